This design comes from an exercise in tuning for small area, a short achievable clock period and few clock cycles per item on the open sky130 flow, not from production work.
The RTL was checked by simulation tests, not by an equivalence proof against the original design.
The runs stand in the order in which they began. Some may have run side by side, so a run need not build on the results above it, and the first need not be the original design.
The series may have gaps, and a smaller design here may also do less where the tests do not look.
No activity file was given, so power comes from the tool's default toggle rates.

$ cat design/flow/config.mk
export PLATFORM = sky130hd
export DESIGN_NAME = PROCESSOR
export DESIGN_NICKNAME = PROCESSOR
export VERILOG_FILES = /design/flow/design.v
export SDC_FILE = /design/flow/constraint.sdc
export NUM_CORES = 4
export LEC_CHECK = 0
export CAP_MARGIN = 20
export CORE_MARGIN = 2
export CORE_UTILIZATION = 40
export SLEW_MARGIN = 20
$ cat design/flow/constraint.sdc
create_clock -name core_clock -period 10.0 [get_ports {iClk}]
set_input_delay 2.0000 -clock core_clock [delete_from_list [all_inputs] [get_ports {iClk}]]
set_output_delay 2.0000 -clock core_clock [all_outputs]
set_load 0.01 [all_outputs]
$ cat design/flow/design.v
module REG32(
    iClk,
    nRst, iEn,
    iD, oQ
);
input wire iClk, nRst, iEn;
input wire [31:0] iD;
output reg [31:0] oQ;
always@(posedge iClk or negedge nRst)
begin
    if(!nRst) oQ <= 32'd0;
    else begin
        if(iEn) oQ <= iD;
    end
end
endmodule
module registers(
    iClk, nRst, iWrite,
    iAddrA, iAddrB, iAddrC,
    oRegA, oRegB, iRegC
);
input wire iClk, nRst, iWrite;
input wire [4:0] iAddrA, iAddrB, iAddrC;
output wire [31:0] oRegA, oRegB;
input wire [31:0] iRegC;
wire r1_write, r2_write, r3_write, r5_write, r6_write,
     r7_write, r8_write, r9_write, r10_write, r11_write,
     r12_write, r13_write, r14_write, r15_write, r16_write,
     r17_write, r18_write, r19_write, r20_write, r21_write,
     r22_write, r23_write, r24_write, r25_write, r26_write,
     r27_write, r28_write, r29_write, r30_write, r31_write;
wire [31:0] r1_out, r2_out, r3_out, r4_out, r5_out,
            r6_out, r7_out, r8_out, r9_out, r10_out,
            r11_out, r12_out, r13_out, r14_out, r15_out,
            r16_out, r17_out, r18_out, r19_out, r20_out,
            r21_out, r22_out, r23_out, r24_out, r25_out,
            r26_out, r27_out, r28_out, r29_out, r30_out, r31_out;
assign r1_write  = (iAddrC == 5'b00001) && iWrite;
assign r2_write  = (iAddrC == 5'b00010) && iWrite;
assign r3_write  = (iAddrC == 5'b00011) && iWrite;
assign r4_write  = (iAddrC == 5'b00100) && iWrite;
assign r5_write  = (iAddrC == 5'b00101) && iWrite;
assign r6_write  = (iAddrC == 5'b00110) && iWrite;
assign r7_write  = (iAddrC == 5'b00111) && iWrite;
assign r8_write  = (iAddrC == 5'b01000) && iWrite;
assign r9_write  = (iAddrC == 5'b01001) && iWrite;
assign r10_write = (iAddrC == 5'b01010) && iWrite;
assign r11_write = (iAddrC == 5'b01011) && iWrite;
assign r12_write = (iAddrC == 5'b01100) && iWrite;
assign r13_write = (iAddrC == 5'b01101) && iWrite;
assign r14_write = (iAddrC == 5'b01110) && iWrite;
assign r15_write = (iAddrC == 5'b01111) && iWrite;
assign r16_write = (iAddrC == 5'b10000) && iWrite;
assign r17_write = (iAddrC == 5'b10001) && iWrite;
assign r18_write = (iAddrC == 5'b10010) && iWrite;
assign r19_write = (iAddrC == 5'b10011) && iWrite;
assign r20_write = (iAddrC == 5'b10100) && iWrite;
assign r21_write = (iAddrC == 5'b10101) && iWrite;
assign r22_write = (iAddrC == 5'b10110) && iWrite;
assign r23_write = (iAddrC == 5'b10111) && iWrite;
assign r24_write = (iAddrC == 5'b11000) && iWrite;
assign r25_write = (iAddrC == 5'b11001) && iWrite;
assign r26_write = (iAddrC == 5'b11010) && iWrite;
assign r27_write = (iAddrC == 5'b11011) && iWrite;
assign r28_write = (iAddrC == 5'b11100) && iWrite;
assign r29_write = (iAddrC == 5'b11101) && iWrite;
assign r30_write = (iAddrC == 5'b11110) && iWrite;
assign r31_write = (iAddrC == 5'b11111) && iWrite;
assign oRegA =  (iAddrA == 5'b00001) ? r1_out  :
                (iAddrA == 5'b00010) ? r2_out  :
                (iAddrA == 5'b00011) ? r3_out  :
                (iAddrA == 5'b00100) ? r4_out  :
                (iAddrA == 5'b00101) ? r5_out  :
                (iAddrA == 5'b00110) ? r6_out  :
                (iAddrA == 5'b00111) ? r7_out  :
                (iAddrA == 5'b01000) ? r8_out  :
                (iAddrA == 5'b01001) ? r9_out  :
                (iAddrA == 5'b01010) ? r10_out :
                (iAddrA == 5'b01011) ? r11_out :
                (iAddrA == 5'b01100) ? r12_out :
                (iAddrA == 5'b01101) ? r13_out :
                (iAddrA == 5'b01110) ? r14_out :
                (iAddrA == 5'b01111) ? r15_out :
                (iAddrA == 5'b10000) ? r16_out :
                (iAddrA == 5'b10001) ? r17_out :
                (iAddrA == 5'b10010) ? r18_out :
                (iAddrA == 5'b10011) ? r19_out :
                (iAddrA == 5'b10100) ? r20_out :
                (iAddrA == 5'b10101) ? r21_out :
                (iAddrA == 5'b10110) ? r22_out :
                (iAddrA == 5'b10111) ? r23_out :
                (iAddrA == 5'b11000) ? r24_out :
                (iAddrA == 5'b11001) ? r25_out :
                (iAddrA == 5'b11010) ? r26_out :
                (iAddrA == 5'b11011) ? r27_out :
                (iAddrA == 5'b11100) ? r28_out :
                (iAddrA == 5'b11101) ? r29_out :
                (iAddrA == 5'b11110) ? r30_out :
                (iAddrA == 5'b11111) ? r31_out :
                32'd0;
assign oRegB =  (iAddrB == 5'b00001) ? r1_out  :
                (iAddrB == 5'b00010) ? r2_out  :
                (iAddrB == 5'b00011) ? r3_out  :
                (iAddrB == 5'b00100) ? r4_out  :
                (iAddrB == 5'b00101) ? r5_out  :
                (iAddrB == 5'b00110) ? r6_out  :
                (iAddrB == 5'b00111) ? r7_out  :
                (iAddrB == 5'b01000) ? r8_out  :
                (iAddrB == 5'b01001) ? r9_out  :
                (iAddrB == 5'b01010) ? r10_out :
                (iAddrB == 5'b01011) ? r11_out :
                (iAddrB == 5'b01100) ? r12_out :
                (iAddrB == 5'b01101) ? r13_out :
                (iAddrB == 5'b01110) ? r14_out :
                (iAddrB == 5'b01111) ? r15_out :
                (iAddrB == 5'b10000) ? r16_out :
                (iAddrB == 5'b10001) ? r17_out :
                (iAddrB == 5'b10010) ? r18_out :
                (iAddrB == 5'b10011) ? r19_out :
                (iAddrB == 5'b10100) ? r20_out :
                (iAddrB == 5'b10101) ? r21_out :
                (iAddrB == 5'b10110) ? r22_out :
                (iAddrB == 5'b10111) ? r23_out :
                (iAddrB == 5'b11000) ? r24_out :
                (iAddrB == 5'b11001) ? r25_out :
                (iAddrB == 5'b11010) ? r26_out :
                (iAddrB == 5'b11011) ? r27_out :
                (iAddrB == 5'b11100) ? r28_out :
                (iAddrB == 5'b11101) ? r29_out :
                (iAddrB == 5'b11110) ? r30_out :
                (iAddrB == 5'b11111) ? r31_out :
                32'd0;
REG32 r1(  .iClk(iClk), .nRst(nRst), .iEn(r1_write),  .iD(iRegC), .oQ(r1_out)  );
REG32 r2(  .iClk(iClk), .nRst(nRst), .iEn(r2_write),  .iD(iRegC), .oQ(r2_out)  );
REG32 r3(  .iClk(iClk), .nRst(nRst), .iEn(r3_write),  .iD(iRegC), .oQ(r3_out)  );
REG32 r4(  .iClk(iClk), .nRst(nRst), .iEn(r4_write),  .iD(iRegC), .oQ(r4_out)  );
REG32 r5(  .iClk(iClk), .nRst(nRst), .iEn(r5_write),  .iD(iRegC), .oQ(r5_out)  );
REG32 r6(  .iClk(iClk), .nRst(nRst), .iEn(r6_write),  .iD(iRegC), .oQ(r6_out)  );
REG32 r7(  .iClk(iClk), .nRst(nRst), .iEn(r7_write),  .iD(iRegC), .oQ(r7_out)  );
REG32 r8(  .iClk(iClk), .nRst(nRst), .iEn(r8_write),  .iD(iRegC), .oQ(r8_out)  );
REG32 r9(  .iClk(iClk), .nRst(nRst), .iEn(r9_write),  .iD(iRegC), .oQ(r9_out)  );
REG32 r10( .iClk(iClk), .nRst(nRst), .iEn(r10_write), .iD(iRegC), .oQ(r10_out) );
REG32 r11( .iClk(iClk), .nRst(nRst), .iEn(r11_write), .iD(iRegC), .oQ(r11_out) );
REG32 r12( .iClk(iClk), .nRst(nRst), .iEn(r12_write), .iD(iRegC), .oQ(r12_out) );
REG32 r13( .iClk(iClk), .nRst(nRst), .iEn(r13_write), .iD(iRegC), .oQ(r13_out) );
REG32 r14( .iClk(iClk), .nRst(nRst), .iEn(r14_write), .iD(iRegC), .oQ(r14_out) );
REG32 r15( .iClk(iClk), .nRst(nRst), .iEn(r15_write), .iD(iRegC), .oQ(r15_out) );
REG32 r16( .iClk(iClk), .nRst(nRst), .iEn(r16_write), .iD(iRegC), .oQ(r16_out) );
REG32 r17( .iClk(iClk), .nRst(nRst), .iEn(r17_write), .iD(iRegC), .oQ(r17_out) );
REG32 r18( .iClk(iClk), .nRst(nRst), .iEn(r18_write), .iD(iRegC), .oQ(r18_out) );
REG32 r19( .iClk(iClk), .nRst(nRst), .iEn(r19_write), .iD(iRegC), .oQ(r19_out) );
REG32 r20( .iClk(iClk), .nRst(nRst), .iEn(r20_write), .iD(iRegC), .oQ(r20_out) );
REG32 r21( .iClk(iClk), .nRst(nRst), .iEn(r21_write), .iD(iRegC), .oQ(r21_out) );
REG32 r22( .iClk(iClk), .nRst(nRst), .iEn(r22_write), .iD(iRegC), .oQ(r22_out) );
REG32 r23( .iClk(iClk), .nRst(nRst), .iEn(r23_write), .iD(iRegC), .oQ(r23_out) );
REG32 r24( .iClk(iClk), .nRst(nRst), .iEn(r24_write), .iD(iRegC), .oQ(r24_out) );
REG32 r25( .iClk(iClk), .nRst(nRst), .iEn(r25_write), .iD(iRegC), .oQ(r25_out) );
REG32 r26( .iClk(iClk), .nRst(nRst), .iEn(r26_write), .iD(iRegC), .oQ(r26_out) );
REG32 r27( .iClk(iClk), .nRst(nRst), .iEn(r27_write), .iD(iRegC), .oQ(r27_out) );
REG32 r28( .iClk(iClk), .nRst(nRst), .iEn(r28_write), .iD(iRegC), .oQ(r28_out) );
REG32 r29( .iClk(iClk), .nRst(nRst), .iEn(r29_write), .iD(iRegC), .oQ(r29_out) );
REG32 r30( .iClk(iClk), .nRst(nRst), .iEn(r30_write), .iD(iRegC), .oQ(r30_out) );
REG32 r31( .iClk(iClk), .nRst(nRst), .iEn(r31_write), .iD(iRegC), .oQ(r31_out) );
endmodule
module ALU(
    iOP,
    iRegA, iRegB,
    oRegC,
    oNEG, oZERO
);
input  wire [3:0]  iOP;
input  wire [31:0] iRegA, iRegB;
output wire [31:0] oRegC;
output wire        oNEG, oZERO;
assign oRegC =  (iOP == 4'b0000) ? iRegA  +   iRegB  :  
                (iOP == 4'b0001) ? iRegA  -   iRegB  :  
                (iOP == 4'b0010) ? iRegA  *   iRegB  :  
                (iOP == 4'b0011) ? iRegA  <<  iRegB  :  
                (iOP == 4'b0100) ? iRegA  <<< iRegB  :  
                (iOP == 4'b0101) ? iRegA  >>  iRegB  :  
                (iOP == 4'b0111) ? iRegA  >>> iRegB  :  
                (iOP == 4'b1000) ? (iRegA >=  iRegB) :  
                (iOP == 4'b1000) ? (iRegA >   iRegB) :  
                iRegA + iRegB;
assign oNEG = oRegC[31];
assign oZERO = (oRegC == 32'd0);
endmodule
module PROCESSOR (
    iClk, nRst, iRDY,
    oMemAddr, oMemData,
    iMemData,
    oMemWrite, oMemRead
);
input wire iClk, nRst, iRDY;  
output wire [31:0] oMemAddr, oMemData;
input wire  [31:0] iMemData;
output wire        oMemWrite, oMemRead;
parameter REG_RA = 5'b11111;
wire [31:0] PC_out, PC_TEMP_out, IR_out;
wire [31:0] RA_out, RB_out, RM_out;
wire [31:0] RY_out, RZ_out;
wire [31:0] PC_adder_out;
wire [3:0] ALU_op;
wire [31:0] ALU_out;
wire ALU_zero_out, ALU_neg_out;
wire [31:0] MuxB_out;
wire [4:0] MuxC_out;
wire [31:0] MuxINC_out;
wire [31:0] MuxMA_out;
wire [31:0] MuxPC_out;
wire [31:0] MuxY_out;
reg T1, T2, T3, T4, T5;
wire [4:0] RF_AddrA, RF_AddrB, RF_AddrC;  
wire [31:0] RF_oA, RF_oB;
wire RF_Write;
wire INS_addi, INS_br, INS_ldw, INS_stw, INS_call, INS_Rtype;
wire INSX_add, INSX_sub, INSX_ret;
wire INS_beq, INS_blt;
wire [5:0] IR_Opcode;
wire [10:0] IR_OPX;  
wire [4:0] IR_src1;
wire [4:0] IR_src2;
wire [4:0] IR_dest;
wire [15:0] IR_imm16;  
wire [25:0] IR_imm26;  
wire [31:0] imm32;     
assign imm32[31:16] = {16{IR_imm16[15]}};
assign imm32[15:0]  = IR_imm16;
assign IR_src1   = IR_out[31:27];
assign IR_src2   = IR_out[26:22];
assign IR_dest   = IR_out[21:17];
assign IR_imm16  = IR_out[21:6];
assign IR_imm26  = IR_out[31:6];
assign IR_OPX    = IR_out[16:6];
assign IR_Opcode = IR_out[5:0];
wire B_Select, INC_Select, MA_Select;
wire [1:0] C_Select, Y_Select, PC_Select;
wire PC_en, PC_temp_en, IR_en;
assign RF_AddrA = IR_src1;
assign RF_AddrB = IR_src2;
assign RF_AddrC = MuxC_out;
assign RF_Write = iRDY && T5 && (INS_ldw || INS_addi || INSX_add || INSX_sub || INS_call);
registers regs(
    .iClk(iClk),
    .nRst(nRst),
    .iWrite(RF_Write),
    .iAddrA(RF_AddrA),
    .iAddrB(RF_AddrB),
    .iAddrC(RF_AddrC),
    .oRegA(RF_oA),
    .oRegB(RF_oB),
    .iRegC(RY_out)
);
assign ALU_op = (INS_addi || INSX_add)            ? 4'b000  :
                (INSX_sub || INS_blt || INS_beq)  ? 4'b0001 :
                                                    4'b0000 ;
ALU u1(
    .iOP(ALU_op),
    .iRegA(RA_out),
    .iRegB(MuxB_out),
    .oRegC(ALU_out),
    .oNEG(ALU_neg_out),
    .oZERO(ALU_zero_out)
);
assign PC_en = iRDY && (T1 || (T3 && (INS_br || INS_call)));
assign PC_temp_en = iRDY && T3 && INS_call;  
assign IR_en = iRDY && T1;
REG32 PC      ( .iClk(iClk), .nRst(nRst), .iEn(PC_en),      .iD(MuxPC_out), .oQ(PC_out) );
REG32 PC_Temp ( .iClk(iClk), .nRst(nRst), .iEn(PC_temp_en), .iD(PC_out),    .oQ(PC_TEMP_out) );
REG32 IR      ( .iClk(iClk), .nRst(nRst), .iEn(IR_en),      .iD(iMemData),  .oQ(IR_out) );
REG32 RA      ( .iClk(iClk), .nRst(nRst), .iEn(iRDY),       .iD(RF_oA),     .oQ(RA_out) );
REG32 RB      ( .iClk(iClk), .nRst(nRst), .iEn(iRDY),       .iD(RF_oB),     .oQ(RB_out) );
REG32 RM      ( .iClk(iClk), .nRst(nRst), .iEn(iRDY),       .iD(RB_out),    .oQ(RM_out) );
REG32 RY      ( .iClk(iClk), .nRst(nRst), .iEn(iRDY),       .iD(MuxY_out),  .oQ(RY_out) );
REG32 RZ      ( .iClk(iClk), .nRst(nRst), .iEn(iRDY),       .iD(ALU_out),   .oQ(RZ_out) );
assign PC_adder_out = PC_out + MuxINC_out;
assign B_Select = ~INS_Rtype;  
assign C_Select = INS_Rtype ?  2'b01 :   
                  INS_call  ?  2'b10 :
                  2'b00; 
assign INC_Select = T3 && INS_br;  
assign MA_Select = T1;  
assign PC_Select = INS_call ? 2'b10 :
                   INSX_ret  ? 2'b01 : 2'b00; 
assign Y_Select = (T4 && INS_ldw)  ? 2'b01 :
                  (T4 && INS_call) ? 2'b10 : 2'b00;
assign MuxB_out   = B_Select   ? imm32        : RB_out;
assign MuxINC_out = INC_Select ? imm32        : 32'd4;
assign MuxMA_out  = MA_Select  ? PC_out       : RZ_out;
assign MuxPC_out  = (PC_Select == 2'b01) ? RA_out   :
                    (PC_Select == 2'b10) ? IR_imm26 :
                     PC_adder_out;
assign MuxY_out   = (Y_Select == 2'b10) ? PC_TEMP_out :
                    (Y_Select == 2'b01) ? iMemData    :
                    RZ_out;
assign MuxC_out   = (C_Select == 2'b01) ? IR_dest :
                    (C_Select == 2'b10) ? REG_RA  :
                    IR_src2;
assign INS_addi = (IR_Opcode == 6'b000100);
assign INS_br = (IR_Opcode == 6'b000110) || (INS_beq && ALU_zero_out) || (INS_blt && (RA_out < RB_out));
assign INS_ldw = (IR_Opcode == 6'b010111);
assign INS_stw = (IR_Opcode == 6'b010101);
assign INS_beq = (IR_Opcode == 6'h26);
assign INS_blt = (IR_Opcode == 6'h16);
assign INS_call = (IR_Opcode == 6'h00);
assign INS_Rtype = (IR_Opcode == 6'h3A);
assign INSX_add = INS_Rtype && (IR_OPX == {6'h31, 5'h0});
assign INSX_sub = INS_Rtype && (IR_OPX == {6'h39, 5'h0});
assign INSX_ret = INS_Rtype && (IR_OPX == {6'h05, 5'h0});
assign oMemRead = (T1 || (T4 && INS_ldw));  
assign oMemWrite = T4 && INS_stw;  
assign oMemAddr = MuxMA_out;
assign oMemData = RM_out;
always@(posedge iClk or negedge nRst)
begin
    if(!nRst) begin
        T1 <= 1'b1;
        T2 <= 1'b0;
        T3 <= 1'b0;
        T4 <= 1'b0;
        T5 <= 1'b0;
    end
    else if(iRDY) begin
        T1 <= T5;
        T2 <= T1;
        T3 <= T2;
        T4 <= T3;
        T5 <= T4;
    end
end
endmodule
$ cat design/flow/run.sh
#!/bin/bash
# synth_recipe.tcl (not shown) runs the flow's synth.tcl, then flattens the netlist and writes it again
# the make line also repeats each setting of config.mk as NAME=value (left out here)
make -C /OpenROAD-flow-scripts/flow DESIGN_CONFIG=/design/flow/config.mk WORK_HOME=/design/flow/orfs CLKGATE_MAP_FILE= SYNTH_SCRIPT=/design/flow/synth_recipe.tcl finish
==> summary.txt, run 1 <==
Setup path
  – Arr. time, crit path: between 10 and 15 ns
  – Buffer and inverter count on the worst path: 1
  – Slowest-stage cell, CP: or4_4
  – CP startpoint: IR.oQ[9]$_DFFE_PN0P_
  – Worst Reg-to-Reg Cells: between 40 and 50
  – Critical Setup Path Class: reg2reg
  – Most frequent CP cell: o21ai_0
  – Max incr delay on CP: ~0.58 ns
  – R2R setup slack: 0.45 ns
  – Reg-to-reg startpoint: IR.oQ[9]$_DFFE_PN0P_
  – Crit path required time: around 11 ns
  – FF-to-FF End: PC.oQ[31]$_DFFE_PN0P_
  – Startpoint Class: flip-flop
  – Crit-path max FO: 7
  – End of the critical path: PC.oQ[31]$_DFFE_PN0P_
  – Setup crit end kind: flip-flop
  – Delay-heaviest family, CP: compound AO/OA/AOI/OAI gates
  – Crit path depth: 44

Global routing
  – Gr ovfl total: 0
  – Gr usage total: 31.4%
  – First-pass GRT wire length: 391,000 um
  – Initial antenna violation count: 11
  – Vias in the first global route: 54,600
  – Largest net degree at the start of global routing: roughly 170

Placed design
  – Pre-CTS WS: -0.0928 ns
  – Port bufs: 100
  – DP Area: about 0.07 mm^2
  – RD Place Congestion: roughly 0.97
  – Placed cells: 8,193
  – Post-DP HPWL: approximately 180,000 um

Clock network
  – Clk slew on worst S/H paths: 0.06 ns
  – CTS buffer count: 144
  – Clock Sinks: between 1,000 and 1,500
  – Clock Latency Late Sink: between 0.8 and 0.9 ns
  – Root Driver: clkbuf_16
  – Clock Tree Buf Depth: 3
  – H-tree depth: 4
  – Hold_buf cts: 0
  – CTS tree: done

Timing
  – Worst slew pin tran: 1.19 ns
  – Setup violators final: 0
  – Tmin final: between 9 and 10 ns
  – Final max-slew violation count: 0
  – Rel. slew slack: between 20% and 30%
  – Peak Freq: approximately 0.10 GHz
  – Fin crit share: between 90% and 100%
  – Final worst slack: 0.453 ns
  – Final Skew: approximately 0.036 ns
  – Hold Violations, Final: 0

Synthesis
  – Syn Area/Cell: about 11 um^2
  – Synth top area cells: dfrtp_1 (47%), mux2_2 (20%), a22oi_1 (3.4%), a21oi_1 (2.6%), nor2_1 (2.4%)
  – Share of the yosys chip area belonging to registers: between 40% and 50%
  – Top-count cell post-synth: dfrtp_1
  – Share of the synthesized area in the top cell type: a little under half
  – Post-synthesis cell type count: between 80 and 90
  – Post-synthesis cell area: approximately 0.066 mm^2
  – Cell taking the most area after synthesis: dfrtp_1
  – Synth Instances: slightly above 6,000
  – Post-synth ARST share: 100%
  – Post-synth EDFFs: 0
  – Yosys warns: 3
  – Top cells by count, synth: dfrtp_1 (1,252), mux2_2 (1,192), nor2_1 (421), clkbuf_1 (364), nand2_1 (354)
  – Main flop type after synthesis: dfrtp_1
  – Synthesis-stage register bit count: between 1,000 and 1,500

Drt
  – Antenna-violating nets left: 0
  – Drt drc: 0
  – Vias post-DR: 56,400
  – Post-Route WL: about 270,000 um
  – Via density: roughly 6.7
  – DR pass1 iterations: 6
  – Routed wire length per instance: ~32 um
  – DRT iter0 DRCs: a little under 8,000

Floorplan
  – Starting Density: about two fifths
  – Core area: roughly 0.16 mm^2
  – Die area: between 0.15 and 0.2 mm^2
  – Num ports: ~100
  – Die Width: ~400 um
  – Rows: between 100 and 150
  – Die Y-Extent: between 400 and 500 um

Cells and area
  – Final nets: about 6,300
  – FF/Latch Area: around 0.031 mm^2
  – Utilization after layout: around 46%
  – Post-route cell area: between 0.07 and 0.08 mm^2
  – Final std cells w/o fill: 8,462
  – Layout area overhead: 13.5%
  – Share of cells above drive strength 1: between 20 and 30%
  – Footprint of the multi-input gates: about 0.033 mm^2
  – # fillers: around 15,000

Power and ir drop
  – Seq pwr share: 30.3%
  – Logic gate share of total power: 45.3%
  – Sw Share: around 45%
  – Psw: roughly 10 mW
  – Pwr dens: a little under 300 mW/mm^2
  – Clk pwr share: approximately a quarter
  – Worst vdd ir: ~0.18 mV
  – Leak: between 30 and 40 nW
  – Cell-internal power: about 12 mW

Run status
  – Status: no timing/DRC/antenna violations

Min path
  – Hold Crit Depth: 2
  – Hold_sp: PC_Temp.oQ[30]$_DFFE_PN0P_
  – Worst min path class: reg2reg

Flow run
  – Max Cap Viol: 0
==> final cells by class <==
type / count / share of cell area (%)
Timing Repair Buffer: 347 / 3.96
Antenna cell: 5 / 0.0166
Clock inverter: 47 / 0.807
Sequential cell: 1253 / 41.6
Clock buffer: 211 / 5.55
Tap cell: 2189 / 3.64
Inverter: 80 / 0.399
Multi-Input combinational cell: 4330 / 44.0
==> timing repair <==
item	CTS	global route
endpoints found under the setup margin	1	12
pin swaps	0	2
buffers inserted	0	5
gates resized for setup	2	26
hold endpoints to repair	0	0
==> worst min-delay path, stage by stage, from the launching register on <==
cell     delay, ns
dfrtp_1       0.35
nand2_1       0.05
o21ai_0       0.06
==> through the flow <==
stage / hold slack (ns) / setup TNS (ns) / power (mW)
global route: 0.516 / -0.0176 / 22.8
CTS: 0.485 / 0 / 21.7
finish: 0.484 / 0 / 22.1
global placement: 0.463 / 0 / 16.2
floorplan: 0.451 / 0 / 11.5
detailed placement: 0.472 / -0.0928 / 16.3
==> cell families after synthesis <==
logic type / after synthesis / synth area share [%]
AO/OA/AOI/OAI: 1677 / 17.1
flip-flops: 1253 / 47.3
multiplexers: 1246 / 21.0
AND/OR/NAND/NOR: 1224 / 8.33
buffers and inverters: 576 / 3.29
adder cells (fa/ha/maj): 95 / 1.81
XOR/XNOR: 88 / 1.18
==> layer usage <==
| metal | wire length [um] | track usage, % | vias up |
|---|---|---|---|
| met5 | 61 | 0 | - |
| met1 | 106000 | 41.2 | 28900 |
| met4 | 15800 | 16.3 | 10 |
| met2 | 122000 | 48.3 | 3517 |
| met3 | 27900 | 7.39 | 789 |
| li1 | - | - | 23200 |
==> cells in the final DEF (no fill, tap or decap), types with 110 or more instances in the layout <==
cell type / count
clkbuf_16: 146
a22oi_1: 301
o21ai_0: 264
nand2_1: 341
o22ai_1: 189
a21oi_1: 340
nor2_1: 395
mux2_2: 1192
dfrtp_1: 1248
nor3_1: 110
buf_4: 239
==> worst min path at each step <==
| stage | endpoint |
|---|---|
| after floorplan | PC_Temp.oQ[1]$_DFFE_PN0P_ |
| after global routing | PC_Temp.oQ[31]$_DFFE_PN0P_ |
| final | PC_Temp.oQ[30]$_DFFE_PN0P_ |
| after CTS | PC_Temp.oQ[30]$_DFFE_PN0P_ |
| after global placement | PC_Temp.oQ[30]$_DFFE_PN0P_ |
| after detailed placement | PC_Temp.oQ[30]$_DFFE_PN0P_ |
==> power by group through the flow <==
stage / Clock, mW / Combinational, mW / Sequential (mW)
6_report: 5.40 / 10.0 / 6.68
3_5_place_dp: 0 / 9.58 / 6.74
4_1_cts: 5.44 / 9.62 / 6.65
5_1_grt: 5.65 / 10.4 / 6.73
3_3_place_gp: 0 / 9.51 / 6.74
2_1_floorplan: 0 / 5.24 / 6.25
Testbench counts, summed over its fixed seeds: cycles 319,205, txns 72,000.
==> run 2: changes to the inputs <==
==> design/flow/design.v (replaced) <==
module REG32(
    iClk,
    nRst, iEn,
    iD, oQ
);
input wire iClk, nRst, iEn;
input wire [31:0] iD;
output reg [31:0] oQ;
always@(posedge iClk or negedge nRst)
begin
    if(!nRst) oQ <= 32'd0;
    else begin
        if(iEn) oQ <= iD;
    end
end
endmodule
module registers(
    iClk, nRst, iWrite,
    iAddrA, iAddrB, iAddrC,
    oRegA, oRegB, iRegC
);
input wire iClk, nRst, iWrite;
input wire [4:0] iAddrA, iAddrB, iAddrC;
output reg [31:0] oRegA, oRegB;
input wire [31:0] iRegC;
reg [32*32-1:32] rf;    
reg [31:1] vld;
wire [31:1] we;
wire [31:1] selA, selB;
genvar g;
generate
    for (g = 1; g < 32; g = g + 1) begin : dec
        assign we[g]   = iWrite && (iAddrC == g);
        assign selA[g] = vld[g] && (iAddrA == g);
        assign selB[g] = vld[g] && (iAddrB == g);
    end
endgenerate
integer k;
always @* begin
    oRegA = 32'd0;
    oRegB = 32'd0;
    for (k = 1; k < 32; k = k + 1) begin
        oRegA = oRegA | ({32{selA[k]}} & rf[k*32 +: 32]);
        oRegB = oRegB | ({32{selB[k]}} & rf[k*32 +: 32]);
    end
end
always @(posedge iClk) begin
    for (k = 1; k < 32; k = k + 1)
        if (we[k]) rf[k*32 +: 32] <= iRegC;
end
always @(posedge iClk or negedge nRst) begin
    if (!nRst) vld <= 31'd0;
    else vld <= vld | we;
end
endmodule
module ALU(
    iSub,
    iRegA, iRegB,
    oRegC
);
input  wire        iSub;
input  wire [31:0] iRegA, iRegB;
output wire [31:0] oRegC;
assign oRegC = iRegA + (iRegB ^ {32{iSub}}) + {31'd0, iSub};
endmodule
module PROCESSOR (
    iClk, nRst, iRDY,
    oMemAddr, oMemData,
    iMemData,
    oMemWrite, oMemRead
);
input wire iClk, nRst, iRDY;
output wire [31:0] oMemAddr, oMemData;
input wire  [31:0] iMemData;
output wire        oMemWrite, oMemRead;
reg        mcyc;       
reg        mst;        
reg [4:0]  db;         
reg [1:0]  pfm;        
reg [31:0] r1;         
wire [31:0] fa;        
wire [31:0] ins  = iMemData;
wire [4:0]  fA   = ins[31:27];
wire [4:0]  fB   = ins[26:22];
wire [4:0]  fC   = ins[21:17];
wire [10:0] opx  = ins[16:6];
wire [5:0]  op   = ins[5:0];
wire [31:0] imm  = {{16{ins[21]}}, ins[21:6]};
wire [31:0] imm26 = {6'd0, ins[31:6]};
wire i_addi = (op == 6'h04);
wire i_ldw  = (op == 6'h17);
wire i_stw  = (op == 6'h15);
wire i_br   = (op == 6'h06);
wire i_beq  = (op == 6'h26);
wire i_blt  = (op == 6'h16);
wire i_call = (op == 6'h00);
wire i_rt   = (op == 6'h3A);
wire x_add  = i_rt && (opx == 11'h620);
wire x_sub  = i_rt && (opx == 11'h720);
wire x_ret  = i_rt && (opx == 11'h0A0);
wire [31:0] ra, rb;
wire        rf_we;
wire [4:0]  rf_wa;
wire [31:0] rf_wd;
registers regs(
    .iClk(iClk), .nRst(nRst), .iWrite(rf_we),
    .iAddrA(fA), .iAddrB(mcyc ? db : fB), .iAddrC(rf_wa),
    .oRegA(ra), .oRegB(rb), .iRegC(rf_wd)
);
wire [31:0] pf = (pfm == 2'd1) ? fa :
                 (pfm == 2'd2) ? r1 :
                 fa + 32'd4;
wire [31:0] sum;
ALU alu(.iSub(x_sub), .iRegA(ra), .iRegB(i_rt ? rb : imm), .oRegC(sum));
wire taken = i_br || (i_beq && (ra == imm)) || (i_blt && (ra < rb));
wire [31:0] fa_nx = i_call ? imm26 :
                    taken  ? pf + imm :
                    pf;
wire fwr = i_addi || x_add || x_sub || i_call;
assign rf_we = iRDY && (mcyc ? !mst : fwr);
assign rf_wa = mcyc   ? db :
               i_rt   ? fC :
               i_call ? 5'd31 :
               fB;
assign rf_wd = mcyc   ? iMemData :
               i_call ? pf :
               sum;
wire fen = iRDY && !mcyc;    
REG32 FA(.iClk(iClk), .nRst(nRst), .iEn(fen), .iD(fa_nx), .oQ(fa));
always @(posedge iClk) begin
    if (fen) begin
        r1  <= x_ret ? ra : sum;
        db  <= fB;
        mst <= i_stw;
    end
end
always @(posedge iClk or negedge nRst) begin
    if (!nRst) begin
        mcyc <= 1'b0;
        pfm  <= 2'd1;    
    end else if (iRDY) begin
        if (mcyc) begin
            mcyc <= 1'b0;
        end else begin
            mcyc <= i_ldw || i_stw;
            pfm  <= i_call ? 2'd1 : x_ret ? 2'd2 : 2'd0;
        end
    end
end
assign oMemRead  = !mcyc || !mst;
assign oMemWrite = mcyc && mst;
assign oMemAddr  = mcyc ? r1 : fa;
assign oMemData  = rb;
endmodule
==> summary.txt, run 2 <==
Drt
  – Post-Route WL: 299,000 um (+10%)
  – DR pass1 iterations: 17 (+11)
  – Antenna-violating nets left: 0 (unchanged)
  – Via density: 7.79 (+17%)
  – DRT iter0 DRCs: 12,700 (+60%)
  – Drt drc: 0 (unchanged)
  – Routed wire length per instance: 45.9 um (+43%)
  – Vias post-DR: 50,700 (-10%)

Floorplan
  – Starting Density: 40.2% (-0.061 points)
  – Rows: 135 (-9.4%)
  – Die Y-Extent: 373 um (-9.4%)
  – Die area: 0.139 mm^2 (-18%)
  – Num ports: 101 (unchanged)
  – Die Width: 373 um (-9.4%)
  – Core area: 0.135 mm^2 (-18%)

Setup path
  – Crit-path max FO: 31 (+24)
  – Most frequent CP cell: nand2_1
  – R2R setup slack: 2.03 ns (+1.58 ns)
  – Max incr delay on CP: 0.84 ns (+0.26 ns)
  – Reg-to-reg startpoint: mcyc$_DFFE_PN0P_
  – Setup crit end kind: flip-flop
  – Worst Reg-to-Reg Cells: 20 (-55%)
  – Crit path required time: 10.48 ns (-0.25 ns)
  – Crit path cell chain: clkdlybuf4s50_1 > buf_4 > nand4b_1 > nand2_1 > and3_2 > buf_4 > buf_4 > a22oi_1 > nand3_1 > or4_1 > o21ai_0 > xnor2_1 > ha_1 > nand2_1 > nor2_1 > a211oi_1 > and3_1 > nand2_1 > nand2_1 > a211oi_2 > o21a_1 > o21ai_0 > a21oi_1 > o21ai_4
  – Arr. time, crit path: 9.47 ns (-0.81 ns)
  – FF-to-FF End: regs.rf[603]$_DFFE_PP_
  – Startpoint Class: primary input
  – Critical Setup Path Class: in2reg
  – Slowest-stage cell, CP: and3_2

Clock network
  – Clock Tree Buf Depth: 3 (unchanged)
  – Setup bufs post-CTS: 0 (unchanged)
  – Hold_buf cts: 0 (unchanged)
  – H-tree depth: 3 (-1)
  – Cts repair resizes: 0 (-2)
  – CTS buffer count: 114 (-21%)
  – Clock Sinks: 1,096 (-13%)
  – Clock Latency Late Sink: 0.80 ns (-0.02 ns)
  – Root Driver: clkbuf_16
  – Clk slew on worst S/H paths: 0.06 ns (about the same)
  – CTS tree: done

Global routing
  – Vias in the first global route: 45,400 (-17%)
  – GRT met1 Usage: 50.9% (+9.8 points)
  – Met3 Usage GRT: 22.5% (+15 points)
  – First-pass GRT wire length: 394,000 um (+0.78%)
  – Grt peak-use layer: met2
  – Largest net degree at the start of global routing: 67 (-61%)
  – Initial antenna violation count: 30 (+19)
  – Gr usage total: 41.9% (+11 points)
  – Gr ovfl total: 0 (unchanged)
  – GR Util met2: 56.6% (+8.4 points)

Min path
  – Hold EP: regs.vld[9]$_DFF_PN0_
  – Worst min path class: reg2reg
  – Hold_sp: regs.vld[9]$_DFF_PN0_
  – Hold Crit Depth: 2 (unchanged)

Power and ir drop
  – Sw Share: 28.8% (-17 points)
  – Pwr dens: 195 mW/mm^2 (-34%)
  – Clk pwr share: 36.6% (+12 points)
  – Cell-internal power: 8.79 mW (-27%)
  – Worst vdd ir: 0.164 mV (-11%)
  – Logic gate share of total power: 18.2% (-27 points)
  – Psw: 3.56 mW (-65%)
  – Leak: 22.9 nW (-36%)
  – Seq pwr share: 45.2% (+15 points)

Synthesis
  – Post-synth EDFFs: 1,030 (+1,030)
  – Yosys warns: 3 (unchanged)
  – Share of the synthesized area in the top cell type: 56.9% (+9.7 points)
  – Post-synthesis cell area: 0.0543 mm^2 (-18%)
  – Post-synth ARST share: 6.02% (-94 points)
  – Main flop type after synthesis: edfxtp_1
  – Synthesis-stage register bit count: 1,096 (-13%)
  – Share of the yosys chip area belonging to registers: 60.0% (+13 points)
  – Syn Area/Cell: 12.4 um^2 (+15%)
  – Top cells by count, synth: edfxtp_1 (1,030), a22oi_1 (511), nand3_1 (380), clkbuf_1 (219), and3_1 (199)
  – Synth Instances: 4,388 (-29%)
  – Top-count cell post-synth: edfxtp_1
  – Post-synthesis cell type count: 93 (+6.9%)
  – Cell taking the most area after synthesis: edfxtp_1
  – Synth top area cells: edfxtp_1 (57%), a22oi_1 (7.1%), nand3_1 (3.5%), dfrtp_1 (3.0%), and3_1 (2.3%)

Cells and area
  – # fillers: 12,000 (-22%)
  – Most frequent cells in the layout: edfxtp_1 (1,030), a22oi_1 (510), nand3_1 (380)
  – Final nets: 4,724 (-25%)
  – Layout area overhead: 16.9%
  – Max reg flops: between 900 and 1,000
  – Biggest register: regs.rf
  – Most common cell after layout, fill and taps aside: edfxtp_1
  – Share of cells above drive strength 1: 15.3% (-13 points)
  – Biggest regs: regs.rf: 992 flops, FA.oQ: 32 flops, r1: 32 flops

Timing
  – Worst slew pin tran: 1.32 ns (+0.128 ns)
  – Hold Violations, Final: 0 (unchanged)
  – Hold WS: 0.534 ns (+0.0494 ns)
  – Setup violators final: 0 (unchanged)
  – Rel. slew slack: 11.9% (-8.5 points)
  – Setup tns final: 0 ns (unchanged)
  – Tmin final: 8.99 ns (-0.556 ns)
  – Peak Freq: 0.111 GHz (+6.2%)
  – Final max-slew violation count: 0 (unchanged)
  – Final Skew: 0.0369 ns (+0.000397 ns)
  – RSZ-0062 raised after global routing: false
  – Fin crit share: 89.9% (-5.6 points)

Run status
  – Status: no timing/DRC/antenna violations

Placed design
  – Port bufs: 100 (unchanged)
  – RD Place Congestion: 1.01 (+4.5%)
  – Post-DP HPWL: 185,000 um (+2.7%)

Flow run
  – Max Cap Viol: 0 (unchanged)
## run 2: cell count changes after synthesis, moves of 137 or more
cell and change:
dfrtp_1 -1187, mux2_2 -1137, edfxtp_1 +1030, nand3_1 +271, nor2_1 -267, a21oi_1 -257, a22oi_1 +210, o22ai_1 -184
and3_1 +180, nand2_1 -169, clkbuf_1 -145, o21ai_0 -137
## run 2: power groups by stage
stage                     Sequential (mW)  Clock (mW)  Combinational (mW)
after floorplan                      5.65           0                1.18
after global routing                 5.59        4.69                2.35
final                                5.58        4.53                2.25
after CTS                            5.58        4.49                2.14
after global placement               5.67           0                2.12
after detailed placement             5.67           0                2.13
## run 2: worst max-delay path by stage
stage | start | to | cells past startpoint
3_5_place_dp | iMemData[24] | regs.rf[123]$_DFFE_PP_ | 21
5_1_grt | iMemData[24] | regs.rf[603]$_DFFE_PP_ | 21
6_report | iMemData[24] | regs.rf[603]$_DFFE_PP_ | 24
2_1_floorplan | iMemData[24] | regs.rf[1020]$_DFFE_PP_ | 24
4_1_cts | iMemData[25] | regs.rf[603]$_DFFE_PP_ | 21
3_3_place_gp | iMemData[24] | regs.rf[123]$_DFFE_PP_ | 21
## run 2: layout make-up
| class | count | area (um^2) | area share [%] |
|---|---|---|---|
| Timing Repair Buffer | 408 | 3510 | 5.53 |
| Tap cell | 1781 | 2230 | 3.51 |
| Inverter | 91 | 342 | 0.538 |
| Multi-Input combinational cell | 2884 | 20900 | 32.9 |
| Clock buffer | 131 | 2960 | 4.66 |
| Clock inverter | 82 | 915 | 1.44 |
| Antenna cell | 41 | 103 | 0.162 |
| Sequential cell | 1096 | 32600 | 51.3 |
## run 2: metal layers
| metal | wire length (um) | share of wire (%) |
|---|---|---|
| met1 | 100000 | 33 |
| met2 | 117000 | 39 |
| met3 | 54600 | 18 |
| met4 | 26900 | 9.0 |
| met5 | 420 | 0.14 |
## run 2: logic make-up after synthesis
family          after synthesis  synth area share, %
compound gates             1198                 16.7
xor+xnor                     91                 1.47
fa+ha+maj                   117                 2.62
buf+inv                     408                 3.14
flops                      1096                 60.0
mux                         111                 2.17
simple gates               1367                 13.9
## run 2: critical path: cells and delay by family
| kind | cells | cell delay, ns |
|---|---|---|
| AOI/OAI and AO/OA | 8 | 2.17 |
| xor gates and xnor gates | 1 | 0.34 |
| adders and majority gates | 1 | 0.36 |
| buffers and inverters | 4 | 1.74 |
| and+or+nand+nor | 10 | 2.76 |
## run 2: metrics by stage
step	cell area, um^2	std cells	utilization [%]	worst slack [ns]	power, mW
6_report	63500	6514	47.0	1.01	12.4
5_1_grt	63400	6483	46.9	1.02	12.6
4_1_cts	63300	6469	46.9	0.977	12.2
3_5_place_dp	59400	6256	44.0	0.215	7.81
3_3_place_gp	59400	6253	44.0	0.244	7.79
2_1_floorplan	54300	4388	-	1.35	6.83
Testbench counts for the RTL of run 2, summed over its fixed seeds: cycles 72,000, txns 72,000.
==> run 3: changes to the inputs <==
==> design/flow/design.v (replaced) <==
module AO22(a1, a2, b1, b2, x);
input wire a1, a2, b1, b2;
output wire x;
assign x = (a1 & a2) | (b1 & b2);
endmodule
module AOI222(a1, a2, b1, b2, c1, c2, y);
input wire a1, a2, b1, b2, c1, c2;
output wire y;
assign y = ~((a1 & a2) | (b1 & b2) | (c1 & c2));
endmodule
module AOI22(a1, a2, b1, b2, y);
input wire a1, a2, b1, b2;
output wire y;
assign y = ~((a1 & a2) | (b1 & b2));
endmodule
module REG32(
    iClk,
    nRst, iEn,
    iD, oQ
);
input wire iClk, nRst, iEn;
input wire [31:0] iD;
output reg [31:0] oQ;
always@(posedge iClk or negedge nRst)
begin
    if(!nRst) oQ <= 32'd0;
    else begin
        if(iEn) oQ <= iD;
    end
end
endmodule
module registers(
    iClk, nRst,
    iWrite, iAddrW, iDataW,
    iBypV, iBypAddr, iBypData,
    iAddrA, iAddrB,
    oRegA, oRegB
);
input wire iClk, nRst;
input wire iWrite;
input wire [4:0] iAddrW;
input wire [31:0] iDataW;
input wire iBypV;
input wire [4:0] iBypAddr;
input wire [31:0] iBypData;
input wire [4:0] iAddrA, iAddrB;
output wire [31:0] oRegA, oRegB;
reg  [32*32-1:32] rf;    
wire [32*32-1:32] rf_d;
reg  [31:1] vld;
wire [31:1] we, nwe, byp;
wire [31:0] selA, selB;   
assign selA[0] = iBypV && (iBypAddr == iAddrA) && (iAddrA != 5'd0);
assign selB[0] = iBypV && (iBypAddr == iAddrB) && (iAddrB != 5'd0);
genvar g, b;
generate
    for (g = 1; g < 32; g = g + 1) begin : dec
        assign we[g]   = iWrite && (iAddrW == g);
        assign nwe[g]  = !we[g];
        assign byp[g]  = iBypV && (iBypAddr == g);
        assign selA[g] = vld[g] && !byp[g] && (iAddrA == g);
        assign selB[g] = vld[g] && !byp[g] && (iAddrB == g);
        for (b = 0; b < 32; b = b + 1) begin : wb
            AO22 wr(.a1(we[g]), .a2(iDataW[b]), .b1(nwe[g]), .b2(rf[g*32+b]), .x(rf_d[g*32+b]));
        end
    end
    for (b = 0; b < 32; b = b + 1) begin : rd
        wire [31:0] col = {rf[31*32+b], rf[30*32+b], rf[29*32+b], rf[28*32+b],
                           rf[27*32+b], rf[26*32+b], rf[25*32+b], rf[24*32+b],
                           rf[23*32+b], rf[22*32+b], rf[21*32+b], rf[20*32+b],
                           rf[19*32+b], rf[18*32+b], rf[17*32+b], rf[16*32+b],
                           rf[15*32+b], rf[14*32+b], rf[13*32+b], rf[12*32+b],
                           rf[11*32+b], rf[10*32+b], rf[ 9*32+b], rf[ 8*32+b],
                           rf[ 7*32+b], rf[ 6*32+b], rf[ 5*32+b], rf[ 4*32+b],
                           rf[ 3*32+b], rf[ 2*32+b], rf[ 1*32+b], iBypData[b]};
        RDBIT pa(.iSel(selA), .iD(col), .oQ(oRegA[b]));
        RDBIT pb(.iSel(selB), .iD(col), .oQ(oRegB[b]));
    end
endgenerate
always @(posedge iClk) rf <= rf_d;
always @(posedge iClk or negedge nRst) begin
    if (!nRst) vld <= 31'd0;
    else vld <= vld | we;
end
endmodule
module RDBIT(iSel, iD, oQ);
input  wire [31:0] iSel, iD;
output wire        oQ;
wire [10:0] n;
genvar t;
generate
    for (t = 0; t < 10; t = t + 1) begin : g3
        AOI222 u(.a1(iSel[3*t]), .a2(iD[3*t]), .b1(iSel[3*t+1]), .b2(iD[3*t+1]),
                 .c1(iSel[3*t+2]), .c2(iD[3*t+2]), .y(n[t]));
    end
endgenerate
AOI222 u10(.a1(iSel[30]), .a2(iD[30]), .b1(iSel[31]), .b2(iD[31]), .c1(1'b0), .c2(1'b0), .y(n[10]));
assign oQ = ~(&n[3:0]) | ~(&n[7:4]) | ~(&n[10:8]);
endmodule
module ALU(
    iSub,
    iRegA, iRegB,
    oRegC
);
input  wire        iSub;
input  wire [31:0] iRegA, iRegB;
output wire [31:0] oRegC;
assign oRegC = iRegA + iRegB + {31'd0, iSub};
endmodule
module PROCESSOR (
    iClk, nRst, iRDY,
    oMemAddr, oMemData,
    iMemData,
    oMemWrite, oMemRead
);
input wire iClk, nRst, iRDY;
output wire [31:0] oMemAddr, oMemData;
input wire  [31:0] iMemData;
output wire        oMemWrite, oMemRead;
wire [4:0]  fA   = iMemData[31:27];
wire [4:0]  fB   = iMemData[26:22];
wire [10:0] fOpx = iMemData[16:6];
wire [5:0]  fOp  = iMemData[5:0];
wire f_addi = (fOp == 6'h04);
wire f_ldw  = (fOp == 6'h17);
wire f_stw  = (fOp == 6'h15);
wire f_br   = (fOp == 6'h06);
wire f_beq  = (fOp == 6'h26);
wire f_blt  = (fOp == 6'h16);
wire f_call = (fOp == 6'h00);
wire f_rt   = (fOp == 6'h3A);
wire f_add  = f_rt && (fOpx == 11'h620);
wire f_sub  = f_rt && (fOpx == 11'h720);
wire f_ret  = f_rt && (fOpx == 11'h0A0);
wire f_wr   = f_addi || f_add || f_sub || f_call;
wire [4:0] f_dest = f_rt ? iMemData[21:17] : f_call ? 5'd31 : fB;
reg [31:0] eA, eB;       
reg [31:0] eY;           
reg [25:0] eI;           
reg [31:0] ePF;          
reg e_wr, e_call, e_ret, e_br, e_beq, e_blt, e_ldw, e_stw, e_rt, e_sub;
reg e_done;              
reg [4:0] e_dest;        
wire [31:0] e_imm   = {{16{eI[15]}}, eI[15:0]};
wire [31:0] e_imm26 = {6'd0, eI};
wire [31:0] sum;
ALU alu(.iSub(e_sub), .iRegA(eA), .iRegB(eY), .oRegC(sum));
wire [31:0] e_res = e_call ? ePF : sum;
wire e_taken = e_br || (e_beq && (eA == e_imm)) || (e_blt && (eA < eB));
wire [31:0] nfa = e_call  ? e_imm26 :
                  e_taken ? ePF + e_imm :
                  ePF;
wire mem = (e_ldw || e_stw) && !e_done;    
wire [31:0] ra, rb;
registers regs(
    .iClk(iClk), .nRst(nRst),
    .iWrite(iRDY && (mem ? e_ldw : e_wr)), .iAddrW(e_dest), .iDataW(mem ? iMemData : e_res),
    .iBypV(e_wr), .iBypAddr(e_dest), .iBypData(e_res),
    .iAddrA(fA), .iAddrB(fB),
    .oRegA(ra), .oRegB(rb)
);
wire [31:0] pf_nx = e_call ? e_imm26 :
                    e_ret  ? eA :
                    nfa + 32'd4;
wire fetch = iRDY && !mem;    
always @(posedge iClk) begin
    if (fetch) begin
        eA    <= ra;
        eB    <= rb;
        eY    <= f_rt ? (rb ^ {32{f_sub}}) : {{16{iMemData[21]}}, iMemData[21:6]};
        ePF   <= pf_nx;
        e_ret <= f_ret;
        e_br  <= f_br;
        e_beq <= f_beq;
        e_blt <= f_blt;
        e_rt  <= f_rt;
        e_sub <= f_sub;
        e_dest <= f_dest;
    end
end
always @(posedge iClk or negedge nRst) begin
    if (!nRst) begin
        eI     <= 26'd0;
        e_call <= 1'b1;
        e_wr   <= 1'b0;
        e_ldw  <= 1'b0;
        e_stw  <= 1'b0;
        e_done <= 1'b0;
    end else if (iRDY) begin
        if (mem) begin
            e_done <= 1'b1;
        end else begin
            eI     <= iMemData[31:6];
            e_call <= f_call;
            e_wr   <= f_wr;
            e_ldw  <= f_ldw;
            e_stw  <= f_stw;
            e_done <= 1'b0;
        end
    end
end
assign oMemAddr  = mem ? sum : nfa;
assign oMemRead  = !(mem && e_stw);
assign oMemWrite = mem && e_stw;
assign oMemData  = eB;
endmodule
--- a/design/flow/config.mk
+++ b/design/flow/config.mk
@@ -9,3 +9,6 @@
 export CORE_MARGIN = 2
-export CORE_UTILIZATION = 40
+export CORE_UTILIZATION = 30
+export SETUP_SLACK_MARGIN = 5
 export SLEW_MARGIN = 20
+export SYNTH_HIERARCHICAL = 1
+export SYNTH_MINIMUM_KEEP_SIZE = 0
==> summary.txt, run 3 <==
Cells and area
  – Max reg flops: 992 (unchanged)
  – Share of cells above drive strength 1: 17.0% (+1.8 points)
  – Utilization after layout: 37.3% (-9.7 points)
  – Final nets: 5,492 (+16%)
  – Layout area overhead: 23.4%
  – Most common cell after layout, fill and taps aside: a22o_1
  – Most frequent cells in the layout: a22o_1 (994), dfxtp_1 (992), a222oi_1 (704)
  – Post-route cell area: 0.0664 mm^2 (+4.5%)
  – Biggest register: regs.rf

Timing
  – RSZ-0062 raised after global routing: true
  – Worst slew pin tran: 1.05 ns (-0.266 ns)
  – Setup tns final: 0 ns (unchanged)
  – Fin crit share: 61.4% (-29 points)
  – Peak Freq: 0.163 GHz (+47%)
  – Hold Violations, Final: 0 (unchanged)
  – Hold WS: 0.466 ns (-0.0672 ns)
  – Rel. slew slack: 29.9% (+18 points)
  – Final max-slew violation count: 0 (unchanged)
  – Tmin final: 6.14 ns (-2.85 ns)
  – Setup violators final: 0 (unchanged)
  – Final Skew: 0.0461 ns (+0.00918 ns)

Clock network
  – Hold_buf cts: 0 (unchanged)
  – CTS tree: done
  – CTS buffer count: 132 (+16%)
  – H-tree depth: 4 (+1)
  – Clock Sinks: 1,192 (+8.8%)
  – Clock Tree Buf Depth: 3 (unchanged)
  – Clk slew on worst S/H paths: 0.06 ns (about the same)
  – Clock Latency Late Sink: 0.80 ns (about the same)
  – Root Driver: clkbuf_16

Power and ir drop
  – Clk pwr share: 39.2% (+2.6 points)
  – Leak: 24.9 nW (+8.6%)
  – Sw Share: 30.7% (+1.9 points)
  – Logic gate share of total power: 19.4% (+1.2 points)
  – Tot Pwr: 12.7 mW (+2.9%)
  – Psw: 3.91 mW (+9.8%)
  – Pwr dens: 192 mW/mm^2 (-1.5%)
  – Seq pwr share: 41.4% (-3.8 points)
  – Cell-internal power: 8.81 mW (+0.17%)
  – Worst vdd ir: 0.145 mV (-12%)

Synthesis
  – Top cells by count, synth: a22o_1 (994), dfxtp_1 (992), a222oi_1 (704), nand2_1 (177), nand4_1 (159)
  – Cell taking the most area after synthesis: dfxtp_1
  – Synth top area cells: dfxtp_1 (37%), a22o_1 (16%), a222oi_1 (13%), edfxtp_1 (7.7%), dfrtp_1 (2.8%)
  – Post-synth EDFFs: 138 (-87%)
  – Synth Instances: 4,849 (+11%)
  – Syn Area/Cell: 11.1 um^2 (-10%)
  – Post-synth ARST share: 5.20% (-0.82 points)
  – Main flop type after synthesis: dfxtp_1
  – Yosys warns: 8 (+5)
  – Post-synthesis cell type count: 102 (+9.7%)
  – Synthesis-stage register bit count: 1,192 (+8.8%)
  – Post-synthesis cell area: 0.0538 mm^2 (-0.97%)
  – Share of the yosys chip area belonging to registers: 47.5% (-12 points)
  – Share of the synthesized area in the top cell type: 36.9% (-20 points)
  – Top-count cell post-synth: a22o_1

Global routing
  – First-pass GRT wire length: 368,000 um (-6.4%)
  – Largest net degree at the start of global routing: 91 (+36%)
  – Gr usage total: 27.4% (-15 points)
  – Gr ovfl total: 0 (unchanged)
  – Initial antenna violation count: 32 (+6.7%)
  – Vias in the first global route: 51,000 (+12%)

Setup path
  – Slowest-stage cell, CP: or4b_4
  – CP startpoint: eA[0]$_DFFE_PP_
  – Most frequent CP cell: fa_2
  – Delay-heaviest family, CP: compound AO/OA/AOI/OAI gates
  – Setup crit end kind: output port
  – Crit-path max FO: 3 (-90%)
  – Critical Setup Path Class: reg2out
  – Crit path required time: 8.00 ns (-2.48 ns)
  – Startpoint Class: flip-flop
  – Arr. time, crit path: 4.14 ns (-5.33 ns)
  – Crit path cell chain: fa_2 > fa_2 > a21o_2 > a221o_1 > nor3b_2 > or4b_4 > a31oi_4 > xnor2_2 > nor2_1 > a21oi_2 > buf_2
  – Reg-to-reg startpoint: eA[31]$_DFFE_PP_
  – Max incr delay on CP: 0.54 ns (-0.30 ns)
  – Buffer and inverter count on the worst path: 1 (-3)

Run status
  – Status: no timing/DRC/antenna violations

Flow run
  – Max Cap Viol: 0 (unchanged)

Drt
  – Drt drc: 0 (unchanged)
  – DR pass1 iterations: 17 (unchanged)
  – Antenna-violating nets left: 0 (unchanged)
  – Vias post-DR: 54,300 (+6.9%)
  – DRT iter0 DRCs: 12,900 (+2.2%)
  – Via density: 6.93 (-11%)
  – Post-Route WL: 266,000 um (-11%)
  – Routed wire length per instance: 33.9 um (-26%)

Placed design
  – RD Place Congestion: 0.991 (-2.4%)
  – Port bufs: 100 (unchanged)
  – Post-DP HPWL: 156,000 um (-15%)
  – DP Area: 0.0593 mm^2 (-0.31%)

Floorplan
  – Die Width: 427 um (+15%)
  – Starting Density: 30.2% (-10 points)
  – Die Y-Extent: 427 um (+15%)
  – Num ports: 101 (unchanged)
  – Die area: 0.183 mm^2 (+32%)
  – Core area: 0.178 mm^2 (+32%)
  – Rows: 155 (+15%)

Min path
  – Hold_sp: regs.vld[18]$_DFF_PN0_
  – Worst min path class: reg2reg
[run 3: modules after synthesis (local to each module, per instance)]
module | flip-flops and latches | area, um^2 | cells
registers | 1023 | 22200 | 1299
RDBIT | 0 | 27.5 | 5
AOI222 | 0 | 10.0 | 1
ALU | 0 | 1820 | 258
AO22 | 0 | 8.76 | 1
PROCESSOR | 169 | 12300 | 1276
[run 3: logic make-up (layout without fill, tap and decap cells)]
group | after synthesis | after routing | share of synthesized area, %
compound gates | 2171 | 2177 | 35.0
flops | 1192 | 1192 | 47.5
simple gates | 907 | 907 | 9.14
buf+inv | 193 | 738 | 1.46
mux | 114 | 114 | 2.33
xor+xnor | 112 | 112 | 1.82
fa+ha+maj | 96 | 96 | 2.27
other cells | 64 | 143 | 0.447
[run 3: area by class of cell]
class	count	area, um^2
timing repair buffer	404	3450
inverter	97	374
antenna	15	37.5
tap	2355	2950
clock inverter	41	559
fill	17300	112000
multi-input combinational	3534	29600
sequential	1192	25600
clock buffer	196	3830
[run 3: worst register-to-register path: stages (launching register included)]
cell and delay [ns]:
edfxtp_1 0.45, ha_4 0.31, nand4_1 0.13, buf_6 0.17
buf_4 0.13, o31ai_4 0.49, buf_4 0.22, o21ai_4 0.07
buf_6 0.14, buf_12 0.13, buf_8 0.14, buf_6 0.11
mux2_4 0.31, buf_6 0.13, inv_4 0.05, ha_4 0.12
inv_2 0.04, or4b_4 0.53, buf_4 0.18, nor4_4 0.23
a311oi_1 0.14, a2111oi_0 0.52
[run 3: final timing paths]
kind,to,cells past startpoint,slack (ns)
worst max-delay path,oMemAddr[16],11,3.86
worst min-delay path,regs.vld[18]$_DFF_PN0_,1,0.47
worst max register to register,ePF[16]$_DFFE_PP_,21,4.98
worst min register to register,regs.vld[18]$_DFF_PN0_,1,0.47
max in group asynchronous,regs.vld[20]$_DFF_PN0_,2,7.74
min in group asynchronous,eI[11]$_DFFE_PN0P_,1,1.11
[run 3: metal layers]
layer	vias to the layer above	global-route usage (%)	routed length, um
li1	22100	-	-
met1	26700	34.6	98300
met5	-	0.132	80
met4	12	18.0	19100
met3	960	8.71	36300
met2	4549	40.0	112000
[run 3: stage by stage]
step	setup WS [ns]	cells
4_1_cts	3.71	7742
3_5_place_dp	3.57	7411
3_3_place_gp	3.61	7411
2_1_floorplan	5.00	4913
6_report	3.86	7834
5_1_grt	3.75	7823
[run 3: repair_timing]
action                                  CTS  global route
gates cloned                              7             1
endpoints found under the setup margin   84            64
pin swaps                                62            70
setup buffers                            87            76
resized for setup                       285           161
[run 3: power by group through the flow]
stage | Sequential, mW | Clock (mW) | Combinational (mW)
final | 5.26 | 4.99 | 2.47
after global routing | 5.28 | 5.21 | 2.56
after CTS | 5.25 | 5.01 | 2.22
after detailed placement | 5.36 | 0 | 2.02
after global placement | 5.35 | 0 | 2.00
after floorplan | 5.29 | 0 | 1.23
Testbench counts for the RTL of run 3, summed over its fixed seeds: cycles 72,000, txns 72,000.
==> run 4: changes to the inputs <==
--- a/design/flow/design.v
+++ b/design/flow/design.v
@@ -107,3 +107,4 @@
 output wire [31:0] oRegC;
-assign oRegC = iRegA + iRegB + {31'd0, iSub};
+wire [32:0] t = {iRegA, 1'b1} + {iRegB, iSub};
+assign oRegC = t[32:1];
 endmodule
--- a/design/flow/config.mk
+++ b/design/flow/config.mk
@@ -10,2 +10,4 @@
 export CORE_UTILIZATION = 30
+export CTS_CLUSTER_DIAMETER = 80
+export CTS_CLUSTER_SIZE = 25
 export SETUP_SLACK_MARGIN = 5
==> summary.txt, run 4 <==
Run status
  – Status: no timing/DRC/antenna violations

Synthesis
  – Top-count cell post-synth: a22o_1
  – Synth Instances: 4,803 (-0.95%)
  – Post-synthesis cell area: 0.0536 mm^2 (-0.40%)
  – Main flop type after synthesis: dfxtp_1
  – Share of the synthesized area in the top cell type: 37.1% (+0.15 points)
  – Yosys warns: 8 (unchanged)
  – Share of the yosys chip area belonging to registers: 47.7% (+0.19 points)
  – Post-synth EDFFs: 138 (unchanged)
  – Top cells by count, synth: a22o_1 (996), dfxtp_1 (992), a222oi_1 (704), nand2_1 (174), nand4_1 (161)
  – Post-synthesis cell type count: 97 (-4.9%)
  – Synthesis-stage register bit count: 1,192 (unchanged)
  – Syn Area/Cell: 11.2 um^2 (+0.56%)
  – Post-synth ARST share: 5.20% (unchanged)
  – Synth top area cells: dfxtp_1 (37%), a22o_1 (16%), a222oi_1 (13%), edfxtp_1 (7.7%), dfrtp_1 (2.8%)
  – Cell taking the most area after synthesis: dfxtp_1

Timing
  – Setup tns final: 0 ns (unchanged)
  – Final Skew: 0.0980 ns (+0.0519 ns)
  – RSZ-0062 raised after global routing: true
  – Worst slew pin tran: 1.19 ns (+0.143 ns)
  – Hold Violations, Final: 0 (unchanged)
  – Setup violators final: 0 (unchanged)
  – Final max-slew violation count: 0 (unchanged)
  – Peak Freq: 0.164 GHz (+0.89%)
  – Fin crit share: 60.8% (-0.54 points)
  – Hold WS: 0.473 ns (+0.00688 ns)
  – Tmin final: 6.08 ns (-0.0539 ns)
  – Rel. slew slack: 20.1% (-9.8 points)

Drt
  – Post-Route WL: 264,000 um (-0.71%)
  – WL met1: 96,300 um (-2.0%)
  – Max Used Layer: met5
  – Wire length on met3: 37,200 um (+2.7%)
  – Via density: 7.00 (+1.1%)
  – Vias post-DR: 54,200 (-0.18%)
  – Routed wire length per instance: 34.1 um (+0.53%)
  – Drt drc: 0 (unchanged)
  – DR pass1 iterations: 15 (-2)
  – Antenna-violating nets left: 0 (unchanged)
  – WL met2: 111,000 um (-0.63%)
  – DRT iter0 DRCs: 13,300 (+3.0%)

Setup path
  – Setup crit end kind: output port
  – Startpoint Class: flip-flop
  – Arr. time, crit path: 4.08 ns (-0.06 ns)
  – Crit path required time: 8.00 ns (about the same)
  – R2R setup slack: 4.05 ns (-0.93 ns)
  – Worst Reg-to-Reg Cells: 37 (+76%)
  – Crit-path max FO: 3 (unchanged)
  – Reg-to-reg startpoint: ePF[2]$_DFFE_PP_
  – FF-to-FF End: ePF[24]$_DFFE_PP_
  – Critical Setup Path Class: reg2out

Global routing
  – Gr usage total: 27.2% (-0.21 points)
  – Initial antenna violation count: 29 (-9.4%)
  – Largest net degree at the start of global routing: 96 (+5.5%)
  – First-pass GRT wire length: 367,000 um (-0.39%)
  – Gr ovfl total: 0 (unchanged)
  – Vias in the first global route: 50,900 (-0.27%)

Cells and area
  – Biggest register: regs.rf
  – Utilization after layout: 36.4% (-0.88 points)
  – Most common cell after layout, fill and taps aside: a22o_1
  – Max reg flops: 992 (unchanged)
  – Post-route cell area: 0.0648 mm^2 (-2.5%)
  – # fillers: 17,400 (+0.48%)
  – Final nets: 5,468 (-0.44%)
  – Most frequent cells in the layout: a22o_1 (995), dfxtp_1 (992), a222oi_1 (704)
  – Share of cells above drive strength 1: 17.2% (+0.17 points)
  – Layout area overhead: 20.9%

Placed design
  – DP Area: 0.0591 mm^2 (-0.25%)
  – RD Place Congestion: 1.00 (+1.4%)
  – Post-DP HPWL: 158,000 um (+1.0%)
  – Port bufs: 100 (unchanged)

Floorplan
  – Die Width: 427 um (-0.20%)
  – Rows: 155 (unchanged)
  – Num ports: 101 (unchanged)
  – Die Y-Extent: 427 um (-0.20%)
  – Die area: 0.182 mm^2 (-0.39%)
  – Core area: 0.178 mm^2 (-0.11%)
  – Starting Density: 30.1% (-0.087 points)

Clock network
  – Clock Sinks: 1,192 (unchanged)
  – H-tree depth: 2 (-2)
  – Clock Latency Late Sink: 0.80 ns (about the same)
  – Clk slew on worst S/H paths: 0.10 ns (+0.04 ns)
  – Hold_buf cts: 0 (unchanged)
  – CTS tree: done
  – Clock Tree Buf Depth: 3 (unchanged)
  – Root Driver: clkbuf_16
  – CTS buffer count: 60 (-55%)

Min path
  – Worst min path class: reg2reg
  – Hold Crit Depth: 1 (unchanged)
  – Hold EP: regs.vld[29]$_DFF_PN0_
  – Hold_sp: regs.vld[29]$_DFF_PN0_

Power and ir drop
  – Leak: 24.1 nW (-3.1%)
  – Worst vdd ir: 0.163 mV (+12%)
  – Pwr dens: 170 mW/mm^2 (-11%)
  – Tot Pwr: 11.0 mW (-13%)

Flow run
  – Max Cap Viol: 0 (unchanged)
## run 4: changes by cell type after synthesis, moves of 5 or more
| cell | previous run | this run |
|---|---|---|
| xnor2_1 | 54 | 65 |
| o21a_1 | 15 | 20 |
| nand2b_1 | 56 | 49 |
| o2111ai_1 | 2 | 7 |
| inv_1 | 95 | 83 |
| and4_1 | 10 | 5 |
| o21ai_0 | 115 | 101 |
| or3_1 | 80 | 70 |
| a41oi_1 | 6 | 1 |
| nor2_1 | 116 | 121 |
## run 4: worst max-delay path, cell delays in order (launching register included)
cell and delay [ns]:
edfxtp_1 0.45, buf_6 0.16, fa_2 0.36, a21o_1 0.20, a221o_1 0.39, a211o_1 0.36, o2111a_1 0.27, or4_1 0.39
and4_1 0.22, a21o_1 0.18, a22o_1 0.20, buf_2 0.14
## run 4: layer usage
metal	vias to the layer above	track usage, %
li1	21900	-
met5	-	0.0265
met4	16	17.1
met1	26500	34.4
met2	4790	40.2
met3	1013	8.34
## run 4: per-stage QoR
| step | cells | setup slack, ns |
|---|---|---|
| 2_1_floorplan | 4867 | 4.97 |
| 3_3_place_gp | 7375 | 3.73 |
| 3_5_place_dp | 7375 | 3.65 |
| 4_1_cts | 7655 | 3.91 |
| 5_1_grt | 7728 | 3.85 |
| 6_report | 7737 | 3.92 |
## run 4: Yosys stat by module, one instance, submodules excluded
module	area, um^2	cells	times used	flops+latches
ALU	1740	243	1	0
registers	22200	1299	1	1023
PROCESSOR	12200	1245	1	169
AO22	8.76	1	992	0
AOI222	10.0	1	704	0
RDBIT	27.5	5	64	0
## run 4: worst max-delay path by stage
stage                     slack [ns]            to              start  cells after the start
after floorplan                 4.97  oMemAddr[26]  eI[0]$_DFFE_PN0P_                     10
after global placement          3.73   oMemAddr[3]   eA[26]$_DFFE_PP_                     10
after detailed placement        3.65   oMemAddr[3]   eA[26]$_DFFE_PP_                     10
after CTS                       3.91  oMemAddr[26]   ePF[0]$_DFFE_PP_                     11
after global routing            3.85  oMemAddr[26]   ePF[0]$_DFFE_PP_                     11
final                           3.92  oMemAddr[26]   ePF[1]$_DFFE_PP_                     11
## run 4: layout make-up
cell class,instances,area [um^2],share of cell area (%)
clock buffers,77,1600,2.47
flip-flops and latches,1192,25600,39.5
well taps,2355,2950,4.55
inverters,84,320,0.495
clock inverters,18,273,0.421
multi-input cells,3498,29700,45.8
repair buffers,501,4370,6.75
diodes,12,30.0,0.0464
## run 4: report_power, final
group          total [mW]  internal (mW)  switching (mW)
Combinational        2.81           1.13            1.68
Sequential           5.27           5.06           0.207
Clock                2.94           1.18            1.77
Total                11.0           7.37            3.65
## run 4: kinds of logic after synthesis
| group | share of synthesized area (%) |
|---|---|
| simple gates | 8.84 |
| other cells | 0.448 |
| compound gates | 35.0 |
| fa+ha+maj | 2.27 |
| mux | 2.38 |
| flops | 47.7 |
| xor+xnor | 2.06 |
| buf+inv | 1.34 |
## run 4: what timing repair did
| action | in CTS | in global routing |
|---|---|---|
| cloned | 3 | 0 |
| hold endpoints to repair | 0 | 0 |
| buffers inserted | 182 | 70 |
| endpoints found under the setup margin | 82 | 66 |
| resized for setup | 363 | 175 |
| pin swaps | 107 | 101 |
Testbench counts for the RTL of run 4, summed over its fixed seeds: cycles 72,000, txns 72,000.
==> run 5: changes to the inputs <==
--- a/design/flow/design.v
+++ b/design/flow/design.v
@@ -74,5 +74,5 @@
                            rf[ 7*32+b], rf[ 6*32+b], rf[ 5*32+b], rf[ 4*32+b],
-                           rf[ 3*32+b], rf[ 2*32+b], rf[ 1*32+b], iBypData[b]};
-        RDBIT pa(.iSel(selA), .iD(col), .oQ(oRegA[b]));
-        RDBIT pb(.iSel(selB), .iD(col), .oQ(oRegB[b]));
+                           rf[ 3*32+b], rf[ 2*32+b], rf[ 1*32+b], 1'b0};
+        RDBIT pa(.iSel(selA[31:1]), .iD(col[31:1]), .iBypS(selA[0]), .iBypD(iBypData[b]), .oQ(oRegA[b]));
+        RDBIT pb(.iSel(selB[31:1]), .iD(col[31:1]), .iBypS(selB[0]), .iBypD(iBypData[b]), .oQ(oRegB[b]));
     end
@@ -85,6 +85,7 @@
 endmodule
-module RDBIT(iSel, iD, oQ);
-input  wire [31:0] iSel, iD;
+module RDBIT(iSel, iD, iBypS, iBypD, oQ);
+input  wire [31:1] iSel, iD;
+input  wire        iBypS, iBypD;
 output wire        oQ;
-wire [10:0] n;
+wire [9:0] n;
 genvar t;
@@ -92,8 +93,7 @@
     for (t = 0; t < 10; t = t + 1) begin : g3
-        AOI222 u(.a1(iSel[3*t]), .a2(iD[3*t]), .b1(iSel[3*t+1]), .b2(iD[3*t+1]),
-                 .c1(iSel[3*t+2]), .c2(iD[3*t+2]), .y(n[t]));
+        AOI222 u(.a1(iSel[3*t+1]), .a2(iD[3*t+1]), .b1(iSel[3*t+2]), .b2(iD[3*t+2]),
+                 .c1(iSel[3*t+3]), .c2(iD[3*t+3]), .y(n[t]));
     end
 endgenerate
-AOI222 u10(.a1(iSel[30]), .a2(iD[30]), .b1(iSel[31]), .b2(iD[31]), .c1(1'b0), .c2(1'b0), .y(n[10]));
-assign oQ = ~(&n[3:0]) | ~(&n[7:4]) | ~(&n[10:8]);
+assign oQ = ~(&n[3:0]) | ~(&n[7:4]) | ~(&n[9:8]) | (iSel[31] & iD[31]) | (iBypS & iBypD);
 endmodule
--- a/design/flow/config.mk
+++ b/design/flow/config.mk
@@ -16 +16,2 @@
 export SYNTH_MINIMUM_KEEP_SIZE = 0
+export TNS_END_PERCENT = 20
==> summary.txt, run 5 <==
Floorplan
  – Die Width: 426 um (about the same)
  – Starting Density: 30.1% (about the same)
  – Rows: 155 (unchanged)
  – Core area: 0.178 mm^2 (-0.11%)
  – Die Y-Extent: 426 um (about the same)
  – Num ports: 101 (unchanged)
  – Die area: 0.182 mm^2 (-0.15%)

Power and ir drop
  – Pwr dens: 167 mW/mm^2 (-1.6%)
  – Tot Pwr: 10.6 mW (-3.8%)
  – Worst vdd ir: 0.104 mV (-36%)
  – Leak: 23.3 nW (-3.3%)

Synthesis
  – Combinational family with the most area after synthesis: compound AO/OA/AOI/OAI gates
  – Mux contribution to synthesized area: 2.39% (+0.0036 points)
  – Synthesis-stage register bit count: 1,192 (unchanged)
  – Share of the yosys chip area belonging to registers: 47.8% (+0.071 points)
  – Synth Area in Adders: 2.27% (+0.0034 points)
  – Synth Area in XOR/XNOR: 2.06% (+0.0031 points)
  – Synth top area cells: dfxtp_1 (37%), a22o_1 (17%), a222oi_1 (12%), edfxtp_1 (7.7%), dfrtp_1 (2.9%)
  – Post-synth EDFFs: 138 (unchanged)
  – Main flop type after synthesis: dfxtp_1
  – Share of the synthesized area in the top cell type: 37.1% (+0.055 points)
  – Syn Area/Cell: 11.3 um^2 (+1.2%)
  – Top cells by count, synth: a22o_1 (1,060), dfxtp_1 (992), a222oi_1 (640), nand2_1 (238), nand4_1 (161)
  – Top-count cell post-synth: a22o_1
  – Post-synthesis cell type count: 97 (unchanged)
  – Yosys warns: 8 (unchanged)
  – Synth Instances: 4,739 (-1.3%)
  – Post-synth ARST share: 5.20% (unchanged)
  – Compound-gate portion of the synthesized area: 34.9% (-0.097 points)
  – Cell taking the most area after synthesis: dfxtp_1
  – Post-synthesis cell area: 0.0535 mm^2 (-0.15%)
  – Post-Synth Simple-Gate Area: 9.30% (+0.46 points)

Setup path
  – Startpoint Class: flip-flop
  – Reg-to-reg startpoint: eA[2]$_DFFE_PP_
  – R2R setup slack: 4.86 ns (+0.81 ns)
  – Setup crit end kind: output port
  – Arr. time, crit path: 4.12 ns (+0.04 ns)
  – Worst Reg-to-Reg Cells: 23 (-38%)
  – CP startpoint: ePF[0]$_DFFE_PP_
  – Most frequent CP cell: buf_4
  – Critical Setup Path Class: reg2out
  – Slowest-stage cell, CP: edfxtp_1
  – Crit path required time: 8.00 ns (about the same)
  – Crit-path max FO: 4 (+1)
  – FF-to-FF End: ePF[30]$_SDFFCE_PP0P_
  – Crit path cell chain: ha_4 > fa_2 > a21o_1 > a221o_1 > a211o_4 > o2111ai_2 > buf_4 > buf_4 > nand2_2 > a211oi_4 > nor2_2 > a21oi_2 > o31ai_4 > buf_6
  – End of the critical path: oMemAddr[28]
  – Max incr delay on CP: 0.45 ns (about the same)

Run status
  – Status: no timing/DRC/antenna violations

Placed design
  – Pre-CTS WS: 3.56 ns (-0.0903 ns)
  – Placed cells: 7,240 (-1.8%)
  – Post-DP HPWL: 156,000 um (-1.0%)
  – RD Place Congestion: 0.977 (-2.8%)
  – Port bufs: 100 (unchanged)

Clock network
  – Hold_buf cts: 0 (unchanged)
  – Root Driver: clkbuf_16
  – Clock Latency Late Sink: 0.70 ns (-0.10 ns)
  – Clock Tree Buf Depth: 3 (unchanged)
  – CTS buffer count: 66 (+10%)
  – Clk slew on worst S/H paths: 0.10 ns (about the same)
  – H-tree depth: 3 (+1)
  – Clock Sinks: 1,192 (unchanged)
  – CTS tree: done

Cells and area
  – Utilization after layout: 35.6% (-0.77 points)
  – Most common cell after layout, fill and taps aside: a22o_1
  – Final nets: 5,237 (-4.2%)
  – Share of cells above drive strength 1: 16.7% (-0.53 points)
  – Most frequent cells in the layout: a22o_1 (1,060), dfxtp_1 (992), a222oi_1 (640)
  – Final std cells w/o fill: 7,506 (-3.0%)
  – # fillers: 17,300 (-0.39%)
  – Layout area overhead: 18.3%
  – Max reg flops: 992 (unchanged)
  – Biggest register: regs.rf

Timing
  – Peak Freq: 0.163 GHz (-0.61%)
  – Worst slew pin tran: 1.19 ns (-0.00734 ns)
  – Final Skew: 0.0433 ns (-0.0547 ns)
  – Rel. slew slack: 20.6% (+0.50 points)
  – Tmin final: 6.12 ns (+0.0373 ns)
  – Fin crit share: 61.2% (+0.37 points)
  – Final max-slew violation count: 0 (unchanged)
  – Final worst slack: 3.88 ns (-0.0373 ns)
  – Hold Violations, Final: 0 (unchanged)
  – Setup tns final: 0 ns (unchanged)
  – Setup violators final: 0 (unchanged)
  – RSZ-0062 raised after global routing: true

Global routing
  – Gr ovfl total: 0 (unchanged)
  – Initial antenna violation count: 12 (-59%)
  – First-pass GRT wire length: 360,000 um (-1.9%)
  – Largest net degree at the start of global routing: 94 (-2.1%)
  – Vias in the first global route: 48,700 (-4.2%)
  – Gr usage total: 26.8% (-0.43 points)

Drt
  – DR pass1 iterations: 13 (-2)
  – Vias post-DR: 52,700 (-2.7%)
  – Post-Route WL: 259,000 um (-2.0%)
  – Drt drc: 0 (unchanged)
  – Antenna-violating nets left: 0 (unchanged)
  – Via density: 7.02 (+0.33%)
  – Routed wire length per instance: 34.4 um (+1.0%)
  – DRT iter0 DRCs: 12,200 (-8.5%)

Flow run
  – Max Cap Viol: 0 (unchanged)

Min path
  – Worst min path class: reg2reg
## run 5: cell count changes after synthesis
cell,delta
nand3_1,-64
nand2_1,+64
a222oi_1,-64
or3_1,-64
or4_4,+64
a22o_1,+64
conb_1,-64
## run 5: layout make-up
class / count / area (um^2) / area share [%]
clock inverters: 24 / 400 / 0.632
repair buffers: 392 / 3510 / 5.55
inverters: 84 / 320 / 0.506
flip-flops and latches: 1192 / 25600 / 40.4
diodes: 5 / 12.5 / 0.0198
clock buffers: 84 / 1830 / 2.88
well taps: 2355 / 2950 / 4.65
multi-input cells: 3370 / 28700 / 45.4
## run 5: modules after synthesis (local to each module, per instance)
module | cells | flip-flops and latches | copies in the design
AO22 | 1 | 0 | 992
AOI222 | 1 | 0 | 640
registers | 1299 | 1023 | 1
ALU | 243 | 0 | 1
RDBIT | 5 | 0 | 64
PROCESSOR | 1245 | 169 | 1
## run 5: critical path: cells and delay by family (launching register included)
kind	cells	cell delay, ns
AOI/OAI and AO/OA	7	1.85
adders and majority gates	2	0.56
DFF	1	0.45
buffers and inverters	3	0.41
and+or+nand+nor	2	0.14
## run 5: metrics by stage
stage | instance area, um^2 | hold WS [ns]
after floorplan | 53500 | 0.427
after global placement | 58500 | 0.443
after detailed placement | 58500 | 0.447
after CTS | 62100 | 0.472
after global routing | 63300 | 0.496
final | 63300 | 0.476
## run 5: layer usage
layer  track usage, %  share of wire, %
met5            0.635             0.071
met4             15.5               6.5
met3             9.18                15
met2             39.0                42
met1             34.2                37
## run 5: cell families after synthesis
| group | after synthesis |
|---|---|
| AO/OA/AOI/OAI | 2151 |
| XOR/XNOR | 126 |
| adder cells (fa/ha/maj) | 96 |
| buffers and inverters | 178 |
| flip-flops | 1192 |
| multiplexers | 116 |
| AND/OR/NAND/NOR | 880 |
## run 5: worst min path at each step
stage | cells after the start | to | startpoint
4_1_cts | 1 | regs.vld[28]$_DFF_PN0_ | regs.vld[28]$_DFF_PN0_
3_3_place_gp | 1 | regs.vld[13]$_DFF_PN0_ | regs.vld[13]$_DFF_PN0_
5_1_grt | 1 | regs.vld[13]$_DFF_PN0_ | regs.vld[13]$_DFF_PN0_
3_5_place_dp | 1 | regs.vld[13]$_DFF_PN0_ | regs.vld[13]$_DFF_PN0_
2_1_floorplan | 1 | regs.vld[10]$_DFF_PN0_ | regs.vld[10]$_DFF_PN0_
6_report | 1 | regs.vld[28]$_DFF_PN0_ | regs.vld[28]$_DFF_PN0_
## run 5: what timing repair did
item                       4_1_cts  5_1_grt
buffers inserted                87       61
cloned                           3        1
setup endpoints to repair      169      234
pin swaps                       59       87
gates resized for setup        229      204
## run 5: where the power goes
group | internal, mW | switching, mW
Sequential | 5.04 | 0.187
Clock | 1.46 | 1.81
Combinational | 0.793 | 1.31
Total | 7.30 | 3.31
Testbench counts for the RTL of run 5, summed over its fixed seeds: cycles 72,000, txns 72,000.
==> run 6: changes to the inputs <==
--- a/design/flow/design.v
+++ b/design/flow/design.v
@@ -107,4 +107,999 @@
 output wire [31:0] oRegC;
-wire [32:0] t = {iRegA, 1'b1} + {iRegB, iSub};
-assign oRegC = t[32:1];
+FADD32C add(.iA(iRegA), .iB(iRegB), .iCI(iSub), .oS(oRegC));
+endmodule
+module G_NAND2(a, b, y); input wire a, b; output wire y; assign y = ~(a & b); endmodule
+module G_NOR2(a, b, y);  input wire a, b; output wire y; assign y = ~(a | b); endmodule
+module G_INV(a, y);      input wire a;    output wire y; assign y = ~a; endmodule
+module G_XOR2(a, b, y);  input wire a, b; output wire y; assign y = a ^ b; endmodule
+module G_XNOR2(a, b, y); input wire a, b; output wire y; assign y = ~(a ^ b); endmodule
+module G_AOI21(a1, a2, b1, y); input wire a1, a2, b1; output wire y; assign y = ~((a1 & a2) | b1); endmodule
+module G_OAI21(a1, a2, b1, y); input wire a1, a2, b1; output wire y; assign y = ~((a1 | a2) & b1); endmodule
+module G_NAND2B(a, b, y); input wire a, b; output wire y; assign y = ~(a & ~b); endmodule
+module G_NOR2B(a, b, y);  input wire a, b; output wire y; assign y = ~(a | ~b); endmodule
+module G_NOR3(a, b, c, y);  input wire a, b, c; output wire y; assign y = ~(a | b | c); endmodule
+module G_AO221(a1, a2, b1, b2, c1, y); input wire a1, a2, b1, b2, c1; output wire y; assign y = (a1 & a2) | (b1 & b2) | c1; endmodule
+module G_NAND4(a, b, c, d, y); input wire a, b, c, d; output wire y; assign y = ~(a & b & c & d); endmodule
+module FADD32C(iA, iB, iCI, oS);
+input  wire [31:0] iA, iB;
+input  wire        iCI;
+output wire [31:0] oS;
+wire n1, n3, n5, n7, n9, n11, n13, n15, n17, n19, n21, n23, n25, n27, n29, n31, n33, n35, n37, n39, n41, n43, n45, n47, n49, n51, n53, n55, n57, n59, n61, n63, n65, n67, n69, n71, n73, n75, n77, n79, n81, n83, n85, n87, n89, n91, n93, n95, n97, n99, n101, n103, n105, n107, n109, n111, n113, n115, n117, n119, n121, n123, n125, n127, n129, n131, n133, n135, n137, n139, n141, n143, n145, n147, n149, n151, n153, n155, n157, n159, n161, n163, n165, n167, n169, n171, n173, n175, n177, n179, n181, n183, n185, n187, n189, n191, n193, n195, n197, n199, n201, n203, n205, n207, n209, n211, n213, n215, n217, n219, n221, n223, n225, n227, n229, n231, n233, n235, n237, n239, n241, n243, n245, n247, n249, n251, n253, n255, n257, n259, n261, n263, n265, n267, n269, n271, n273, n275, n277, n279, n281, n283, n285, n287, n289, n291, n293, n295, n297, n299, n301, n303, n305, n307, n309, n311, n313, n315, n317, n319, n321, n323, n325, n327, n329, n331, n333, n335, n337, n339, n341, n343, n345, n347, n349, n351, n353, n355, n357, n359, n361, n363, n365, n367, n369, n371, n373, n375, n377, n379, n381, n383, n385, n387, n389, n391, n393, n395, n397, n399, n401, n403, n405, n407, n409, n411, n413, n415, n417, n419, n421, n423, n425, n427, n429, n431, n433, n435, n437, n439, n441, n443, n445, n447, n449, n451, n453, n455, n457, n459, n461, n463, n465, n467, n469, n471, n473, n475, n477, n479, n481, n483, n485, n487, n489, n491, n493, n495, n497, n499, n501, n503, n505, n507, n509, n511, n513, n515, n517, n519, n521, n523, n525, n527, n529, n531, n533, n535, n537, n539, n541, n543, n545, n547, n549, n551, n553, n555, n557, n559, n561, n563, n565, n567, n569, n571, n573, n575, n577, n579, n581, n583, n585, n587, n589, n591, n593, n595, n597, n599, n601, n603, n605, n607, n609, n611, n613, n615, n617, n619, n621, n623, n625, n627, n629, n631, n633, n635, n637, n639, n641, n643, n645, n647, n649, n651, n653, n655, n657, n659, n661, n663, n665, n667, n669, n671, n673, n675, n677, n679, n681, n683, n685, n687, n689, n691, n693, n695, n697, n699, n701, n703, n705, n707, n709, n711, n713, n715, n717, n719, n721, n723, n725, n727;
+G_XOR2 u2(.a(iA[0]), .b(iB[0]), .y(n1));
+G_XOR2 u4(.a(iA[1]), .b(iB[1]), .y(n3));
+G_XOR2 u6(.a(iA[2]), .b(iB[2]), .y(n5));
+G_XOR2 u8(.a(iA[3]), .b(iB[3]), .y(n7));
+G_XOR2 u10(.a(iA[4]), .b(iB[4]), .y(n9));
+G_XOR2 u12(.a(iA[5]), .b(iB[5]), .y(n11));
+G_XOR2 u14(.a(iA[6]), .b(iB[6]), .y(n13));
+G_XOR2 u16(.a(iA[7]), .b(iB[7]), .y(n15));
+G_XOR2 u18(.a(iA[8]), .b(iB[8]), .y(n17));
+G_XOR2 u20(.a(iA[9]), .b(iB[9]), .y(n19));
+G_XOR2 u22(.a(iA[10]), .b(iB[10]), .y(n21));
+G_XOR2 u24(.a(iA[11]), .b(iB[11]), .y(n23));
+G_XOR2 u26(.a(iA[12]), .b(iB[12]), .y(n25));
+G_XOR2 u28(.a(iA[13]), .b(iB[13]), .y(n27));
+G_XOR2 u30(.a(iA[14]), .b(iB[14]), .y(n29));
+G_XOR2 u32(.a(iA[15]), .b(iB[15]), .y(n31));
+G_XOR2 u34(.a(iA[16]), .b(iB[16]), .y(n33));
+G_XOR2 u36(.a(iA[17]), .b(iB[17]), .y(n35));
+G_XOR2 u38(.a(iA[18]), .b(iB[18]), .y(n37));
+G_XOR2 u40(.a(iA[19]), .b(iB[19]), .y(n39));
+G_XOR2 u42(.a(iA[20]), .b(iB[20]), .y(n41));
+G_XOR2 u44(.a(iA[21]), .b(iB[21]), .y(n43));
+G_XOR2 u46(.a(iA[22]), .b(iB[22]), .y(n45));
+G_XOR2 u48(.a(iA[23]), .b(iB[23]), .y(n47));
+G_XOR2 u50(.a(iA[24]), .b(iB[24]), .y(n49));
+G_XOR2 u52(.a(iA[25]), .b(iB[25]), .y(n51));
+G_XOR2 u54(.a(iA[26]), .b(iB[26]), .y(n53));
+G_XOR2 u56(.a(iA[27]), .b(iB[27]), .y(n55));
+G_XOR2 u58(.a(iA[28]), .b(iB[28]), .y(n57));
+G_XOR2 u60(.a(iA[29]), .b(iB[29]), .y(n59));
+G_XOR2 u62(.a(iA[30]), .b(iB[30]), .y(n61));
+G_XOR2 u64(.a(iA[31]), .b(iB[31]), .y(n63));
+G_NAND2 u66(.a(iA[0]), .b(iB[0]), .y(n65));
+G_NOR2 u68(.a(iA[0]), .b(iB[0]), .y(n67));
+G_NAND2 u70(.a(iA[1]), .b(iB[1]), .y(n69));
+G_NOR2 u72(.a(iA[1]), .b(iB[1]), .y(n71));
+G_NAND2 u74(.a(iA[2]), .b(iB[2]), .y(n73));
+G_NOR2 u76(.a(iA[2]), .b(iB[2]), .y(n75));
+G_NAND2 u78(.a(iA[3]), .b(iB[3]), .y(n77));
+G_NOR2 u80(.a(iA[3]), .b(iB[3]), .y(n79));
+G_NAND2 u82(.a(iA[4]), .b(iB[4]), .y(n81));
+G_NOR2 u84(.a(iA[4]), .b(iB[4]), .y(n83));
+G_NAND2 u86(.a(iA[5]), .b(iB[5]), .y(n85));
+G_NOR2 u88(.a(iA[5]), .b(iB[5]), .y(n87));
+G_NAND2 u90(.a(iA[6]), .b(iB[6]), .y(n89));
+G_NOR2 u92(.a(iA[6]), .b(iB[6]), .y(n91));
+G_NAND2 u94(.a(iA[7]), .b(iB[7]), .y(n93));
+G_NOR2 u96(.a(iA[7]), .b(iB[7]), .y(n95));
+G_NAND2 u98(.a(iA[8]), .b(iB[8]), .y(n97));
+G_NOR2 u100(.a(iA[8]), .b(iB[8]), .y(n99));
+G_NAND2 u102(.a(iA[9]), .b(iB[9]), .y(n101));
+G_NOR2 u104(.a(iA[9]), .b(iB[9]), .y(n103));
+G_NAND2 u106(.a(iA[10]), .b(iB[10]), .y(n105));
+G_NOR2 u108(.a(iA[10]), .b(iB[10]), .y(n107));
+G_NAND2 u110(.a(iA[11]), .b(iB[11]), .y(n109));
+G_NOR2 u112(.a(iA[11]), .b(iB[11]), .y(n111));
+G_NAND2 u114(.a(iA[12]), .b(iB[12]), .y(n113));
+G_NOR2 u116(.a(iA[12]), .b(iB[12]), .y(n115));
+G_NAND2 u118(.a(iA[13]), .b(iB[13]), .y(n117));
+G_NOR2 u120(.a(iA[13]), .b(iB[13]), .y(n119));
+G_NAND2 u122(.a(iA[14]), .b(iB[14]), .y(n121));
+G_NOR2 u124(.a(iA[14]), .b(iB[14]), .y(n123));
+G_NAND2 u126(.a(iA[15]), .b(iB[15]), .y(n125));
+G_NOR2 u128(.a(iA[15]), .b(iB[15]), .y(n127));
+G_NAND2 u130(.a(iA[16]), .b(iB[16]), .y(n129));
+G_NOR2 u132(.a(iA[16]), .b(iB[16]), .y(n131));
+G_NAND2 u134(.a(iA[17]), .b(iB[17]), .y(n133));
+G_NOR2 u136(.a(iA[17]), .b(iB[17]), .y(n135));
+G_NAND2 u138(.a(iA[18]), .b(iB[18]), .y(n137));
+G_NOR2 u140(.a(iA[18]), .b(iB[18]), .y(n139));
+G_NAND2 u142(.a(iA[19]), .b(iB[19]), .y(n141));
+G_NOR2 u144(.a(iA[19]), .b(iB[19]), .y(n143));
+G_NAND2 u146(.a(iA[20]), .b(iB[20]), .y(n145));
+G_NOR2 u148(.a(iA[20]), .b(iB[20]), .y(n147));
+G_NAND2 u150(.a(iA[21]), .b(iB[21]), .y(n149));
+G_NOR2 u152(.a(iA[21]), .b(iB[21]), .y(n151));
+G_NAND2 u154(.a(iA[22]), .b(iB[22]), .y(n153));
+G_NOR2 u156(.a(iA[22]), .b(iB[22]), .y(n155));
+G_NAND2 u158(.a(iA[23]), .b(iB[23]), .y(n157));
+G_NOR2 u160(.a(iA[23]), .b(iB[23]), .y(n159));
+G_NAND2 u162(.a(iA[24]), .b(iB[24]), .y(n161));
+G_NOR2 u164(.a(iA[24]), .b(iB[24]), .y(n163));
+G_NAND2 u166(.a(iA[25]), .b(iB[25]), .y(n165));
+G_NOR2 u168(.a(iA[25]), .b(iB[25]), .y(n167));
+G_NAND2 u170(.a(iA[26]), .b(iB[26]), .y(n169));
+G_NOR2 u172(.a(iA[26]), .b(iB[26]), .y(n171));
+G_NAND2 u174(.a(iA[27]), .b(iB[27]), .y(n173));
+G_NOR2 u176(.a(iA[27]), .b(iB[27]), .y(n175));
+G_NAND2 u178(.a(iA[28]), .b(iB[28]), .y(n177));
+G_NOR2 u180(.a(iA[28]), .b(iB[28]), .y(n179));
+G_NAND2 u182(.a(iA[29]), .b(iB[29]), .y(n181));
+G_NOR2 u184(.a(iA[29]), .b(iB[29]), .y(n183));
+G_NAND2 u186(.a(iA[30]), .b(iB[30]), .y(n185));
+G_NOR2 u188(.a(iA[30]), .b(iB[30]), .y(n187));
+G_INV u190(.a(iCI), .y(n189));
+G_OAI21 u192(.a1(n67), .a2(n189), .b1(n65), .y(n191));
+G_OAI21 u194(.a1(n71), .a2(n65), .b1(n69), .y(n193));
+G_NOR2 u196(.a(n71), .b(n67), .y(n195));
+G_OAI21 u198(.a1(n75), .a2(n69), .b1(n73), .y(n197));
+G_NOR2 u200(.a(n75), .b(n71), .y(n199));
+G_OAI21 u202(.a1(n79), .a2(n73), .b1(n77), .y(n201));
+G_NOR2 u204(.a(n79), .b(n75), .y(n203));
+G_OAI21 u206(.a1(n83), .a2(n77), .b1(n81), .y(n205));
+G_NOR2 u208(.a(n83), .b(n79), .y(n207));
+G_OAI21 u210(.a1(n87), .a2(n81), .b1(n85), .y(n209));
+G_NOR2 u212(.a(n87), .b(n83), .y(n211));
+G_OAI21 u214(.a1(n91), .a2(n85), .b1(n89), .y(n213));
+G_NOR2 u216(.a(n91), .b(n87), .y(n215));
+G_OAI21 u218(.a1(n95), .a2(n89), .b1(n93), .y(n217));
+G_NOR2 u220(.a(n95), .b(n91), .y(n219));
+G_OAI21 u222(.a1(n99), .a2(n93), .b1(n97), .y(n221));
+G_NOR2 u224(.a(n99), .b(n95), .y(n223));
+G_OAI21 u226(.a1(n103), .a2(n97), .b1(n101), .y(n225));
+G_NOR2 u228(.a(n103), .b(n99), .y(n227));
+G_OAI21 u230(.a1(n107), .a2(n101), .b1(n105), .y(n229));
+G_NOR2 u232(.a(n107), .b(n103), .y(n231));
+G_OAI21 u234(.a1(n111), .a2(n105), .b1(n109), .y(n233));
+G_NOR2 u236(.a(n111), .b(n107), .y(n235));
+G_OAI21 u238(.a1(n115), .a2(n109), .b1(n113), .y(n237));
+G_NOR2 u240(.a(n115), .b(n111), .y(n239));
+G_OAI21 u242(.a1(n119), .a2(n113), .b1(n117), .y(n241));
+G_NOR2 u244(.a(n119), .b(n115), .y(n243));
+G_OAI21 u246(.a1(n123), .a2(n117), .b1(n121), .y(n245));
+G_NOR2 u248(.a(n123), .b(n119), .y(n247));
+G_OAI21 u250(.a1(n127), .a2(n121), .b1(n125), .y(n249));
+G_NOR2 u252(.a(n127), .b(n123), .y(n251));
+G_OAI21 u254(.a1(n131), .a2(n125), .b1(n129), .y(n253));
+G_NOR2 u256(.a(n131), .b(n127), .y(n255));
+G_OAI21 u258(.a1(n135), .a2(n129), .b1(n133), .y(n257));
+G_NOR2 u260(.a(n135), .b(n131), .y(n259));
+G_OAI21 u262(.a1(n139), .a2(n133), .b1(n137), .y(n261));
+G_NOR2 u264(.a(n139), .b(n135), .y(n263));
+G_OAI21 u266(.a1(n143), .a2(n137), .b1(n141), .y(n265));
+G_NOR2 u268(.a(n143), .b(n139), .y(n267));
+G_OAI21 u270(.a1(n147), .a2(n141), .b1(n145), .y(n269));
+G_NOR2 u272(.a(n147), .b(n143), .y(n271));
+G_OAI21 u274(.a1(n151), .a2(n145), .b1(n149), .y(n273));
+G_NOR2 u276(.a(n151), .b(n147), .y(n275));
+G_OAI21 u278(.a1(n155), .a2(n149), .b1(n153), .y(n277));
+G_NOR2 u280(.a(n155), .b(n151), .y(n279));
+G_OAI21 u282(.a1(n159), .a2(n153), .b1(n157), .y(n281));
+G_NOR2 u284(.a(n159), .b(n155), .y(n283));
+G_OAI21 u286(.a1(n163), .a2(n157), .b1(n161), .y(n285));
+G_NOR2 u288(.a(n163), .b(n159), .y(n287));
+G_OAI21 u290(.a1(n167), .a2(n161), .b1(n165), .y(n289));
+G_NOR2 u292(.a(n167), .b(n163), .y(n291));
+G_OAI21 u294(.a1(n171), .a2(n165), .b1(n169), .y(n293));
+G_NOR2 u296(.a(n171), .b(n167), .y(n295));
+G_OAI21 u298(.a1(n175), .a2(n169), .b1(n173), .y(n297));
+G_NOR2 u300(.a(n175), .b(n171), .y(n299));
+G_OAI21 u302(.a1(n179), .a2(n173), .b1(n177), .y(n301));
+G_NOR2 u304(.a(n179), .b(n175), .y(n303));
+G_OAI21 u306(.a1(n183), .a2(n177), .b1(n181), .y(n305));
+G_NOR2 u308(.a(n183), .b(n179), .y(n307));
+G_OAI21 u310(.a1(n187), .a2(n181), .b1(n185), .y(n309));
+G_NOR2 u312(.a(n187), .b(n183), .y(n311));
+G_AOI21 u314(.a1(n195), .a2(iCI), .b1(n193), .y(n313));
+G_AOI21 u316(.a1(n199), .a2(n191), .b1(n197), .y(n315));
+G_AOI21 u318(.a1(n203), .a2(n193), .b1(n201), .y(n317));
+G_NAND2 u320(.a(n203), .b(n195), .y(n319));
+G_AOI21 u322(.a1(n207), .a2(n197), .b1(n205), .y(n321));
+G_NAND2 u324(.a(n207), .b(n199), .y(n323));
+G_AOI21 u326(.a1(n211), .a2(n201), .b1(n209), .y(n325));
+G_NAND2 u328(.a(n211), .b(n203), .y(n327));
+G_AOI21 u330(.a1(n215), .a2(n205), .b1(n213), .y(n329));
+G_NAND2 u332(.a(n215), .b(n207), .y(n331));
+G_AOI21 u334(.a1(n219), .a2(n209), .b1(n217), .y(n333));
+G_NAND2 u336(.a(n219), .b(n211), .y(n335));
+G_AOI21 u338(.a1(n223), .a2(n213), .b1(n221), .y(n337));
+G_NAND2 u340(.a(n223), .b(n215), .y(n339));
+G_AOI21 u342(.a1(n227), .a2(n217), .b1(n225), .y(n341));
+G_NAND2 u344(.a(n227), .b(n219), .y(n343));
+G_AOI21 u346(.a1(n231), .a2(n221), .b1(n229), .y(n345));
+G_NAND2 u348(.a(n231), .b(n223), .y(n347));
+G_AOI21 u350(.a1(n235), .a2(n225), .b1(n233), .y(n349));
+G_NAND2 u352(.a(n235), .b(n227), .y(n351));
+G_AOI21 u354(.a1(n239), .a2(n229), .b1(n237), .y(n353));
+G_NAND2 u356(.a(n239), .b(n231), .y(n355));
+G_AOI21 u358(.a1(n243), .a2(n233), .b1(n241), .y(n357));
+G_NAND2 u360(.a(n243), .b(n235), .y(n359));
+G_AOI21 u362(.a1(n247), .a2(n237), .b1(n245), .y(n361));
+G_NAND2 u364(.a(n247), .b(n239), .y(n363));
+G_AOI21 u366(.a1(n251), .a2(n241), .b1(n249), .y(n365));
+G_NAND2 u368(.a(n251), .b(n243), .y(n367));
+G_AOI21 u370(.a1(n255), .a2(n245), .b1(n253), .y(n369));
+G_NAND2 u372(.a(n255), .b(n247), .y(n371));
+G_AOI21 u374(.a1(n259), .a2(n249), .b1(n257), .y(n373));
+G_NAND2 u376(.a(n259), .b(n251), .y(n375));
+G_AOI21 u378(.a1(n263), .a2(n253), .b1(n261), .y(n377));
+G_NAND2 u380(.a(n263), .b(n255), .y(n379));
+G_AOI21 u382(.a1(n267), .a2(n257), .b1(n265), .y(n381));
+G_NAND2 u384(.a(n267), .b(n259), .y(n383));
+G_AOI21 u386(.a1(n271), .a2(n261), .b1(n269), .y(n385));
+G_NAND2 u388(.a(n271), .b(n263), .y(n387));
+G_AOI21 u390(.a1(n275), .a2(n265), .b1(n273), .y(n389));
+G_NAND2 u392(.a(n275), .b(n267), .y(n391));
+G_AOI21 u394(.a1(n279), .a2(n269), .b1(n277), .y(n393));
+G_NAND2 u396(.a(n279), .b(n271), .y(n395));
+G_AOI21 u398(.a1(n283), .a2(n273), .b1(n281), .y(n397));
+G_NAND2 u400(.a(n283), .b(n275), .y(n399));
+G_AOI21 u402(.a1(n287), .a2(n277), .b1(n285), .y(n401));
+G_NAND2 u404(.a(n287), .b(n279), .y(n403));
+G_AOI21 u406(.a1(n291), .a2(n281), .b1(n289), .y(n405));
+G_NAND2 u408(.a(n291), .b(n283), .y(n407));
+G_AOI21 u410(.a1(n295), .a2(n285), .b1(n293), .y(n409));
+G_NAND2 u412(.a(n295), .b(n287), .y(n411));
+G_AOI21 u414(.a1(n299), .a2(n289), .b1(n297), .y(n413));
+G_NAND2 u416(.a(n299), .b(n291), .y(n415));
+G_AOI21 u418(.a1(n303), .a2(n293), .b1(n301), .y(n417));
+G_NAND2 u420(.a(n303), .b(n295), .y(n419));
+G_AOI21 u422(.a1(n307), .a2(n297), .b1(n305), .y(n421));
+G_NAND2 u424(.a(n307), .b(n299), .y(n423));
+G_AOI21 u426(.a1(n311), .a2(n301), .b1(n309), .y(n425));
+G_NAND2 u428(.a(n311), .b(n303), .y(n427));
+G_INV u430(.a(iCI), .y(n429));
+G_OAI21 u432(.a1(n319), .a2(n429), .b1(n317), .y(n431));
+G_INV u434(.a(n191), .y(n433));
+G_OAI21 u436(.a1(n323), .a2(n433), .b1(n321), .y(n435));
+G_OAI21 u438(.a1(n327), .a2(n313), .b1(n325), .y(n437));
+G_OAI21 u440(.a1(n331), .a2(n315), .b1(n329), .y(n439));
+G_OAI21 u442(.a1(n335), .a2(n317), .b1(n333), .y(n441));
+G_NOR2 u444(.a(n335), .b(n319), .y(n443));
+G_OAI21 u446(.a1(n339), .a2(n321), .b1(n337), .y(n445));
+G_NOR2 u448(.a(n339), .b(n323), .y(n447));
+G_OAI21 u450(.a1(n343), .a2(n325), .b1(n341), .y(n449));
+G_NOR2 u452(.a(n343), .b(n327), .y(n451));
+G_OAI21 u454(.a1(n347), .a2(n329), .b1(n345), .y(n453));
+G_NOR2 u456(.a(n347), .b(n331), .y(n455));
+G_OAI21 u458(.a1(n351), .a2(n333), .b1(n349), .y(n457));
+G_NOR2 u460(.a(n351), .b(n335), .y(n459));
+G_OAI21 u462(.a1(n355), .a2(n337), .b1(n353), .y(n461));
+G_NOR2 u464(.a(n355), .b(n339), .y(n463));
+G_OAI21 u466(.a1(n359), .a2(n341), .b1(n357), .y(n465));
+G_NOR2 u468(.a(n359), .b(n343), .y(n467));
+G_OAI21 u470(.a1(n363), .a2(n345), .b1(n361), .y(n469));
+G_NOR2 u472(.a(n363), .b(n347), .y(n471));
+G_OAI21 u474(.a1(n367), .a2(n349), .b1(n365), .y(n473));
+G_NOR2 u476(.a(n367), .b(n351), .y(n475));
+G_OAI21 u478(.a1(n371), .a2(n353), .b1(n369), .y(n477));
+G_NOR2 u480(.a(n371), .b(n355), .y(n479));
+G_OAI21 u482(.a1(n375), .a2(n357), .b1(n373), .y(n481));
+G_NOR2 u484(.a(n375), .b(n359), .y(n483));
+G_OAI21 u486(.a1(n379), .a2(n361), .b1(n377), .y(n485));
+G_NOR2 u488(.a(n379), .b(n363), .y(n487));
+G_OAI21 u490(.a1(n383), .a2(n365), .b1(n381), .y(n489));
+G_NOR2 u492(.a(n383), .b(n367), .y(n491));
+G_OAI21 u494(.a1(n387), .a2(n369), .b1(n385), .y(n493));
+G_NOR2 u496(.a(n387), .b(n371), .y(n495));
+G_OAI21 u498(.a1(n391), .a2(n373), .b1(n389), .y(n497));
+G_NOR2 u500(.a(n391), .b(n375), .y(n499));
+G_OAI21 u502(.a1(n395), .a2(n377), .b1(n393), .y(n501));
+G_NOR2 u504(.a(n395), .b(n379), .y(n503));
+G_OAI21 u506(.a1(n399), .a2(n381), .b1(n397), .y(n505));
+G_NOR2 u508(.a(n399), .b(n383), .y(n507));
+G_OAI21 u510(.a1(n403), .a2(n385), .b1(n401), .y(n509));
+G_NOR2 u512(.a(n403), .b(n387), .y(n511));
+G_OAI21 u514(.a1(n407), .a2(n389), .b1(n405), .y(n513));
+G_NOR2 u516(.a(n407), .b(n391), .y(n515));
+G_OAI21 u518(.a1(n411), .a2(n393), .b1(n409), .y(n517));
+G_NOR2 u520(.a(n411), .b(n395), .y(n519));
+G_OAI21 u522(.a1(n415), .a2(n397), .b1(n413), .y(n521));
+G_NOR2 u524(.a(n415), .b(n399), .y(n523));
+G_OAI21 u526(.a1(n419), .a2(n401), .b1(n417), .y(n525));
+G_NOR2 u528(.a(n419), .b(n403), .y(n527));
+G_OAI21 u530(.a1(n423), .a2(n405), .b1(n421), .y(n529));
+G_NOR2 u532(.a(n423), .b(n407), .y(n531));
+G_OAI21 u534(.a1(n427), .a2(n409), .b1(n425), .y(n533));
+G_NOR2 u536(.a(n427), .b(n411), .y(n535));
+G_AOI21 u538(.a1(n443), .a2(iCI), .b1(n441), .y(n537));
+G_AOI21 u540(.a1(n447), .a2(n191), .b1(n445), .y(n539));
+G_INV u542(.a(n313), .y(n541));
+G_AOI21 u544(.a1(n451), .a2(n541), .b1(n449), .y(n543));
+G_INV u546(.a(n315), .y(n545));
+G_AOI21 u548(.a1(n455), .a2(n545), .b1(n453), .y(n547));
+G_AOI21 u550(.a1(n459), .a2(n431), .b1(n457), .y(n549));
+G_AOI21 u552(.a1(n463), .a2(n435), .b1(n461), .y(n551));
+G_AOI21 u554(.a1(n467), .a2(n437), .b1(n465), .y(n553));
+G_AOI21 u556(.a1(n471), .a2(n439), .b1(n469), .y(n555));
+G_AOI21 u558(.a1(n475), .a2(n441), .b1(n473), .y(n557));
+G_NAND2 u560(.a(n475), .b(n443), .y(n559));
+G_AOI21 u562(.a1(n479), .a2(n445), .b1(n477), .y(n561));
+G_NAND2 u564(.a(n479), .b(n447), .y(n563));
+G_AOI21 u566(.a1(n483), .a2(n449), .b1(n481), .y(n565));
+G_NAND2 u568(.a(n483), .b(n451), .y(n567));
+G_AOI21 u570(.a1(n487), .a2(n453), .b1(n485), .y(n569));
+G_NAND2 u572(.a(n487), .b(n455), .y(n571));
+G_AOI21 u574(.a1(n491), .a2(n457), .b1(n489), .y(n573));
+G_NAND2 u576(.a(n491), .b(n459), .y(n575));
+G_AOI21 u578(.a1(n495), .a2(n461), .b1(n493), .y(n577));
+G_NAND2 u580(.a(n495), .b(n463), .y(n579));
+G_AOI21 u582(.a1(n499), .a2(n465), .b1(n497), .y(n581));
+G_NAND2 u584(.a(n499), .b(n467), .y(n583));
+G_AOI21 u586(.a1(n503), .a2(n469), .b1(n501), .y(n585));
+G_NAND2 u588(.a(n503), .b(n471), .y(n587));
+G_AOI21 u590(.a1(n507), .a2(n473), .b1(n505), .y(n589));
+G_NAND2 u592(.a(n507), .b(n475), .y(n591));
+G_AOI21 u594(.a1(n511), .a2(n477), .b1(n509), .y(n593));
+G_NAND2 u596(.a(n511), .b(n479), .y(n595));
+G_AOI21 u598(.a1(n515), .a2(n481), .b1(n513), .y(n597));
+G_NAND2 u600(.a(n515), .b(n483), .y(n599));
+G_AOI21 u602(.a1(n519), .a2(n485), .b1(n517), .y(n601));
+G_NAND2 u604(.a(n519), .b(n487), .y(n603));
+G_AOI21 u606(.a1(n523), .a2(n489), .b1(n521), .y(n605));
+G_NAND2 u608(.a(n523), .b(n491), .y(n607));
+G_AOI21 u610(.a1(n527), .a2(n493), .b1(n525), .y(n609));
+G_NAND2 u612(.a(n527), .b(n495), .y(n611));
+G_AOI21 u614(.a1(n531), .a2(n497), .b1(n529), .y(n613));
+G_NAND2 u616(.a(n531), .b(n499), .y(n615));
+G_AOI21 u618(.a1(n535), .a2(n501), .b1(n533), .y(n617));
+G_NAND2 u620(.a(n535), .b(n503), .y(n619));
+G_INV u622(.a(iCI), .y(n621));
+G_OAI21 u624(.a1(n559), .a2(n621), .b1(n557), .y(n623));
+G_INV u626(.a(n191), .y(n625));
+G_OAI21 u628(.a1(n563), .a2(n625), .b1(n561), .y(n627));
+G_OAI21 u630(.a1(n567), .a2(n313), .b1(n565), .y(n629));
+G_OAI21 u632(.a1(n571), .a2(n315), .b1(n569), .y(n631));
+G_INV u634(.a(n431), .y(n633));
+G_OAI21 u636(.a1(n575), .a2(n633), .b1(n573), .y(n635));
+G_INV u638(.a(n435), .y(n637));
+G_OAI21 u640(.a1(n579), .a2(n637), .b1(n577), .y(n639));
+G_INV u642(.a(n437), .y(n641));
+G_OAI21 u644(.a1(n583), .a2(n641), .b1(n581), .y(n643));
+G_INV u646(.a(n439), .y(n645));
+G_OAI21 u648(.a1(n587), .a2(n645), .b1(n585), .y(n647));
+G_OAI21 u650(.a1(n591), .a2(n537), .b1(n589), .y(n649));
+G_OAI21 u652(.a1(n595), .a2(n539), .b1(n593), .y(n651));
+G_OAI21 u654(.a1(n599), .a2(n543), .b1(n597), .y(n653));
+G_OAI21 u656(.a1(n603), .a2(n547), .b1(n601), .y(n655));
+G_OAI21 u658(.a1(n607), .a2(n549), .b1(n605), .y(n657));
+G_OAI21 u660(.a1(n611), .a2(n551), .b1(n609), .y(n659));
+G_OAI21 u662(.a1(n615), .a2(n553), .b1(n613), .y(n661));
+G_OAI21 u664(.a1(n619), .a2(n555), .b1(n617), .y(n663));
+G_XOR2 u666(.a(n1), .b(iCI), .y(n665));
+G_XOR2 u668(.a(n3), .b(n191), .y(n667));
+G_XNOR2 u670(.a(n5), .b(n313), .y(n669));
+G_XNOR2 u672(.a(n7), .b(n315), .y(n671));
+G_XOR2 u674(.a(n9), .b(n431), .y(n673));
+G_XOR2 u676(.a(n11), .b(n435), .y(n675));
+G_XOR2 u678(.a(n13), .b(n437), .y(n677));
+G_XOR2 u680(.a(n15), .b(n439), .y(n679));
+G_XNOR2 u682(.a(n17), .b(n537), .y(n681));
+G_XNOR2 u684(.a(n19), .b(n539), .y(n683));
+G_XNOR2 u686(.a(n21), .b(n543), .y(n685));
+G_XNOR2 u688(.a(n23), .b(n547), .y(n687));
+G_XNOR2 u690(.a(n25), .b(n549), .y(n689));
+G_XNOR2 u692(.a(n27), .b(n551), .y(n691));
+G_XNOR2 u694(.a(n29), .b(n553), .y(n693));
+G_XNOR2 u696(.a(n31), .b(n555), .y(n695));
+G_XOR2 u698(.a(n33), .b(n623), .y(n697));
+G_XOR2 u700(.a(n35), .b(n627), .y(n699));
+G_XOR2 u702(.a(n37), .b(n629), .y(n701));
+G_XOR2 u704(.a(n39), .b(n631), .y(n703));
+G_XOR2 u706(.a(n41), .b(n635), .y(n705));
+G_XOR2 u708(.a(n43), .b(n639), .y(n707));
+G_XOR2 u710(.a(n45), .b(n643), .y(n709));
+G_XOR2 u712(.a(n47), .b(n647), .y(n711));
+G_XOR2 u714(.a(n49), .b(n649), .y(n713));
+G_XOR2 u716(.a(n51), .b(n651), .y(n715));
+G_XOR2 u718(.a(n53), .b(n653), .y(n717));
+G_XOR2 u720(.a(n55), .b(n655), .y(n719));
+G_XOR2 u722(.a(n57), .b(n657), .y(n721));
+G_XOR2 u724(.a(n59), .b(n659), .y(n723));
+G_XOR2 u726(.a(n61), .b(n661), .y(n725));
+G_XOR2 u728(.a(n63), .b(n663), .y(n727));
+assign oS[0] = n665;
+assign oS[1] = n667;
+assign oS[2] = n669;
+assign oS[3] = n671;
+assign oS[4] = n673;
+assign oS[5] = n675;
+assign oS[6] = n677;
+assign oS[7] = n679;
+assign oS[8] = n681;
+assign oS[9] = n683;
+assign oS[10] = n685;
+assign oS[11] = n687;
+assign oS[12] = n689;
+assign oS[13] = n691;
+assign oS[14] = n693;
+assign oS[15] = n695;
+assign oS[16] = n697;
+assign oS[17] = n699;
+assign oS[18] = n701;
+assign oS[19] = n703;
+assign oS[20] = n705;
+assign oS[21] = n707;
+assign oS[22] = n709;
+assign oS[23] = n711;
+assign oS[24] = n713;
+assign oS[25] = n715;
+assign oS[26] = n717;
+assign oS[27] = n719;
+assign oS[28] = n721;
+assign oS[29] = n723;
+assign oS[30] = n725;
+assign oS[31] = n727;
+endmodule
+module FADD32(iA, iB, oS);
+input  wire [31:0] iA, iB;
+output wire [31:0] oS;
+wire n1, n3, n5, n7, n9, n11, n13, n15, n17, n19, n21, n23, n25, n27, n29, n31, n33, n35, n37, n39, n41, n43, n45, n47, n49, n51, n53, n55, n57, n59, n61, n63, n65, n67, n69, n71, n73, n75, n77, n79, n81, n83, n85, n87, n89, n91, n93, n95, n97, n99, n101, n103, n105, n107, n109, n111, n113, n115, n117, n119, n121, n123, n125, n127, n129, n131, n133, n135, n137, n139, n141, n143, n145, n147, n149, n151, n153, n155, n157, n159, n161, n163, n165, n167, n169, n171, n173, n175, n177, n179, n181, n183, n185, n187, n189, n191, n193, n195, n197, n199, n201, n203, n205, n207, n209, n211, n213, n215, n217, n219, n221, n223, n225, n227, n229, n231, n233, n235, n237, n239, n241, n243, n245, n247, n249, n251, n253, n255, n257, n259, n261, n263, n265, n267, n269, n271, n273, n275, n277, n279, n281, n283, n285, n287, n289, n291, n293, n295, n297, n299, n301, n303, n305, n307, n309, n311, n313, n315, n317, n319, n321, n323, n325, n327, n329, n331, n333, n335, n337, n339, n341, n343, n345, n347, n349, n351, n353, n355, n357, n359, n361, n363, n365, n367, n369, n371, n373, n375, n377, n379, n381, n383, n385, n387, n389, n391, n393, n395, n397, n399, n401, n403, n405, n407, n409, n411, n413, n415, n417, n419, n421, n423, n425, n427, n429, n431, n433, n435, n437, n439, n441, n443, n445, n447, n449, n451, n453, n455, n457, n459, n461, n463, n465, n467, n469, n471, n473, n475, n477, n479, n481, n483, n485, n487, n489, n491, n493, n495, n497, n499, n501, n503, n505, n507, n509, n511, n513, n515, n517, n519, n521, n523, n525, n527, n529, n531, n533, n535, n537, n539, n541, n543, n545, n547, n549, n551, n553, n555, n557, n559, n561, n563, n565, n567, n569, n571, n573, n575, n577, n579, n581, n583, n585, n587, n589, n591, n593, n595, n597, n599, n601, n603, n605, n607, n609, n611, n613, n615, n617, n619, n621, n623, n625, n627, n629, n631, n633, n635, n637, n639, n641, n643, n645, n647, n649, n651, n653, n655, n657, n659, n661, n663, n665, n667, n669, n671, n673, n675, n677, n679, n681, n683, n685, n687, n689, n691, n693, n695, n697, n699, n701, n703, n705;
+G_XOR2 u2(.a(iA[0]), .b(iB[0]), .y(n1));
+G_XOR2 u4(.a(iA[1]), .b(iB[1]), .y(n3));
+G_XOR2 u6(.a(iA[2]), .b(iB[2]), .y(n5));
+G_XOR2 u8(.a(iA[3]), .b(iB[3]), .y(n7));
+G_XOR2 u10(.a(iA[4]), .b(iB[4]), .y(n9));
+G_XOR2 u12(.a(iA[5]), .b(iB[5]), .y(n11));
+G_XOR2 u14(.a(iA[6]), .b(iB[6]), .y(n13));
+G_XOR2 u16(.a(iA[7]), .b(iB[7]), .y(n15));
+G_XOR2 u18(.a(iA[8]), .b(iB[8]), .y(n17));
+G_XOR2 u20(.a(iA[9]), .b(iB[9]), .y(n19));
+G_XOR2 u22(.a(iA[10]), .b(iB[10]), .y(n21));
+G_XOR2 u24(.a(iA[11]), .b(iB[11]), .y(n23));
+G_XOR2 u26(.a(iA[12]), .b(iB[12]), .y(n25));
+G_XOR2 u28(.a(iA[13]), .b(iB[13]), .y(n27));
+G_XOR2 u30(.a(iA[14]), .b(iB[14]), .y(n29));
+G_XOR2 u32(.a(iA[15]), .b(iB[15]), .y(n31));
+G_XOR2 u34(.a(iA[16]), .b(iB[16]), .y(n33));
+G_XOR2 u36(.a(iA[17]), .b(iB[17]), .y(n35));
+G_XOR2 u38(.a(iA[18]), .b(iB[18]), .y(n37));
+G_XOR2 u40(.a(iA[19]), .b(iB[19]), .y(n39));
+G_XOR2 u42(.a(iA[20]), .b(iB[20]), .y(n41));
+G_XOR2 u44(.a(iA[21]), .b(iB[21]), .y(n43));
+G_XOR2 u46(.a(iA[22]), .b(iB[22]), .y(n45));
+G_XOR2 u48(.a(iA[23]), .b(iB[23]), .y(n47));
+G_XOR2 u50(.a(iA[24]), .b(iB[24]), .y(n49));
+G_XOR2 u52(.a(iA[25]), .b(iB[25]), .y(n51));
+G_XOR2 u54(.a(iA[26]), .b(iB[26]), .y(n53));
+G_XOR2 u56(.a(iA[27]), .b(iB[27]), .y(n55));
+G_XOR2 u58(.a(iA[28]), .b(iB[28]), .y(n57));
+G_XOR2 u60(.a(iA[29]), .b(iB[29]), .y(n59));
+G_XOR2 u62(.a(iA[30]), .b(iB[30]), .y(n61));
+G_XOR2 u64(.a(iA[31]), .b(iB[31]), .y(n63));
+G_NAND2 u66(.a(iA[0]), .b(iB[0]), .y(n65));
+G_NOR2 u68(.a(iA[0]), .b(iB[0]), .y(n67));
+G_NAND2 u70(.a(iA[1]), .b(iB[1]), .y(n69));
+G_NOR2 u72(.a(iA[1]), .b(iB[1]), .y(n71));
+G_NAND2 u74(.a(iA[2]), .b(iB[2]), .y(n73));
+G_NOR2 u76(.a(iA[2]), .b(iB[2]), .y(n75));
+G_NAND2 u78(.a(iA[3]), .b(iB[3]), .y(n77));
+G_NOR2 u80(.a(iA[3]), .b(iB[3]), .y(n79));
+G_NAND2 u82(.a(iA[4]), .b(iB[4]), .y(n81));
+G_NOR2 u84(.a(iA[4]), .b(iB[4]), .y(n83));
+G_NAND2 u86(.a(iA[5]), .b(iB[5]), .y(n85));
+G_NOR2 u88(.a(iA[5]), .b(iB[5]), .y(n87));
+G_NAND2 u90(.a(iA[6]), .b(iB[6]), .y(n89));
+G_NOR2 u92(.a(iA[6]), .b(iB[6]), .y(n91));
+G_NAND2 u94(.a(iA[7]), .b(iB[7]), .y(n93));
+G_NOR2 u96(.a(iA[7]), .b(iB[7]), .y(n95));
+G_NAND2 u98(.a(iA[8]), .b(iB[8]), .y(n97));
+G_NOR2 u100(.a(iA[8]), .b(iB[8]), .y(n99));
+G_NAND2 u102(.a(iA[9]), .b(iB[9]), .y(n101));
+G_NOR2 u104(.a(iA[9]), .b(iB[9]), .y(n103));
+G_NAND2 u106(.a(iA[10]), .b(iB[10]), .y(n105));
+G_NOR2 u108(.a(iA[10]), .b(iB[10]), .y(n107));
+G_NAND2 u110(.a(iA[11]), .b(iB[11]), .y(n109));
+G_NOR2 u112(.a(iA[11]), .b(iB[11]), .y(n111));
+G_NAND2 u114(.a(iA[12]), .b(iB[12]), .y(n113));
+G_NOR2 u116(.a(iA[12]), .b(iB[12]), .y(n115));
+G_NAND2 u118(.a(iA[13]), .b(iB[13]), .y(n117));
+G_NOR2 u120(.a(iA[13]), .b(iB[13]), .y(n119));
+G_NAND2 u122(.a(iA[14]), .b(iB[14]), .y(n121));
+G_NOR2 u124(.a(iA[14]), .b(iB[14]), .y(n123));
+G_NAND2 u126(.a(iA[15]), .b(iB[15]), .y(n125));
+G_NOR2 u128(.a(iA[15]), .b(iB[15]), .y(n127));
+G_NAND2 u130(.a(iA[16]), .b(iB[16]), .y(n129));
+G_NOR2 u132(.a(iA[16]), .b(iB[16]), .y(n131));
+G_NAND2 u134(.a(iA[17]), .b(iB[17]), .y(n133));
+G_NOR2 u136(.a(iA[17]), .b(iB[17]), .y(n135));
+G_NAND2 u138(.a(iA[18]), .b(iB[18]), .y(n137));
+G_NOR2 u140(.a(iA[18]), .b(iB[18]), .y(n139));
+G_NAND2 u142(.a(iA[19]), .b(iB[19]), .y(n141));
+G_NOR2 u144(.a(iA[19]), .b(iB[19]), .y(n143));
+G_NAND2 u146(.a(iA[20]), .b(iB[20]), .y(n145));
+G_NOR2 u148(.a(iA[20]), .b(iB[20]), .y(n147));
+G_NAND2 u150(.a(iA[21]), .b(iB[21]), .y(n149));
+G_NOR2 u152(.a(iA[21]), .b(iB[21]), .y(n151));
+G_NAND2 u154(.a(iA[22]), .b(iB[22]), .y(n153));
+G_NOR2 u156(.a(iA[22]), .b(iB[22]), .y(n155));
+G_NAND2 u158(.a(iA[23]), .b(iB[23]), .y(n157));
+G_NOR2 u160(.a(iA[23]), .b(iB[23]), .y(n159));
+G_NAND2 u162(.a(iA[24]), .b(iB[24]), .y(n161));
+G_NOR2 u164(.a(iA[24]), .b(iB[24]), .y(n163));
+G_NAND2 u166(.a(iA[25]), .b(iB[25]), .y(n165));
+G_NOR2 u168(.a(iA[25]), .b(iB[25]), .y(n167));
+G_NAND2 u170(.a(iA[26]), .b(iB[26]), .y(n169));
+G_NOR2 u172(.a(iA[26]), .b(iB[26]), .y(n171));
+G_NAND2 u174(.a(iA[27]), .b(iB[27]), .y(n173));
+G_NOR2 u176(.a(iA[27]), .b(iB[27]), .y(n175));
+G_NAND2 u178(.a(iA[28]), .b(iB[28]), .y(n177));
+G_NOR2 u180(.a(iA[28]), .b(iB[28]), .y(n179));
+G_NAND2 u182(.a(iA[29]), .b(iB[29]), .y(n181));
+G_NOR2 u184(.a(iA[29]), .b(iB[29]), .y(n183));
+G_NAND2 u186(.a(iA[30]), .b(iB[30]), .y(n185));
+G_NOR2 u188(.a(iA[30]), .b(iB[30]), .y(n187));
+G_OAI21 u190(.a1(n71), .a2(n65), .b1(n69), .y(n189));
+G_OAI21 u192(.a1(n75), .a2(n69), .b1(n73), .y(n191));
+G_NOR2 u194(.a(n75), .b(n71), .y(n193));
+G_OAI21 u196(.a1(n79), .a2(n73), .b1(n77), .y(n195));
+G_NOR2 u198(.a(n79), .b(n75), .y(n197));
+G_OAI21 u200(.a1(n83), .a2(n77), .b1(n81), .y(n199));
+G_NOR2 u202(.a(n83), .b(n79), .y(n201));
+G_OAI21 u204(.a1(n87), .a2(n81), .b1(n85), .y(n203));
+G_NOR2 u206(.a(n87), .b(n83), .y(n205));
+G_OAI21 u208(.a1(n91), .a2(n85), .b1(n89), .y(n207));
+G_NOR2 u210(.a(n91), .b(n87), .y(n209));
+G_OAI21 u212(.a1(n95), .a2(n89), .b1(n93), .y(n211));
+G_NOR2 u214(.a(n95), .b(n91), .y(n213));
+G_OAI21 u216(.a1(n99), .a2(n93), .b1(n97), .y(n215));
+G_NOR2 u218(.a(n99), .b(n95), .y(n217));
+G_OAI21 u220(.a1(n103), .a2(n97), .b1(n101), .y(n219));
+G_NOR2 u222(.a(n103), .b(n99), .y(n221));
+G_OAI21 u224(.a1(n107), .a2(n101), .b1(n105), .y(n223));
+G_NOR2 u226(.a(n107), .b(n103), .y(n225));
+G_OAI21 u228(.a1(n111), .a2(n105), .b1(n109), .y(n227));
+G_NOR2 u230(.a(n111), .b(n107), .y(n229));
+G_OAI21 u232(.a1(n115), .a2(n109), .b1(n113), .y(n231));
+G_NOR2 u234(.a(n115), .b(n111), .y(n233));
+G_OAI21 u236(.a1(n119), .a2(n113), .b1(n117), .y(n235));
+G_NOR2 u238(.a(n119), .b(n115), .y(n237));
+G_OAI21 u240(.a1(n123), .a2(n117), .b1(n121), .y(n239));
+G_NOR2 u242(.a(n123), .b(n119), .y(n241));
+G_OAI21 u244(.a1(n127), .a2(n121), .b1(n125), .y(n243));
+G_NOR2 u246(.a(n127), .b(n123), .y(n245));
+G_OAI21 u248(.a1(n131), .a2(n125), .b1(n129), .y(n247));
+G_NOR2 u250(.a(n131), .b(n127), .y(n249));
+G_OAI21 u252(.a1(n135), .a2(n129), .b1(n133), .y(n251));
+G_NOR2 u254(.a(n135), .b(n131), .y(n253));
+G_OAI21 u256(.a1(n139), .a2(n133), .b1(n137), .y(n255));
+G_NOR2 u258(.a(n139), .b(n135), .y(n257));
+G_OAI21 u260(.a1(n143), .a2(n137), .b1(n141), .y(n259));
+G_NOR2 u262(.a(n143), .b(n139), .y(n261));
+G_OAI21 u264(.a1(n147), .a2(n141), .b1(n145), .y(n263));
+G_NOR2 u266(.a(n147), .b(n143), .y(n265));
+G_OAI21 u268(.a1(n151), .a2(n145), .b1(n149), .y(n267));
+G_NOR2 u270(.a(n151), .b(n147), .y(n269));
+G_OAI21 u272(.a1(n155), .a2(n149), .b1(n153), .y(n271));
+G_NOR2 u274(.a(n155), .b(n151), .y(n273));
+G_OAI21 u276(.a1(n159), .a2(n153), .b1(n157), .y(n275));
+G_NOR2 u278(.a(n159), .b(n155), .y(n277));
+G_OAI21 u280(.a1(n163), .a2(n157), .b1(n161), .y(n279));
+G_NOR2 u282(.a(n163), .b(n159), .y(n281));
+G_OAI21 u284(.a1(n167), .a2(n161), .b1(n165), .y(n283));
+G_NOR2 u286(.a(n167), .b(n163), .y(n285));
+G_OAI21 u288(.a1(n171), .a2(n165), .b1(n169), .y(n287));
+G_NOR2 u290(.a(n171), .b(n167), .y(n289));
+G_OAI21 u292(.a1(n175), .a2(n169), .b1(n173), .y(n291));
+G_NOR2 u294(.a(n175), .b(n171), .y(n293));
+G_OAI21 u296(.a1(n179), .a2(n173), .b1(n177), .y(n295));
+G_NOR2 u298(.a(n179), .b(n175), .y(n297));
+G_OAI21 u300(.a1(n183), .a2(n177), .b1(n181), .y(n299));
+G_NOR2 u302(.a(n183), .b(n179), .y(n301));
+G_OAI21 u304(.a1(n187), .a2(n181), .b1(n185), .y(n303));
+G_NOR2 u306(.a(n187), .b(n183), .y(n305));
+G_INV u308(.a(n65), .y(n307));
+G_AOI21 u310(.a1(n193), .a2(n307), .b1(n191), .y(n309));
+G_AOI21 u312(.a1(n197), .a2(n189), .b1(n195), .y(n311));
+G_AOI21 u314(.a1(n201), .a2(n191), .b1(n199), .y(n313));
+G_NAND2 u316(.a(n201), .b(n193), .y(n315));
+G_AOI21 u318(.a1(n205), .a2(n195), .b1(n203), .y(n317));
+G_NAND2 u320(.a(n205), .b(n197), .y(n319));
+G_AOI21 u322(.a1(n209), .a2(n199), .b1(n207), .y(n321));
+G_NAND2 u324(.a(n209), .b(n201), .y(n323));
+G_AOI21 u326(.a1(n213), .a2(n203), .b1(n211), .y(n325));
+G_NAND2 u328(.a(n213), .b(n205), .y(n327));
+G_AOI21 u330(.a1(n217), .a2(n207), .b1(n215), .y(n329));
+G_NAND2 u332(.a(n217), .b(n209), .y(n331));
+G_AOI21 u334(.a1(n221), .a2(n211), .b1(n219), .y(n333));
+G_NAND2 u336(.a(n221), .b(n213), .y(n335));
+G_AOI21 u338(.a1(n225), .a2(n215), .b1(n223), .y(n337));
+G_NAND2 u340(.a(n225), .b(n217), .y(n339));
+G_AOI21 u342(.a1(n229), .a2(n219), .b1(n227), .y(n341));
+G_NAND2 u344(.a(n229), .b(n221), .y(n343));
+G_AOI21 u346(.a1(n233), .a2(n223), .b1(n231), .y(n345));
+G_NAND2 u348(.a(n233), .b(n225), .y(n347));
+G_AOI21 u350(.a1(n237), .a2(n227), .b1(n235), .y(n349));
+G_NAND2 u352(.a(n237), .b(n229), .y(n351));
+G_AOI21 u354(.a1(n241), .a2(n231), .b1(n239), .y(n353));
+G_NAND2 u356(.a(n241), .b(n233), .y(n355));
+G_AOI21 u358(.a1(n245), .a2(n235), .b1(n243), .y(n357));
+G_NAND2 u360(.a(n245), .b(n237), .y(n359));
+G_AOI21 u362(.a1(n249), .a2(n239), .b1(n247), .y(n361));
+G_NAND2 u364(.a(n249), .b(n241), .y(n363));
+G_AOI21 u366(.a1(n253), .a2(n243), .b1(n251), .y(n365));
+G_NAND2 u368(.a(n253), .b(n245), .y(n367));
+G_AOI21 u370(.a1(n257), .a2(n247), .b1(n255), .y(n369));
+G_NAND2 u372(.a(n257), .b(n249), .y(n371));
+G_AOI21 u374(.a1(n261), .a2(n251), .b1(n259), .y(n373));
+G_NAND2 u376(.a(n261), .b(n253), .y(n375));
+G_AOI21 u378(.a1(n265), .a2(n255), .b1(n263), .y(n377));
+G_NAND2 u380(.a(n265), .b(n257), .y(n379));
+G_AOI21 u382(.a1(n269), .a2(n259), .b1(n267), .y(n381));
+G_NAND2 u384(.a(n269), .b(n261), .y(n383));
+G_AOI21 u386(.a1(n273), .a2(n263), .b1(n271), .y(n385));
+G_NAND2 u388(.a(n273), .b(n265), .y(n387));
+G_AOI21 u390(.a1(n277), .a2(n267), .b1(n275), .y(n389));
+G_NAND2 u392(.a(n277), .b(n269), .y(n391));
+G_AOI21 u394(.a1(n281), .a2(n271), .b1(n279), .y(n393));
+G_NAND2 u396(.a(n281), .b(n273), .y(n395));
+G_AOI21 u398(.a1(n285), .a2(n275), .b1(n283), .y(n397));
+G_NAND2 u400(.a(n285), .b(n277), .y(n399));
+G_AOI21 u402(.a1(n289), .a2(n279), .b1(n287), .y(n401));
+G_NAND2 u404(.a(n289), .b(n281), .y(n403));
+G_AOI21 u406(.a1(n293), .a2(n283), .b1(n291), .y(n405));
+G_NAND2 u408(.a(n293), .b(n285), .y(n407));
+G_AOI21 u410(.a1(n297), .a2(n287), .b1(n295), .y(n409));
+G_NAND2 u412(.a(n297), .b(n289), .y(n411));
+G_AOI21 u414(.a1(n301), .a2(n291), .b1(n299), .y(n413));
+G_NAND2 u416(.a(n301), .b(n293), .y(n415));
+G_AOI21 u418(.a1(n305), .a2(n295), .b1(n303), .y(n417));
+G_NAND2 u420(.a(n305), .b(n297), .y(n419));
+G_OAI21 u422(.a1(n315), .a2(n65), .b1(n313), .y(n421));
+G_INV u424(.a(n189), .y(n423));
+G_OAI21 u426(.a1(n319), .a2(n423), .b1(n317), .y(n425));
+G_OAI21 u428(.a1(n323), .a2(n309), .b1(n321), .y(n427));
+G_OAI21 u430(.a1(n327), .a2(n311), .b1(n325), .y(n429));
+G_OAI21 u432(.a1(n331), .a2(n313), .b1(n329), .y(n431));
+G_NOR2 u434(.a(n331), .b(n315), .y(n433));
+G_OAI21 u436(.a1(n335), .a2(n317), .b1(n333), .y(n435));
+G_NOR2 u438(.a(n335), .b(n319), .y(n437));
+G_OAI21 u440(.a1(n339), .a2(n321), .b1(n337), .y(n439));
+G_NOR2 u442(.a(n339), .b(n323), .y(n441));
+G_OAI21 u444(.a1(n343), .a2(n325), .b1(n341), .y(n443));
+G_NOR2 u446(.a(n343), .b(n327), .y(n445));
+G_OAI21 u448(.a1(n347), .a2(n329), .b1(n345), .y(n447));
+G_NOR2 u450(.a(n347), .b(n331), .y(n449));
+G_OAI21 u452(.a1(n351), .a2(n333), .b1(n349), .y(n451));
+G_NOR2 u454(.a(n351), .b(n335), .y(n453));
+G_OAI21 u456(.a1(n355), .a2(n337), .b1(n353), .y(n455));
+G_NOR2 u458(.a(n355), .b(n339), .y(n457));
+G_OAI21 u460(.a1(n359), .a2(n341), .b1(n357), .y(n459));
+G_NOR2 u462(.a(n359), .b(n343), .y(n461));
+G_OAI21 u464(.a1(n363), .a2(n345), .b1(n361), .y(n463));
+G_NOR2 u466(.a(n363), .b(n347), .y(n465));
+G_OAI21 u468(.a1(n367), .a2(n349), .b1(n365), .y(n467));
+G_NOR2 u470(.a(n367), .b(n351), .y(n469));
+G_OAI21 u472(.a1(n371), .a2(n353), .b1(n369), .y(n471));
+G_NOR2 u474(.a(n371), .b(n355), .y(n473));
+G_OAI21 u476(.a1(n375), .a2(n357), .b1(n373), .y(n475));
+G_NOR2 u478(.a(n375), .b(n359), .y(n477));
+G_OAI21 u480(.a1(n379), .a2(n361), .b1(n377), .y(n479));
+G_NOR2 u482(.a(n379), .b(n363), .y(n481));
+G_OAI21 u484(.a1(n383), .a2(n365), .b1(n381), .y(n483));
+G_NOR2 u486(.a(n383), .b(n367), .y(n485));
+G_OAI21 u488(.a1(n387), .a2(n369), .b1(n385), .y(n487));
+G_NOR2 u490(.a(n387), .b(n371), .y(n489));
+G_OAI21 u492(.a1(n391), .a2(n373), .b1(n389), .y(n491));
+G_NOR2 u494(.a(n391), .b(n375), .y(n493));
+G_OAI21 u496(.a1(n395), .a2(n377), .b1(n393), .y(n495));
+G_NOR2 u498(.a(n395), .b(n379), .y(n497));
+G_OAI21 u500(.a1(n399), .a2(n381), .b1(n397), .y(n499));
+G_NOR2 u502(.a(n399), .b(n383), .y(n501));
+G_OAI21 u504(.a1(n403), .a2(n385), .b1(n401), .y(n503));
+G_NOR2 u506(.a(n403), .b(n387), .y(n505));
+G_OAI21 u508(.a1(n407), .a2(n389), .b1(n405), .y(n507));
+G_NOR2 u510(.a(n407), .b(n391), .y(n509));
+G_OAI21 u512(.a1(n411), .a2(n393), .b1(n409), .y(n511));
+G_NOR2 u514(.a(n411), .b(n395), .y(n513));
+G_OAI21 u516(.a1(n415), .a2(n397), .b1(n413), .y(n515));
+G_NOR2 u518(.a(n415), .b(n399), .y(n517));
+G_OAI21 u520(.a1(n419), .a2(n401), .b1(n417), .y(n519));
+G_NOR2 u522(.a(n419), .b(n403), .y(n521));
+G_INV u524(.a(n65), .y(n523));
+G_AOI21 u526(.a1(n433), .a2(n523), .b1(n431), .y(n525));
+G_AOI21 u528(.a1(n437), .a2(n189), .b1(n435), .y(n527));
+G_INV u530(.a(n309), .y(n529));
+G_AOI21 u532(.a1(n441), .a2(n529), .b1(n439), .y(n531));
+G_INV u534(.a(n311), .y(n533));
+G_AOI21 u536(.a1(n445), .a2(n533), .b1(n443), .y(n535));
+G_AOI21 u538(.a1(n449), .a2(n421), .b1(n447), .y(n537));
+G_AOI21 u540(.a1(n453), .a2(n425), .b1(n451), .y(n539));
+G_AOI21 u542(.a1(n457), .a2(n427), .b1(n455), .y(n541));
+G_AOI21 u544(.a1(n461), .a2(n429), .b1(n459), .y(n543));
+G_AOI21 u546(.a1(n465), .a2(n431), .b1(n463), .y(n545));
+G_NAND2 u548(.a(n465), .b(n433), .y(n547));
+G_AOI21 u550(.a1(n469), .a2(n435), .b1(n467), .y(n549));
+G_NAND2 u552(.a(n469), .b(n437), .y(n551));
+G_AOI21 u554(.a1(n473), .a2(n439), .b1(n471), .y(n553));
+G_NAND2 u556(.a(n473), .b(n441), .y(n555));
+G_AOI21 u558(.a1(n477), .a2(n443), .b1(n475), .y(n557));
+G_NAND2 u560(.a(n477), .b(n445), .y(n559));
+G_AOI21 u562(.a1(n481), .a2(n447), .b1(n479), .y(n561));
+G_NAND2 u564(.a(n481), .b(n449), .y(n563));
+G_AOI21 u566(.a1(n485), .a2(n451), .b1(n483), .y(n565));
+G_NAND2 u568(.a(n485), .b(n453), .y(n567));
+G_AOI21 u570(.a1(n489), .a2(n455), .b1(n487), .y(n569));
+G_NAND2 u572(.a(n489), .b(n457), .y(n571));
+G_AOI21 u574(.a1(n493), .a2(n459), .b1(n491), .y(n573));
+G_NAND2 u576(.a(n493), .b(n461), .y(n575));
+G_AOI21 u578(.a1(n497), .a2(n463), .b1(n495), .y(n577));
+G_NAND2 u580(.a(n497), .b(n465), .y(n579));
+G_AOI21 u582(.a1(n501), .a2(n467), .b1(n499), .y(n581));
+G_NAND2 u584(.a(n501), .b(n469), .y(n583));
+G_AOI21 u586(.a1(n505), .a2(n471), .b1(n503), .y(n585));
+G_NAND2 u588(.a(n505), .b(n473), .y(n587));
+G_AOI21 u590(.a1(n509), .a2(n475), .b1(n507), .y(n589));
+G_NAND2 u592(.a(n509), .b(n477), .y(n591));
+G_AOI21 u594(.a1(n513), .a2(n479), .b1(n511), .y(n593));
+G_NAND2 u596(.a(n513), .b(n481), .y(n595));
+G_AOI21 u598(.a1(n517), .a2(n483), .b1(n515), .y(n597));
+G_NAND2 u600(.a(n517), .b(n485), .y(n599));
+G_AOI21 u602(.a1(n521), .a2(n487), .b1(n519), .y(n601));
+G_NAND2 u604(.a(n521), .b(n489), .y(n603));
+G_OAI21 u606(.a1(n547), .a2(n65), .b1(n545), .y(n605));
+G_INV u608(.a(n189), .y(n607));
+G_OAI21 u610(.a1(n551), .a2(n607), .b1(n549), .y(n609));
+G_OAI21 u612(.a1(n555), .a2(n309), .b1(n553), .y(n611));
+G_OAI21 u614(.a1(n559), .a2(n311), .b1(n557), .y(n613));
+G_INV u616(.a(n421), .y(n615));
+G_OAI21 u618(.a1(n563), .a2(n615), .b1(n561), .y(n617));
+G_INV u620(.a(n425), .y(n619));
+G_OAI21 u622(.a1(n567), .a2(n619), .b1(n565), .y(n621));
+G_INV u624(.a(n427), .y(n623));
+G_OAI21 u626(.a1(n571), .a2(n623), .b1(n569), .y(n625));
+G_INV u628(.a(n429), .y(n627));
+G_OAI21 u630(.a1(n575), .a2(n627), .b1(n573), .y(n629));
+G_OAI21 u632(.a1(n579), .a2(n525), .b1(n577), .y(n631));
+G_OAI21 u634(.a1(n583), .a2(n527), .b1(n581), .y(n633));
+G_OAI21 u636(.a1(n587), .a2(n531), .b1(n585), .y(n635));
+G_OAI21 u638(.a1(n591), .a2(n535), .b1(n589), .y(n637));
+G_OAI21 u640(.a1(n595), .a2(n537), .b1(n593), .y(n639));
+G_OAI21 u642(.a1(n599), .a2(n539), .b1(n597), .y(n641));
+G_OAI21 u644(.a1(n603), .a2(n541), .b1(n601), .y(n643));
+G_XNOR2 u646(.a(n3), .b(n65), .y(n645));
+G_XOR2 u648(.a(n5), .b(n189), .y(n647));
+G_XNOR2 u650(.a(n7), .b(n309), .y(n649));
+G_XNOR2 u652(.a(n9), .b(n311), .y(n651));
+G_XOR2 u654(.a(n11), .b(n421), .y(n653));
+G_XOR2 u656(.a(n13), .b(n425), .y(n655));
+G_XOR2 u658(.a(n15), .b(n427), .y(n657));
+G_XOR2 u660(.a(n17), .b(n429), .y(n659));
+G_XNOR2 u662(.a(n19), .b(n525), .y(n661));
+G_XNOR2 u664(.a(n21), .b(n527), .y(n663));
+G_XNOR2 u666(.a(n23), .b(n531), .y(n665));
+G_XNOR2 u668(.a(n25), .b(n535), .y(n667));
+G_XNOR2 u670(.a(n27), .b(n537), .y(n669));
+G_XNOR2 u672(.a(n29), .b(n539), .y(n671));
+G_XNOR2 u674(.a(n31), .b(n541), .y(n673));
+G_XNOR2 u676(.a(n33), .b(n543), .y(n675));
+G_XOR2 u678(.a(n35), .b(n605), .y(n677));
+G_XOR2 u680(.a(n37), .b(n609), .y(n679));
+G_XOR2 u682(.a(n39), .b(n611), .y(n681));
+G_XOR2 u684(.a(n41), .b(n613), .y(n683));
+G_XOR2 u686(.a(n43), .b(n617), .y(n685));
+G_XOR2 u688(.a(n45), .b(n621), .y(n687));
+G_XOR2 u690(.a(n47), .b(n625), .y(n689));
+G_XOR2 u692(.a(n49), .b(n629), .y(n691));
+G_XOR2 u694(.a(n51), .b(n631), .y(n693));
+G_XOR2 u696(.a(n53), .b(n633), .y(n695));
+G_XOR2 u698(.a(n55), .b(n635), .y(n697));
+G_XOR2 u700(.a(n57), .b(n637), .y(n699));
+G_XOR2 u702(.a(n59), .b(n639), .y(n701));
+G_XOR2 u704(.a(n61), .b(n641), .y(n703));
+G_XOR2 u706(.a(n63), .b(n643), .y(n705));
+assign oS[0] = n1;
+assign oS[1] = n645;
+assign oS[2] = n647;
+assign oS[3] = n649;
+assign oS[4] = n651;
+assign oS[5] = n653;
+assign oS[6] = n655;
+assign oS[7] = n657;
+assign oS[8] = n659;
+assign oS[9] = n661;
+assign oS[10] = n663;
+assign oS[11] = n665;
+assign oS[12] = n667;
+assign oS[13] = n669;
+assign oS[14] = n671;
+assign oS[15] = n673;
+assign oS[16] = n675;
+assign oS[17] = n677;
+assign oS[18] = n679;
+assign oS[19] = n681;
+assign oS[20] = n683;
+assign oS[21] = n685;
+assign oS[22] = n687;
+assign oS[23] = n689;
+assign oS[24] = n691;
+assign oS[25] = n693;
+assign oS[26] = n695;
+assign oS[27] = n697;
+assign oS[28] = n699;
+assign oS[29] = n701;
+assign oS[30] = n703;
+assign oS[31] = n705;
+endmodule
+module FLT32(iA, iB, oLT);
+input  wire [31:0] iA, iB;
+output wire [3:0] oLT;
+wire n1, n3, n5, n7, n9, n11, n13, n15, n17, n19, n21, n23, n25, n27, n29, n31, n33, n35, n37, n39, n41, n43, n45, n47, n49, n51, n53, n55, n57, n59, n61, n63, n65, n67, n69, n71, n73, n75, n77, n79, n81, n83, n85, n87, n89, n91, n93, n95, n97, n99, n101, n103, n105, n107, n109, n111, n113, n115, n117, n119, n121, n123, n125, n127, n129, n131, n133, n135, n137, n139, n141, n143, n145, n147, n149, n151, n153, n155, n157, n159, n161, n163, n165, n167, n169, n171, n173, n175, n177, n179, n181, n183, n185, n187, n189, n191, n193, n195, n197, n199, n201, n203, n205, n207, n209, n211, n213, n215, n217, n219, n221, n223, n225, n227, n229, n231, n233, n235, n237, n239, n241, n243, n245, n247, n249, n251, n253, n255, n257, n259;
+G_NAND2B u2(.a(iA[0]), .b(iB[0]), .y(n1));
+G_NOR2B u4(.a(iA[0]), .b(iB[0]), .y(n3));
+G_NAND2B u6(.a(iA[1]), .b(iB[1]), .y(n5));
+G_NOR2B u8(.a(iA[1]), .b(iB[1]), .y(n7));
+G_NAND2B u10(.a(iA[2]), .b(iB[2]), .y(n9));
+G_NOR2B u12(.a(iA[2]), .b(iB[2]), .y(n11));
+G_NAND2B u14(.a(iA[3]), .b(iB[3]), .y(n13));
+G_NOR2B u16(.a(iA[3]), .b(iB[3]), .y(n15));
+G_NAND2B u18(.a(iA[4]), .b(iB[4]), .y(n17));
+G_NOR2B u20(.a(iA[4]), .b(iB[4]), .y(n19));
+G_NAND2B u22(.a(iA[5]), .b(iB[5]), .y(n21));
+G_NOR2B u24(.a(iA[5]), .b(iB[5]), .y(n23));
+G_NAND2B u26(.a(iA[6]), .b(iB[6]), .y(n25));
+G_NOR2B u28(.a(iA[6]), .b(iB[6]), .y(n27));
+G_NAND2B u30(.a(iA[7]), .b(iB[7]), .y(n29));
+G_NOR2B u32(.a(iA[7]), .b(iB[7]), .y(n31));
+G_NAND2B u34(.a(iA[8]), .b(iB[8]), .y(n33));
+G_NOR2B u36(.a(iA[8]), .b(iB[8]), .y(n35));
+G_NAND2B u38(.a(iA[9]), .b(iB[9]), .y(n37));
+G_NOR2B u40(.a(iA[9]), .b(iB[9]), .y(n39));
+G_NAND2B u42(.a(iA[10]), .b(iB[10]), .y(n41));
+G_NOR2B u44(.a(iA[10]), .b(iB[10]), .y(n43));
+G_NAND2B u46(.a(iA[11]), .b(iB[11]), .y(n45));
+G_NOR2B u48(.a(iA[11]), .b(iB[11]), .y(n47));
+G_NAND2B u50(.a(iA[12]), .b(iB[12]), .y(n49));
+G_NOR2B u52(.a(iA[12]), .b(iB[12]), .y(n51));
+G_NAND2B u54(.a(iA[13]), .b(iB[13]), .y(n53));
+G_NOR2B u56(.a(iA[13]), .b(iB[13]), .y(n55));
+G_NAND2B u58(.a(iA[14]), .b(iB[14]), .y(n57));
+G_NOR2B u60(.a(iA[14]), .b(iB[14]), .y(n59));
+G_NAND2B u62(.a(iA[15]), .b(iB[15]), .y(n61));
+G_NOR2B u64(.a(iA[15]), .b(iB[15]), .y(n63));
+G_NAND2B u66(.a(iA[16]), .b(iB[16]), .y(n65));
+G_NOR2B u68(.a(iA[16]), .b(iB[16]), .y(n67));
+G_NAND2B u70(.a(iA[17]), .b(iB[17]), .y(n69));
+G_NOR2B u72(.a(iA[17]), .b(iB[17]), .y(n71));
+G_NAND2B u74(.a(iA[18]), .b(iB[18]), .y(n73));
+G_NOR2B u76(.a(iA[18]), .b(iB[18]), .y(n75));
+G_NAND2B u78(.a(iA[19]), .b(iB[19]), .y(n77));
+G_NOR2B u80(.a(iA[19]), .b(iB[19]), .y(n79));
+G_NAND2B u82(.a(iA[20]), .b(iB[20]), .y(n81));
+G_NOR2B u84(.a(iA[20]), .b(iB[20]), .y(n83));
+G_NAND2B u86(.a(iA[21]), .b(iB[21]), .y(n85));
+G_NOR2B u88(.a(iA[21]), .b(iB[21]), .y(n87));
+G_NAND2B u90(.a(iA[22]), .b(iB[22]), .y(n89));
+G_NOR2B u92(.a(iA[22]), .b(iB[22]), .y(n91));
+G_NAND2B u94(.a(iA[23]), .b(iB[23]), .y(n93));
+G_NOR2B u96(.a(iA[23]), .b(iB[23]), .y(n95));
+G_NAND2B u98(.a(iA[24]), .b(iB[24]), .y(n97));
+G_NOR2B u100(.a(iA[24]), .b(iB[24]), .y(n99));
+G_NAND2B u102(.a(iA[25]), .b(iB[25]), .y(n101));
+G_NOR2B u104(.a(iA[25]), .b(iB[25]), .y(n103));
+G_NAND2B u106(.a(iA[26]), .b(iB[26]), .y(n105));
+G_NOR2B u108(.a(iA[26]), .b(iB[26]), .y(n107));
+G_NAND2B u110(.a(iA[27]), .b(iB[27]), .y(n109));
+G_NOR2B u112(.a(iA[27]), .b(iB[27]), .y(n111));
+G_NAND2B u114(.a(iA[28]), .b(iB[28]), .y(n113));
+G_NOR2B u116(.a(iA[28]), .b(iB[28]), .y(n115));
+G_NAND2B u118(.a(iA[29]), .b(iB[29]), .y(n117));
+G_NOR2B u120(.a(iA[29]), .b(iB[29]), .y(n119));
+G_NAND2B u122(.a(iA[30]), .b(iB[30]), .y(n121));
+G_NOR2B u124(.a(iA[30]), .b(iB[30]), .y(n123));
+G_NAND2B u126(.a(iA[31]), .b(iB[31]), .y(n125));
+G_NOR2B u128(.a(iA[31]), .b(iB[31]), .y(n127));
+G_OAI21 u130(.a1(n127), .a2(n121), .b1(n125), .y(n129));
+G_NOR2 u132(.a(n127), .b(n123), .y(n131));
+G_OAI21 u134(.a1(n119), .a2(n113), .b1(n117), .y(n133));
+G_NOR2 u136(.a(n119), .b(n115), .y(n135));
+G_OAI21 u138(.a1(n111), .a2(n105), .b1(n109), .y(n137));
+G_NOR2 u140(.a(n111), .b(n107), .y(n139));
+G_OAI21 u142(.a1(n103), .a2(n97), .b1(n101), .y(n141));
+G_NOR2 u144(.a(n103), .b(n99), .y(n143));
+G_OAI21 u146(.a1(n95), .a2(n89), .b1(n93), .y(n145));
+G_NOR2 u148(.a(n95), .b(n91), .y(n147));
+G_OAI21 u150(.a1(n87), .a2(n81), .b1(n85), .y(n149));
+G_NOR2 u152(.a(n87), .b(n83), .y(n151));
+G_OAI21 u154(.a1(n79), .a2(n73), .b1(n77), .y(n153));
+G_NOR2 u156(.a(n79), .b(n75), .y(n155));
+G_OAI21 u158(.a1(n71), .a2(n65), .b1(n69), .y(n157));
+G_NOR2 u160(.a(n71), .b(n67), .y(n159));
+G_OAI21 u162(.a1(n63), .a2(n57), .b1(n61), .y(n161));
+G_NOR2 u164(.a(n63), .b(n59), .y(n163));
+G_OAI21 u166(.a1(n55), .a2(n49), .b1(n53), .y(n165));
+G_NOR2 u168(.a(n55), .b(n51), .y(n167));
+G_OAI21 u170(.a1(n47), .a2(n41), .b1(n45), .y(n169));
+G_NOR2 u172(.a(n47), .b(n43), .y(n171));
+G_OAI21 u174(.a1(n39), .a2(n33), .b1(n37), .y(n173));
+G_NOR2 u176(.a(n39), .b(n35), .y(n175));
+G_OAI21 u178(.a1(n31), .a2(n25), .b1(n29), .y(n177));
+G_NOR2 u180(.a(n31), .b(n27), .y(n179));
+G_OAI21 u182(.a1(n23), .a2(n17), .b1(n21), .y(n181));
+G_NOR2 u184(.a(n23), .b(n19), .y(n183));
+G_OAI21 u186(.a1(n15), .a2(n9), .b1(n13), .y(n185));
+G_NOR2 u188(.a(n15), .b(n11), .y(n187));
+G_OAI21 u190(.a1(n7), .a2(n1), .b1(n5), .y(n189));
+G_NOR2 u192(.a(n7), .b(n3), .y(n191));
+G_AOI21 u194(.a1(n131), .a2(n133), .b1(n129), .y(n193));
+G_NAND2 u196(.a(n131), .b(n135), .y(n195));
+G_AOI21 u198(.a1(n139), .a2(n141), .b1(n137), .y(n197));
+G_NAND2 u200(.a(n139), .b(n143), .y(n199));
+G_AOI21 u202(.a1(n147), .a2(n149), .b1(n145), .y(n201));
+G_NAND2 u204(.a(n147), .b(n151), .y(n203));
+G_AOI21 u206(.a1(n155), .a2(n157), .b1(n153), .y(n205));
+G_NAND2 u208(.a(n155), .b(n159), .y(n207));
+G_AOI21 u210(.a1(n163), .a2(n165), .b1(n161), .y(n209));
+G_NAND2 u212(.a(n163), .b(n167), .y(n211));
+G_AOI21 u214(.a1(n171), .a2(n173), .b1(n169), .y(n213));
+G_NAND2 u216(.a(n171), .b(n175), .y(n215));
+G_AOI21 u218(.a1(n179), .a2(n181), .b1(n177), .y(n217));
+G_NAND2 u220(.a(n179), .b(n183), .y(n219));
+G_AOI21 u222(.a1(n187), .a2(n189), .b1(n185), .y(n221));
+G_NAND2 u224(.a(n187), .b(n191), .y(n223));
+G_OAI21 u226(.a1(n195), .a2(n197), .b1(n193), .y(n225));
+G_NOR2 u228(.a(n195), .b(n199), .y(n227));
+G_OAI21 u230(.a1(n203), .a2(n205), .b1(n201), .y(n229));
+G_NOR2 u232(.a(n203), .b(n207), .y(n231));
+G_OAI21 u234(.a1(n211), .a2(n213), .b1(n209), .y(n233));
+G_NOR2 u236(.a(n211), .b(n215), .y(n235));
+G_OAI21 u238(.a1(n219), .a2(n221), .b1(n217), .y(n237));
+G_NOR2 u240(.a(n219), .b(n223), .y(n239));
+G_AOI21 u242(.a1(n227), .a2(n229), .b1(n225), .y(n241));
+G_NAND2 u244(.a(n227), .b(n231), .y(n243));
+G_AOI21 u246(.a1(n235), .a2(n237), .b1(n233), .y(n245));
+G_NAND2 u248(.a(n235), .b(n239), .y(n247));
+G_OAI21 u250(.a1(n243), .a2(n245), .b1(n241), .y(n249));
+G_NOR2 u252(.a(n243), .b(n247), .y(n251));
+G_NOR2 u254(.a(n249), .b(n251), .y(n253));
+G_NOR2 u256(.a(n249), .b(n251), .y(n255));
+G_NOR2 u258(.a(n249), .b(n251), .y(n257));
+G_NOR2 u260(.a(n249), .b(n251), .y(n259));
+assign oLT = {n259, n257, n255, n253};
+endmodule
+module FEQ32(iA, iB, oEQ);
+input  wire [31:0] iA, iB;
+output wire [3:0] oEQ;
+wire n1, n3, n5, n7, n9, n11, n13, n15, n17, n19, n21, n23, n25, n27, n29, n31, n33, n35, n37, n39, n41, n43, n45, n47, n49, n51, n53, n55, n57, n59, n61, n63, n65, n67, n69, n71, n73, n75, n77, n79, n81, n83, n85, n87, n89, n91, n93, n95, n97, n99;
+G_XNOR2 u2(.a(iA[0]), .b(iB[0]), .y(n1));
+G_XNOR2 u4(.a(iA[1]), .b(iB[1]), .y(n3));
+G_XNOR2 u6(.a(iA[2]), .b(iB[2]), .y(n5));
+G_XNOR2 u8(.a(iA[3]), .b(iB[3]), .y(n7));
+G_XNOR2 u10(.a(iA[4]), .b(iB[4]), .y(n9));
+G_XNOR2 u12(.a(iA[5]), .b(iB[5]), .y(n11));
+G_XNOR2 u14(.a(iA[6]), .b(iB[6]), .y(n13));
+G_XNOR2 u16(.a(iA[7]), .b(iB[7]), .y(n15));
+G_XNOR2 u18(.a(iA[8]), .b(iB[8]), .y(n17));
+G_XNOR2 u20(.a(iA[9]), .b(iB[9]), .y(n19));
+G_XNOR2 u22(.a(iA[10]), .b(iB[10]), .y(n21));
+G_XNOR2 u24(.a(iA[11]), .b(iB[11]), .y(n23));
+G_XNOR2 u26(.a(iA[12]), .b(iB[12]), .y(n25));
+G_XNOR2 u28(.a(iA[13]), .b(iB[13]), .y(n27));
+G_XNOR2 u30(.a(iA[14]), .b(iB[14]), .y(n29));
+G_XNOR2 u32(.a(iA[15]), .b(iB[15]), .y(n31));
+G_XNOR2 u34(.a(iA[16]), .b(iB[16]), .y(n33));
+G_XNOR2 u36(.a(iA[17]), .b(iB[17]), .y(n35));
+G_XNOR2 u38(.a(iA[18]), .b(iB[18]), .y(n37));
+G_XNOR2 u40(.a(iA[19]), .b(iB[19]), .y(n39));
+G_XNOR2 u42(.a(iA[20]), .b(iB[20]), .y(n41));
+G_XNOR2 u44(.a(iA[21]), .b(iB[21]), .y(n43));
+G_XNOR2 u46(.a(iA[22]), .b(iB[22]), .y(n45));
+G_XNOR2 u48(.a(iA[23]), .b(iB[23]), .y(n47));
+G_XNOR2 u50(.a(iA[24]), .b(iB[24]), .y(n49));
+G_XNOR2 u52(.a(iA[25]), .b(iB[25]), .y(n51));
+G_XNOR2 u54(.a(iA[26]), .b(iB[26]), .y(n53));
+G_XNOR2 u56(.a(iA[27]), .b(iB[27]), .y(n55));
+G_XNOR2 u58(.a(iA[28]), .b(iB[28]), .y(n57));
+G_XNOR2 u60(.a(iA[29]), .b(iB[29]), .y(n59));
+G_XNOR2 u62(.a(iA[30]), .b(iB[30]), .y(n61));
+G_XNOR2 u64(.a(iA[31]), .b(iB[31]), .y(n63));
+G_NAND4 u66(.a(n1), .b(n3), .c(n5), .d(n7), .y(n65));
+G_NAND4 u68(.a(n9), .b(n11), .c(n13), .d(n15), .y(n67));
+G_NAND4 u70(.a(n17), .b(n19), .c(n21), .d(n23), .y(n69));
+G_NAND4 u72(.a(n25), .b(n27), .c(n29), .d(n31), .y(n71));
+G_NAND4 u74(.a(n33), .b(n35), .c(n37), .d(n39), .y(n73));
+G_NAND4 u76(.a(n41), .b(n43), .c(n45), .d(n47), .y(n75));
+G_NAND4 u78(.a(n49), .b(n51), .c(n53), .d(n55), .y(n77));
+G_NAND4 u80(.a(n57), .b(n59), .c(n61), .d(n63), .y(n79));
+G_NOR2 u82(.a(n65), .b(n67), .y(n81));
+G_NOR2 u84(.a(n69), .b(n71), .y(n83));
+G_NOR2 u86(.a(n73), .b(n75), .y(n85));
+G_NOR2 u88(.a(n77), .b(n79), .y(n87));
+G_NAND2 u90(.a(n81), .b(n83), .y(n89));
+G_NAND2 u92(.a(n85), .b(n87), .y(n91));
+G_NOR2 u94(.a(n89), .b(n91), .y(n93));
+G_NOR2 u96(.a(n89), .b(n91), .y(n95));
+G_NOR2 u98(.a(n89), .b(n91), .y(n97));
+G_NOR2 u100(.a(n89), .b(n91), .y(n99));
+assign oEQ = {n99, n97, n95, n93};
 endmodule
@@ -149,7 +1144,27 @@
 wire [31:0] e_res = e_call ? ePF : sum;
-wire e_taken = e_br || (e_beq && (eA == e_imm)) || (e_blt && (eA < eB));
-wire [31:0] nfa = e_call  ? e_imm26 :
-                  e_taken ? ePF + e_imm :
-                  ePF;
+wire [3:0] e_eq, e_lt;
+FEQ32 ceq(.iA(eA), .iB(e_imm), .oEQ(e_eq));
+FLT32 clt(.iA(eA), .iB(eB), .oLT(e_lt));
+wire [31:0] tgt;
+FADD32 atg(.iA(ePF), .iB(e_imm), .oS(tgt));
 wire mem = (e_ldw || e_stw) && !e_done;    
+wire sc = !mem && e_call;
+genvar gq, gb;
+generate
+    for (gq = 0; gq < 4; gq = gq + 1) begin : nf
+        wire st, sp;
+        G_AO221 ust(.a1(e_blt), .a2(e_lt[gq]), .b1(e_beq), .b2(e_eq[gq]), .c1(e_br), .y(st));
+        G_NOR3  usp(.a(st), .b(mem), .c(e_call), .y(sp));
+        for (gb = 8*gq; gb < 8*gq + 8; gb = gb + 1) begin : b
+            wire y1, y2;
+            AOI222 uo(.a1(mem), .a2(sum[gb]), .b1(st), .b2(tgt[gb]), .c1(sp), .c2(ePF[gb]), .y(y1));
+            if (gb < 26) begin : i26
+                G_NAND2 ui(.a(sc), .b(eI[gb]), .y(y2));
+                G_NAND2 uc(.a(y1), .b(y2), .y(oMemAddr[gb]));
+            end else begin : n26
+                G_INV uc(.a(y1), .y(oMemAddr[gb]));
+            end
+        end
+    end
+endgenerate
 wire [31:0] ra, rb;
@@ -164,3 +1179,3 @@
                     e_ret  ? eA :
-                    nfa + 32'd4;
+                    oMemAddr + 32'd4;     
 wire fetch = iRDY && !mem;    
@@ -202,3 +1217,2 @@
 end
-assign oMemAddr  = mem ? sum : nfa;
 assign oMemRead  = !(mem && e_stw);
==> summary.txt, run 6 <==
Run status
  – Status: no timing/DRC/antenna violations

Synthesis
  – Top cells by count, synth: a22o_1 (1,056), dfxtp_1 (992), a222oi_1 (672), nand2_1 (364), nor2_1 (218)
  – Synth Instances: 4,919 (+3.8%)
  – Cell taking the most area after synthesis: dfxtp_1
  – Combinational family with the most area after synthesis: compound AO/OA/AOI/OAI gates
  – Synthesis-stage register bit count: 1,192 (unchanged)
  – Post-synthesis cell type count: 60 (-38%)
  – Yosys warns: 8 (unchanged)
  – Top-count cell post-synth: a22o_1
  – Share of the synthesized area in the top cell type: 36.7% (-0.39 points)
  – Synth top area cells: dfxtp_1 (37%), a22o_1 (17%), a222oi_1 (12%), edfxtp_1 (7.7%), dfrtp_1 (2.8%)
  – Syn Area/Cell: 11.0 um^2 (-2.6%)
  – Compound-gate portion of the synthesized area: 34.5% (-0.37 points)
  – Post-Synth Simple-Gate Area: 10.6% (+1.3 points)
  – Post-synth ARST share: 5.20% (unchanged)
  – Share of the yosys chip area belonging to registers: 47.3% (-0.50 points)
  – Post-synthesis cell area: 0.0541 mm^2 (+1.1%)
  – Mux contribution to synthesized area: 2.04% (-0.34 points)
  – Synth Area in XOR/XNOR: 3.64% (+1.6 points)
  – Post-synth EDFFs: 138 (unchanged)
  – Main flop type after synthesis: dfxtp_1
  – Synth Area in Adders: 0.0231% (-2.2 points)

Cells and area
  – Max reg flops: 992 (unchanged)
  – Share of cells above drive strength 1: 17.2% (+0.56 points)
  – Final nets: 5,296 (+1.1%)
  – Footprint of the multi-input gates: 0.0285 mm^2 (-0.78%)
  – Most frequent cells in the layout: a22o_1 (1,056), dfxtp_1 (992), a222oi_1 (672)
  – Most common cell after layout, fill and taps aside: a22o_1
  – # fillers: 17,800 (+2.9%)
  – Biggest register: regs.rf
  – FF/Latch Area: 0.0256 mm^2 (about the same)
  – Layout area overhead: 15.6%

Global routing
  – Largest net degree at the start of global routing: 81 (-14%)
  – Gr ovfl total: 0 (unchanged)
  – Vias in the first global route: 47,900 (-1.8%)
  – Gr usage total: 26.6% (-0.21 points)
  – First-pass GRT wire length: 362,000 um (+0.48%)
  – Initial antenna violation count: 18 (+6)

Setup path
  – Reg-to-reg startpoint: e_wr$_DFFE_PN0P_
  – Max incr delay on CP: 0.55 ns (+0.10 ns)
  – Setup crit end kind: output port
  – Startpoint Class: flip-flop
  – Crit-path max FO: 4 (unchanged)
  – Crit path cell chain: buf_6 > nor2b_4 > nor2_2 > a21oi_2 > o21ai_2 > a21oi_4 > o21ai_4 > nor2_1 > a221o_2 > nor3_4 > buf_6 > a222oi_1 > nand2_2 > buf_6
  – Arr. time, crit path: 3.69 ns (-0.43 ns)
  – Slowest-stage cell, CP: a222oi_1
  – Critical Setup Path Class: reg2out
  – CP startpoint: eA[18]$_DFFE_PP_
  – Crit path required time: 8.00 ns (about the same)
  – Most frequent CP cell: buf_6

Clock network
  – Clock Sinks: 1,192 (unchanged)
  – CTS buffer count: 61 (-7.6%)
  – H-tree depth: 2 (-1)
  – Root Driver: clkbuf_16
  – Clock Tree Buf Depth: 3 (unchanged)
  – CTS tree: done
  – Clk slew on worst S/H paths: 0.10 ns (about the same)
  – Clock Latency Late Sink: 0.78 ns (+0.08 ns)

Timing
  – Tmin final: 5.69 ns (-0.432 ns)
  – Setup tns final: 0 ns (unchanged)
  – Setup violators final: 0 (unchanged)
  – Peak Freq: 0.176 GHz (+7.6%)
  – Hold Violations, Final: 0 (unchanged)
  – RSZ-0062 raised after global routing: true
  – Final worst slack: 4.31 ns (+0.432 ns)
  – Fin crit share: 56.9% (-4.3 points)
  – Worst slew pin tran: 1.15 ns (-0.0380 ns)
  – Final max-slew violation count: 0 (unchanged)
  – Rel. slew slack: 23.2% (+2.6 points)
  – Final Skew: 0.0511 ns (+0.00784 ns)

Drt
  – Post-Route WL: 261,000 um (+0.91%)
  – Via density: 6.92 (-1.5%)
  – Drt drc: 0 (unchanged)
  – Antenna-violating nets left: 0 (unchanged)
  – Routed wire length per instance: 34.1 um (-1.1%)
  – DRT iter0 DRCs: 13,800 (+13%)
  – DR pass1 iterations: 15 (+2)
  – Vias post-DR: 52,900 (+0.42%)

Placed design
  – RD Place Congestion: 0.999 (+2.3%)
  – Pre-CTS WS: 3.85 ns (+0.285 ns)
  – Port bufs: 100 (unchanged)
  – Post-DP HPWL: 163,000 um (+4.4%)

Flow run
  – Max Cap Viol: 0 (unchanged)

Floorplan
  – Starting Density: 30.2% (+0.15 points)
  – Die Y-Extent: 429 um (+0.52%)
  – Die area: 0.184 mm^2 (+1.0%)
  – Rows: 155 (unchanged)
  – Core area: 0.179 mm^2 (+0.55%)
  – Die Width: 429 um (+0.52%)
  – Num ports: 101 (unchanged)

Power and ir drop
  – Seq pwr share: 51.5% (+2.2 points)
  – Psw: 3.33 mW (+0.75%)
  – Cell-internal power: 6.89 mW (-5.6%)
  – Leak: 23.0 nW (-1.4%)
  – Clk pwr share: 28.8% (-2.0 points)
  – Logic gate share of total power: 19.7% (-0.2 points)
  – Worst vdd ir: 0.145 mV (+40%)
  – Pwr dens: 163 mW/mm^2 (-2.4%)
  – Sw Share: 32.6% (+1.4 points)

Min path
  – Worst min path class: reg2reg
  – Hold_sp: regs.vld[14]$_DFF_PN0_
[run 6: cell types whose count changed after synthesis, moves of 24 or more]
cell / change
o21ai_1: +177
nand2_1: +126
a21oi_2: +116
nor2_1: +97
a21oi_1: -93
ha_1: -93
xor2_1: +89
buf_4: +71
o21ai_0: -45
a222oi_1: +32
clkbuf_1: -32
nor2b_4: +32
a21o_1: -30
nand2b_1: +24
[run 6: path summary, 6_finish.rpt]
kind / to / slack [ns] / depth (start not counted)
min in group asynchronous: eI[6]$_DFFE_PN0P_ / 1.27 / 1
worst min-delay path: regs.vld[14]$_DFF_PN0_ / 0.47 / 1
worst max-delay path: oMemAddr[19] / 4.31 / 14
worst min register to register: regs.vld[14]$_DFF_PN0_ / 0.47 / 1
worst max register to register: eY[21]$_DFFE_PP_ / 5.21 / 9
max in group asynchronous: regs.vld[30]$_DFF_PN0_ / 8.11 / 1
[run 6: kinds of logic after synthesis]
group / after synthesis
compound gates: 2154
xor+xnor: 225
fa+ha+maj: 1
buf+inv: 195
flops: 1192
mux: 99
simple gates: 1053
[run 6: modules after synthesis, one instance, submodules excluded, a selection]
module / flip-flops and latches / cells inside / cell area [um^2] / copies in the design
PROCESSOR: 169 / 602 / 7960 / 1
FLT32: 0 / 4 / 30.0 / 1
G_NOR2B: 0 / 1 / 13.8 / 32
AOI222: 0 / 1 / 10.0 / 672
G_NOR3: 0 / 1 / 10.0 / 4
G_XNOR2: 0 / 1 / 8.76 / 53
G_XOR2: 0 / 1 / 8.76 / 106
G_NAND2B: 0 / 1 / 6.26 / 32
G_INV: 0 / 1 / 3.75 / 27
[run 6: power groups by stage]
stage / Clock, mW / Sequential, mW / Combinational (mW)
after global routing: 3.12 / 5.28 / 2.08
after floorplan: 0 / 5.30 / 1.19
after CTS: 2.96 / 5.25 / 1.90
after global placement: 0 / 5.37 / 1.75
after detailed placement: 0 / 5.38 / 1.76
final: 2.95 / 5.26 / 2.01
[run 6: layout make-up]
type | count | share of cell area, %
well taps | 2355 | 4.71
diodes | 7 | 0.0280
flip-flops and latches | 1192 | 40.9
multi-input cells | 3532 | 45.6
clock buffers | 73 | 2.55
inverters | 73 | 0.446
clock inverters | 23 | 0.454
repair buffers | 400 | 5.30
[run 6: metal layers]
metal / wire, um / GRT usage, % / vias to the layer above
li1: - / - / 21500
met1: 97200 / 34.6 / 26100
met2: 110000 / 39.4 / 4525
met3: 37200 / 7.89 / 729
met4: 16600 / 14.2 / 10
met5: 58 / 0 / -
[run 6: per-stage QoR]
step | hold WS, ns | area [um^2] | instances | util [%] | total power [mW]
4_1_cts | 0.471 | 62200 | 7632 | 34.8 | 10.1
3_3_place_gp | 0.443 | 58900 | 7389 | 33.0 | 7.13
2_1_floorplan | 0.427 | 54300 | 4919 | - | 6.49
3_5_place_dp | 0.446 | 58900 | 7389 | 33.0 | 7.14
6_report | 0.467 | 62500 | 7655 | 35.0 | 10.2
5_1_grt | 0.483 | 62500 | 7649 | 34.9 | 10.5
[run 6: repair_timing]
action	in CTS	in global routing
setup buffers	147	15
pin swaps	78	53
resized for setup	228	54
hold endpoints to repair	0	0
hold buffers	0	0
endpoints found under the setup margin	122	122
[run 6: critical path: cells and delay by family, from the launching register on]
kind	cells	cell delay, ns
and+or+nand+nor	5	0.53
AOI/OAI and AO/OA	6	1.37
buffers and inverters	3	0.51
DFF	1	0.49
Testbench counts for the RTL of run 6, summed over its fixed seeds: cycles 72,000, txns 72,000.
==> run 7: changes to the inputs <==
--- a/design/flow/design.v
+++ b/design/flow/design.v
@@ -120,2 +120,4 @@
 module G_AO221(a1, a2, b1, b2, c1, y); input wire a1, a2, b1, b2, c1; output wire y; assign y = (a1 & a2) | (b1 & b2) | c1; endmodule
+module G_NAND3(a, b, c, y); input wire a, b, c; output wire y; assign y = ~(a & b & c); endmodule
+module G_AOI221(a1, a2, b1, b2, c1, y); input wire a1, a2, b1, b2, c1; output wire y; assign y = ~((a1 & a2) | (b1 & b2) | c1); endmodule
 module G_NAND4(a, b, c, d, y); input wire a, b, c, d; output wire y; assign y = ~(a & b & c & d); endmodule
@@ -1136,2 +1138,3 @@
 reg [31:0] ePF;          
+reg        eS;           
 reg e_wr, e_call, e_ret, e_br, e_beq, e_blt, e_ldw, e_stw, e_rt, e_sub;
@@ -1139,3 +1142,3 @@
 reg [4:0] e_dest;        
-wire [31:0] e_imm   = {{16{eI[15]}}, eI[15:0]};
+wire [31:0] e_imm   = {{16{eS}}, eI[15:0]};    
 wire [31:0] e_imm26 = {6'd0, eI};
@@ -1151,2 +1154,3 @@
 wire sc = !mem && e_call;
+wire nmc = e_br || mem || e_call;    
 genvar gq, gb;
@@ -1156,11 +1160,13 @@
         G_AO221 ust(.a1(e_blt), .a2(e_lt[gq]), .b1(e_beq), .b2(e_eq[gq]), .c1(e_br), .y(st));
-        G_NOR3  usp(.a(st), .b(mem), .c(e_call), .y(sp));
+        G_AOI221 usp(.a1(e_blt), .a2(e_lt[gq]), .b1(e_beq), .b2(e_eq[gq]), .c1(nmc), .y(sp));
         for (gb = 8*gq; gb < 8*gq + 8; gb = gb + 1) begin : b
-            wire y1, y2;
-            AOI222 uo(.a1(mem), .a2(sum[gb]), .b1(st), .b2(tgt[gb]), .c1(sp), .c2(ePF[gb]), .y(y1));
+            wire ys, yt, yp, yi;
+            G_NAND2 us(.a(mem), .b(sum[gb]), .y(ys));
+            G_NAND2 ut(.a(st), .b(tgt[gb]), .y(yt));
+            G_NAND2 up(.a(sp), .b(ePF[gb]), .y(yp));
             if (gb < 26) begin : i26
-                G_NAND2 ui(.a(sc), .b(eI[gb]), .y(y2));
-                G_NAND2 uc(.a(y1), .b(y2), .y(oMemAddr[gb]));
+                G_NAND2 ui(.a(sc), .b(eI[gb]), .y(yi));
+                G_NAND4 uc(.a(ys), .b(yt), .c(yp), .d(yi), .y(oMemAddr[gb]));
             end else begin : n26
-                G_INV uc(.a(y1), .y(oMemAddr[gb]));
+                G_NAND3 uc(.a(ys), .b(yt), .c(yp), .y(oMemAddr[gb]));
             end
@@ -1181,8 +1187,17 @@
 wire fetch = iRDY && !mem;    
+wire [128:0] eq_q = {eS, eA, eB, eY, ePF};
+wire [128:0] eq_n = {iMemData[21], ra, rb, f_rt ? (rb ^ {32{f_sub}}) : {{16{iMemData[21]}}, iMemData[21:6]}, pf_nx};
+wire [128:0] eq_d;
+wire nfetch = !fetch;
+genvar ge;
+generate
+    for (ge = 0; ge < 129; ge = ge + 1) begin : ed
+        AO22 u(.a1(fetch), .a2(eq_n[ge]), .b1(nfetch), .b2(eq_q[ge]), .x(eq_d[ge]));
+    end
+endgenerate
+always @(posedge iClk) begin
+    {eS, eA, eB, eY, ePF} <= eq_d;
+end
 always @(posedge iClk) begin
     if (fetch) begin
-        eA    <= ra;
-        eB    <= rb;
-        eY    <= f_rt ? (rb ^ {32{f_sub}}) : {{16{iMemData[21]}}, iMemData[21:6]};
-        ePF   <= pf_nx;
         e_ret <= f_ret;
==> summary.txt, run 7 <==
Run status
  – Status: no timing/DRC/antenna violations

Timing
  – Fin crit share: 53.2% (-3.7 points)
  – Hold WS: 0.475 ns (+0.00829 ns)
  – Tmin final: 5.32 ns (-0.366 ns)
  – Worst slew pin tran: 1.23 ns (+0.0826 ns)
  – Setup tns final: 0 ns (unchanged)
  – RSZ-0062 raised after global routing: true
  – Rel. slew slack: 17.6% (-5.6 points)
  – Peak Freq: 0.188 GHz (+6.9%)
  – Final Skew: 0.0689 ns (+0.0178 ns)
  – Setup violators final: 0 (unchanged)
  – Hold Violations, Final: 0 (unchanged)
  – Final max-slew violation count: 0 (unchanged)

Floorplan
  – Starting Density: 30.2% (about the same)
  – Num ports: 101 (unchanged)
  – Core area: 0.179 mm^2 (unchanged)
  – Die area: 0.184 mm^2 (about the same)
  – Die Y-Extent: 429 um (about the same)
  – Rows: 155 (unchanged)
  – Die Width: 429 um (about the same)

Drt
  – Via density: 6.96 (+0.58%)
  – WL met1: 101,000 um (+4.3%)
  – Antenna-violating nets left: 0 (unchanged)
  – Vias post-DR: 54,200 (+2.3%)
  – Drt drc: 0 (unchanged)
  – WL met2: 113,000 um (+2.5%)
  – DRT iter0 DRCs: 12,700 (-7.5%)
  – Post-Route WL: 272,000 um (+4.1%)
  – Max Used Layer: met5
  – Wire length on met3: 38,600 um (+4.0%)
  – DR pass1 iterations: 14 (-1)
  – Routed wire length per instance: 34.9 um (+2.4%)

Min path
  – Hold EP: regs.vld[11]$_DFF_PN0_
  – Hold Crit Depth: 1 (unchanged)
  – Hold_sp: regs.vld[11]$_DFF_PN0_
  – Worst min path class: reg2reg

Setup path
  – Slowest-stage cell, CP: or4_4
  – Most frequent CP cell: buf_4
  – Delay-heaviest family, CP: simple AND/OR/NAND/NOR gates
  – Crit path required time: 10.64 ns (+2.64 ns)
  – Startpoint Class: primary input
  – Arr. time, crit path: 5.96 ns (+2.27 ns)
  – Critical Setup Path Class: in2reg
  – Buffer and inverter count on the worst path: 4 (+1)
  – Crit-path max FO: 32 (+28)
  – Worst Reg-to-Reg Cells: 10 (+1)
  – Crit path cell chain: clkdlybuf4s50_1 > buf_4 > nand3b_1 > buf_4 > nor3_4 > buf_6 > a222oi_1 > nand4_1 > or4_4 > xor2_1 > o21ai_0 > a22o_1
  – Setup crit end kind: flip-flop
  – Max incr delay on CP: 0.78 ns (+0.23 ns)
  – FF-to-FF End: eY[2]$_DFF_P_
  – R2R setup slack: 5.05 ns (-0.16 ns)
  – Reg-to-reg startpoint: e_dest[0]$_DFFE_PP_

Synthesis
  – Post-synth ARST share: 5.20% (about the same)
  – Synthesis-stage register bit count: 1,193 (+0.084%)
  – Synth Instances: 5,098 (+3.6%)
  – Post-synthesis cell area: 0.0541 mm^2 (about the same)
  – Yosys warns: 8 (unchanged)
  – Synth top area cells: dfxtp_1 (42%), a22o_1 (19%), a222oi_1 (12%), nand2_1 (3.0%), dfrtp_1 (2.8%)
  – Post-synth EDFFs: 10 (-93%)
  – Share of the synthesized area in the top cell type: 41.5% (+4.8 points)
  – Cell taking the most area after synthesis: dfxtp_1
  – Post-synthesis cell type count: 69 (+15%)
  – Main flop type after synthesis: dfxtp_1
  – Top cells by count, synth: a22o_1 (1,185), dfxtp_1 (1,121), a222oi_1 (640), nand2_1 (432), nor2_1 (226)
  – Syn Area/Cell: 10.6 um^2 (-3.5%)
  – Top-count cell post-synth: a22o_1
  – Share of the yosys chip area belonging to registers: 44.9% (-2.3 points)

Power and ir drop
  – Pwr dens: 161 mW/mm^2 (-1.7%)
  – Leak: 23.0 nW (about the same)
  – Seq pwr share: 51.1% (-0.4 points)
  – Worst vdd ir: 0.107 mV (-26%)
  – Clk pwr share: 32.9% (+4.1 points)
  – Cell-internal power: 6.91 mW (+0.32%)
  – Psw: 3.16 mW (-5.0%)
  – Logic gate share of total power: 16.0% (-3.7 points)
  – Sw Share: 31.4% (-1.2 points)

Cells and area
  – Most common cell after layout, fill and taps aside: a22o_1
  – Max reg flops: 992 (unchanged)
  – Share of cells above drive strength 1: 17.8% (+0.53 points)
  – Most frequent cells in the layout: a22o_1 (1,185), dfxtp_1 (1,046), a222oi_1 (640)
  – Final std cells w/o fill: 7,789 (+1.8%)
  – Final nets: 5,417 (+2.3%)
  – Biggest register: regs.rf
  – Layout area overhead: 15.9%
  – # fillers: 17,900 (+0.49%)

Global routing
  – Largest net degree at the start of global routing: 71 (-12%)
  – Initial antenna violation count: 18 (unchanged)
  – First-pass GRT wire length: 377,000 um (+4.1%)
  – Gr usage total: 27.7% (+1.2 points)
  – Vias in the first global route: 50,100 (+4.8%)
  – Gr ovfl total: 0 (unchanged)

Clock network
  – Clock Latency Late Sink: 0.74 ns (-0.04 ns)
  – CTS tree: done
  – Clock Tree Buf Depth: 3 (unchanged)
  – Clock Sinks: 1,193 (+0.084%)
  – CTS buffer count: 69 (+13%)
  – Root Driver: clkbuf_16
  – H-tree depth: 3 (+1)
  – Clk slew on worst S/H paths: 0.10 ns (about the same)
  – Hold_buf cts: 0 (unchanged)

Placed design
  – RD Place Congestion: 0.991 (-0.84%)
  – Placed cells: 7,574 (+2.5%)
  – Post-DP HPWL: 168,000 um (+2.8%)
  – Port bufs: 100 (unchanged)

Flow run
  – Max Cap Viol: 0 (unchanged)
==> run 7: changes by cell type in the layout (fill, tap and decap cells not counted), moves of 39 or more <==
cell | before | now
a22o_1 | 1056 | 1185
edfxtp_1 | 138 | 10
buf_4 | 280 | 209
nand2_1 | 345 | 409
dfxtp_1 | 992 | 1046
dfxtp_4 | 0 | 39
==> run 7: worst max-delay path by stage <==
| stage | from | to | slack [ns] | cells after the start |
|---|---|---|---|---|
| floorplan | iMemData[26] | eY[8]$_DFF_P_ | 4.82 | 10 |
| global placement | iMemData[24] | eY[0]$_DFF_P_ | 3.82 | 10 |
| detailed placement | iMemData[24] | eY[0]$_DFF_P_ | 3.81 | 10 |
| CTS | iMemData[23] | eY[0]$_DFF_P_ | 4.72 | 10 |
| global route | eB[14]$_DFF_P_ | oMemAddr[21] | 4.69 | 12 |
| finish | iMemData[26] | eY[2]$_DFF_P_ | 4.68 | 12 |
==> run 7: kinds of logic after synthesis <==
kind of cell | share of synthesized area [%]
adders and majority gates | 0.0231
AOI/OAI and AO/OA | 36.1
buffers and inverters | 1.80
muxes | 2.05
xor gates and xnor gates | 3.61
and+or+nand+nor | 11.5
DFF | 44.9
==> run 7: per-module statistics from Yosys, one instance, submodules excluded, excerpt <==
module,cells,times used
G_NAND2B,1,32
G_INV,1,21
PROCESSOR,588,1
AO22,1,1121
registers,1299,1
FEQ32,4,1
G_AOI221,1,4
G_NAND2,1,282
G_XOR2,1,106
RDBIT,5,64
G_NOR2B,1,32
==> run 7: area by class of cell <==
| type | count | area [um^2] | share of cell area, % |
|---|---|---|---|
| well taps | 2355 | 2950 | 4.70 |
| flip-flops and latches | 1193 | 24500 | 39.1 |
| multi-input cells | 3727 | 29900 | 47.7 |
| inverters | 60 | 229 | 0.365 |
| clock inverters | 33 | 448 | 0.715 |
| clock buffers | 84 | 1840 | 2.94 |
| repair buffers | 330 | 2780 | 4.44 |
| diodes | 7 | 17.5 | 0.0279 |
==> run 7: metal layers <==
layer	track usage, %	vias to the layer above
met5	0.0781	-
met4	16.8	4
met3	8.71	811
met1	35.7	26700
met2	40.4	4542
li1	-	22100
==> run 7: what timing repair did <==
item / 4_1_cts / 5_1_grt
cloned: 1 / 0
hold endpoints to repair: 0 / 0
gates resized for setup: 309 / 84
pin swaps: 25 / 23
buffers inserted: 73 / 16
endpoints found under the setup margin: 100 / 92
==> run 7: through the flow <==
stage	power, mW	setup slack [ns]	area (um^2)	utilization (%)
2_1_floorplan	6.21	4.82	54300	-
3_3_place_gp	6.69	3.82	58900	33.0
3_5_place_dp	6.71	3.81	58900	33.0
4_1_cts	10.0	4.72	62400	34.9
5_1_grt	10.3	4.69	62700	35.0
6_report	10.1	4.68	62700	35.1
==> run 7: power by group through the flow <==
stage	sequential, mW	clock (mW)	combinational (mW)
CTS	5.13	3.33	1.54
floorplan	5.17	0	1.04
finish	5.15	3.32	1.61
detailed placement	5.25	0	1.46
global route	5.17	3.48	1.68
global placement	5.25	0	1.45
Testbench counts for the RTL of run 7, summed over its fixed seeds: cycles 72,000, txns 72,000.
==> run 8: changes to the inputs <==
--- a/design/flow/design.v
+++ b/design/flow/design.v
@@ -1139,3 +1139,3 @@
 reg        eS;           
-reg e_wr, e_call, e_ret, e_br, e_beq, e_blt, e_ldw, e_stw, e_rt, e_sub;
+reg e_wr, e_call, e_ret, e_br, e_beq, e_blt, e_ldw, e_stw, e_sub;
 reg e_done;              
@@ -1203,6 +1203,2 @@
         e_ret <= f_ret;
-        e_br  <= f_br;
-        e_beq <= f_beq;
-        e_blt <= f_blt;
-        e_rt  <= f_rt;
         e_sub <= f_sub;
@@ -1215,2 +1211,5 @@
         e_call <= 1'b1;
+        e_br   <= 1'b0;
+        e_beq  <= 1'b0;
+        e_blt  <= 1'b0;
         e_wr   <= 1'b0;
@@ -1225,2 +1224,5 @@
             e_call <= f_call;
+            e_br   <= f_br;
+            e_beq  <= f_beq;
+            e_blt  <= f_blt;
             e_wr   <= f_wr;
==> summary.txt, run 8 <==
Setup path
  – Crit path cell chain: clkdlybuf4s50_1 > nor2b_2 > and4b_1 > nand2_1 > buf_4 > inv_2 > a22o_1
  – Crit-path max FO: 32 (unchanged)
  – Critical Setup Path Class: in2reg
  – Setup crit end kind: flip-flop
  – FF-to-FF End: eY[16]$_DFF_P_
  – Max incr delay on CP: 0.82 ns (+0.04 ns)
  – Startpoint Class: primary input
  – Reg-to-reg startpoint: e_wr$_DFFE_PN0P_
  – Crit path required time: 10.70 ns (+0.06 ns)
  – Slowest-stage cell, CP: inv_2
  – Arr. time, crit path: 6.05 ns (+0.09 ns)
  – Worst Reg-to-Reg Cells: 10 (unchanged)
  – R2R setup slack: 5.18 ns (+0.13 ns)

Synthesis
  – Share of the yosys chip area belonging to registers: 44.9% (-0.083 points)
  – Main flop type after synthesis: dfxtp_1
  – Synth Instances: 5,114 (+0.31%)
  – Synthesis-stage register bit count: 1,193 (unchanged)
  – Yosys warns: 8 (unchanged)
  – Syn Area/Cell: 10.6 um^2 (-0.19%)
  – Post-synthesis cell area: 0.0541 mm^2 (+0.12%)
  – Post-synth ARST share: 5.45% (+0.25 points)
  – Cell taking the most area after synthesis: dfxtp_1
  – Top-count cell post-synth: a22o_1
  – Synth top area cells: dfxtp_1 (41%), a22o_1 (19%), a222oi_1 (12%), nand2_1 (3.0%), dfrtp_1 (3.0%)
  – Share of the synthesized area in the top cell type: 41.5% (-0.051 points)
  – Post-synth EDFFs: 7 (-3)
  – Top cells by count, synth: a22o_1 (1,187), dfxtp_1 (1,121), a222oi_1 (640), nand2_1 (438), nor2_1 (222)
  – Post-synthesis cell type count: 63 (-8.7%)

Global routing
  – Gr usage total: 28.7% (+1.0 points)
  – Initial antenna violation count: 19 (+1)
  – Vias in the first global route: 51,100 (+1.9%)
  – Largest net degree at the start of global routing: 76 (+7.0%)
  – Gr ovfl total: 0 (unchanged)
  – GR Util met2: 41.7% (+1.3 points)
  – Grt peak-use layer: met2
  – First-pass GRT wire length: 388,000 um (+3.1%)
  – Met3 Usage GRT: 10.9% (+2.2 points)
  – GRT met1 Usage: 35.6% (-0.10 points)

Run status
  – Status: no timing/DRC/antenna violations

Power and ir drop
  – Psw: 2.80 mW (-11%)
  – Worst vdd ir: 0.172 mV (+61%)
  – Pwr dens: 148 mW/mm^2 (-8.0%)
  – Logic gate share of total power: 12.9% (-3.1 points)
  – Cell-internal power: 6.48 mW (-6.3%)
  – Sw Share: 30.2% (-1.2 points)
  – Clk pwr share: 32.2% (-0.7 points)
  – Seq pwr share: 54.9% (+3.8 points)
  – Tot Pwr: 9.28 mW (-7.9%)
  – Leak: 23.0 nW (-0.11%)

Timing
  – RSZ-0062 raised after global routing: true
  – Setup tns final: 0 ns (unchanged)
  – Hold WS: 0.473 ns (-0.00212 ns)
  – Setup violators final: 0 (unchanged)
  – Final max-slew violation count: 0 (unchanged)
  – Fin crit share: 53.5% (+0.29 points)
  – Hold Violations, Final: 0 (unchanged)
  – Worst slew pin tran: 1.23 ns (-0.00488 ns)
  – Final Skew: 0.0516 ns (-0.0173 ns)
  – Peak Freq: 0.187 GHz (-0.55%)
  – Rel. slew slack: 17.9% (+0.33 points)
  – Tmin final: 5.35 ns (+0.0293 ns)

Placed design
  – Post-DP HPWL: 171,000 um (+2.1%)
  – RD Place Congestion: 0.987 (-0.39%)
  – Port bufs: 100 (unchanged)
  – DP Area: 0.0589 mm^2 (about the same)

Floorplan
  – Rows: 155 (unchanged)
  – Die area: 0.184 mm^2 (+0.12%)
  – Die Y-Extent: 429 um (about the same)
  – Starting Density: 30.3% (+0.037 points)
  – Core area: 0.179 mm^2 (unchanged)
  – Num ports: 101 (unchanged)
  – Die Width: 429 um (about the same)

Clock network
  – CTS tree: done
  – Clock Latency Late Sink: 0.78 ns (+0.04 ns)
  – Clock Tree Buf Depth: 3 (unchanged)
  – Root Driver: clkbuf_16
  – H-tree depth: 2 (-1)
  – Clock Sinks: 1,193 (unchanged)
  – CTS buffer count: 61 (-12%)
  – Clk slew on worst S/H paths: 0.10 ns (about the same)

Drt
  – Vias post-DR: 54,900 (+1.3%)
  – Drt drc: 0 (unchanged)
  – DR pass1 iterations: 14 (unchanged)
  – Post-Route WL: 282,000 um (+3.8%)
  – Antenna-violating nets left: 0 (unchanged)
  – DRT iter0 DRCs: 14,100 (+11%)
  – Routed wire length per instance: 36.2 um (+3.7%)
  – Via density: 7.04 (+1.2%)

Cells and area
  – Max reg flops: 992 (unchanged)
  – Biggest register: regs.rf
  – Most common cell after layout, fill and taps aside: a22o_1
  – Layout area overhead: 15.9% (about the same)
  – Post-route cell area: 0.0627 mm^2 (about the same)
  – Share of cells above drive strength 1: 18.7% (+0.95 points)
  – Most frequent cells in the layout: a22o_1 (1,187), dfxtp_1 (1,042), a222oi_1 (640)
  – Final nets: 5,440 (+0.42%)

Min path
  – Worst min path class: reg2reg
  – Hold Crit Depth: 1 (unchanged)
  – Hold_sp: regs.vld[31]$_DFF_PN0_
  – Hold EP: regs.vld[31]$_DFF_PN0_

Flow run
  – Max Cap Viol: 0 (unchanged)
==> run 8: worst max path at each step <==
| stage | startpoint | endpoint | depth (start not counted) |
|---|---|---|---|
| floorplan | iMemData[26] | eY[8]$_DFF_P_ | 10 |
| CTS | eB[30]$_DFF_P_ | oMemAddr[25] | 12 |
| global route | eA[0]$_DFF_P_ | oMemAddr[25] | 14 |
| finish | iRDY | regs.rf[127]$_DFF_P_ | 7 |
| detailed placement | iMemData[24] | eY[16]$_DFF_P_ | 10 |
| global placement | iMemData[24] | eY[16]$_DFF_P_ | 10 |
==> run 8: power groups by stage <==
| stage | logic (mW) | clock network, mW | registers [mW] |
|---|---|---|---|
| 6_report | 1.19 | 2.99 | 5.10 |
| 5_1_grt | 1.25 | 3.15 | 5.11 |
| 4_1_cts | 1.11 | 2.98 | 5.08 |
| 3_5_place_dp | 1.07 | 0 | 5.20 |
| 3_3_place_gp | 1.06 | 0 | 5.20 |
| 2_1_floorplan | 0.758 | 0 | 5.13 |
==> run 8: per-layer routing <==
metal	wire [um]	vias to the layer above	share of wire, %
met5	203	-	0.072
met4	20400	12	7.2
met3	43300	1062	15
met2	116000	4906	41
met1	102000	26700	36
li1	-	22200	-
==> run 8: area by class of cell <==
class	count	area, um^2
Fill cell	17900	116000
Multi-Input combinational cell	3736	30200
Sequential cell	1193	24500
Tap cell	2355	2950
Timing Repair Buffer	347	2940
Clock buffer	71	1570
Clock inverter	22	300
Inverter	65	255
Antenna cell	10	25.0
==> run 8: logic make-up after synthesis <==
family	synth area share, %
AOI/OAI and AO/OA	36.1
xor gates and xnor gates	3.61
adders and majority gates	0.0231
buffers and inverters	1.88
DFF	44.9
muxes	2.06
and+or+nand+nor	11.5
==> run 8: per-stage QoR <==
stage                     cells  util, %  worst slack (ns)
final                      7799     35.1              4.65
after global routing       7794     35.1              4.71
after CTS                  7748     34.6              4.73
after detailed placement   7580     32.9              3.66
after global placement     7580     32.9              3.53
after floorplan            5114        -              4.81
==> run 8: worst max-delay path: cells and delay by family <==
| kind | cells | cell delay, ns |
|---|---|---|
| simple gates | 3 | 1.73 |
| buf+inv | 3 | 1.94 |
| compound gates | 1 | 0.27 |
==> run 8: modules after synthesis (local to each module, per instance), excerpt <==
module / flops+latches / copies in the design / cells inside
AO22: 0 / 1121 / 1
AOI222: 0 / 640 / 1
FEQ32: 0 / 1 / 4
G_NAND2: 0 / 282 / 1
G_NAND2B: 0 / 32 / 1
G_NAND3: 0 / 6 / 1
G_NAND4: 0 / 34 / 1
G_XOR2: 0 / 106 / 1
RDBIT: 0 / 64 / 5
==> run 8: timing repair <==
action / CTS / global route
endpoints found under the setup margin: 284 / 137
pin swaps: 28 / 23
gates cloned: 2 / 0
resized for setup: 347 / 136
hold buffers: 0 / 0
buffers inserted: 73 / 40
Testbench counts for the RTL of run 8, summed over its fixed seeds: cycles 72,000, txns 72,000.
==> run 9: changes to the inputs <==
--- a/design/flow/design.v
+++ b/design/flow/design.v
@@ -89,3 +89,5 @@
 output wire        oQ;
-wire [9:0] n;
+wire [11:0] n;
+wire [2:0] o;
+wire x, y;
 genvar t;
@@ -97,3 +99,10 @@
 endgenerate
-assign oQ = ~(&n[3:0]) | ~(&n[7:4]) | ~(&n[9:8]) | (iSel[31] & iD[31]) | (iBypS & iBypD);
+G_NAND2 u31(.a(iSel[31]), .b(iD[31]), .y(n[10]));
+G_NAND2 ubp(.a(iBypS), .b(iBypD), .y(n[11]));
+G_NAND4 uo0(.a(n[0]), .b(n[1]), .c(n[2]),  .d(n[3]),  .y(o[0]));
+G_NAND4 uo1(.a(n[4]), .b(n[5]), .c(n[6]),  .d(n[7]),  .y(o[1]));
+G_NAND4 uo2(.a(n[8]), .b(n[9]), .c(n[10]), .d(n[11]), .y(o[2]));
+G_NOR2  ux(.a(o[0]), .b(o[1]), .y(x));
+G_INV   uy(.a(o[2]), .y(y));
+G_NAND2 uq(.a(x), .b(y), .y(oQ));
 endmodule
@@ -915,70 +924,70 @@
 endmodule
-module FLT32(iA, iB, oLT);
-input  wire [31:0] iA, iB;
+module FLT32(iA, iBn, oLT);
+input  wire [31:0] iA, iBn;
 output wire [3:0] oLT;
 wire n1, n3, n5, n7, n9, n11, n13, n15, n17, n19, n21, n23, n25, n27, n29, n31, n33, n35, n37, n39, n41, n43, n45, n47, n49, n51, n53, n55, n57, n59, n61, n63, n65, n67, n69, n71, n73, n75, n77, n79, n81, n83, n85, n87, n89, n91, n93, n95, n97, n99, n101, n103, n105, n107, n109, n111, n113, n115, n117, n119, n121, n123, n125, n127, n129, n131, n133, n135, n137, n139, n141, n143, n145, n147, n149, n151, n153, n155, n157, n159, n161, n163, n165, n167, n169, n171, n173, n175, n177, n179, n181, n183, n185, n187, n189, n191, n193, n195, n197, n199, n201, n203, n205, n207, n209, n211, n213, n215, n217, n219, n221, n223, n225, n227, n229, n231, n233, n235, n237, n239, n241, n243, n245, n247, n249, n251, n253, n255, n257, n259;
-G_NAND2B u2(.a(iA[0]), .b(iB[0]), .y(n1));
-G_NOR2B u4(.a(iA[0]), .b(iB[0]), .y(n3));
-G_NAND2B u6(.a(iA[1]), .b(iB[1]), .y(n5));
-G_NOR2B u8(.a(iA[1]), .b(iB[1]), .y(n7));
-G_NAND2B u10(.a(iA[2]), .b(iB[2]), .y(n9));
-G_NOR2B u12(.a(iA[2]), .b(iB[2]), .y(n11));
-G_NAND2B u14(.a(iA[3]), .b(iB[3]), .y(n13));
-G_NOR2B u16(.a(iA[3]), .b(iB[3]), .y(n15));
-G_NAND2B u18(.a(iA[4]), .b(iB[4]), .y(n17));
-G_NOR2B u20(.a(iA[4]), .b(iB[4]), .y(n19));
-G_NAND2B u22(.a(iA[5]), .b(iB[5]), .y(n21));
-G_NOR2B u24(.a(iA[5]), .b(iB[5]), .y(n23));
-G_NAND2B u26(.a(iA[6]), .b(iB[6]), .y(n25));
-G_NOR2B u28(.a(iA[6]), .b(iB[6]), .y(n27));
-G_NAND2B u30(.a(iA[7]), .b(iB[7]), .y(n29));
-G_NOR2B u32(.a(iA[7]), .b(iB[7]), .y(n31));
-G_NAND2B u34(.a(iA[8]), .b(iB[8]), .y(n33));
-G_NOR2B u36(.a(iA[8]), .b(iB[8]), .y(n35));
-G_NAND2B u38(.a(iA[9]), .b(iB[9]), .y(n37));
-G_NOR2B u40(.a(iA[9]), .b(iB[9]), .y(n39));
-G_NAND2B u42(.a(iA[10]), .b(iB[10]), .y(n41));
-G_NOR2B u44(.a(iA[10]), .b(iB[10]), .y(n43));
-G_NAND2B u46(.a(iA[11]), .b(iB[11]), .y(n45));
-G_NOR2B u48(.a(iA[11]), .b(iB[11]), .y(n47));
-G_NAND2B u50(.a(iA[12]), .b(iB[12]), .y(n49));
-G_NOR2B u52(.a(iA[12]), .b(iB[12]), .y(n51));
-G_NAND2B u54(.a(iA[13]), .b(iB[13]), .y(n53));
-G_NOR2B u56(.a(iA[13]), .b(iB[13]), .y(n55));
-G_NAND2B u58(.a(iA[14]), .b(iB[14]), .y(n57));
-G_NOR2B u60(.a(iA[14]), .b(iB[14]), .y(n59));
-G_NAND2B u62(.a(iA[15]), .b(iB[15]), .y(n61));
-G_NOR2B u64(.a(iA[15]), .b(iB[15]), .y(n63));
-G_NAND2B u66(.a(iA[16]), .b(iB[16]), .y(n65));
-G_NOR2B u68(.a(iA[16]), .b(iB[16]), .y(n67));
-G_NAND2B u70(.a(iA[17]), .b(iB[17]), .y(n69));
-G_NOR2B u72(.a(iA[17]), .b(iB[17]), .y(n71));
-G_NAND2B u74(.a(iA[18]), .b(iB[18]), .y(n73));
-G_NOR2B u76(.a(iA[18]), .b(iB[18]), .y(n75));
-G_NAND2B u78(.a(iA[19]), .b(iB[19]), .y(n77));
-G_NOR2B u80(.a(iA[19]), .b(iB[19]), .y(n79));
-G_NAND2B u82(.a(iA[20]), .b(iB[20]), .y(n81));
-G_NOR2B u84(.a(iA[20]), .b(iB[20]), .y(n83));
-G_NAND2B u86(.a(iA[21]), .b(iB[21]), .y(n85));
-G_NOR2B u88(.a(iA[21]), .b(iB[21]), .y(n87));
-G_NAND2B u90(.a(iA[22]), .b(iB[22]), .y(n89));
-G_NOR2B u92(.a(iA[22]), .b(iB[22]), .y(n91));
-G_NAND2B u94(.a(iA[23]), .b(iB[23]), .y(n93));
-G_NOR2B u96(.a(iA[23]), .b(iB[23]), .y(n95));
-G_NAND2B u98(.a(iA[24]), .b(iB[24]), .y(n97));
-G_NOR2B u100(.a(iA[24]), .b(iB[24]), .y(n99));
-G_NAND2B u102(.a(iA[25]), .b(iB[25]), .y(n101));
-G_NOR2B u104(.a(iA[25]), .b(iB[25]), .y(n103));
-G_NAND2B u106(.a(iA[26]), .b(iB[26]), .y(n105));
-G_NOR2B u108(.a(iA[26]), .b(iB[26]), .y(n107));
-G_NAND2B u110(.a(iA[27]), .b(iB[27]), .y(n109));
-G_NOR2B u112(.a(iA[27]), .b(iB[27]), .y(n111));
-G_NAND2B u114(.a(iA[28]), .b(iB[28]), .y(n113));
-G_NOR2B u116(.a(iA[28]), .b(iB[28]), .y(n115));
-G_NAND2B u118(.a(iA[29]), .b(iB[29]), .y(n117));
-G_NOR2B u120(.a(iA[29]), .b(iB[29]), .y(n119));
-G_NAND2B u122(.a(iA[30]), .b(iB[30]), .y(n121));
-G_NOR2B u124(.a(iA[30]), .b(iB[30]), .y(n123));
-G_NAND2B u126(.a(iA[31]), .b(iB[31]), .y(n125));
-G_NOR2B u128(.a(iA[31]), .b(iB[31]), .y(n127));
+G_NAND2 u2(.a(iA[0]), .b(iBn[0]), .y(n1));
+G_NOR2 u4(.a(iA[0]), .b(iBn[0]), .y(n3));
+G_NAND2 u6(.a(iA[1]), .b(iBn[1]), .y(n5));
+G_NOR2 u8(.a(iA[1]), .b(iBn[1]), .y(n7));
+G_NAND2 u10(.a(iA[2]), .b(iBn[2]), .y(n9));
+G_NOR2 u12(.a(iA[2]), .b(iBn[2]), .y(n11));
+G_NAND2 u14(.a(iA[3]), .b(iBn[3]), .y(n13));
+G_NOR2 u16(.a(iA[3]), .b(iBn[3]), .y(n15));
+G_NAND2 u18(.a(iA[4]), .b(iBn[4]), .y(n17));
+G_NOR2 u20(.a(iA[4]), .b(iBn[4]), .y(n19));
+G_NAND2 u22(.a(iA[5]), .b(iBn[5]), .y(n21));
+G_NOR2 u24(.a(iA[5]), .b(iBn[5]), .y(n23));
+G_NAND2 u26(.a(iA[6]), .b(iBn[6]), .y(n25));
+G_NOR2 u28(.a(iA[6]), .b(iBn[6]), .y(n27));
+G_NAND2 u30(.a(iA[7]), .b(iBn[7]), .y(n29));
+G_NOR2 u32(.a(iA[7]), .b(iBn[7]), .y(n31));
+G_NAND2 u34(.a(iA[8]), .b(iBn[8]), .y(n33));
+G_NOR2 u36(.a(iA[8]), .b(iBn[8]), .y(n35));
+G_NAND2 u38(.a(iA[9]), .b(iBn[9]), .y(n37));
+G_NOR2 u40(.a(iA[9]), .b(iBn[9]), .y(n39));
+G_NAND2 u42(.a(iA[10]), .b(iBn[10]), .y(n41));
+G_NOR2 u44(.a(iA[10]), .b(iBn[10]), .y(n43));
+G_NAND2 u46(.a(iA[11]), .b(iBn[11]), .y(n45));
+G_NOR2 u48(.a(iA[11]), .b(iBn[11]), .y(n47));
+G_NAND2 u50(.a(iA[12]), .b(iBn[12]), .y(n49));
+G_NOR2 u52(.a(iA[12]), .b(iBn[12]), .y(n51));
+G_NAND2 u54(.a(iA[13]), .b(iBn[13]), .y(n53));
+G_NOR2 u56(.a(iA[13]), .b(iBn[13]), .y(n55));
+G_NAND2 u58(.a(iA[14]), .b(iBn[14]), .y(n57));
+G_NOR2 u60(.a(iA[14]), .b(iBn[14]), .y(n59));
+G_NAND2 u62(.a(iA[15]), .b(iBn[15]), .y(n61));
+G_NOR2 u64(.a(iA[15]), .b(iBn[15]), .y(n63));
+G_NAND2 u66(.a(iA[16]), .b(iBn[16]), .y(n65));
+G_NOR2 u68(.a(iA[16]), .b(iBn[16]), .y(n67));
+G_NAND2 u70(.a(iA[17]), .b(iBn[17]), .y(n69));
+G_NOR2 u72(.a(iA[17]), .b(iBn[17]), .y(n71));
+G_NAND2 u74(.a(iA[18]), .b(iBn[18]), .y(n73));
+G_NOR2 u76(.a(iA[18]), .b(iBn[18]), .y(n75));
+G_NAND2 u78(.a(iA[19]), .b(iBn[19]), .y(n77));
+G_NOR2 u80(.a(iA[19]), .b(iBn[19]), .y(n79));
+G_NAND2 u82(.a(iA[20]), .b(iBn[20]), .y(n81));
+G_NOR2 u84(.a(iA[20]), .b(iBn[20]), .y(n83));
+G_NAND2 u86(.a(iA[21]), .b(iBn[21]), .y(n85));
+G_NOR2 u88(.a(iA[21]), .b(iBn[21]), .y(n87));
+G_NAND2 u90(.a(iA[22]), .b(iBn[22]), .y(n89));
+G_NOR2 u92(.a(iA[22]), .b(iBn[22]), .y(n91));
+G_NAND2 u94(.a(iA[23]), .b(iBn[23]), .y(n93));
+G_NOR2 u96(.a(iA[23]), .b(iBn[23]), .y(n95));
+G_NAND2 u98(.a(iA[24]), .b(iBn[24]), .y(n97));
+G_NOR2 u100(.a(iA[24]), .b(iBn[24]), .y(n99));
+G_NAND2 u102(.a(iA[25]), .b(iBn[25]), .y(n101));
+G_NOR2 u104(.a(iA[25]), .b(iBn[25]), .y(n103));
+G_NAND2 u106(.a(iA[26]), .b(iBn[26]), .y(n105));
+G_NOR2 u108(.a(iA[26]), .b(iBn[26]), .y(n107));
+G_NAND2 u110(.a(iA[27]), .b(iBn[27]), .y(n109));
+G_NOR2 u112(.a(iA[27]), .b(iBn[27]), .y(n111));
+G_NAND2 u114(.a(iA[28]), .b(iBn[28]), .y(n113));
+G_NOR2 u116(.a(iA[28]), .b(iBn[28]), .y(n115));
+G_NAND2 u118(.a(iA[29]), .b(iBn[29]), .y(n117));
+G_NOR2 u120(.a(iA[29]), .b(iBn[29]), .y(n119));
+G_NAND2 u122(.a(iA[30]), .b(iBn[30]), .y(n121));
+G_NOR2 u124(.a(iA[30]), .b(iBn[30]), .y(n123));
+G_NAND2 u126(.a(iA[31]), .b(iBn[31]), .y(n125));
+G_NOR2 u128(.a(iA[31]), .b(iBn[31]), .y(n127));
 G_OAI21 u130(.a1(n127), .a2(n121), .b1(n125), .y(n129));
@@ -1134,3 +1143,3 @@
 wire [4:0] f_dest = f_rt ? iMemData[21:17] : f_call ? 5'd31 : fB;
-reg [31:0] eA, eB;       
+reg [31:0] eA, eBn;      
 reg [31:0] eY;           
@@ -1149,3 +1158,3 @@
 FEQ32 ceq(.iA(eA), .iB(e_imm), .oEQ(e_eq));
-FLT32 clt(.iA(eA), .iB(eB), .oLT(e_lt));
+FLT32 clt(.iA(eA), .iBn(eBn), .oLT(e_lt));
 wire [31:0] tgt;
@@ -1187,4 +1196,4 @@
 wire fetch = iRDY && !mem;    
-wire [128:0] eq_q = {eS, eA, eB, eY, ePF};
-wire [128:0] eq_n = {iMemData[21], ra, rb, f_rt ? (rb ^ {32{f_sub}}) : {{16{iMemData[21]}}, iMemData[21:6]}, pf_nx};
+wire [128:0] eq_q = {eS, eA, eBn, eY, ePF};
+wire [128:0] eq_n = {iMemData[21], ra, ~rb, f_rt ? (rb ^ {32{f_sub}}) : {{16{iMemData[21]}}, iMemData[21:6]}, pf_nx};
 wire [128:0] eq_d;
@@ -1198,3 +1207,3 @@
 always @(posedge iClk) begin
-    {eS, eA, eB, eY, ePF} <= eq_d;
+    {eS, eA, eBn, eY, ePF} <= eq_d;
 end
@@ -1236,3 +1245,3 @@
 assign oMemWrite = mem && e_stw;
-assign oMemData  = eB;
+assign oMemData  = ~eBn;
 endmodule
==> summary.txt, run 9 <==
Run status
  – Status: no timing/DRC/antenna violations

Power and ir drop
  – Seq pwr share: 54.2% (-0.7 points)
  – Sw Share: 33.4% (+3.2 points)
  – Cell-internal power: 7.40 mW (+14%)
  – Psw: 3.71 mW (+32%)
  – Logic gate share of total power: 20.5% (+7.6 points)
  – Pwr dens: 179 mW/mm^2 (+21%)
  – Worst vdd ir: 0.166 mV (-3.7%)
  – Leak: 23.2 nW (+0.92%)
  – Tot Pwr: 11.1 mW (+20%)
  – Clk pwr share: 25.3% (-6.9 points)

Placed design
  – Post-DP HPWL: 163,000 um (-5.1%)
  – Pre-CTS WS: 3.94 ns (+0.276 ns)
  – Port bufs: 100 (unchanged)
  – Placed cells: 7,853 (+3.6%)
  – DP Area: 0.0588 mm^2 (-0.28%)
  – RD Place Congestion: 1.05 (+5.9%)

Global routing
  – First-pass GRT wire length: 367,000 um (-5.4%)
  – Vias in the first global route: 51,100 (-0.063%)
  – Gr usage total: 26.6% (-2.1 points)
  – Gr ovfl total: 0 (unchanged)
  – Initial antenna violation count: 19 (unchanged)
  – Largest net degree at the start of global routing: 74 (-2.6%)

Clock network
  – Root Driver: clkbuf_16
  – CTS tree: done
  – CTS buffer count: 57 (-6.6%)
  – Clock Tree Buf Depth: 3 (unchanged)
  – Clock Latency Late Sink: 0.75 ns (-0.03 ns)
  – Clock Sinks: 1,193 (unchanged)
  – Clk slew on worst S/H paths: 0.10 ns (about the same)
  – H-tree depth: 2 (unchanged)

Drt
  – Via density: 6.80 (-3.4%)
  – DR pass1 iterations: 14 (unchanged)
  – Post-Route WL: 262,000 um (-7.3%)
  – Routed wire length per instance: 32.5 um (-10%)
  – DRT iter0 DRCs: 12,600 (-10%)
  – Antenna-violating nets left: 0 (unchanged)
  – Drt drc: 0 (unchanged)
  – Vias post-DR: 54,800 (-0.17%)

Timing
  – Final max-slew violation count: 0 (unchanged)
  – RSZ-0062 raised after global routing: true
  – Fin crit share: 53.1% (-0.44 points)
  – Tmin final: 5.31 ns (-0.0435 ns)
  – Hold WS: 0.473 ns (-0.000314 ns)
  – Final Skew: 0.0494 ns (-0.00227 ns)
  – Setup tns final: 0 ns (unchanged)
  – Final worst slack: 4.69 ns (+0.0435 ns)
  – Peak Freq: 0.188 GHz (+0.82%)
  – Hold Violations, Final: 0 (unchanged)
  – Worst slew pin tran: 1.11 ns (-0.118 ns)
  – Rel. slew slack: 25.9% (+8.0 points)
  – Setup violators final: 0 (unchanged)

Floorplan
  – Core area: 0.179 mm^2 (unchanged)
  – Rows: 155 (unchanged)
  – Die Y-Extent: 428 um (about the same)
  – Starting Density: 30.2% (-0.042 points)
  – Num ports: 101 (unchanged)
  – Die area: 0.184 mm^2 (-0.14%)
  – Die Width: 428 um (about the same)

Setup path
  – Startpoint Class: flip-flop
  – Reg-to-reg startpoint: eA[5]$_DFF_P_
  – Arr. time, crit path: 3.31 ns (-2.74 ns)
  – FF-to-FF End: ePF[25]$_DFF_P_
  – Most frequent CP cell: nand2_1
  – Crit-path max FO: 5 (-84%)
  – R2R setup slack: 5.10 ns (-0.08 ns)
  – Crit path required time: 8.00 ns (-2.70 ns)
  – Crit path cell chain: nor2_2 > nor2_1 > nand2_1 > o21ai_2 > a21oi_2 > o21ai_4 > nor2_4 > a221o_2 > buf_6 > nand2_1 > nand4_1 > buf_2
  – Worst Reg-to-Reg Cells: 25 (+15)
  – Max incr delay on CP: 0.47 ns (-0.35 ns)
  – Setup crit end kind: output port
  – Critical Setup Path Class: reg2out
  – Slowest-stage cell, CP: a221o_2

Synthesis
  – Main flop type after synthesis: dfxtp_1
  – Post-synthesis cell type count: 66 (+4.8%)
  – Top-count cell post-synth: a22o_1
  – Cell taking the most area after synthesis: dfxtp_1
  – Syn Area/Cell: 10.0 um^2 (-5.1%)
  – Post-synthesis cell area: 0.0541 mm^2 (-0.14%)
  – Synth Instances: 5,380 (+5.2%)
  – Post-synth ARST share: 5.45% (unchanged)
  – Top cells by count, synth: a22o_1 (1,123), dfxtp_1 (1,121), a222oi_1 (640), nand2_1 (601), nor2_1 (318)
  – Synthesis-stage register bit count: 1,193 (unchanged)
  – Share of the yosys chip area belonging to registers: 44.9% (+0.062 points)
  – Post-synth EDFFs: 7 (unchanged)
  – Share of the synthesized area in the top cell type: 41.5% (+0.058 points)
  – Synth top area cells: dfxtp_1 (42%), a22o_1 (18%), a222oi_1 (12%), nand2_1 (4.2%), dfrtp_1 (3.0%)
  – Yosys warns: 8 (unchanged)

Cells and area
  – Share of cells above drive strength 1: 15.3% (-3.4 points)
  – Most frequent cells in the layout: a22o_1 (1,123), dfxtp_1 (1,067), a222oi_1 (640)
  – Biggest register: regs.rf
  – Post-route cell area: 0.0622 mm^2 (-0.79%)
  – Final std cells w/o fill: 8,059 (+3.3%)
  – Most common cell after layout, fill and taps aside: a22o_1
  – Final nets: 5,707 (+4.9%)
  – Layout area overhead: 15.1%
  – Utilization after layout: 34.8% (-0.28 points)
  – Max reg flops: 992 (unchanged)

Min path
  – Hold_sp: regs.vld[5]$_DFF_PN0_
  – Worst min path class: reg2reg
  – Hold EP: regs.vld[5]$_DFF_PN0_
  – Hold Crit Depth: 1 (unchanged)

Flow run
  – Max Cap Viol: 0 (unchanged)
==> run 9: changes by cell type after synthesis, moves of 11 or more <==
cell      before   now
clkbuf_1      21    32
or4_4         64     1
nor2b_4       32     0
nand4_1      168   234
nor2_1       222   318
xnor2_1       75   104
nand2_1      438   601
xor2_1       148   116
inv_1         65   189
a22o_1      1187  1123
nand2b_1      71    41
==> run 9: timing repair <==
item                                    in CTS  in global routing
endpoints found under the setup margin      87                150
resized for setup                          296                117
hold buffers                                 0                  0
gates cloned                                 1                  0
buffers inserted                            92                 21
pin swaps                                   34                 27
endpoints found under the hold margin        0                  0
==> run 9: power groups by stage <==
stage | Sequential [mW] | Clock, mW | Combinational, mW
2_1_floorplan | 5.89 | 0 | 1.48
3_3_place_gp | 6.07 | 0 | 2.03
3_5_place_dp | 6.09 | 0 | 2.06
4_1_cts | 5.98 | 2.82 | 2.17
5_1_grt | 6.08 | 2.97 | 2.39
6_report | 6.02 | 2.81 | 2.27
==> run 9: cell families after synthesis <==
kind of cell               synth area share (%)
AOI/OAI and AO/OA                          35.1
muxes                                      2.05
DFF                                        44.9
xor gates and xnor gates                   3.56
and+or+nand+nor                            11.6
buffers and inverters                      2.74
adders and majority gates                0.0231
==> run 9: final cells by class <==
| cell class | instances | area, um^2 |
|---|---|---|
| well taps | 2355 | 2950 |
| fillers | 18000 | 117000 |
| clock inverters | 11 | 150 |
| diodes | 7 | 17.5 |
| clock buffers | 74 | 1550 |
| flip-flops and latches | 1193 | 24400 |
| inverters | 190 | 716 |
| repair buffers | 355 | 2970 |
| multi-input cells | 3874 | 29400 |
==> run 9: worst max-delay path by stage <==
stage / depth (start not counted) / slack [ns] / startpoint / to
final: 12 / 4.69 / eA[5]$_DFF_P_ / oMemAddr[0]
after global routing: 13 / 4.67 / eA[18]$_DFF_P_ / oMemAddr[0]
after CTS: 11 / 4.78 / eA[23]$_DFF_P_ / oMemAddr[29]
after detailed placement: 13 / 3.94 / iMemData[23] / eY[4]$_DFF_P_
after global placement: 13 / 3.96 / iMemData[23] / eY[4]$_DFF_P_
after floorplan: 10 / 4.41 / iMemData[22] / eY[8]$_DFF_P_
==> run 9: critical path: cells and delay by family, from the launching register on <==
kind / cells / cell delay [ns]
AOI/OAI and AO/OA: 4 / 1.11
DFF: 1 / 0.45
and+or+nand+nor: 6 / 0.61
buffers and inverters: 2 / 0.38
==> run 9: metal layers <==
layer	wire [um]	share of wire, %	GRT usage [%]	vias to the layer above
met5	66	0.025	0	-
met4	17200	6.6	15.3	8
met3	35600	14	7.66	821
met2	110000	42	39.6	4494
met1	99100	38	34.3	26800
li1	-	-	-	22700
==> run 9: Yosys stat by module (local to each module, per instance), a selection <==
module    cell area [um^2]  cells inside  flip-flops and latches  times used
AOI222                10.0             1                       0         640
FLT32                 30.0             4                       0           1
G_AOI221              15.0             1                       0           4
G_INV                 3.75             1                       0          85
G_NAND2               3.75             1                       0         506
G_NOR2                3.75             1                       0         296
G_OAI21               5.00             1                       0         168
G_XNOR2               8.76             1                       0          53
G_XOR2                8.76             1                       0         106
Testbench counts for the RTL of run 9, summed over its fixed seeds: cycles 72,000, txns 72,000.

-- re-timing with driven ports --
In the flow no input, the clock included, has a driving cell. The finished layouts below were timed again as built, in two steps. Step 1, drivers: a clkbuf_16 drives iClk and a buf_2 each remaining input, both assumed. Step 2 adds t to the input delays and takes it off the output delays; t is the mean of the earliest and latest rising clock arrival at the registers after step 1. Input paths then give back, and output paths get back, about the clock's delay inside the block. Slacks: no drivers / after step 1 / after step 2; pairs: no drivers / after step 1.
run | t, ns | setup slack, ns | worst setup path at the end | worst register clock-pin slew, ns | worst data-port slew with drivers (ns)
run 1 | 0.884 | 0.453 / 0.453 / 0.453 | register to register | 0.06 / 0.06 | 0.08
run 2 | 0.859 | 1.009 / 1.025 / 0.199 | input to register | 0.07 / 0.07 | 0.10
run 3 | 0.866 | 3.863 / 3.777 / 4.096 | input to register | 0.07 / 0.07 | 0.17
run 4 | 0.837 | 3.917 / 3.827 / 3.974 | input to register | 0.11 / 0.11 | 0.16
run 5 | 0.774 | 3.880 / 3.788 / 3.829 | input to register | 0.11 / 0.11 | 0.12
run 6 | 0.826 | 4.312 / 4.236 / 3.571 | input to register | 0.11 / 0.11 | 0.14
run 7 | 0.792 | 4.678 / 4.658 / 3.888 | input to register | 0.11 / 0.11 | 0.18
run 8 | 0.843 | 4.649 / 4.637 / 3.873 | input to register | 0.11 / 0.11 | 0.13
run 9 | 0.808 | 4.692 / 4.608 / 3.869 | input to register | 0.11 / 0.11 | 0.18
After both steps every run listed still meets setup and hold. For run 9, which loses most, drivers alone change the setup slack by -0.084 ns; drivers and shift together by -0.823 ns.
